This is an optimization exercise on Yosys and OpenROAD, whose aim is small area, a short achievable clock period and few clock cycles, not a production implementation. RTL that was checked went through simulation tests only; none was proved equivalent to the original. The runs stand in the order in which they began. Some may have run side by side, so a run need not build on the results above it, and the first need not be the original design. The series may have gaps, and a smaller design here may also do less where the tests do not look. No functional check of the RTL was part of runs 7 to 10.

## design.v

```verilog
`timescale 1ns / 1ps
module div_algo (
   output  reg 	[15 : 0]   Q,
   output  reg  	[15 : 0]   R,
   input    		[15 : 0]   N,
   input    		[15 : 0]   D);
	integer i;
	always@(*) begin
		Q = 0;
		R = 0;
		for(i = 15; i >= 0; i = i - 1) begin
			R = R << 1;
			R[0] = N[i];
			if(R >= D)begin
				R = R - D;
				Q[i] = 1;
			end 
		end 
	end 
endmodule
`timescale 1ns / 1ps
module base2_to_base3_fsm(
    output reg [31 : 0]  	base3_no,
    output reg           	done,
    output reg [15 : 0]   	N,
    output reg [15 : 0]   	D,
    input		[15 : 0]    base2_no,
    input             		en,
    input              		clk,
    input              		rst,
    input    	[15 : 0]   	Q,
    input    	[15 : 0]   	R);
	reg [15:0] base2_no_r, base2_no_r_q;
	reg [31:0] base3_no_q;
	reg [15:0] N_q;
	reg[1:0] next_state, state;
	integer i, next_i;
	always@(posedge clk)begin
		if(rst)
			state <= 0;
		else
			state <= next_state;
		i <= next_i;
		base2_no_r_q <= base2_no_r;
		base3_no_q <= base3_no;
		N_q <= N;
	end 
	always@(*) done = (state == 3);
	always@(*)begin
		N = (state == 1) ? base2_no_r_q : N_q;
		D = 3;
	end
	always@(*)begin
		next_state = state;
		next_i = i;
		base2_no_r = base2_no_r_q;
		base3_no = base3_no_q;
		case(state)
		0: begin
			base3_no = 0;
			next_i = 0;
			if(en == 1)begin
				base2_no_r = base2_no;
				next_state = 1;
			end else
				next_state = 0;
		end 
		1:begin
			next_state = 2;
		end 
		2:begin
			base3_no[i +: 2] = R[1:0]; 
			next_i = i + 2; 
			base2_no_r = Q;
			if(base2_no_r != 0)
				next_state = 1;
			else
				next_state = 3;
		end 
		3:begin
			next_state = 0;
		end 
		endcase
	end 
endmodule
`timescale 1ns / 1ps
module base2_to_base3 (
    output   [31 : 0]  base3_no,
    output             done,
    input    [15 : 0]  base2_no,
    input              en,
    input              clk,
    input              rst);
	wire[15:0] D, N, Q, R;
	base2_to_base3_fsm fsm(.base3_no(base3_no), .done(done),.N(N),.D(D),.base2_no(base2_no),.en(en),.clk(clk),.rst(rst),.Q(Q),.R(R));
	div_algo div(.Q(Q), .N(N), .D(D), .R(R));
endmodule
`timescale 1ns / 1ps
module process (
        input                clk,		    		 
        input                rst,		    		 
        input  [23:0]        in_pix,	        	 
        output [7:0]         str_addr,           
        input  [15:0]        str_data,           
        output  reg [6-1:0]  row, col, 	       
        output  reg          out_we, 		   	 
        output  reg [23:0]   out_pix,	        	 
        output  reg          gray_done,		    
        output  reg          compress_done,		 
        output  reg          encode_done         
    );
	reg en;
	wire done;
	reg [15:0] base2;
	wire [31:0] base3_no;
	base2_to_base3 b2_to_b3(.base3_no(base3_no), .done(done), .base2_no(base2), .en(en), .clk(clk), .rst(rst));
	reg [4:0] state, next_state;
	reg [6-1:0] i, j;
	reg [6-1:0] next_i, next_j;
	reg [6-1:0] block_i, block_j;
	reg [6-1:0]	next_block_i, next_block_j;
	reg [23:0] RGB, RGB_q;  
	reg [1:0] min_index, max_index, min_index_q, max_index_q;
	reg [1:0] iterator;
	reg [11:0] sum, next_sum;
	reg [7:0] AVG, VAR, AVG_q, VAR_q;
	reg [4:0] beta, next_beta; 
	reg [15:0] aux, aux_q;  
	reg [7:0] Lm, Hm, Lm_q, Hm_q;
	reg [1:0] op, next_op;  
	reg [11:0] string_iterator, next_string_iterator;
	reg [27:0] base3_iterator, next_base3_iterator;
	reg [27:0] base3, base3_q;
	reg second_ignored, second_ignored_q;
	reg [6-1:0] second_i, second_j, second_i_q, second_j_q;
	assign str_addr = string_iterator[11:4];
	always@(posedge clk)begin
		if(rst)begin
			state <= 0;
			i <= 0;
			j <= 0;
			block_i <= 0;
			block_j <= 0;
			string_iterator <= 0;
		end else begin
			state <= next_state;
			i <= next_i;
			j <= next_j;
			block_i <= next_block_i;
			block_j <= next_block_j;
			string_iterator <= next_string_iterator;
		end
		op <= next_op;
		sum <= next_sum;
		beta <= next_beta;
		base3_iterator <= next_base3_iterator;
		RGB_q <= RGB;
		min_index_q <= min_index;
		max_index_q <= max_index;
		AVG_q <= AVG;
		VAR_q <= VAR;
		aux_q <= aux;
		Lm_q <= Lm;
		Hm_q <= Hm;
		base3_q <= base3;
		second_ignored_q <= second_ignored;
		second_i_q <= second_i;
		second_j_q <= second_j;
	end 
	always@(*)begin
		en = (state == 11) && (done == 0);
		base2 = str_data;
	end
	always@(*)begin
		next_state = state;
		next_i = i;
		next_j = j;
		next_block_i = block_i;
		next_block_j = block_j;
		next_op = op;
		next_sum = sum;
		next_beta = beta;
		next_string_iterator = string_iterator;
		next_base3_iterator = base3_iterator;
		RGB = RGB_q;
		min_index = min_index_q;
		max_index = max_index_q;
		AVG = AVG_q;
		VAR = VAR_q;
		aux = aux_q;
		Lm = Lm_q;
		Hm = Hm_q;
		base3 = base3_q;
		second_ignored = second_ignored_q;
		second_i = second_i_q;
		second_j = second_j_q;
		row = i + block_i;
		col = j + block_j;
		out_pix = 0;
		out_we =	0;
		gray_done = 0;
		compress_done = 0;
		encode_done =  0;
		case(state)
		0:begin
			RGB = in_pix;
			max_index = 0;
			min_index = 0;
			for(iterator = 1; iterator < 3; iterator = iterator + 1)begin
				if(RGB[iterator*8 +: 8] <= RGB[min_index*8 +: 8])
						min_index = iterator;
				if(RGB[iterator*8 +: 8] >= RGB[max_index*8 +: 8])
						max_index = iterator;
			end
			next_state = 1;
		end 
		1:begin
			out_pix[23:16] = 0;
			out_pix[7:0] = 0;
			out_pix[15:8] = (RGB[min_index*8 +: 8] + RGB[max_index*8 +: 8])/2;
			out_we = 1;
			if(i <= 63 && j < 63)begin
				next_i = i;
				next_j = j + 1;
				next_state = 0;
			end
			else if(i < 63 && j == 63)begin
				next_i = i + 1;
				next_j = 0;
				next_state = 0;
			end
			else if(i == 63 && j == 63)
				next_state = 2;
		end 
		2:begin
			gray_done = 1;
			next_op = 0;
			next_sum = 0;
			AVG = 0;
			VAR = 0;
			next_i = 0;
			next_j = 0;
			next_block_i = 0;
			next_block_j = 0;
			next_state = 3;
		end 
		3:begin
			case(op)
				0: next_state = 4;
				1: next_state = 5;
				2: next_state = 6;
				3: next_state = 7;
			endcase
		end 
		4:begin
			next_sum = sum + in_pix[15:8];
			next_state = 8;
		end 
		5:begin
			next_sum = sum + ((in_pix[15:8] > AVG) ? (in_pix[15:8] - AVG) : (AVG - in_pix[15:8]));
			next_state = 8;
		end 
		6:begin
			if(in_pix[15:8] >= AVG)begin
				aux[{i[1:0], j[1:0]}] = 1;
				next_beta = beta + 1;
			end else
				aux[{i[1:0], j[1:0]}] = 0;
			next_state = 8;
		end 
		7:begin
			out_pix[23:16] = 0;
			out_pix[7:0] = 0;
			if(aux[{i[1:0], j[1:0]}] == 0)
				out_pix[15:8] = Lm;
			else
				out_pix[15:8] = Hm;
			out_we = 1;
			next_state = 8;
		end 
		8:begin
			next_state = 3;
			if(i <= 3 && j < 3)begin
				next_i = i;
				next_j = j + 1;
			end
			else if(i < 3 && j == 3)begin
				next_i = i + 1;
				next_j = 0;
			end
			else if(i == 3 && j == 3)begin
				case(op)
				0:begin
					AVG = sum /16;
					next_sum = 0;
					next_i = 0;
					next_j = 0;
					next_op = 1;
				end 
				1:begin
					VAR = sum /16;
					next_sum = 0;
					next_i = 0;
					next_j = 0;
					next_beta = 0;
					next_op = 2;
				end 
				2:begin
					Lm = AVG - {VAR, 4'b0000}/{5'd16 - beta, 1'b0};
					Hm = AVG + {VAR, 4'b0000}/{beta, 1'b0};
					next_i = 0;
					next_j = 0;
					next_op = 3;
				end 
				3:begin
					next_state = 9;
				end 
				endcase
			end 
		end 
		9:begin
			next_op = 0;
			next_sum = 0;
			AVG = 0;
			VAR = 0;
			Lm = 0;
			Hm = 0;
			next_i = 0;
			next_j = 0;
			if(block_i + 3 <= 63 && block_j + 3  < 63)begin
				next_block_i = block_i;
				next_block_j = block_j + 4;
				next_state = 3;
			end
			else if(block_i + 3   < 63 && block_j + 3  == 63)begin
				next_block_i = block_i + 4;
				next_block_j = 0;
				next_state = 3;
			end
			else if(block_i + 3  == 63 && block_j + 3  == 63)
				next_state = 10;
		end 
		10:begin
			compress_done = 1;
			next_i = 0;
			next_j = 0;
			next_block_i = 0;
			next_block_j = 0;
			next_string_iterator = 0;
			next_state = 11;
		end 
		11:begin
			if(done == 0)begin
				next_state = 11;
			end
			else begin
				base3 = base3_no[27:0];
				next_string_iterator = string_iterator + 16;
				next_base3_iterator = 0;
				second_ignored = 0;
				next_op = 0;
				next_state = 17;
			end
		end 
		17:begin
			case(op)
				0:next_state = 15;
				1:next_state = 16;
			endcase
		end 
		15:begin
			next_state = 13;
			if(i == 0 && j == 0)begin 
				Hm = in_pix[15:8];
			end
			else if(in_pix[15:8] != Hm && second_ignored == 0)begin 
					second_ignored = 1;
					second_i = row; 
					second_j = col;
					next_op = 1;
					next_i = 0;
					next_j = 1;
					next_state = 17;
			end
			else if(i == 3 && j == 3 && second_ignored == 0)begin
				second_i = block_i;
				second_j = block_j + 1;
				next_op = 1;
				next_i = 0;
				next_j = 1;
				next_state = 17;
			end
		end 
		16:begin
			if(row != second_i || col != second_j) begin 
				if(base3[base3_iterator +: 2] == 1)begin
					out_pix[7:0] = 0;
					out_pix[23:16] = 0;
					out_pix[15:8] = in_pix[15:8] + 1;
					out_we = 1;
					next_base3_iterator = base3_iterator + 2;
				end
				else if(base3[base3_iterator +: 2] == 2) begin
					out_pix[7:0] = 0;
					out_pix[23:16] = 0;
					out_pix[15:8] = in_pix[15:8] - 1;
					out_we = 1;
					next_base3_iterator = base3_iterator + 2;
				end
				else if(base3[base3_iterator +: 2] == 0)
					next_base3_iterator = base3_iterator + 2;
			end
			next_state = 13;
		end 
		13:begin
			next_state = 17;
			if(i <= 3 && j < 3)begin
				next_i = i;
				next_j = j + 1;
			end
			else if(i < 3 && j == 3)begin
				next_i = i + 1;
				next_j = 0;
			end
			else if(i == 3 && j == 3)
				next_state = 14;
		end 
		14:begin
			next_state = 11;
			next_i = 0;
			next_j = 0;
			second_ignored = 0;
			next_op = 0;
			next_base3_iterator = 0;
			if(block_i + 3 <= 63 && block_j + 3  < 63)begin
				next_block_i = block_i;
				next_block_j = block_j + 4;
			end
			else if(block_i + 3   < 63 && block_j + 3  == 63)begin
				next_block_i = block_i + 4;
				next_block_j = 0;
			end
			else if(block_i + 3  == 63 && block_j + 3  == 63)
				next_state = 18;
		end 
		18:begin
			encode_done = 1;
		end 
		endcase
	end 
endmodule
```

## run.sh

```bash
#!/bin/bash
# synth_recipe.tcl (not shown) runs the flow's synth.tcl, then flattens the netlist and writes it again
# the make line also repeats each setting of config.mk as NAME=value (left out here)
make -C /OpenROAD-flow-scripts/flow DESIGN_CONFIG=/design/flow/config.mk WORK_HOME=/design/flow/orfs CLKGATE_MAP_FILE= SYNTH_SCRIPT=/design/flow/synth_recipe.tcl finish
```

## config.mk

```make
export PLATFORM = sky130hd
export DESIGN_NAME = process
export DESIGN_NICKNAME = process
export VERILOG_FILES = /design/flow/design.v
export SDC_FILE = /design/flow/constraint.sdc
export NUM_CORES = 4
export LEC_CHECK = 0
export CAP_MARGIN = 20
export CORE_MARGIN = 2
export CORE_UTILIZATION = 40
export SLEW_MARGIN = 20
```

## constraint.sdc

```tcl
create_clock -name core_clock -period 25.0 [get_ports {clk}]
set_input_delay 5.0000 -clock core_clock [delete_from_list [all_inputs] [get_ports {clk}]]
set_output_delay 5.0000 -clock core_clock [all_outputs]
set_load 0.01 [all_outputs]
```

==> impl_metrics.tcl, run 1 <==
set metrics [dict create \
    critPathArrivalTime_ps 23050 \
    cts_inserted_buffers 30 \
    path_class "flop to flop" \
    syn_area_um2 26230 \
    r2r-end "base3_q[23]" \
    crit_cells 86 \
    syn2layout_area_growth_pct 9.440 \
    fin_area_um2 28710 \
    io_pins 90 \
    grt_start_max_net_pins 50 \
    timing.rr.start "b2_to_b3.fsm.state[1]" \
    path_delay_family "simple AND/OR/NAND/NOR gates" \
    yosys-top-cells-area "edfxtp_1 (22%), ha_1 (9.8%), dfxtp_1 (6.0%)" \
    clock_sinks 268 \
    synth_top_area_cell "edfxtp_1" \
    hpwl_um 52050 \
    io_buffers 73 \
    worstSetupStartpoint "b2_to_b3.fsm.state[1]" \
    rr_worst_depth 86 \
    finalCriticalPeriod_ps 22690 \
    synth_cells 3130 \
    grt_usage_pct 19.66 \
    seq_area_um2 7259 \
    antenna_found_initial 1 \
    drc 0 \
    synthDistinctLibCells 133 \
    finalSetupViolCount 0 \
    cts-root-buf "clkbuf_16" \
    multiInputGateArea_um2 17880 \
    critPathCaptureType "flop" \
    hold_viol 0 \
    synth_ff_type "edfxtp_1" \
    synth_top_area_share_pct 21.64 \
    setup_tns_ps 0 \
    clkTransAtPathRegs_ps 60 \
    tightest_slew_ps 1019 \
    fin_ws_ps 2310 \
    dpl-instance-area_um2 27600 \
    rows 93 \
    drive_above_1_share_pct 7.712 \
    viasPerCell 5.709 \
    first_pass_iters 5 \
    clk_path_buf_depth 3 \
    cp-endpoint "base3_q[23]" \
    cp_common_cell "ha_1" \
    num_antenna_cells 0 \
    rsz0062_at_grt "no" \
    slew_headroom_pct 30.98 \
    grt_overflow_total 0 \
    vias 22940 \
    postSynthAreaPerCell_um2 8.380 \
    skew_ps 23.94 \
    slowest_stage "dfxtp_2" \
    slew_violations 0 \
    synth_edf_count 189 \
    routed_wl_um 68150 \
    drv_cap 0 \
    h-tree-depth 1 \
    tritoncts "done" \
    coreArea_um2 64700 \
    crit_buf_inv 10 \
    grt_pass1_vias 21630 \
    wl_per_cell_um 16.96 \
    post-place-ws_ps 1260 \
    fillers 6509 \
    rrSetupSlack_ps 2310 \
    post-place-cells 3960 \
    ys.warnings.count 3 \
    critPathMaxFanout 23 \
    start_util_pct 40.54 \
    fin_crit_sh_pct 90.76 \
    gp_congestion 0.8894 \
    critical_path_required_ps 25360 \
    die_area_um2 67640 \
    min-delay-path-class "flop to flop" \
    synth-async-reset-ratio_pct 0 \
    start_kind "flop" \
    drtIter0Drc 1604 \
    ant_nets 0 \
    fp.dieW_um 260.1 \
    clock_latency_ps 580 \
    die_h_um 260.1 \
    ys_seq_area_share_pct 27.67 \
    grt_pass1_wl_um 111500 \
    status "complete, no violations" \
    ys_seq_elements 268 \
    fmax_ghz 0.04407 \
    slowest_delay_ps 610 \
    final_nets 3395 \
    cts_hold_buf 0 \
    layoutNonFillerInstCount 4019 \
]
cell type report:
| cell class | instances | share of cell area, % |
|---|---|---|
| multi-input combinational | 2605 | 62.30 |
| sequential | 268 | 25.29 |
| clock inverter | 14 | 0.6059 |
| clock buffer | 42 | 3.064 |
| timing repair buffer | 100 | 3.252 |
| tap | 855 | 3.727 |
| inverter | 135 | 1.765 |
layout by cell type (no fill, tap or decap), types with 67 or more instances in the layout:
master / count
nor2_1: 324
nand2_1: 320
ha_1: 205
a21oi_1: 191
edfxtp_1: 189
o21ai_0: 160
inv_1: 128
xnor2_1: 117
nor3_1: 97
nand3_1: 91
xor2_1: 84
dfxtp_1: 77
clkdlybuf4s50_1: 73
mux2i_1: 67
per-layer routing:
metal | vias to the layer above | GRT usage [%] | share of wire [%]
met3 | 89 | 1.959 | 4.1
li1 | 11580 | - | -
met4 | 2 | 4.889 | 2.4
met1 | 10770 | 27.27 | 48
met2 | 504 | 32.71 | 46
met5 | - | 0 | 0.019
repair_timing:
action | 4_1_cts | 5_1_grt
endpoints found under the setup margin | 0 | 58
gates resized for setup | 0 | 6
buffers inserted | 0 | 3
kinds of logic after synthesis:
logic type / count (synthesis) / share of synthesized area, %
fa+ha+maj: 214 / 10.40
mux: 128 / 5.839
xor+xnor: 206 / 7.036
other cells: 1 / 0.01430
simple gates: 1222 / 23.29
flops: 268 / 27.67
buf+inv: 272 / 4.494
compound gates: 819 / 21.26
worst min path at each step:
stage / start / endpoint / slack [ps] / depth (start not counted)
after CTS: b2_to_b3.fsm.base3_no_q[10] / b2_to_b3.fsm.base3_no_q[10] / 450 / 2
after global routing: b2_to_b3.fsm.base3_no_q[4] / b2_to_b3.fsm.base3_no_q[4] / 470 / 2
after global placement: b2_to_b3.fsm.base3_no_q[14] / b2_to_b3.fsm.base3_no_q[14] / 430 / 2
after floorplan: b2_to_b3.fsm.base3_no_q[0] / b2_to_b3.fsm.base3_no_q[0] / 420 / 2
final: b2_to_b3.fsm.base3_no_q[15] / b2_to_b3.fsm.base3_no_q[15] / 450 / 2
after detailed placement: b2_to_b3.fsm.base3_no_q[4] / b2_to_b3.fsm.base3_no_q[4] / 440 / 2
per-stage QoR:
stage / hold WS [ps] / utilization (%)
after floorplan: 418.4 / -
after global routing: 466.8 / 44.37
final: 452.9 / 44.37
after detailed placement: 435.2 / 42.66
after CTS: 453.1 / 44.29
after global placement: 430.9 / 42.66
cells in the mapped netlist, types with 45 or more instances:
master	n
a21o_1	64
a21oi_1	191
and2_1	45
clkbuf_1	87
dfxtp_1	79
edfxtp_1	189
ha_1	206
inv_1	128
mux2i_1	67
nand2_1	321
nand3_1	91
nand4_1	49
nor2_1	325
nor3_1	97
o21a_1	54
o21ai_0	161
xnor2_1	118
xor2_1	84
worst min-delay path, stage by stage (launching register included):
cell     delay, ps
dfxtp_1        300
nand2_1         40
o21ai_1         60
registers in the layout (all words and copies together), names as in the netlist, 12 cells and up:
signal / cells
b2_to_b3.fsm.base2_no_r_q: 16
RGB_q: 24
b2_to_b3.fsm.i: 31
aux_q: 16
b2_to_b3.fsm.base3_no_q: 28
sum: 12
b2_to_b3.fsm.N_q: 16
base3_q: 28
Testbench counts, summed over its fixed seeds: cycles 1,278,137.
Power of run 1 is not shown: the default activity estimate is doubtful for this run.
==> run 2: changes to the inputs <==
==> design.v (replaced) <==
`timescale 1ns / 1ps
module process (
        input                clk,
        input                rst,
        input  [23:0]        in_pix,
        output [7:0]         str_addr,
        input  [15:0]        str_data,
        output reg [5:0]     row, col,
        output reg           out_we,
        output [23:0]        out_pix,
        output reg           gray_done,
        output reg           compress_done,
        output reg           encode_done
    );
	localparam PH_GRAY = 2'd0, PH_CMP = 2'd1, PH_ENC = 2'd2, PH_DONE = 2'd3;
	localparam C_P1 = 2'd0, C_P3 = 2'd1, C_P2 = 2'd2, C_WT = 2'd3;
	localparam E_RD = 2'd0, E_AL = 2'd1, E_WR = 2'd2;
	localparam T_NONE = 2'd0, T_P1 = 2'd1, T_P2 = 2'd2, T_ER = 2'd3;
	reg [1:0]  ph;
	reg [12:0] gc;           
	reg [1:0]  cp;           
	reg [1:0]  ep;           
	reg [3:0]  k;            
	reg [8:0]  n;            
	reg [7:0]  e;            
	reg [7:0]  g_q;          
	reg [1:0]  v_tag;        
	reg [1:0]  d_tag;        
	reg [3:0]  d_k;
	reg [23:0] in_q;
	reg [11:0] S;            
	reg [11:0] D;            
	reg [4:0]  beta;
	reg [15:0] bm;           
	reg        div_go, div_rdy;
	reg [3:0]  dcnt;
	reg [7:0]  num, qh, ql, avgB;
	reg [3:0]  rh, rl;
	reg [15:0] val;
	reg [31:0] dig;          
	reg [3:0]  ccnt;
	reg [7:0]  q0, oth;
	reg        found;
	reg [3:0]  s;
	assign out_pix  = {8'd0, g_q, 8'd0};
	assign str_addr = e;
	wire [7:0] G = in_q[15:8];
	wire [7:0] cr = in_q[23:16], cg = in_q[15:8], cb = in_q[7:0];
	wire [7:0] mx1 = (cr > cg) ? cr : cg;
	wire [7:0] mn1 = (cr > cg) ? cg : cr;
	wire [7:0] mx  = (cb > mx1) ? cb : mx1;
	wire [7:0] mn  = (cb < mn1) ? cb : mn1;
	wire [8:0] mm  = mx + mn;
	wire [7:0] gray = mm[8:1];
	wire [7:0] avg  = S[11:4];
	wire [8:0] diff = {1'b0, G} - {1'b0, avg};
	wire       ge   = ~diff[8];
	wire [4:0] dl   = 5'd16 - beta;
	wire [4:0] th   = {rh, num[7]};
	wire [4:0] tl   = {rl, num[7]};
	wire       gh   = th >= beta;
	wire       gl   = tl >= dl;
	wire [4:0] th2  = th - beta;
	wire [4:0] tl2  = tl - dl;
	wire [12:0] sad = {D, 1'b0} - {9'd0, S[3:0]};
	reg [15:0] v3;
	reg [1:0]  r3;
	integer i;
	always @(*) begin
		r3 = 2'd0;
		for (i = 15; i >= 0; i = i - 1) begin
			if ({r3, val[i]} >= 3'd3) begin
				v3[i] = 1'b1;
				r3 = {r3, val[i]} - 3'd3;
			end else begin
				v3[i] = 1'b0;
				r3 = {r3[0], val[i]};
			end
		end
	end
	wire [3:0] s_eff = found ? s : (G != q0) ? 4'd15 : 4'd1;
	reg  [31:0] pd_al;
	integer j;
	always @(*) begin
		pd_al = 32'd0;
		for (j = 1; j < 16; j = j + 1)
			if (j < s_eff)
				pd_al[2*j +: 2] = dig[2*j +: 2];
			else if (j > s_eff)
				pd_al[2*j +: 2] = dig[2*j-2 +: 2];
	end
	reg [3:0] wk;
	reg       wany;
	integer m;
	always @(*) begin
		wk = 4'd0;
		wany = 1'b0;
		for (m = 15; m >= 1; m = m - 1)
			if (dig[2*m +: 2] != 2'd0) begin
				wk = m;
				wany = 1'b1;
			end
	end
	wire [1:0] wdig = dig[2*wk +: 2];
	wire [7:0] wlvl = bm[wk] ? q0 : oth;
	reg [5:0] n_row, n_col;
	reg       n_we;
	reg [1:0] n_tag;
	reg [3:0] n_k;
	reg [1:0] nb_ph, nb_cp, nb_ep;
	reg [8:0] nb_n;
	reg [7:0] nb_e, n_blk;
	reg [12:0] nb_gc;
	reg       p3go;
	always @(posedge clk) begin
		in_q  <= in_pix;
		d_tag <= v_tag;
		d_k   <= k;
		case (d_tag)
		T_P1: S <= (d_k == 4'd0 ? 12'd0 : S) + G;
		T_P2: begin
			D    <= (d_k == 4'd0 ? 12'd0 : D) + (ge ? {4'd0, diff[7:0]} : 12'd0);
			beta <= (d_k == 4'd0 ? 5'd0 : beta) + ge;
			bm   <= {bm[14:0], ge};
		end
		T_ER: begin
			bm <= {(G == q0) | (d_k == 4'd0), bm[15:1]};
			if (d_k == 4'd0) begin
				q0 <= G;
				found <= 1'b0;
			end else if (!found && G != q0) begin
				found <= 1'b1;
				s <= d_k;
				oth <= G;
			end
		end
		default: ;
		endcase
		div_go <= (d_tag == T_P2) && (d_k == 4'd15);
		if (div_go) begin
			num  <= sad[11:4];
			avgB <= avg;
			rh   <= 4'd0;
			rl   <= 4'd0;
			dcnt <= 4'd11;
		end else if (dcnt != 4'd0) begin
			num <= {num[6:0], 1'b0};
			rh  <= gh ? th2[3:0] : th[3:0];
			rl  <= gl ? tl2[3:0] : tl[3:0];
			qh  <= {qh[6:0], gh};
			ql  <= {ql[6:0], gl};
			dcnt <= dcnt - 4'd1;
			if (dcnt == 4'd1) div_rdy <= 1'b1;
		end
		if (ccnt != 4'd0) begin
			val  <= v3;
			ccnt <= ccnt - 4'd1;
		end
		gray_done     <= 1'b0;
		compress_done <= 1'b0;
		n_we  = 1'b0;
		n_tag = T_NONE;
		n_k   = 4'd0;
		nb_ph = ph;
		nb_cp = cp;
		nb_ep = ep;
		nb_n  = n;
		nb_e  = e;
		nb_gc = gc + 13'd1;
		p3go  = 1'b0;
		case (ph)
		PH_GRAY: begin
			g_q <= gray;
			if (gc == 13'd8191) begin
				gray_done <= 1'b1;
				nb_ph = PH_CMP;
				nb_cp = C_P1;
				nb_n  = 9'd0;
				n_tag = T_P1;
			end else
				n_we = nb_gc[1];
		end
		PH_CMP: begin
			case (cp)
			C_P1: if (k != 4'd15) begin
					n_tag = T_P1; n_k = k + 4'd1;
				end else if (n == 9'd0) begin
					nb_cp = C_P2; n_tag = T_P2; div_rdy <= 1'b0;
				end else if (div_rdy) begin
					nb_cp = C_P3; p3go = 1'b1;
				end else
					nb_cp = C_WT;
			C_P3: if (k != 4'd15) begin
					n_k = k + 4'd1; p3go = 1'b1;
				end else if (n != 9'd256) begin
					nb_cp = C_P2; n_tag = T_P2; div_rdy <= 1'b0;
				end else begin
					compress_done <= 1'b1;
					nb_ph = PH_ENC;
					nb_ep = E_RD;
					nb_e  = 8'd0;
					n_tag = T_ER;
				end
			C_P2: if (k != 4'd15) begin
					n_tag = T_P2; n_k = k + 4'd1;
				end else begin
					nb_n = n + 9'd1;
					if (n != 9'd255) begin
						nb_cp = C_P1; n_tag = T_P1;
					end else
						nb_cp = C_WT;
				end
			C_WT: if (div_rdy) begin
					nb_cp = C_P3; p3go = 1'b1;
				end
			endcase
			if (p3go) begin
				g_q <= bm[15] ? avgB + qh : avgB - ql;
				bm  <= {bm[14:0], 1'b0};
				n_we = 1'b1;
			end
		end
		PH_ENC: begin
			case (ep)
			E_RD: begin
				if (k == 4'd0) begin
					val  <= str_data;
					ccnt <= 4'd14;
				end
				if (ccnt != 4'd0)
					dig[29:0] <= {r3, dig[29:2]};
				if (k != 4'd15) begin
					n_tag = T_ER; n_k = k + 4'd1;
				end else
					nb_ep = E_AL;
			end
			E_AL: begin
				dig   <= pd_al;
				nb_ep = E_WR;
			end
			default: begin
				if (wany) begin
					n_k  = wk;
					n_we = 1'b1;
					g_q  <= (wdig == 2'd1) ? wlvl + 8'd1 : wlvl - 8'd1;
					dig[2*wk +: 2] <= 2'd0;
				end else if (e != 8'd255) begin
					nb_e  = e + 8'd1;
					nb_ep = E_RD;
					n_tag = T_ER;
				end else begin
					nb_ph = PH_DONE;
					encode_done <= 1'b1;
				end
			end
			endcase
		end
		default: ;
		endcase
		if (nb_ph == PH_GRAY) begin
			n_row = nb_gc[12:7];
			n_col = {nb_gc[6:2], nb_gc[0]};
		end else begin
			if (nb_ph == PH_CMP)
				n_blk = (nb_cp == C_P3 || nb_cp == C_WT) ? nb_n[7:0] - 8'd1 : nb_n[7:0];
			else
				n_blk = nb_e;
			n_row = {n_blk[7:4], n_k[3:2]};
			n_col = {n_blk[3:0], n_k[1:0]};
		end
		ph     <= nb_ph;
		cp     <= nb_cp;
		ep     <= nb_ep;
		n      <= nb_n;
		e      <= nb_e;
		gc     <= nb_gc;
		v_tag  <= n_tag;
		k      <= n_k;
		out_we <= n_we;
		row    <= n_row;
		col    <= n_col;
		if (rst) begin
			ph <= PH_GRAY;
			gc <= 13'd0;
			k  <= 4'd0;
			v_tag <= T_NONE;
			d_tag <= T_NONE;
			out_we <= 1'b0;
			row <= 6'd0;
			col <= 6'd0;
			gray_done <= 1'b0;
			compress_done <= 1'b0;
			encode_done <= 1'b0;
			ccnt <= 4'd0;
			dcnt <= 4'd0;
			e <= 8'd0;
			div_go <= 1'b0;
		end
	end
endmodule
==> impl_metrics.tcl, run 2 <==
set metrics [dict create \
    status "complete, no violations" \
    crit_buf_inv 2 \
    rsz0062_at_grt "no" \
    synth_ff_type "dfxtp_1" \
    tritoncts "done" \
    h-tree-depth 1 \
    syn2layout_area_growth_pct 13.56 \
    min-delay-path-class "flop to flop" \
    critPathArrivalTime_ps 14120 \
    synthDistinctLibCells 83 \
    coreArea_um2 40550 \
    grt_usage_pct 18.43 \
    final_nets 2021 \
    start_util_pct 40.33 \
    final_util_pct 45.80 \
    slowest_delay_ps 580 \
    yosysMostFrequentCell "nor2_1" \
    antenna_found_initial 1 \
    finalCriticalPeriod_ps 13730 \
    final_common_cell "nor2_1" \
    slowest_stage "a2111oi_1" \
    grt_pass1_vias 13040 \
    postSynthAreaPerCell_um2 9.076 \
    reg_top3 "dig (32), in_q (24)" \
    path_delay_family "compound AO/OA/AOI/OAI gates" \
    synth_edf_count 124 \
    ant_nets 0 \
    path_class "flop to flop" \
    rows 74 \
    slew_headroom_pct 29.81 \
    ys_seq_area_share_pct 39.29 \
    wl_per_cell_um 16.19 \
    worstSetupStartpoint "val[14]" \
    clock_sinks 259 \
    post-cts-setup-buffers 0 \
    grt_overflow_total 0 \
    hp-start "k[0]" \
    io_buffers 73 \
    largest_reg_flops 32 \
    clock_latency_ps 590 \
    io_pins 90 \
    largest-register "dig" \
    ys_seq_elements 259 \
    num_antenna_cells 0 \
    cts.repair.resized 0 \
    synth_top_area_share_pct 22.77 \
    seq_area_um2 6427 \
    timing.rr.start "val[14]" \
    vias 13270 \
    setup_tns_ps 0 \
    critical_path_required_ps 25390 \
    start_kind "flop" \
    die_area_um2 42520 \
    cts-root-buf "clkbuf_16" \
    first_pass_iters 6 \
    grt_start_max_net_pins 57 \
    drive_above_1_share_pct 5.842 \
    drtIter0Drc 851 \
    synth_cells 1802 \
    finalSetupViolCount 0 \
    gp_congestion 0.8792 \
    viasPerCell 5.493 \
    clkTransAtPathRegs_ps 60 \
    fmax_ghz 0.07283 \
    fin_area_um2 18570 \
    fp.dieW_um 206.2 \
    hold_viol 0 \
    dpl-instance-area_um2 17600 \
    fin_crit_sh_pct 54.92 \
    routed_wl_um 39100 \
    skew_ps 29.51 \
    yosys-top-cells-area "edfxtp_1 (23%), dfxtp_1 (17%), ha_1 (8.6%)" \
    fillers 3924 \
    syn_area_um2 16360 \
    tightest_slew_ps 1053 \
    cp_common_cell "ha_1" \
    clk_path_buf_depth 3 \
    hpwl_um 28630 \
    synthTopCellsByCount "nor2_1 (174), inv_1 (140), dfxtp_1 (135), a21oi_1 (128), edfxtp_1 (124)" \
    drv_cap 0 \
    multiInputGateArea_um2 9104 \
    synth-async-reset-ratio_pct 0 \
    slew_violations 0 \
    synth_top_area_cell "edfxtp_1" \
    critPathCaptureType "flop" \
    cts_inserted_buffers 30 \
    cts_hold_buf 0 \
    ys.warnings.count 1 \
    critPathMaxFanout 9 \
    die_h_um 206.2 \
    grt_pass1_wl_um 64490 \
    final_cell_mix "nor2_1 (173), inv_1 (140), dfxtp_1 (134)" \
    drc 0 \
]
==> run 2: cell type report <==
class                      count  area share [%]
timing repair buffer          92           4.675
sequential                   259           34.60
multi-input combinational   1333           49.01
inverter                     143           2.890
clock buffer                  47           4.776
clock inverter                 9          0.4581
tap                          532           3.584
==> run 2: per-layer routing <==
layer	vias to the layer above	global-route usage, %	routed length, um
li1	6624	-	-
met4	0	4.388	622
met2	302	31.86	18620
met5	-	0	0
met3	54	2.491	1899
met1	6285	24.34	17950
==> run 2: logic make-up (layout without fill, tap and decap cells) <==
kind of cell,Yosys count,count (layout),synth area share [%]
xor gates and xnor gates,98,98,5.248
buffers and inverters,225,291,5.531
adders and majority gates,120,120,9.547
muxes,65,65,4.154
and+or+nand+nor,537,537,16.16
other,1,16,0.02293
DFF,259,259,39.29
AOI/OAI and AO/OA,497,497,20.05
==> run 2: path summary, 6_finish.rpt <==
kind,cells past startpoint,to,slack (ps)
worst min register to register,0,d_k[0],380
worst max-delay path,64,dig[29],11270
worst max register to register,64,dig[29],11270
worst min-delay path,0,d_k[0],380
==> run 2: per-stage QoR <==
stage	instances	hold slack [ps]	setup WS, ps
after floorplan	1817	354.6	12850
after global placement	2358	365.6	12120
after detailed placement	2359	366.8	11490
after CTS	2415	375.9	11440
after global routing	2415	393.9	9942
final	2415	376.4	11270
Testbench counts for the RTL of run 2, summed over its fixed seeds: cycles 428,710.
Power of run 2 is not shown: the default activity estimate is doubtful for this run.
==> run 3: changes to the inputs <==
==> design.v (replaced) <==
`timescale 1ns / 1ps
module process (
        input                clk,
        input                rst,
        input  [23:0]        in_pix,
        output [7:0]         str_addr,
        input  [15:0]        str_data,
        output reg [5:0]     row, col,
        output reg           out_we,
        output [23:0]        out_pix,
        output reg           gray_done,
        output reg           compress_done,
        output reg           encode_done
    );
	localparam PH_GRAY = 2'd0, PH_CMP = 2'd1, PH_ENC = 2'd2, PH_DONE = 2'd3;
	localparam C_P1 = 2'd0, C_P3 = 2'd1, C_P2 = 2'd2, C_WT = 2'd3;
	localparam E_RD = 2'd0, E_AL = 2'd1, E_WK = 2'd2;
	localparam T_NONE = 2'd0, T_P1 = 2'd1, T_P2 = 2'd2, T_ER = 2'd3;
	reg [1:0]  ph;
	reg [1:0]  gs;           
	reg [1:0]  cp;           
	reg [1:0]  ep;           
	reg [7:0]  g_q;          
	reg [1:0]  v_tag;        
	reg [1:0]  d_tag;        
	reg [3:0]  d_k;          
	reg [23:0] in_q;
	reg [11:0] S;            
	reg [11:0] D;            
	reg [4:0]  beta;
	reg [15:0] bm;           
	reg        div_go, div_rdy;
	reg [3:0]  dcnt;
	reg [7:0]  num, qh, ql, avgB;
	reg [3:0]  rh, rl;
	reg [15:0] val;          
	reg [7:0]  q0, oth;
	reg        found;
	reg [3:0]  s;            
	reg [3:0]  p;            
	wire [7:0] blk = {row[5:2], col[5:2]};
	wire [3:0] k   = {row[1:0], col[1:0]};
	assign out_pix  = {8'd0, g_q, 8'd0};
	assign str_addr = blk;
	wire [7:0] G = in_q[15:8];
	wire [7:0] cr = in_q[23:16], cg = in_q[15:8], cb = in_q[7:0];
	wire       rg  = cr > cg;
	wire [7:0] mx1 = rg ? cr : cg;
	wire [7:0] mn1 = rg ? cg : cr;
	wire [7:0] mx  = (cb > mx1) ? cb : mx1;
	wire [7:0] mn  = (cb < mn1) ? cb : mn1;
	wire [8:0] mm  = mx + mn;
	wire [7:0] avg  = S[11:4];
	wire [8:0] diff = {1'b0, G} - {1'b0, avg};
	wire       ge   = ~diff[8];
	wire [4:0] dl   = 5'd16 - beta;
	wire [4:0] th   = {rh, num[7]};
	wire [4:0] tl   = {rl, num[7]};
	wire       gh   = th >= beta;
	wire       gl   = tl >= dl;
	wire [4:0] th2  = th - beta;
	wire [4:0] tl2  = tl - dl;
	wire [12:0] sad = {D, 1'b0} - {9'd0, S[3:0]};
	function [1:0] madd3;   
		input [1:0] a, b;
		case ({a, b})
		4'b0000, 4'b0110, 4'b1001: madd3 = 2'd0;
		4'b0001, 4'b0100, 4'b1010: madd3 = 2'd1;
		4'b0010, 4'b1000, 4'b0101: madd3 = 2'd2;
		default:                   madd3 = 2'bxx;
		endcase
	endfunction
	function [1:0] neg3;
		input [1:0] a;
		neg3 = {a[0], a[1]};
	endfunction
	reg [1:0]  pre [0:15];
	reg [15:0] v3;
	reg [1:0]  r3;
	reg [1:0]  up;
	integer i, l, bs;
	always @(*) begin
		for (i = 0; i < 16; i = i + 1)
			pre[i] = {1'b0, val[15-i]};
		for (l = 0; l < 4; l = l + 1)
			for (i = 0; i < 16; i = i + 1)
				if ((i >> l) & 1) begin
					bs = ((i >> (l + 1)) << (l + 1)) + (1 << l) - 1;
					up = ((i & ((1 << l) - 1)) % 2 == 0) ? neg3(pre[bs]) : pre[bs];
					pre[i] = madd3(up, pre[i]);
				end
		r3 = pre[15];
		v3[15] = 1'b0;
		for (i = 0; i < 15; i = i + 1)
			v3[14-i] = (pre[i] == 2'd2) | (pre[i] == 2'd1 & val[14-i]);
	end
	wire [3:0] s_al = found ? s : (G != q0) ? 4'd15 : 4'd1;
	wire [3:0] sx   = (ep == E_AL) ? s_al : s;
	wire [3:0] pc   = (ep == E_AL) ? 4'd1 : p;
	wire [3:0] pp   = (pc == sx) ? pc + 4'd1 : pc;
	wire       eqp  = (ep == E_AL) ? bm[pp + 4'd1] : bm[pp];
	wire [7:0] lvl  = eqp ? q0 : oth;
	reg [5:0] n_row, n_col;
	reg       n_we;
	reg [1:0] n_tag;
	reg [1:0] nb_ph, nb_cp, nb_ep;
	reg [7:0] n_blk;
	reg [3:0] n_k;
	reg       p3go;
	always @(posedge clk) begin
		in_q  <= in_pix;
		d_tag <= v_tag;
		d_k   <= k;
		case (d_tag)
		T_P1: S <= (d_k == 4'd0 ? 12'd0 : S) + G;
		T_P2: begin
			D    <= (d_k == 4'd0 ? 12'd0 : D) + (ge ? {4'd0, diff[7:0]} : 12'd0);
			beta <= (d_k == 4'd0 ? 5'd0 : beta) + ge;
			bm   <= {bm[14:0], ge};
		end
		T_ER: begin
			bm <= {(G == q0) | (d_k == 4'd0), bm[15:1]};
			if (d_k == 4'd0) begin
				q0 <= G;
				found <= 1'b0;
			end else if (!found && G != q0) begin
				found <= 1'b1;
				s <= d_k;
				oth <= G;
			end
		end
		default: ;
		endcase
		div_go <= (d_tag == T_P2) && (d_k == 4'd15);
		if (div_go) begin
			num  <= sad[11:4];
			avgB <= avg;
			rh   <= 4'd0;
			rl   <= 4'd0;
			dcnt <= 4'd11;
		end else if (dcnt != 4'd0) begin
			num <= {num[6:0], 1'b0};
			rh  <= gh ? th2[3:0] : th[3:0];
			rl  <= gl ? tl2[3:0] : tl[3:0];
			qh  <= {qh[6:0], gh};
			ql  <= {ql[6:0], gl};
			dcnt <= dcnt - 4'd1;
			if (dcnt == 4'd1) div_rdy <= 1'b1;
		end
		gray_done     <= 1'b0;
		compress_done <= 1'b0;
		n_we  = 1'b0;
		n_tag = T_NONE;
		nb_ph = ph;
		nb_cp = cp;
		nb_ep = ep;
		n_blk = blk;
		n_k   = 4'd0;
		n_row = row;
		n_col = col;
		p3go  = 1'b0;
		case (ph)
		PH_GRAY: begin
			g_q <= mm[8:1];
			gs  <= gs + 2'd1;
			n_col[0] = ~col[0];
			if (gs == 2'd3)
				{n_row, n_col[5:1]} = {row, col[5:1]} + 11'd1;
			n_we = ~gs[1] & gs[0] | gs[1] & ~gs[0];
			if (gs == 2'd3 && {row, col} == 12'hfff) begin
				gray_done <= 1'b1;
				nb_ph = PH_CMP;
				nb_cp = C_P1;
				n_tag = T_P1;
				n_we  = 1'b0;
			end
		end
		PH_CMP: begin
			case (cp)
			C_P1: if (k != 4'd15) begin
					n_tag = T_P1; n_k = k + 4'd1;
				end else if (blk == 8'd0) begin
					nb_cp = C_P2; n_tag = T_P2; div_rdy <= 1'b0;
				end else begin
					n_blk = blk - 8'd1;
					if (div_rdy) begin
						nb_cp = C_P3; p3go = 1'b1;
					end else
						nb_cp = C_WT;
				end
			C_P3: if (k != 4'd15) begin
					n_k = k + 4'd1; p3go = 1'b1;
				end else if (blk != 8'd255) begin
					n_blk = blk + 8'd1;
					nb_cp = C_P2; n_tag = T_P2; div_rdy <= 1'b0;
				end else begin
					compress_done <= 1'b1;
					nb_ph = PH_ENC;
					nb_ep = E_RD;
					n_blk = 8'd0;
					n_tag = T_ER;
				end
			C_P2: if (k != 4'd15) begin
					n_tag = T_P2; n_k = k + 4'd1;
				end else if (blk != 8'd255) begin
					n_blk = blk + 8'd1;
					nb_cp = C_P1; n_tag = T_P1;
				end else
					nb_cp = C_WT;
			default: if (div_rdy) begin
					nb_cp = C_P3; p3go = 1'b1;
				end
			endcase
			if (p3go) begin
				g_q <= bm[15] ? avgB + qh : avgB - ql;
				bm  <= {bm[14:0], 1'b0};
				n_we = 1'b1;
			end
			n_row = {n_blk[7:4], n_k[3:2]};
			n_col = {n_blk[3:0], n_k[1:0]};
		end
		PH_ENC: begin
			case (ep)
			E_RD: begin
				if (k == 4'd0)
					val <= str_data;
				if (k != 4'd15) begin
					n_tag = T_ER; n_k = k + 4'd1;
				end else
					nb_ep = E_AL;
			end
			default: begin
				if (ep == E_AL)
					s <= s_al;
				nb_ep = E_WK;
				if (val != 16'd0) begin
					val <= v3;
					p   <= pp + 4'd1;
					n_k = pp;
					if (r3 != 2'd0) begin
						n_we = 1'b1;
						g_q  <= (r3 == 2'd1) ? lvl + 8'd1 : lvl - 8'd1;
					end
				end else if (blk != 8'd255) begin
					n_blk = blk + 8'd1;
					nb_ep = E_RD;
					n_tag = T_ER;
				end else begin
					nb_ph = PH_DONE;
					encode_done <= 1'b1;
				end
			end
			endcase
			n_row = {n_blk[7:4], n_k[3:2]};
			n_col = {n_blk[3:0], n_k[1:0]};
		end
		default: ;
		endcase
		ph     <= nb_ph;
		cp     <= nb_cp;
		ep     <= nb_ep;
		v_tag  <= n_tag;
		out_we <= n_we;
		row    <= n_row;
		col    <= n_col;
		if (rst) begin
			ph <= PH_GRAY;
			gs <= 2'd0;
			v_tag <= T_NONE;
			d_tag <= T_NONE;
			out_we <= 1'b0;
			row <= 6'd0;
			col <= 6'd0;
			gray_done <= 1'b0;
			compress_done <= 1'b0;
			encode_done <= 1'b0;
			dcnt <= 4'd0;
			div_go <= 1'b0;
		end
	end
endmodule
==> impl_metrics.tcl, run 3 <==
set metrics [dict create \
    first_pass_iters 6 \
    ys.warnings.count 2 \
    drc 0 \
    drive_above_1_share_pct 4.664 \
    slowest_stage "dfxtp_1" \
    layoutNonFillerInstCount 2063 \
    grt_usage_pct 18.38 \
    ys_seq_area_share_pct 36.10 \
    rr_worst_depth 23 \
    status "complete, no violations" \
    rrSetupSlack_ps 18680 \
    yosysMostFrequentCell "nor2_1" \
    post-place-cells 2031 \
    tightest_slew_ps 1036 \
    critical_path_required_ps 20000 \
    io_buffers 73 \
    fin_crit_sh_pct 27.11 \
    ant_nets 0 \
    finalCriticalPeriod_ps 6777 \
    grt_pass1_wl_um 53630 \
    synth_top_area_share_pct 23.65 \
    slew_headroom_pct 30.97 \
    crit_buf_inv 1 \
    slowest_delay_ps 680 \
    slew_violations 0 \
    rows 68 \
    cts-root-buf "clkbuf_16" \
    r2r-end "g_q[6]" \
    final_nets 1767 \
    dpl-instance-area_um2 14850 \
    routed_wl_um 32990 \
    syn_area_um2 13840 \
    fp.dieW_um 190.0 \
    setup_tns_ps 0 \
    final_cell_mix "nor2_1 (159), a21oi_1 (146), ha_1 (122)" \
    yosys-top-cells-area "edfxtp_1 (24%), dfxtp_1 (12%), ha_1 (11%)" \
    hold_viol 0 \
    synth-async-reset-ratio_pct 0 \
    grt_pass1_vias 10510 \
    antenna_found_initial 0 \
    hpwl_um 23890 \
    path_class "flop to primary output" \
    postSynthAreaPerCell_um2 8.813 \
    timing.rr.start "p[0]" \
    fmax_ghz 0.1476 \
    min-delay-path-class "flop to flop" \
    vias 11240 \
    grt_overflow_total 0 \
    synth_top_area_cell "edfxtp_1" \
    cts.repair.resized 0 \
    largest-register "in_q" \
    h-tree-depth 4 \
    synth_edf_count 109 \
    ys_seq_elements 195 \
    skew_ps 21.44 \
    io_pins 90 \
    grt_start_max_net_pins 30 \
    clk_path_buf_depth 2 \
    drtIter0Drc 799 \
    final_common_cell "nor2_1" \
    num_antenna_cells 0 \
    post-cts-setup-buffers 0 \
    fin_hold_ws_ps 434.4 \
    wl_per_cell_um 15.99 \
    cts_inserted_buffers 17 \
    clkTransAtPathRegs_ps 80 \
    reg_top3 "in_q (24), bm (16), val (16)" \
    clock_sinks 195 \
    largest_reg_flops 24 \
    worstSetupStartpoint "row[2]" \
    viasPerCell 5.448 \
    drv_cap 0 \
    tritoncts "done" \
    critPathArrivalTime_ps 1780 \
    path_delay_family "flip-flops" \
    synthDistinctLibCells 74 \
    critPathMaxFanout 17 \
    fin_area_um2 15450 \
    syn2layout_area_growth_pct 11.64 \
    die_area_um2 36100 \
    finalSetupViolCount 0 \
    coreArea_um2 34290 \
    gp_congestion 0.8489 \
    synth_cells 1570 \
    fillers 3281 \
    die_h_um 190.0 \
    start_util_pct 40.36 \
    start_kind "flop" \
    synthTopCellsByCount "nor2_1 (159), a21oi_1 (148), ha_1 (122), edfxtp_1 (109), inv_1 (107)" \
    clock_latency_ps 460 \
    crit_cells 1 \
    cts_hold_buf 0 \
    rsz0062_at_grt "no" \
    cp-endpoint "row[2]" \
    critPathCaptureType "primary output" \
    synth_ff_type "edfxtp_1" \
    cp_cell_sequence "clkdlybuf4s50_1" \
]
-- run 3: cell count changes in the layout (fill, tap and decap cells not counted), sizes merged, moves of 20 or more --
| cell | delta |
|---|---|
| a21oi | +20 |
| dfxtp | -49 |
| inv | -30 |
| clkbuf | -27 |
| xnor2 | +21 |
| a222oi | -24 |
-- run 3: per-stage QoR --
step	utilization (%)	setup slack (ps)
6_report	45.05	18220
5_1_grt	45.05	18170
4_1_cts	45.02	18210
3_5_place_dp	43.30	18710
3_3_place_gp	43.27	18530
2_1_floorplan	-	19280
-- run 3: layout make-up --
type / count / area, um^2 / area share, %
well taps: 455 / 569.3 / 3.685
inverters: 110 / 412.9 / 2.673
flip-flops and latches: 195 / 4995 / 32.33
clock buffers: 20 / 479.2 / 3.102
multi-input cells: 1183 / 8033 / 52.00
repair buffers: 88 / 847.1 / 5.484
clock inverters: 12 / 111.4 / 0.7209
-- run 3: worst reg2reg max path: cells and delay by family, from the launching register on --
| kind | cells | cell delay (ps) |
|---|---|---|
| and+or+nand+nor | 2 | 530 |
| AOI/OAI and AO/OA | 13 | 2730 |
| DFF | 1 | 580 |
| muxes | 3 | 910 |
| adders and majority gates | 2 | 690 |
| xor gates and xnor gates | 3 | 650 |
-- run 3: worst min path at each step --
stage	startpoint	end	slack, ps	cells past startpoint
floorplan	row[0]	d_k[2]	390	0
global placement	col[0]	d_k[0]	430	0
detailed placement	col[0]	d_k[0]	430	0
CTS	col[0]	d_k[0]	440	0
global route	col[0]	d_k[0]	450	0
finish	col[0]	d_k[0]	430	0
-- run 3: cells by family after synthesis --
logic type      count (synthesis)  synth area share, %
fa+ha+maj                     130                12.19
flops                         195                36.10
buf+inv                       207                6.402
simple gates                  447                15.08
mux                            55                4.232
xor+xnor                      103                6.574
other cells                     1              0.02710
compound gates                432                19.40
-- run 3: metal layers --
metal	vias to the layer above	share of wire (%)	GRT usage, %
met5	-	0	0
met4	0	1.7	5.039
met3	43	4.1	2.804
met2	274	48	31.54
met1	5280	46	24.02
li1	5643	-	-
Testbench counts for the RTL of run 3, summed over its fixed seeds: cycles 436,486.
Power of run 3 is not shown: the default activity estimate is doubtful for this run.
==> run 4: changes to the inputs <==
--- a/design.v
+++ b/design.v
@@ -13,7 +13,7 @@
         output reg           encode_done
     );
 	localparam PH_GRAY = 2'd0, PH_CMP = 2'd1, PH_ENC = 2'd2, PH_DONE = 2'd3;
-	localparam C_P1 = 2'd0, C_P3 = 2'd1, C_P2 = 2'd2, C_WT = 2'd3;
+	localparam C_P1 = 2'd0, C_P3 = 2'd1, C_P2 = 2'd2;
 	localparam E_RD = 2'd0, E_AL = 2'd1, E_WK = 2'd2;
 	localparam T_NONE = 2'd0, T_P1 = 2'd1, T_P2 = 2'd2, T_ER = 2'd3;
 	reg [1:0]  ph;
@@ -29,26 +29,28 @@
 	reg [11:0] D;            
 	reg [4:0]  beta;
 	reg [15:0] bm;           
-	reg        div_go, div_rdy;
-	reg [3:0]  dcnt;
-	reg [7:0]  num, qh, ql, avgB;
-	reg [3:0]  rh, rl;
-	reg [15:0] val;          
-	reg [7:0]  q0, oth;
-	reg        found;
-	reg [3:0]  s;            
-	reg [3:0]  p;            
+	reg [15:0] qv;           
+	reg [7:0]  x0;           
+	reg [7:0]  x1;           
+	reg [3:0]  x2;           
+	reg [3:0]  x3;           
+	reg        x4;           
+	wire [7:0] qh = qv[15:8], ql = qv[7:0], avgB = x0, num = x1;
+	wire [3:0] rh = x2, rl = x3;
+	wire       first = x4;
+	wire [15:0] val = qv;
+	wire [7:0] q0 = x0, oth = x1;
+	wire [3:0] s = x2, p = x3;
+	wire       found = x4;
 	wire [7:0] blk = {row[5:2], col[5:2]};
 	wire [3:0] k   = {row[1:0], col[1:0]};
 	assign out_pix  = {8'd0, g_q, 8'd0};
 	assign str_addr = blk;
 	wire [7:0] G = in_q[15:8];
 	wire [7:0] cr = in_q[23:16], cg = in_q[15:8], cb = in_q[7:0];
-	wire       rg  = cr > cg;
-	wire [7:0] mx1 = rg ? cr : cg;
-	wire [7:0] mn1 = rg ? cg : cr;
-	wire [7:0] mx  = (cb > mx1) ? cb : mx1;
-	wire [7:0] mn  = (cb < mn1) ? cb : mn1;
+	wire       rg  = cr >= cg, rb = cr >= cb, gb = cg >= cb;
+	wire [7:0] mx  = (rg & rb) ? cr : gb ? cg : cb;
+	wire [7:0] mn  = (~rg & ~rb) ? cr : gb ? cb : cg;
 	wire [8:0] mm  = mx + mn;
 	wire [7:0] avg  = S[11:4];
 	wire [8:0] diff = {1'b0, G} - {1'b0, avg};
@@ -70,29 +72,42 @@
 		default:                   madd3 = 2'bxx;
 		endcase
 	endfunction
-	function [1:0] neg3;
-		input [1:0] a;
-		neg3 = {a[0], a[1]};
+	function [2:0] step3;
+		input [1:0] r;
+		input       b;
+		case ({r, b})
+		3'b000:  step3 = 3'b0_00;
+		3'b001:  step3 = 3'b0_01;
+		3'b010:  step3 = 3'b0_10;
+		3'b011:  step3 = 3'b1_00;
+		3'b100:  step3 = 3'b1_01;
+		3'b101:  step3 = 3'b1_10;
+		default: step3 = 3'bxxx;
+		endcase
 	endfunction
-	reg [1:0]  pre [0:15];
+	reg [1:0]  pre [0:7];    
+	reg [1:0]  rin;
+	reg [2:0]  t1, t0;
 	reg [15:0] v3;
 	reg [1:0]  r3;
-	reg [1:0]  up;
 	integer i, l, bs;
 	always @(*) begin
-		for (i = 0; i < 16; i = i + 1)
-			pre[i] = {1'b0, val[15-i]};
-		for (l = 0; l < 4; l = l + 1)
-			for (i = 0; i < 16; i = i + 1)
+		for (i = 0; i < 8; i = i + 1)
+			pre[i] = (val[15-2*i -: 2] == 2'd3) ? 2'd0 : val[15-2*i -: 2];
+		for (l = 0; l < 3; l = l + 1)
+			for (i = 0; i < 8; i = i + 1)
 				if ((i >> l) & 1) begin
 					bs = ((i >> (l + 1)) << (l + 1)) + (1 << l) - 1;
-					up = ((i & ((1 << l) - 1)) % 2 == 0) ? neg3(pre[bs]) : pre[bs];
-					pre[i] = madd3(up, pre[i]);
-				end
-		r3 = pre[15];
-		v3[15] = 1'b0;
-		for (i = 0; i < 15; i = i + 1)
-			v3[14-i] = (pre[i] == 2'd2) | (pre[i] == 2'd1 & val[14-i]);
+					pre[i] = madd3(pre[bs], pre[i]);
+				end
+		r3 = pre[7];
+		for (i = 0; i < 8; i = i + 1) begin
+			rin = (i == 0) ? 2'd0 : pre[i-1];
+			t1 = step3(rin, val[15-2*i]);
+			t0 = step3(t1[1:0], val[14-2*i]);
+			v3[15-2*i] = t1[2];
+			v3[14-2*i] = t0[2];
+		end
 	end
 	wire [3:0] s_al = found ? s : (G != q0) ? 4'd15 : 4'd1;
 	wire [3:0] sx   = (ep == E_AL) ? s_al : s;
@@ -121,31 +136,28 @@
 		T_ER: begin
 			bm <= {(G == q0) | (d_k == 4'd0), bm[15:1]};
 			if (d_k == 4'd0) begin
-				q0 <= G;
-				found <= 1'b0;
+				x0 <= G;
+				x4 <= 1'b0;
 			end else if (!found && G != q0) begin
-				found <= 1'b1;
-				s <= d_k;
-				oth <= G;
+				x4 <= 1'b1;
+				x2 <= d_k;
+				x1 <= G;
 			end
 		end
 		default: ;
 		endcase
-		div_go <= (d_tag == T_P2) && (d_k == 4'd15);
-		if (div_go) begin
-			num  <= sad[11:4];
-			avgB <= avg;
-			rh   <= 4'd0;
-			rl   <= 4'd0;
-			dcnt <= 4'd11;
-		end else if (dcnt != 4'd0) begin
-			num <= {num[6:0], 1'b0};
-			rh  <= gh ? th2[3:0] : th[3:0];
-			rl  <= gl ? tl2[3:0] : tl[3:0];
-			qh  <= {qh[6:0], gh};
-			ql  <= {ql[6:0], gl};
-			dcnt <= dcnt - 4'd1;
-			if (dcnt == 4'd1) div_rdy <= 1'b1;
+		if (ph == PH_CMP && cp == C_P1) begin
+			if (k == 4'd1) begin
+				x1 <= sad[11:4];
+				x0 <= avg;
+				x2 <= 4'd0;
+				x3 <= 4'd0;
+			end else if (k >= 4'd2 && k <= 4'd12) begin
+				x1 <= {num[6:0], 1'b0};
+				x2 <= gh ? th2[3:0] : th[3:0];
+				x3 <= gl ? tl2[3:0] : tl[3:0];
+				qv <= {qh[6:0], gh, ql[6:0], gl};
+			end
 		end
 		gray_done     <= 1'b0;
 		compress_done <= 1'b0;
@@ -173,26 +185,24 @@
 				nb_cp = C_P1;
 				n_tag = T_P1;
 				n_we  = 1'b0;
+				x4 <= 1'b1;
 			end
 		end
 		PH_CMP: begin
 			case (cp)
 			C_P1: if (k != 4'd15) begin
 					n_tag = T_P1; n_k = k + 4'd1;
-				end else if (blk == 8'd0) begin
-					nb_cp = C_P2; n_tag = T_P2; div_rdy <= 1'b0;
+				end else if (first) begin
+					nb_cp = C_P2; n_tag = T_P2; x4 <= 1'b0;
 				end else begin
 					n_blk = blk - 8'd1;
-					if (div_rdy) begin
-						nb_cp = C_P3; p3go = 1'b1;
-					end else
-						nb_cp = C_WT;
+					nb_cp = C_P3; p3go = 1'b1;
 				end
 			C_P3: if (k != 4'd15) begin
 					n_k = k + 4'd1; p3go = 1'b1;
 				end else if (blk != 8'd255) begin
 					n_blk = blk + 8'd1;
-					nb_cp = C_P2; n_tag = T_P2; div_rdy <= 1'b0;
+					nb_cp = C_P2; n_tag = T_P2;
 				end else begin
 					compress_done <= 1'b1;
 					nb_ph = PH_ENC;
@@ -202,14 +212,11 @@
 				end
 			C_P2: if (k != 4'd15) begin
 					n_tag = T_P2; n_k = k + 4'd1;
-				end else if (blk != 8'd255) begin
+				end else begin
 					n_blk = blk + 8'd1;
 					nb_cp = C_P1; n_tag = T_P1;
-				end else
-					nb_cp = C_WT;
-			default: if (div_rdy) begin
-					nb_cp = C_P3; p3go = 1'b1;
-				end
+				end
+			default: ;
 			endcase
 			if (p3go) begin
 				g_q <= bm[15] ? avgB + qh : avgB - ql;
@@ -223,7 +230,7 @@
 			case (ep)
 			E_RD: begin
 				if (k == 4'd0)
-					val <= str_data;
+					qv <= str_data;
 				if (k != 4'd15) begin
 					n_tag = T_ER; n_k = k + 4'd1;
 				end else
@@ -231,11 +238,11 @@
 			end
 			default: begin
 				if (ep == E_AL)
-					s <= s_al;
+					x2 <= s_al;
 				nb_ep = E_WK;
 				if (val != 16'd0) begin
-					val <= v3;
-					p   <= pp + 4'd1;
+					qv <= v3;
+					x3 <= pp + 4'd1;
 					n_k = pp;
 					if (r3 != 2'd0) begin
 						n_we = 1'b1;
@@ -274,8 +281,6 @@
 			gray_done <= 1'b0;
 			compress_done <= 1'b0;
 			encode_done <= 1'b0;
-			dcnt <= 4'd0;
-			div_go <= 1'b0;
 		end
 	end
 endmodule
==> impl_metrics.tcl, run 4 <==
set metrics [dict create \
    status "complete, no violations" \
    synth-async-reset-ratio_pct 0 \
    hpwl_um 24760 \
    slowest_stage "dfxtp_1" \
    tritoncts "done" \
    grt_pass1_vias 10470 \
    drv_cap 0 \
    rr_worst_depth 24 \
    finalSetupViolCount 0 \
    drtIter0Drc 686 \
    fmax_ghz 0.1488 \
    cts.repair.resized 0 \
    yosysMostFrequentCell "a21oi_1" \
    critPathMaxFanout 13 \
    vias 10990 \
    dpl-instance-area_um2 13310 \
    hold_viol 0 \
    final_cell_mix "a21oi_1 (154), nor2_1 (148), ha_1 (130)" \
    crit_buf_inv 1 \
    finalCriticalPeriod_ps 6720 \
    synth_top_area_share_pct 17.64 \
    largest_reg_flops 24 \
    wl_per_cell_um 17.18 \
    synth_top_area_cell "dfxtp_1" \
    drc 0 \
    skew_ps 13.66 \
    cp_cell_sequence "clkdlybuf4s50_1" \
    slew_headroom_pct 32.37 \
    path_class "flop to primary output" \
    syn2layout_area_growth_pct 12.16 \
    synthTopCellsByCount "a21oi_1 (154), nor2_1 (148), ha_1 (130), nand2_1 (111), dfxtp_1 (109)" \
    die_h_um 179.9 \
    rows 64 \
    post-cts-setup-buffers 0 \
    clk_path_buf_depth 2 \
    viasPerCell 5.630 \
    final_nets 1723 \
    h-tree-depth 4 \
    synth_ff_type "dfxtp_1" \
    slew_violations 0 \
    ys.warnings.count 2 \
    largest-register "in_q" \
    rsz0062_at_grt "no" \
    first_pass_iters 7 \
    timing.rr.start "ep[1]" \
    postSynthAreaPerCell_um2 8.165 \
    reg_top3 "in_q (24), bm (16), qv (16)" \
    ys_seq_area_share_pct 27.35 \
    coreArea_um2 30510 \
    syn_area_um2 12370 \
    worstSetupStartpoint "col[1]" \
    tightest_slew_ps 1012 \
    r2r-end "g_q[6]" \
    cts_hold_buf 0 \
    die_area_um2 32350 \
    fin_crit_sh_pct 26.88 \
    yosys-top-cells-area "dfxtp_1 (18%), ha_1 (13%), edfxtp_1 (9.7%)" \
    path_delay_family "flip-flops" \
    gp_congestion 0.8806 \
    critPathCaptureType "primary output" \
    grt_usage_pct 20.79 \
    final_common_cell "a21oi_1" \
    clock_sinks 149 \
    ys_seq_elements 149 \
    clkTransAtPathRegs_ps 60 \
    cp-endpoint "col[1]" \
    start_kind "flop" \
    grt_start_max_net_pins 31 \
    rrSetupSlack_ps 18580 \
    setup_tns_ps 0 \
    synth_edf_count 40 \
    fp.dieW_um 179.9 \
    grt_pass1_wl_um 55150 \
    critPathArrivalTime_ps 1720 \
    drive_above_1_share_pct 4.563 \
    critical_path_required_ps 20000 \
    synth_cells 1515 \
    synthDistinctLibCells 73 \
    crit_cells 1 \
    min-delay-path-class "flop to flop" \
    num_antenna_cells 0 \
    clock_latency_ps 440 \
    antenna_found_initial 0 \
    cts_inserted_buffers 17 \
    start_util_pct 40.54 \
    cts-root-buf "clkbuf_16" \
    slowest_delay_ps 650 \
    io_buffers 73 \
    io_pins 90 \
    routed_wl_um 33530 \
    ant_nets 0 \
    fin_area_um2 13870 \
    grt_overflow_total 0 \
]
## run 4: cell type report
type / instances / area (um^2)
clock buffer: 22 / 465.4
inverter: 102 / 382.9
clock inverter: 10 / 97.59
multi-input combinational: 1185 / 8205
sequential: 149 / 3383
fill: 3011 / 16640
timing repair buffer: 88 / 843.3
tap: 396 / 495.5
## run 4: cell families (layout without fill, tap and decap cells)
family / after synthesis / in the layout / share of synthesized area (%)
and+or+nand+nor: 417 / 417 / 15.65
other: 1 / 16 / 0.03032
adders and majority gates: 139 / 139 / 14.53
DFF: 149 / 149 / 27.35
muxes: 66 / 66 / 5.472
buffers and inverters: 196 / 222 / 6.858
AOI/OAI and AO/OA: 454 / 454 / 23.38
xor gates and xnor gates: 93 / 93 / 6.737
## run 4: worst min-delay path by stage
stage,start,end,slack (ps),depth (start not counted)
after floorplan,row[0],d_k[2],390,0
after global routing,v_tag[1],d_tag[1],460,1
after CTS,v_tag[1],d_tag[1],440,1
after detailed placement,v_tag[1],d_tag[1],430,1
final,v_tag[1],d_tag[1],440,1
after global placement,v_tag[0],d_tag[0],420,1
## run 4: routing by layer
metal / vias to the layer above / track usage, % / routed length (um)
li1: 5443 / - / -
met1: 5228 / 27.22 / 15350
met2: 279 / 35.48 / 16050
met3: 39 / 3.282 / 1589
met4: 0 / 5.691 / 543
met5: - / 0 / 0
## run 4: metrics by stage
stage                     setup slack (ps)  hold slack, ps  cells  util [%]
after floorplan                      19340           392.2   1530         -
after global placement               18470           419.7   1920     43.62
after detailed placement             18410           428.3   1920     43.62
after CTS                            18260           442.6   1952     45.47
after global routing                 18130           458.1   1952     45.47
final                                18280           441.6   1952     45.47
Testbench counts for the RTL of run 4, summed over its fixed seeds: cycles 436,518.
Power of run 4 is not shown: the default activity estimate is doubtful for this run.
==> run 5: changes to the inputs <==
==> flow/run.sh (new file) <==
#!/bin/bash
# The standard layout, with ORFS's repair_timing aiming for a setup slack
# of at least 19 ns at the design's 25 ns clock, so that the port buffers and
# slow drivers on the longest paths are sized for speed. make's full output
# goes to standard.log; ORFS keeps each step's log under orfs/logs.
set -euo pipefail
bash standard.sh SETUP_SLACK_MARGIN=19 finish > standard.log 2>&1
==> standard.sh (new file) <==
#!/bin/bash
# synth_recipe.tcl (not shown) runs the flow's synth.tcl, then flattens the netlist and writes it again
# the make line also repeats each setting of config.mk as NAME=value (left out here)
make -C /OpenROAD-flow-scripts/flow DESIGN_CONFIG=/design/flow/config.mk WORK_HOME=/design/flow/orfs CLKGATE_MAP_FILE= SYNTH_SCRIPT=/design/flow/synth_recipe.tcl "${@:-finish}"
removed: run.sh
==> impl_metrics.tcl, run 5 <==
set metrics [dict create \
    io_buffers 73 \
    antenna_found_initial 0 \
    die_area_um2 32350 \
    grt_start_max_net_pins 31 \
    grt_pass1_vias 10580 \
    wl_per_cell_um 17.39 \
    num_antenna_cells 0 \
    tritoncts "done" \
    drtIter0Drc 717 \
    routed_wl_um 34190 \
    hold_depth 0 \
    fmax_ghz 0.1664 \
    cp_cell_sequence "buf_2" \
    clk_path_buf_depth 2 \
    drive_above_1_share_pct 9.299 \
    start_kind "flop" \
    drc 0 \
    synth_top_area_share_pct 17.64 \
    clock_latency_ps 440 \
    slowest_delay_ps 410 \
    path_delay_family "flip-flops" \
    critPathArrivalTime_ps 1010 \
    fin_ws_ps 18990 \
    path_class "flop to primary output" \
    rr_worst_depth 24 \
    drv_cap 0 \
    yosysMostFrequentCell "a21oi_1" \
    synth_edf_count 40 \
    hp-start "col[0]" \
    crit_buf_inv 1 \
    critical_path_required_ps 20000 \
    critPathCaptureType "primary output" \
    synthDistinctLibCells 73 \
    rrSetupSlack_ps 19240 \
    rsz0062_at_grt "yes" \
    grt_pass1_wl_um 55720 \
    hold-path-endpoint "d_k[0]" \
    fp.dieW_um 179.9 \
    largest-register "in_q" \
    clock_sinks 149 \
    first_pass_iters 5 \
    final_nets 1737 \
    reg_top3 "in_q (24), bm (16), qv (16)" \
    io_pins 90 \
    gp_congestion 0.8806 \
    start_util_pct 40.54 \
    rows 64 \
    slowest_stage "edfxtp_1" \
    clkTransAtPathRegs_ps 70 \
    synth-async-reset-ratio_pct 0 \
    vias 11120 \
    yosys-top-cells-area "dfxtp_1 (18%), ha_1 (13%), edfxtp_1 (9.7%)" \
    final_common_cell "a21oi_1" \
    cts_hold_buf 0 \
    post-place-ws_ps 18410 \
    synth_cells 1515 \
    hpwl_um 24760 \
    final_cell_mix "a21oi_1 (152), nor2_1 (148), ha_1 (130)" \
    fin_crit_sh_pct 24.04 \
    syn_area_um2 12370 \
    finalSetupViolCount 0 \
    ant_nets 0 \
    grt_usage_pct 21.04 \
    grt_overflow_total 0 \
    ys.warnings.count 2 \
    r2r-end "g_q[6]" \
    viasPerCell 5.657 \
    finalCriticalPeriod_ps 6010 \
    worstSetupStartpoint "g_q[5]" \
    slew_headroom_pct 32.87 \
    status "complete, no violations" \
    h-tree-depth 4 \
    hold_viol 0 \
    synthTopCellsByCount "a21oi_1 (154), nor2_1 (148), ha_1 (130), nand2_1 (111), dfxtp_1 (109)" \
    min-delay-path-class "flop to flop" \
    tightest_slew_ps 1004 \
    cts_inserted_buffers 17 \
    synth_top_area_cell "dfxtp_1" \
    setup_tns_ps 0 \
    die_h_um 179.9 \
    ys_seq_area_share_pct 27.35 \
    syn2layout_area_growth_pct 12.67 \
    largest_reg_flops 24 \
    cts-root-buf "clkbuf_16" \
    synth_ff_type "dfxtp_1" \
    slew_violations 0 \
    skew_ps 13.19 \
    critPathMaxFanout 1 \
    coreArea_um2 30510 \
    timing.rr.start "ep[1]" \
    ys_seq_elements 149 \
    postSynthAreaPerCell_um2 8.165 \
]
## run 5: cell counts after synthesis
Identical to the previous run, type by type.
## run 5: final cells by class
| cell class | instances | area [um^2] |
|---|---|---|
| fill | 3020 | 16570 |
| multi-input combinational | 1185 | 8264 |
| sequential | 149 | 3445 |
| timing repair buffer | 102 | 787.0 |
| tap | 396 | 495.5 |
| clock buffer | 22 | 465.4 |
| inverter | 102 | 382.9 |
| clock inverter | 10 | 97.59 |
## run 5: how the worst max path moves through the flow
stage                              to  slack, ps  depth (start not counted)
after floorplan           str_addr[0]      19340                          1
after global placement         col[5]      18470                          2
after detailed placement       col[5]      18410                          2
after CTS                      col[1]      18920                          1
after global routing           g_q[6]      18890                         24
final                     out_pix[13]      18990                          1
## run 5: cells by family (layout without fill, tap and decap cells)
logic type	after synthesis	after routing	synth area share, %
AO/OA/AOI/OAI	454	454	23.38
AND/OR/NAND/NOR	417	417	15.65
buffers and inverters	196	236	6.858
flip-flops	149	149	27.35
adder cells (fa/ha/maj)	139	139	14.53
XOR/XNOR	93	93	6.737
multiplexers	66	66	5.472
other	1	16	0.03032
## run 5: stage by stage
stage	instances	cell area [um^2]	hold slack (ps)	utilization, %
2_1_floorplan	1530	12430	392.2	-
3_3_place_gp	1920	13310	419.7	43.62
3_5_place_dp	1920	13310	428.3	43.62
4_1_cts	1966	13890	416.9	45.52
5_1_grt	1966	13940	420.7	45.68
6_report	1966	13940	415.8	45.68
## run 5: repair_timing
| item | CTS | global route |
|---|---|---|
| gates resized for setup | 156 | 19 |
| pin swaps | 0 | 1 |
| setup buffers | 14 | 0 |
| endpoints found under the setup margin | 42 | 14 |
## run 5: routing by layer
layer	vias up	global-route usage, %	part of all wire (%)
met5	-	0	0
met4	0	6.114	1.9
met3	51	3.160	4.2
met2	298	36.08	48
met1	5297	27.36	46
li1	5476	-	-
Power of run 5 is not shown: the default activity estimate is doubtful for this run.
==> run 6: changes to the inputs <==
==> flow/run.sh (replaced) <==
#!/bin/bash
# The standard layout, with ORFS's repair_timing aiming for a setup slack
# of at least 19.5 ns at the design's 25 ns clock, so that the port buffers and
# slow drivers on the longest paths are sized for speed. make's full output
# goes to standard.log; ORFS keeps each step's log under orfs/logs.
set -euo pipefail
bash standard.sh SETUP_SLACK_MARGIN=19.5 finish > standard.log 2>&1
==> impl_metrics.tcl, run 6 <==
set metrics [dict create \
    cts-root-buf "clkbuf_16" \
    clk_path_buf_depth 2 \
    first_pass_iters 5 \
    routed_wl_um 34440 \
    ant_nets 0 \
    critPathArrivalTime_ps 1020 \
    synth_ff_type "dfxtp_1" \
    ys_seq_area_share_pct 27.35 \
    final_cell_mix "a21oi_1 (148), nor2_1 (148), ha_1 (128)" \
    path_delay_family "flip-flops" \
    slew_violations 0 \
    r2r-end "g_q[5]" \
    die_h_um 179.9 \
    timing.rr.start "in_q[10]" \
    antenna_found_initial 0 \
    dpl-instance-area_um2 13330 \
    synth_top_area_share_pct 17.64 \
    hold-path-endpoint "d_tag[0]" \
    synth_cells 1515 \
    grt_pass1_wl_um 55240 \
    finalSetupViolCount 0 \
    vias 11070 \
    path_class "flop to primary output" \
    slew_headroom_pct 29.84 \
    yosys-top-cells-area "dfxtp_1 (18%), ha_1 (13%), edfxtp_1 (9.7%)" \
    reg_top3 "in_q (24), bm (16), qv (16)" \
    grt_start_max_net_pins 31 \
    fin_area_um2 14390 \
    io_pins 90 \
    status "complete, no violations" \
    hold_depth 1 \
    viasPerCell 5.580 \
    grt_usage_pct 21.02 \
    rr_worst_depth 24 \
    grt_pass1_vias 10620 \
    start_util_pct 40.54 \
    fmax_ghz 0.1660 \
    postSynthAreaPerCell_um2 8.165 \
    fp.dieW_um 179.9 \
    num_antenna_cells 0 \
    drc 0 \
    synth_top_area_cell "dfxtp_1" \
    skew_ps 17.12 \
    syn_area_um2 12370 \
    wl_per_cell_um 17.37 \
    drtIter0Drc 785 \
    hpwl_um 24910 \
    grt_overflow_total 0 \
    coreArea_um2 30510 \
    slowest_delay_ps 420 \
    drv_cap 0 \
    largest_reg_flops 24 \
    cts_inserted_buffers 17 \
    rows 64 \
    rrSetupSlack_ps 19630 \
    finalCriticalPeriod_ps 6024 \
    min-delay-path-class "flop to flop" \
    synth_edf_count 40 \
    syn2layout_area_growth_pct 16.30 \
    synth-async-reset-ratio_pct 0 \
    cp_cell_sequence "buf_2" \
    slowest_stage "edfxtp_1" \
    hp-start "v_tag[0]" \
    critical_path_required_ps 20000 \
    clock_sinks 149 \
    fin_crit_sh_pct 24.10 \
    setup_tns_ps 0 \
    start_kind "flop" \
    h-tree-depth 4 \
    gp_congestion 0.8740 \
    drive_above_1_share_pct 11.53 \
    critPathMaxFanout 1 \
    tightest_slew_ps 1049 \
    tritoncts "done" \
    largest-register "in_q" \
    final_nets 1754 \
    rsz0062_at_grt "yes" \
    crit_buf_inv 1 \
    die_area_um2 32350 \
    critPathCaptureType "primary output" \
    ys_seq_elements 149 \
    fillers 2965 \
    hold_viol 0 \
    clkTransAtPathRegs_ps 70 \
    yosysMostFrequentCell "a21oi_1" \
    synthDistinctLibCells 73 \
    clock_latency_ps 450 \
    io_buffers 73 \
    synthTopCellsByCount "a21oi_1 (154), nor2_1 (148), ha_1 (130), nand2_1 (111), dfxtp_1 (109)" \
    ys.warnings.count 2 \
]
run 6: worst max path at each step:
stage                 from           to  slack [ps]  cells past startpoint
finish              g_q[1]   out_pix[9]       18980                      1
global route        g_q[0]   out_pix[8]       18940                      1
CTS                 g_q[7]  out_pix[15]       18970                      1
detailed placement     rst       row[2]       18440                      2
global placement       rst       col[5]       18460                      2
floorplan           col[2]  str_addr[0]       19500                      1
run 6: layer usage:
| metal | part of all wire [%] | up-vias | global-route usage, % |
|---|---|---|---|
| met1 | 44 | 5206 | 26.42 |
| met2 | 49 | 306 | 35.98 |
| met3 | 5.7 | 49 | 4.417 |
| li1 | - | 5504 | - |
| met5 | 0 | - | 0 |
| met4 | 2.2 | 0 | 6.602 |
run 6: cell families after synthesis:
logic type	after synthesis	share of synthesized area [%]
AO/OA/AOI/OAI	454	23.38
XOR/XNOR	93	6.737
adder cells (fa/ha/maj)	139	14.53
buffers and inverters	196	6.858
flip-flops	149	27.35
multiplexers	66	5.472
other	1	0.03032
AND/OR/NAND/NOR	417	15.65
run 6: final cells by class:
| class | instances | area, um^2 | area share [%] |
|---|---|---|---|
| Timing Repair Buffer | 119 | 1052 | 7.315 |
| Tap cell | 396 | 495.5 | 3.444 |
| Multi-Input combinational cell | 1185 | 8377 | 58.23 |
| Sequential cell | 149 | 3452 | 24.00 |
| Clock buffer | 17 | 425.4 | 2.957 |
| Inverter | 102 | 382.9 | 2.662 |
| Clock inverter | 15 | 200.2 | 1.392 |
run 6: metrics by stage:
step / hold slack, ps / worst slack, ps / utilization (%) / std cells
global placement: 419.8 / 18460 / 43.70 / 1921
detailed placement: 428.6 / 18440 / 43.70 / 1921
global route: 455.2 / 18940 / 47.15 / 1983
floorplan: 392.2 / 19500 / - / 1530
finish: 438.8 / 18980 / 47.15 / 1983
CTS: 442.6 / 18970 / 46.49 / 1972
run 6: what timing repair did:
action                                  in CTS  in global routing
buffers inserted                            19                 11
hold buffers                                 0                  0
gates resized for setup                    198                 26
pin swaps                                    5                 14
endpoints found under the setup margin      66                 42
Power of run 6 is not shown: the default activity estimate is doubtful for this run.
==> run 7: changes to the inputs <==
--- a/design.v
+++ b/design.v
@@ -16,6 +16,8 @@
 	localparam C_P1 = 2'd0, C_P3 = 2'd1, C_P2 = 2'd2;
 	localparam E_RD = 2'd0, E_AL = 2'd1, E_WK = 2'd2;
 	localparam T_NONE = 2'd0, T_P1 = 2'd1, T_P2 = 2'd2, T_ER = 2'd3;
+	localparam A_HOLD = 3'd0, A_INC = 3'd1, A_TOG = 3'd2, A_DEC = 3'd3,
+	           A_CLRK = 3'd4, A_WALK = 3'd5, A_NEXT = 3'd6;
 	reg [1:0]  ph;
 	reg [1:0]  gs;           
 	reg [1:0]  cp;           
@@ -58,10 +60,12 @@
 	wire [4:0] dl   = 5'd16 - beta;
 	wire [4:0] th   = {rh, num[7]};
 	wire [4:0] tl   = {rl, num[7]};
-	wire       gh   = th >= beta;
-	wire       gl   = tl >= dl;
-	wire [4:0] th2  = th - beta;
-	wire [4:0] tl2  = tl - dl;
+	wire [5:0] dh   = {1'b0, th} - {1'b0, beta};
+	wire [5:0] dq   = {1'b0, tl} - {1'b0, dl};
+	wire       gh   = ~dh[5];
+	wire       gl   = ~dq[5];
+	wire [4:0] th2  = dh[4:0];
+	wire [4:0] tl2  = dq[4:0];
 	wire [12:0] sad = {D, 1'b0} - {9'd0, S[3:0]};
 	function [1:0] madd3;   
 		input [1:0] a, b;
@@ -119,8 +123,8 @@
 	reg       n_we;
 	reg [1:0] n_tag;
 	reg [1:0] nb_ph, nb_cp, nb_ep;
-	reg [7:0] n_blk;
-	reg [3:0] n_k;
+	reg [2:0] am;            
+	reg [11:0] a_inc, n_a;
 	reg       p3go;
 	always @(posedge clk) begin
 		in_q  <= in_pix;
@@ -166,20 +170,15 @@
 		nb_ph = ph;
 		nb_cp = cp;
 		nb_ep = ep;
-		n_blk = blk;
-		n_k   = 4'd0;
-		n_row = row;
-		n_col = col;
+		am    = A_HOLD;
 		p3go  = 1'b0;
 		case (ph)
 		PH_GRAY: begin
 			g_q <= mm[8:1];
 			gs  <= gs + 2'd1;
-			n_col[0] = ~col[0];
-			if (gs == 2'd3)
-				{n_row, n_col[5:1]} = {row, col[5:1]} + 11'd1;
+			am  = (gs == 2'd3) ? A_INC : A_TOG;
 			n_we = ~gs[1] & gs[0] | gs[1] & ~gs[0];
-			if (gs == 2'd3 && {row, col} == 12'hfff) begin
+			if (gs == 2'd3 && {blk, k} == 12'hfff) begin
 				gray_done <= 1'b1;
 				nb_ph = PH_CMP;
 				nb_cp = C_P1;
@@ -191,30 +190,32 @@
 		PH_CMP: begin
 			case (cp)
 			C_P1: if (k != 4'd15) begin
-					n_tag = T_P1; n_k = k + 4'd1;
+					n_tag = T_P1; am = A_INC;
 				end else if (first) begin
-					nb_cp = C_P2; n_tag = T_P2; x4 <= 1'b0;
+					nb_cp = C_P2; n_tag = T_P2; x4 <= 1'b0; am = A_CLRK;
 				end else begin
-					n_blk = blk - 8'd1;
-					nb_cp = C_P3; p3go = 1'b1;
-				end
-			C_P3: if (k != 4'd15) begin
-					n_k = k + 4'd1; p3go = 1'b1;
-				end else if (blk != 8'd255) begin
-					n_blk = blk + 8'd1;
-					nb_cp = C_P2; n_tag = T_P2;
-				end else begin
-					compress_done <= 1'b1;
-					nb_ph = PH_ENC;
-					nb_ep = E_RD;
-					n_blk = 8'd0;
-					n_tag = T_ER;
-				end
-			C_P2: if (k != 4'd15) begin
-					n_tag = T_P2; n_k = k + 4'd1;
-				end else begin
-					n_blk = blk + 8'd1;
-					nb_cp = C_P1; n_tag = T_P1;
+					nb_cp = C_P3; p3go = 1'b1; am = A_DEC;
+				end
+			C_P3: begin
+					am = A_INC;
+					if (k != 4'd15) begin
+						p3go = 1'b1;
+					end else if (blk != 8'd255) begin
+						nb_cp = C_P2; n_tag = T_P2;
+					end else begin
+						compress_done <= 1'b1;
+						nb_ph = PH_ENC;
+						nb_ep = E_RD;
+						n_tag = T_ER;
+					end
+				end
+			C_P2: begin
+					am = A_INC;
+					if (k != 4'd15)
+						n_tag = T_P2;
+					else begin
+						nb_cp = C_P1; n_tag = T_P1;
+					end
 				end
 			default: ;
 			endcase
@@ -223,8 +224,6 @@
 				bm  <= {bm[14:0], 1'b0};
 				n_we = 1'b1;
 			end
-			n_row = {n_blk[7:4], n_k[3:2]};
-			n_col = {n_blk[3:0], n_k[1:0]};
 		end
 		PH_ENC: begin
 			case (ep)
@@ -232,7 +231,7 @@
 				if (k == 4'd0)
 					qv <= str_data;
 				if (k != 4'd15) begin
-					n_tag = T_ER; n_k = k + 4'd1;
+					n_tag = T_ER; am = A_INC;
 				end else
 					nb_ep = E_AL;
 			end
@@ -243,13 +242,13 @@
 				if (val != 16'd0) begin
 					qv <= v3;
 					x3 <= pp + 4'd1;
-					n_k = pp;
+					am = A_WALK;
 					if (r3 != 2'd0) begin
 						n_we = 1'b1;
 						g_q  <= (r3 == 2'd1) ? lvl + 8'd1 : lvl - 8'd1;
 					end
 				end else if (blk != 8'd255) begin
-					n_blk = blk + 8'd1;
+					am = A_NEXT;
 					nb_ep = E_RD;
 					n_tag = T_ER;
 				end else begin
@@ -258,11 +257,20 @@
 				end
 			end
 			endcase
-			n_row = {n_blk[7:4], n_k[3:2]};
-			n_col = {n_blk[3:0], n_k[1:0]};
 		end
 		default: ;
 		endcase
+		a_inc = {blk, k | {4{am == A_NEXT}}} + 12'd1;
+		case (am)
+		A_INC, A_NEXT: n_a = a_inc;
+		A_TOG:         n_a = {blk, k[3:1], ~k[0]};
+		A_DEC:         n_a = {blk - 8'd1, 4'd0};
+		A_CLRK:        n_a = {blk, 4'd0};
+		A_WALK:        n_a = {blk, pp};
+		default:       n_a = {blk, k};
+		endcase
+		n_row = {n_a[11:8], n_a[3:2]};
+		n_col = {n_a[7:4], n_a[1:0]};
 		ph     <= nb_ph;
 		cp     <= nb_cp;
 		ep     <= nb_ep;
==> flow/run.sh (replaced) <==
#!/bin/bash
# The standard layout, with ORFS's repair_timing aiming for a setup slack
# of at least 19 ns at the design's 25 ns clock, so that the port buffers and
# slow drivers on the longest paths are sized for speed. make's full output
# goes to standard.log; ORFS keeps each step's log under orfs/logs.
set -euo pipefail
bash standard.sh SETUP_SLACK_MARGIN=19 finish > standard.log 2>&1
==> impl_metrics.tcl, run 7 <==
set metrics [dict create \
    status "complete, no violations" \
    path_delay_family "flip-flops" \
    drv_cap 0 \
    cts_hold_buf 0 \
    hold_viol 0 \
    tightest_slew_ps 1012 \
    clkTransAtPathRegs_ps 80 \
    clock_latency_ps 460 \
    post-place-cells 1938 \
    fin_crit_sh_pct 24.17 \
    start_util_pct 40.57 \
    slowest_delay_ps 420 \
    skew_ps 18.57 \
    met3_usage_pct 3.687 \
    die_h_um 179.9 \
    start_kind "flop" \
    yosysMostFrequentCell "nor2_1" \
    hpwl_um 25320 \
    grt_pass1_wl_um 54770 \
    gp_congestion 0.9086 \
    syn2layout_area_growth_pct 13.59 \
    tritoncts "done" \
    min-delay-path-class "flop to flop" \
    synth_edf_count 40 \
    path_class "flop to primary output" \
    routed_wl_um 34290 \
    drc 0 \
    grt_usage_pct 20.96 \
    synth_cells 1523 \
    die_area_um2 32370 \
    rsz0062_at_grt "yes" \
    syn_area_um2 12380 \
    synth_top_area_share_pct 17.63 \
    postSynthAreaPerCell_um2 8.127 \
    antenna_found_initial 0 \
    slew_headroom_pct 32.31 \
    ys_seq_elements 149 \
    ant_nets 0 \
    ys.warnings.count 2 \
    critPathMaxFanout 1 \
    critPathCaptureType "primary output" \
    cp_cell_sequence "buf_2" \
    fmax_ghz 0.1655 \
    grt_pass1_vias 10380 \
    synth-async-reset-ratio_pct 0 \
    h-tree-depth 4 \
    final_cell_mix "nor2_1 (168), a21oi_1 (147), ha_1 (126)" \
    coreArea_um2 30510 \
    io_pins 90 \
    synth_ff_type "dfxtp_1" \
    cts_inserted_buffers 17 \
    first_pass_iters 5 \
    finalSetupViolCount 0 \
    drive_above_1_share_pct 10.34 \
    grtUsageMet1_pct 28.68 \
    clock_sinks 149 \
    slew_violations 0 \
    num_antenna_cells 0 \
    synth_top_area_cell "dfxtp_1" \
    clk_path_buf_depth 2 \
    fp.dieW_um 179.9 \
    cts-root-buf "clkbuf_16" \
    vias 11070 \
    grt_start_max_net_pins 33 \
    rows 64 \
    fin_hold_ws_ps 455.3 \
    reg_top3 "in_q (24), bm (16), qv (16)" \
    yosys-top-cells-area "dfxtp_1 (18%), ha_1 (13%), edfxtp_1 (9.7%)" \
    wl_per_cell_um 17.22 \
    synthTopCellsByCount "nor2_1 (169), a21oi_1 (147), ha_1 (126), nand2_1 (113), dfxtp_1 (109)" \
    synthDistinctLibCells 75 \
    busiest_layer "met2" \
    largest_reg_flops 24 \
    io_buffers 73 \
    critPathArrivalTime_ps 1040 \
    ys_seq_area_share_pct 27.34 \
    viasPerCell 5.559 \
    met2_usage_pct 33.32 \
    finalCriticalPeriod_ps 6044 \
    crit_buf_inv 1 \
    slowest_stage "edfxtp_1" \
    setup_tns_ps 0 \
    largest-register "in_q" \
    grt_overflow_total 0 \
    final_common_cell "nor2_1" \
    critical_path_required_ps 20000 \
    final_nets 1758 \
    drtIter0Drc 711 \
    layoutNonFillerInstCount 1991 \
]
## run 7: path summary, 6_finish.rpt
kind / slack (ps) / to / cells past startpoint / startpoint
hold reg to reg: 460 / d_tag[1] / 1 / v_tag[1]
setup / recovery: 18960 / out_pix[15] / 1 / g_q[7]
hold / removal: 460 / d_tag[1] / 1 / v_tag[1]
setup reg to reg: 19180 / g_q[6] / 23 / x3[3]
## run 7: per-layer routing
metal | part of all wire (%) | vias to the layer above
met3 | 5.1 | 46
li1 | - | 5548
met4 | 2.1 | 0
met5 | 0 | -
met1 | 48 | 5175
met2 | 45 | 298
## run 7: final cells by class
cell class,count,area [um^2]
fill,2951,16450
tap,396,495.5
clock buffer,18,439.2
sequential,149,3451
inverter,95,356.6
timing repair buffer,111,864.6
clock inverter,14,140.1
multi-input combinational,1208,8312
## run 7: worst reg2reg max path: stages, from the launching register on
cell	delay, ps
dfxtp_1	380
nor2b_1	180
a2111oi_4	420
buf_4	210
a21boi_1	140
a21oi_1	300
inv_1	80
ha_1	340
a32o_1	280
or2_1	240
and3_1	160
o311a_1	430
nor2_8	190
mux2_2	390
fa_1	440
a21o_1	180
a21o_1	190
a21o_1	180
a21oi_1	160
xnor2_1	80
a221oi_1	310
a21oi_1	90
o41ai_1	90
mux2i_1	120
## run 7: repair_timing
item / 4_1_cts / 5_1_grt
pin swaps: 0 / 4
resized for setup: 154 / 19
endpoints found under the setup margin: 33 / 22
setup buffers: 13 / 8
## run 7: logic make-up after synthesis
| group | count (synthesis) | share of synthesized area, % |
|---|---|---|
| AND/OR/NAND/NOR | 467 | 17.94 |
| buffers and inverters | 181 | 6.288 |
| AO/OA/AOI/OAI | 437 | 22.72 |
| flip-flops | 149 | 27.34 |
| multiplexers | 60 | 4.984 |
| adder cells (fa/ha/maj) | 136 | 14.19 |
| other | 1 | 0.03030 |
| XOR/XNOR | 92 | 6.510 |
## run 7: stage by stage
| stage | setup WS, ps | util, % | area [um^2] |
|---|---|---|---|
| floorplan | 19340 | - | 12430 |
| global placement | 18560 | 43.86 | 13380 |
| detailed placement | 18520 | 43.86 | 13380 |
| CTS | 18950 | 45.82 | 13980 |
| global route | 18880 | 46.08 | 14060 |
| finish | 18960 | 46.08 | 14060 |
Power of run 7 is not shown: the default activity estimate is doubtful for this run.
==> run 8: changes to the inputs <==
--- a/config.mk
+++ b/config.mk
@@ -5,6 +5,7 @@
 export SDC_FILE = /design/flow/constraint.sdc
 export NUM_CORES = 4
 export LEC_CHECK = 0
+export ABC_AREA = 1
 export CAP_MARGIN = 20
 export CORE_MARGIN = 2
 export CORE_UTILIZATION = 40
==> impl_metrics.tcl, run 8 <==
set metrics [dict create \
    skew_ps 13.88 \
    status "complete, no violations" \
    antenna_found_initial 0 \
    die_h_um 178.5 \
    drtIter0Drc 789 \
    synth_compound_area_share_pct 20.28 \
    die_area_um2 31880 \
    wl_per_cell_um 15.81 \
    min-delay-path-class "flop to flop" \
    critPathCaptureType "primary output" \
    gp_congestion 0.9016 \
    clock_sinks 149 \
    grt_usage_pct 22.18 \
    cp_cell_sequence "buf_2" \
    io_buffers 73 \
    post-place-ws_ps 18490 \
    fmax_ghz 0.1679 \
    finalCriticalPeriod_ps 5956 \
    clk_path_buf_depth 2 \
    clkTransAtPathRegs_ps 70 \
    postSynthAreaPerCell_um2 7.040 \
    critPathArrivalTime_ps 960 \
    synthDistinctLibCells 61 \
    critical_path_required_ps 20000 \
    ant_nets 0 \
    fin_ws_ps 19040 \
    grt_overflow_total 0 \
    multiInputGateArea_um2 7513 \
    fin_hold_ws_ps 400.7 \
    path_delay_family "flip-flops" \
    clock_latency_ps 440 \
    largest_reg_flops 24 \
    final_cell_mix "nand2_1 (277), inv_1 (259), nor2_1 (192)" \
    h-tree-depth 4 \
    grt_pass1_vias 10790 \
    synthAdderAreaFrac_pct 14.25 \
    crit_buf_inv 1 \
    synth_xor_xnor_area_share_pct 3.943 \
    slowest_delay_ps 380 \
    synthSimpleGateAreaFrac_pct 22.55 \
    fin_area_um2 13810 \
    first_pass_iters 5 \
    grt_start_max_net_pins 33 \
    syn_area_um2 12190 \
    rows 63 \
    rsz0062_at_grt "no" \
    critPathMaxFanout 1 \
    hpwl_um 26860 \
    drive_above_1_share_pct 8.991 \
    num_antenna_cells 0 \
    hold_viol 0 \
    start_kind "flop" \
    syn2layout_area_growth_pct 13.35 \
    largest-register "in_q" \
    dpl-instance-area_um2 13210 \
    synth_top_area_cell "dfxtp_1" \
    seq_area_um2 3423 \
    fillers 3055 \
    fp.dieW_um 178.5 \
    synth_ff_type "dfxtp_1" \
    tightest_slew_ps 1039 \
    ys_seq_area_share_pct 27.76 \
    routed_wl_um 34840 \
    synth_top_area_share_pct 17.91 \
    cts_inserted_buffers 17 \
    final_common_cell "nand2_1" \
    synth_edf_count 40 \
    finalSetupViolCount 0 \
    cts-root-buf "clkbuf_16" \
    synthTopCellsByCount "nand2_1 (277), inv_1 (260), nor2_1 (193), o21ai_0 (162), ha_1 (126)" \
    drc 0 \
    viasPerCell 5.222 \
    tritoncts "done" \
    yosysMostFrequentCell "nand2_1" \
    io_pins 90 \
    synth_cells 1731 \
    slew_violations 0 \
    slowest_stage "edfxtp_1" \
    setup_tns_ps 0 \
    final_nets 1976 \
    path_class "flop to primary output" \
    coreArea_um2 29800 \
    grt_pass1_wl_um 55830 \
    ys.warnings.count 2 \
    reg_top3 "in_q (24), bm (16), qv (16)" \
    start_util_pct 40.90 \
    ys_seq_elements 149 \
    fin_crit_sh_pct 23.83 \
    slew_headroom_pct 30.49 \
    synth_top_family_by_area "simple AND/OR/NAND/NOR gates" \
    drv_cap 0 \
    yosys-top-cells-area "dfxtp_1 (18%), ha_1 (13%), edfxtp_1 (9.9%)" \
    synth-async-reset-ratio_pct 0 \
    vias 11500 \
    synthMuxAreaShare_pct 0 \
]
==> run 8: cell count changes after synthesis, moves of 29 or more <==
cell and delta:
mux2i_1 -47, xnor2_1 -39, inv_1 +167, a21o_1 -29, nand3_1 +59, o21ai_0 +86, nand2_1 +164
==> run 8: worst paths after layout <==
kind / from / endpoint / slack (ps) / depth (start not counted)
setup reg to reg: ep[1] / g_q[6] / 19720 / 32
setup / recovery: g_q[2] / out_pix[10] / 19040 / 1
hold / removal: v_tag[0] / d_tag[0] / 400 / 2
hold reg to reg: v_tag[0] / d_tag[0] / 400 / 2
==> run 8: kinds of logic (layout without fill, tap and decap cells) <==
| group | after synthesis | after routing |
|---|---|---|
| simple gates | 629 | 629 |
| compound gates | 428 | 428 |
| buf+inv | 336 | 403 |
| flops | 149 | 149 |
| fa+ha+maj | 134 | 134 |
| xor+xnor | 54 | 54 |
| other cells | 1 | 16 |
==> run 8: metrics by stage <==
stage | instances | utilization [%]
2_1_floorplan | 1746 | -
3_3_place_gp | 2160 | 44.35
3_5_place_dp | 2160 | 44.35
4_1_cts | 2203 | 46.44
5_1_grt | 2203 | 46.36
6_report | 2203 | 46.36
==> run 8: cell type report <==
cell class | instances | area share, %
well taps | 390 | 3.533
repair buffers | 92 | 5.154
clock inverters | 14 | 1.259
clock buffers | 18 | 3.261
inverters | 279 | 7.609
multi-input cells | 1261 | 54.40
flip-flops and latches | 149 | 24.78
==> run 8: repair_timing <==
| action | in CTS | in global routing |
|---|---|---|
| setup endpoints to repair | 45 | 7 |
| hold buffers | 0 | 0 |
| pin swaps | 0 | 0 |
| setup buffers | 11 | 0 |
| gates resized for setup | 145 | 7 |
==> run 8: metal layers <==
layer / track usage, % / vias to the layer above / routed length [um]
met5: 0 / - / 0
met4: 5.522 / 0 / 501
met3: 3.623 / 36 / 1714
met2: 36.81 / 279 / 15860
met1: 29.98 / 5307 / 16760
li1: - / 5881 / -
Power of run 8 is not shown: the default activity estimate is doubtful for this run.
==> run 9: changes to the inputs <==
--- a/design.v
+++ b/design.v
@@ -174,7 +174,6 @@
 		p3go  = 1'b0;
 		case (ph)
 		PH_GRAY: begin
-			g_q <= mm[8:1];
 			gs  <= gs + 2'd1;
 			am  = (gs == 2'd3) ? A_INC : A_TOG;
 			n_we = ~gs[1] & gs[0] | gs[1] & ~gs[0];
@@ -220,7 +219,6 @@
 			default: ;
 			endcase
 			if (p3go) begin
-				g_q <= bm[15] ? avgB + qh : avgB - ql;
 				bm  <= {bm[14:0], 1'b0};
 				n_we = 1'b1;
 			end
@@ -243,10 +241,8 @@
 					qv <= v3;
 					x3 <= pp + 4'd1;
 					am = A_WALK;
-					if (r3 != 2'd0) begin
+					if (r3 != 2'd0)
 						n_we = 1'b1;
-						g_q  <= (r3 == 2'd1) ? lvl + 8'd1 : lvl - 8'd1;
-					end
 				end else if (blk != 8'd255) begin
 					am = A_NEXT;
 					nb_ep = E_RD;
@@ -260,6 +256,8 @@
 		end
 		default: ;
 		endcase
+		g_q <= ph[1] ? ((r3 == 2'd1) ? lvl + 8'd1 : lvl - 8'd1) :
+		       ph[0] ? (bm[15] ? avgB + qh : avgB - ql) : mm[8:1];
 		a_inc = {blk, k | {4{am == A_NEXT}}} + 12'd1;
 		case (am)
 		A_INC, A_NEXT: n_a = a_inc;
==> impl_metrics.tcl, run 9 <==
set metrics [dict create \
    status "complete, no violations" \
    clock_sinks 149 \
    cts-root-buf "clkbuf_16" \
    synth_top_area_cell "dfxtp_1" \
    ys_seq_area_share_pct 27.24 \
    critPathArrivalTime_ps 960 \
    finalCriticalPeriod_ps 5963 \
    tightest_slew_ps 928.2 \
    final_nets 1960 \
    final_common_cell "nand2_1" \
    rrSetupSlack_ps 19910 \
    tritoncts "done" \
    reg_top3 "in_q (24), bm (16), qv (16)" \
    slew_violations 0 \
    wl_per_cell_um 15.65 \
    critPathMaxFanout 1 \
    start_util_pct 40.80 \
    synth_xor_xnor_area_share_pct 3.901 \
    slowest_delay_ps 310 \
    synthDistinctLibCells 64 \
    synth_compound_area_share_pct 20.73 \
    largest_reg_flops 24 \
    hold_viol 0 \
    cts_inserted_buffers 17 \
    first_pass_iters 9 \
    syn2layout_area_growth_pct 12.65 \
    clkTransAtPathRegs_ps 60 \
    grt_pass1_vias 10850 \
    synthSimpleGateAreaFrac_pct 22.63 \
    hp-start "row[1]" \
    drtIter0Drc 858 \
    routed_wl_um 34220 \
    grt_overflow_total 0 \
    min-delay-path-class "flop to flop" \
    yosys-top-cells-area "dfxtp_1 (19%), ha_1 (13%), nand2_1 (9.0%)" \
    rows 63 \
    timing.rr.start "in_q[15]" \
    hpwl_um 26260 \
    synthTopCellsByCount "nand2_1 (292), inv_1 (249), nor2_1 (164), o21ai_0 (143), a21oi_1 (129)" \
    drive_above_1_share_pct 9.405 \
    fillers 3046 \
    rsz0062_at_grt "no" \
    drc 0 \
    fmax_ghz 0.1677 \
    path_class "flop to primary output" \
    grt_start_max_net_pins 38 \
    critical_path_required_ps 20000 \
    rr_worst_depth 31 \
    crit_buf_inv 1 \
    critPathCaptureType "primary output" \
    clock_latency_ps 440 \
    die_area_um2 31720 \
    setup_tns_ps 0 \
    postSynthAreaPerCell_um2 7.066 \
    gp_congestion 0.8881 \
    antenna_found_initial 0 \
    ant_nets 0 \
    num_antenna_cells 0 \
    cp_cell_sequence "clkdlybuf4s15_1" \
    start_kind "flop" \
    vias 11590 \
    synth_top_area_share_pct 19.32 \
    viasPerCell 5.299 \
    coreArea_um2 29720 \
    synth_cells 1716 \
    final_cell_mix "nand2_1 (292), inv_1 (248), nor2_1 (161)" \
    io_buffers 73 \
    h-tree-depth 4 \
    drv_cap 0 \
    hold-path-endpoint "d_k[3]" \
    io_pins 90 \
    finalSetupViolCount 0 \
    slowest_stage "dfxtp_1" \
    slew_headroom_pct 37.89 \
    synthAdderAreaFrac_pct 14.32 \
    ys.warnings.count 2 \
    path_delay_family "flip-flops" \
    clk_path_buf_depth 2 \
    synthMuxAreaShare_pct 0 \
    largest-register "in_q" \
    fin_crit_sh_pct 23.85 \
    skew_ps 14.24 \
    grt_pass1_wl_um 55230 \
    synth_top_family_by_area "simple AND/OR/NAND/NOR gates" \
    syn_area_um2 12130 \
    synth-async-reset-ratio_pct 0 \
    fp.dieW_um 178.1 \
    r2r-end "g_q[6]" \
    grt_usage_pct 22.03 \
    yosysMostFrequentCell "nand2_1" \
    ys_seq_elements 149 \
    multiInputGateArea_um2 7542 \
    seq_area_um2 3337 \
    hold_depth 0 \
    synth_ff_type "dfxtp_1" \
    die_h_um 178.1 \
    synth_edf_count 32 \
]
## run 9: changes by cell type after synthesis, moves of 8 or more
| cell | previous run | this run |
|---|---|---|
| dfxtp_1 | 109 | 117 |
| edfxtp_1 | 40 | 32 |
| inv_1 | 260 | 249 |
| a221oi_1 | 1 | 9 |
| nand2_1 | 277 | 292 |
| nor2_1 | 193 | 164 |
| o21ai_0 | 162 | 143 |
## run 9: worst max path at each step
stage | slack [ps] | endpoint | depth (start not counted) | from
global route | 19010 | col[1] | 1 | col[1]
floorplan | 19200 | ph[1] | 5 | rst
finish | 19040 | out_pix[8] | 1 | g_q[0]
global placement | 18550 | row[0] | 4 | rst
detailed placement | 18540 | row[5] | 4 | rst
CTS | 18980 | str_addr[2] | 1 | col[4]
## run 9: stage by stage
step / cells / worst slack (ps) / utilization (%) / hold WS (ps) / area, um^2
6_report: 2187 / 19040 / 45.96 / 407.4 / 13660
5_1_grt: 2187 / 19010 / 45.96 / 423.6 / 13660
4_1_cts: 2186 / 18980 / 46.05 / 406.7 / 13690
3_5_place_dp: 2143 / 18540 / 44.18 / 395.9 / 13130
3_3_place_gp: 2143 / 18550 / 44.17 / 396.0 / 13130
2_1_floorplan: 1731 / 19200 / - / 388.3 / 12180
## run 9: area by class of cell
type | count | share of cell area, %
Sequential cell | 149 | 24.43
Clock buffer | 20 | 3.343
Inverter | 274 | 7.575
Clock inverter | 12 | 0.5771
Multi-Input combinational cell | 1252 | 55.22
Timing Repair Buffer | 90 | 5.285
Tap cell | 390 | 3.572
## run 9: cell families after synthesis
group / after synthesis
compound gates: 427
buf+inv: 330
fa+ha+maj: 134
other cells: 1
simple gates: 621
xor+xnor: 54
flops: 149
## run 9: metal layers
metal,up-vias,GRT usage (%),share of wire (%)
met5,-,0,0
met4,0,8.060,2.5
met3,57,3.325,5.7
met2,325,34.90,44
met1,5331,30.29,48
li1,5876,-,-
## run 9: what timing repair did
| item | in CTS | in global routing |
|---|---|---|
| endpoints found under the setup margin | 32 | 23 |
| buffers inserted | 11 | 1 |
| gates resized for setup | 128 | 10 |
| hold buffers | 0 | 0 |
| hold endpoints to repair | 0 | 0 |
Power of run 9 is not shown: the default activity estimate is doubtful for this run.
==> run 10: changes to the inputs <==
--- a/design.v
+++ b/design.v
@@ -33,16 +33,14 @@
 	reg [15:0] bm;           
 	reg [15:0] qv;           
 	reg [7:0]  x0;           
-	reg [7:0]  x1;           
-	reg [3:0]  x2;           
 	reg [3:0]  x3;           
 	reg        x4;           
-	wire [7:0] qh = qv[15:8], ql = qv[7:0], avgB = x0, num = x1;
-	wire [3:0] rh = x2, rl = x3;
+	wire [7:0] qh = qv[15:8], ql = qv[7:0], avgB = x0, num = D[11:4];
+	wire [3:0] rh = D[3:0], rl = x3;
 	wire       first = x4;
 	wire [15:0] val = qv;
-	wire [7:0] q0 = x0, oth = x1;
-	wire [3:0] s = x2, p = x3;
+	wire [7:0] q0 = x0, oth = D[7:0];
+	wire [3:0] s = D[11:8], p = x3;
 	wire       found = x4;
 	wire [7:0] blk = {row[5:2], col[5:2]};
 	wire [3:0] k   = {row[1:0], col[1:0]};
@@ -144,21 +142,18 @@
 				x4 <= 1'b0;
 			end else if (!found && G != q0) begin
 				x4 <= 1'b1;
-				x2 <= d_k;
-				x1 <= G;
+				D <= {d_k, G};
 			end
 		end
 		default: ;
 		endcase
 		if (ph == PH_CMP && cp == C_P1) begin
 			if (k == 4'd1) begin
-				x1 <= sad[11:4];
+				D  <= {sad[11:4], 4'd0};
 				x0 <= avg;
-				x2 <= 4'd0;
 				x3 <= 4'd0;
 			end else if (k >= 4'd2 && k <= 4'd12) begin
-				x1 <= {num[6:0], 1'b0};
-				x2 <= gh ? th2[3:0] : th[3:0];
+				D  <= {num[6:0], 1'b0, gh ? th2[3:0] : th[3:0]};
 				x3 <= gl ? tl2[3:0] : tl[3:0];
 				qv <= {qh[6:0], gh, ql[6:0], gl};
 			end
@@ -235,7 +230,7 @@
 			end
 			default: begin
 				if (ep == E_AL)
-					x2 <= s_al;
+					D[11:8] <= s_al;
 				nb_ep = E_WK;
 				if (val != 16'd0) begin
 					qv <= v3;
==> impl_metrics.tcl, run 10 <==
set metrics [dict create \
    synth_top_area_share_pct 19.76 \
    status "complete, no violations" \
    fin_crit_sh_pct 23.89 \
    drive_above_1_share_pct 8.421 \
    ys.warnings.count 2 \
    critPathMaxFanout 7 \
    wl_per_cell_um 15.38 \
    io_pins 90 \
    start_kind "flop" \
    min-delay-path-class "flop to flop" \
    cp_cell_sequence "buf_2" \
    timing.rr.start "in_q[15]" \
    cts_inserted_buffers 17 \
    viasPerCell 5.301 \
    hold_viol 0 \
    drv_cap 0 \
    ys_seq_area_share_pct 25.08 \
    ant_nets 0 \
    routed_wl_um 33780 \
    slew_violations 0 \
    layoutNonFillerInstCount 2196 \
    rsz0062_at_grt "no" \
    clkTransAtPathRegs_ps 60 \
    start_util_pct 40.31 \
    cts-root-buf "clkbuf_16" \
    coreArea_um2 29400 \
    h-tree-depth 4 \
    grt_overflow_total 0 \
    grt_pass1_vias 10860 \
    hp-start "v_tag[1]" \
    crit_buf_inv 1 \
    grt_start_max_net_pins 29 \
    ys_seq_elements 138 \
    r2r-end "g_q[6]" \
    critPathCaptureType "primary output" \
    clock_sinks 138 \
    path_class "flop to primary output" \
    final_cell_mix "nand2_1 (324), inv_1 (234), o21ai_0 (168)" \
    synth_ff_type "dfxtp_1" \
    tightest_slew_ps 1047 \
    drtIter0Drc 847 \
    clk_path_buf_depth 2 \
    slowest_stage "dfxtp_4" \
    gp_congestion 0.9125 \
    fp.dieW_um 176.1 \
    first_pass_iters 6 \
    hold-path-endpoint "d_tag[1]" \
    syn2layout_area_growth_pct 13.42 \
    hold_depth 2 \
    largest-register "in_q" \
    tritoncts "done" \
    rrSetupSlack_ps 19670 \
    die_h_um 176.1 \
    synth-async-reset-ratio_pct 0 \
    slowest_delay_ps 380 \
    syn_area_um2 11850 \
    path_delay_family "flip-flops" \
    slew_headroom_pct 29.74 \
    synthTopCellsByCount "nand2_1 (324), inv_1 (235), o21ai_0 (168), nor2_1 (153)" \
    finalCriticalPeriod_ps 5971 \
    grt_pass1_wl_um 54770 \
    rr_worst_depth 30 \
    dpl-instance-area_um2 12830 \
    synthDistinctLibCells 64 \
    skew_ps 13.30 \
    setup_tns_ps 0 \
    grt_usage_pct 22.00 \
    yosysMostFrequentCell "nand2_1" \
    clock_latency_ps 450 \
    critPathArrivalTime_ps 970 \
    critical_path_required_ps 20000 \
    fillers 2999 \
    vias 11640 \
    postSynthAreaPerCell_um2 6.828 \
    fin_area_um2 13440 \
    largest_reg_flops 24 \
    rows 63 \
    antenna_found_initial 1 \
    die_area_um2 31030 \
    final_common_cell "nand2_1" \
    drc 0 \
    fmax_ghz 0.1675 \
    io_buffers 73 \
    post-place-cells 2153 \
    finalSetupViolCount 0 \
    hpwl_um 25840 \
    synth_cells 1736 \
    yosys-top-cells-area "dfxtp_1 (20%), ha_1 (13%), nand2_1 (10%)" \
    synth_edf_count 21 \
    fin_hold_ws_ps 403.6 \
    reg_top3 "in_q (24), bm (16), qv (16)" \
    synth_top_area_cell "dfxtp_1" \
    final_nets 1967 \
]
[run 10: changes by cell type after synthesis, sizes merged, moves of 5 or more]
cell	before	now
nand2	308	334
o21ai	153	178
inv	272	255
o211ai	19	35
nor2	175	162
clkbuf	26	37
edfxtp	32	21
o22ai	29	20
a31oi	17	25
nor3	25	17
a211oi	13	8
xor2	39	34
[run 10: cell families (layout without fill, tap and decap cells)]
| group | count (synthesis) | in the layout | share of synthesized area [%] |
|---|---|---|---|
| AOI/OAI and AO/OA | 456 | 456 | 22.56 |
| xor gates and xnor gates | 50 | 50 | 3.695 |
| adders and majority gates | 133 | 133 | 14.55 |
| buffers and inverters | 326 | 380 | 11.13 |
| DFF | 138 | 138 | 25.08 |
| other | 1 | 17 | 0.03164 |
| and+or+nand+nor | 632 | 632 | 22.96 |
[run 10: worst max-delay path by stage]
stage | cells past startpoint | end | from | slack (ps)
after global placement | 4 | col[5] | rst | 18630
after global routing | 1 | out_pix[15] | g_q[7] | 19000
after CTS | 1 | str_addr[2] | col[4] | 18990
final | 1 | col[0] | col[0] | 19030
after floorplan | 5 | col[1] | rst | 19220
after detailed placement | 4 | row[2] | rst | 18590
[run 10: final cells by class]
cell class / instances / area (um^2) / share of cell area, %
multi-input cells: 1287 / 7634 / 56.79
flip-flops and latches: 138 / 3012 / 22.40
inverters: 261 / 983.4 / 7.316
repair buffers: 87 / 690.7 / 5.138
clock buffers: 23 / 499.2 / 3.714
well taps: 390 / 488.0 / 3.630
clock inverters: 9 / 133.9 / 0.9959
diodes: 1 / 2.502 / 0.01862
[run 10: per-stage QoR]
step           setup WS (ps)  utilization, %
5_1_grt                19000           45.71
6_report               19030           45.72
4_1_cts                18990           45.93
2_1_floorplan          19220               -
3_5_place_dp           18590           43.64
3_3_place_gp           18630           43.64
[run 10: metal layers]
metal	up-vias	global-route usage [%]	part of all wire, %
met3	60	3.510	5.4
li1	5926	-	-
met5	-	0	0
met1	5342	29.42	47
met4	0	7.886	2.4
met2	312	35.88	45
[run 10: repair_timing]
item,in CTS,in global routing
hold endpoints to repair,0,0
pin swaps,0,0
setup endpoints to repair,32,24
hold buffers,0,0
buffers inserted,9,1
resized for setup,123,15
Power of run 10 is not shown: the default activity estimate is doubtful for this run.
==> run 11: changes to the inputs <==
--- a/design.v
+++ b/design.v
@@ -14,14 +14,12 @@
     );
 	localparam PH_GRAY = 2'd0, PH_CMP = 2'd1, PH_ENC = 2'd2, PH_DONE = 2'd3;
 	localparam C_P1 = 2'd0, C_P3 = 2'd1, C_P2 = 2'd2;
-	localparam E_RD = 2'd0, E_AL = 2'd1, E_WK = 2'd2;
 	localparam T_NONE = 2'd0, T_P1 = 2'd1, T_P2 = 2'd2, T_ER = 2'd3;
 	localparam A_HOLD = 3'd0, A_INC = 3'd1, A_TOG = 3'd2, A_DEC = 3'd3,
-	           A_CLRK = 3'd4, A_WALK = 3'd5, A_NEXT = 3'd6;
+	           A_CLRK = 3'd4, A_WALK = 3'd5, A_NEXT = 3'd6, A_RP = 3'd7;
 	reg [1:0]  ph;
 	reg [1:0]  gs;           
 	reg [1:0]  cp;           
-	reg [1:0]  ep;           
 	reg [7:0]  g_q;          
 	reg [1:0]  v_tag;        
 	reg [1:0]  d_tag;        
@@ -111,19 +109,21 @@
 			v3[14-2*i] = t0[2];
 		end
 	end
-	wire [3:0] s_al = found ? s : (G != q0) ? 4'd15 : 4'd1;
-	wire [3:0] sx   = (ep == E_AL) ? s_al : s;
-	wire [3:0] pc   = (ep == E_AL) ? 4'd1 : p;
-	wire [3:0] pp   = (pc == sx) ? pc + 4'd1 : pc;
-	wire       eqp  = (ep == E_AL) ? bm[pp + 4'd1] : bm[pp];
-	wire [7:0] lvl  = eqp ? q0 : oth;
+	wire [4:0] rp   = S[4:0];    
+	wire [4:0] nd   = S[9:5];    
+	wire [3:0] sx   = found ? s : 4'd1;
+	wire [3:0] pp   = (p == sx) ? p + 4'd1 : p;
+	wire       wrdy = (nd != 5'd0) && (found || nd[4]) && ({1'b0, pp} < nd);
+	wire       bend = (nd != 5'd0) && (val == 16'd0);
+	wire [3:0] eqi  = pp - nd[3:0];
+	wire [7:0] lvl  = bm[eqi] ? q0 : oth;
 	reg [5:0] n_row, n_col;
 	reg       n_we;
 	reg [1:0] n_tag;
-	reg [1:0] nb_ph, nb_cp, nb_ep;
+	reg [1:0] nb_ph, nb_cp;
 	reg [2:0] am;            
 	reg [11:0] a_inc, n_a;
-	reg       p3go;
+	reg       p3go, eswitch;
 	always @(posedge clk) begin
 		in_q  <= in_pix;
 		d_tag <= v_tag;
@@ -137,6 +137,7 @@
 		end
 		T_ER: begin
 			bm <= {(G == q0) | (d_k == 4'd0), bm[15:1]};
+			S[9:5] <= {1'b0, d_k} + 5'd1;
 			if (d_k == 4'd0) begin
 				x0 <= G;
 				x4 <= 1'b0;
@@ -164,9 +165,9 @@
 		n_tag = T_NONE;
 		nb_ph = ph;
 		nb_cp = cp;
-		nb_ep = ep;
 		am    = A_HOLD;
 		p3go  = 1'b0;
+		eswitch = 1'b0;
 		case (ph)
 		PH_GRAY: begin
 			gs  <= gs + 2'd1;
@@ -199,8 +200,8 @@
 					end else begin
 						compress_done <= 1'b1;
 						nb_ph = PH_ENC;
-						nb_ep = E_RD;
 						n_tag = T_ER;
+						eswitch = 1'b1;
 					end
 				end
 			C_P2: begin
@@ -219,35 +220,33 @@
 			end
 		end
 		PH_ENC: begin
-			case (ep)
-			E_RD: begin
-				if (k == 4'd0)
-					qv <= str_data;
-				if (k != 4'd15) begin
-					n_tag = T_ER; am = A_INC;
-				end else
-					nb_ep = E_AL;
-			end
-			default: begin
-				if (ep == E_AL)
-					D[11:8] <= s_al;
-				nb_ep = E_WK;
-				if (val != 16'd0) begin
-					qv <= v3;
-					x3 <= pp + 4'd1;
-					am = A_WALK;
-					if (r3 != 2'd0)
-						n_we = 1'b1;
-				end else if (blk != 8'd255) begin
+			if (v_tag == T_ER && k == 4'd0)
+				qv <= str_data;
+			if (bend) begin
+				if (blk != 8'd255) begin
 					am = A_NEXT;
-					nb_ep = E_RD;
 					n_tag = T_ER;
+					eswitch = 1'b1;
+					d_tag <= T_NONE;
 				end else begin
 					nb_ph = PH_DONE;
 					encode_done <= 1'b1;
 				end
-			end
-			endcase
+			end else begin
+				if (wrdy) begin
+					qv <= v3;
+					x3 <= pp + 4'd1;
+					if (r3 != 2'd0) begin
+						am = A_WALK;
+						n_we = 1'b1;
+					end
+				end
+				if (!n_we && !rp[4]) begin
+					am = A_RP;
+					n_tag = T_ER;
+					S[4:0] <= rp + 5'd1;
+				end
+			end
 		end
 		default: ;
 		endcase
@@ -260,13 +259,18 @@
 		A_DEC:         n_a = {blk - 8'd1, 4'd0};
 		A_CLRK:        n_a = {blk, 4'd0};
 		A_WALK:        n_a = {blk, pp};
+		A_RP:          n_a = {blk, rp[3:0]};
 		default:       n_a = {blk, k};
 		endcase
 		n_row = {n_a[11:8], n_a[3:2]};
 		n_col = {n_a[7:4], n_a[1:0]};
+		if (eswitch) begin
+			S[9:0] <= {5'd0, 5'd1};
+			x3 <= 4'd1;
+			x4 <= 1'b0;
+		end
 		ph     <= nb_ph;
 		cp     <= nb_cp;
-		ep     <= nb_ep;
 		v_tag  <= n_tag;
 		out_we <= n_we;
 		row    <= n_row;
==> impl_metrics.tcl, run 11 <==
set metrics [dict create \
    status "complete, no violations" \
    rsz0062_at_grt "no" \
    vias 12190 \
    num_antenna_cells 0 \
    hold_viol 0 \
    synthMuxAreaShare_pct 0 \
    final_nets 2086 \
    io_pins 90 \
    synth_top_family_by_area "simple AND/OR/NAND/NOR gates" \
    skew_ps 10.29 \
    tritoncts "done" \
    wl_per_cell_um 15.96 \
    finalCriticalPeriod_ps 5934 \
    synth_cells 1839 \
    drv_cap 0 \
    min-delay-path-class "flop to flop" \
    critPathMaxFanout 6 \
    grt_overflow_total 0 \
    path_class "flop to primary output" \
    yosysMostFrequentCell "nand2_1" \
    slew_headroom_pct 28.82 \
    tightest_slew_ps 1065 \
    drc 0 \
    largest_reg_flops 24 \
    synth_xor_xnor_area_share_pct 4.365 \
    io_buffers 73 \
    slew_violations 0 \
    worstSetupStartpoint "row[0]" \
    synth_top_area_cell "dfxtp_1" \
    ant_nets 0 \
    synthSimpleGateAreaFrac_pct 23.32 \
    slowest_delay_ps 370 \
    synth-async-reset-ratio_pct 0 \
    timing.rr.start "in_q[8]" \
    start_kind "flop" \
    drtIter0Drc 1026 \
    hpwl_um 28600 \
    fin_hold_ws_ps 398.0 \
    start_util_pct 40.33 \
    rows 64 \
    r2r-end "D[8]" \
    critPathArrivalTime_ps 930 \
    grt_usage_pct 23.56 \
    drive_above_1_share_pct 7.628 \
    coreArea_um2 30350 \
    clk_path_buf_depth 2 \
    clock_latency_ps 450 \
    ys.warnings.count 2 \
    cp-endpoint "row[0]" \
    synth_top_area_share_pct 20.77 \
    cts-root-buf "clkbuf_16" \
    synthAdderAreaFrac_pct 15.07 \
    slowest_stage "dfxtp_4" \
    die_h_um 178.9 \
    synth_edf_count 9 \
    grt_start_max_net_pins 34 \
    gp_congestion 0.8856 \
    finalSetupViolCount 0 \
    antenna_found_initial 0 \
    final_cell_mix "nand2_1 (364), inv_1 (255), o21ai_0 (198)" \
    rr_worst_depth 31 \
    synthTopCellsByCount "nand2_1 (364), inv_1 (256), o21ai_0 (198), nor2_1 (153), a21oi_1 (135)" \
    postSynthAreaPerCell_um2 6.655 \
    ys_seq_area_share_pct 22.98 \
    syn2layout_area_growth_pct 12.95 \
    cts_inserted_buffers 17 \
    largest-register "in_q" \
    cp_cell_sequence "buf_2" \
    setup_tns_ps 0 \
    h-tree-depth 4 \
    clock_sinks 136 \
    die_area_um2 32010 \
    fp.dieW_um 178.9 \
    fillers 3112 \
    critical_path_required_ps 20000 \
    ys_seq_elements 136 \
    synth_compound_area_share_pct 23.02 \
    crit_cells 1 \
    fmax_ghz 0.1685 \
    routed_wl_um 36860 \
    yosys-top-cells-area "dfxtp_1 (21%), ha_1 (14%), nand2_1 (11%)" \
    synth_ff_type "dfxtp_1" \
    clkTransAtPathRegs_ps 60 \
    grt_pass1_vias 11390 \
    critPathCaptureType "primary output" \
    final_common_cell "nand2_1" \
    viasPerCell 5.277 \
    fin_crit_sh_pct 23.74 \
    first_pass_iters 5 \
    crit_buf_inv 1 \
    grt_pass1_wl_um 59070 \
    path_delay_family "flip-flops" \
    reg_top3 "in_q (24), bm (16), qv (16)" \
    synthDistinctLibCells 59 \
    syn_area_um2 12240 \
    rrSetupSlack_ps 19870 \
]
==> run 11: stage by stage <==
step / instance area [um^2] / instances / setup WS (ps) / utilization [%]
3_5_place_dp: 13230 / 2266 / 18590 / 43.59
4_1_cts: 13870 / 2309 / 18950 / 45.69
2_1_floorplan: 12300 / 1854 / 19340 / -
3_3_place_gp: 13230 / 2266 / 18600 / 43.59
6_report: 13820 / 2310 / 19070 / 45.55
5_1_grt: 13820 / 2310 / 19020 / 45.55
==> run 11: kinds of logic (layout without fill, tap and decap cells) <==
| logic type | Yosys count | count (layout) |
|---|---|---|
| other | 1 | 16 |
| and+or+nand+nor | 670 | 670 |
| DFF | 136 | 136 |
| buffers and inverters | 337 | 397 |
| adders and majority gates | 142 | 142 |
| xor gates and xnor gates | 61 | 61 |
| AOI/OAI and AO/OA | 492 | 492 |
==> run 11: final cells by class <==
type	instances	area, um^2	area share [%]
clock buffers	21	480.5	3.475
clock inverters	10	117.6	0.8508
inverters	274	1037	7.503
multi-input cells	1381	8113	58.68
flip-flops and latches	136	2855	20.65
well taps	396	495.5	3.584
repair buffers	92	725.7	5.249
==> run 11: metal layers <==
metal	share of wire, %	track usage (%)
met1	48	32.36
met5	0.15	1.282
met2	44	37.18
met4	1.7	6.978
met3	5.9	4.495
==> run 11: how the worst min path moves through the flow <==
| stage | startpoint | to | cells after the start |
|---|---|---|---|
| finish | row[1] | d_k[3] | 0 |
| global route | row[0] | d_k[2] | 0 |
| CTS | row[1] | d_k[3] | 0 |
| detailed placement | col[1] | d_k[1] | 0 |
| global placement | col[1] | d_k[1] | 0 |
| floorplan | col[1] | d_k[1] | 0 |
==> run 11: repair_timing <==
item / in CTS / in global routing
hold buffers: 0 / 0
setup endpoints to repair: 32 / 23
setup buffers: 12 / 1
resized for setup: 131 / 13
Testbench counts for the RTL of run 11, summed over its fixed seeds: cycles 415,987.
Power of run 11 is not shown: the default activity estimate is doubtful for this run.
==> run 12: changes to the inputs <==
--- a/design.v
+++ b/design.v
@@ -18,15 +18,15 @@
 	localparam A_HOLD = 3'd0, A_INC = 3'd1, A_TOG = 3'd2, A_DEC = 3'd3,
 	           A_CLRK = 3'd4, A_WALK = 3'd5, A_NEXT = 3'd6, A_RP = 3'd7;
 	reg [1:0]  ph;
-	reg [1:0]  gs;           
 	reg [1:0]  cp;           
+	wire [1:0] gs = {cp[0], k[0]};    
 	reg [7:0]  g_q;          
 	reg [1:0]  v_tag;        
 	reg [1:0]  d_tag;        
 	reg [3:0]  d_k;          
 	reg [23:0] in_q;
 	reg [11:0] S;            
-	reg [11:0] D;            
+	reg [12:0] D;            
 	reg [4:0]  beta;
 	reg [15:0] bm;           
 	reg [15:0] qv;           
@@ -62,51 +62,35 @@
 	wire       gl   = ~dq[5];
 	wire [4:0] th2  = dh[4:0];
 	wire [4:0] tl2  = dq[4:0];
-	wire [12:0] sad = {D, 1'b0} - {9'd0, S[3:0]};
-	function [1:0] madd3;   
-		input [1:0] a, b;
-		case ({a, b})
-		4'b0000, 4'b0110, 4'b1001: madd3 = 2'd0;
-		4'b0001, 4'b0100, 4'b1010: madd3 = 2'd1;
-		4'b0010, 4'b1000, 4'b0101: madd3 = 2'd2;
-		default:                   madd3 = 2'bxx;
+	function [3:0] step4;
+		input [1:0] r;
+		input [1:0] a;
+		case ({r, a})
+		4'd0:  step4 = {2'd0, 2'd0};
+		4'd1:  step4 = {2'd0, 2'd1};
+		4'd2:  step4 = {2'd0, 2'd2};
+		4'd3:  step4 = {2'd1, 2'd0};
+		4'd4:  step4 = {2'd1, 2'd1};
+		4'd5:  step4 = {2'd1, 2'd2};
+		4'd6:  step4 = {2'd2, 2'd0};
+		4'd7:  step4 = {2'd2, 2'd1};
+		4'd8:  step4 = {2'd2, 2'd2};
+		4'd9:  step4 = {2'd3, 2'd0};
+		4'd10: step4 = {2'd3, 2'd1};
+		4'd11: step4 = {2'd3, 2'd2};
+		default: step4 = 4'bxxxx;
 		endcase
 	endfunction
-	function [2:0] step3;
-		input [1:0] r;
-		input       b;
-		case ({r, b})
-		3'b000:  step3 = 3'b0_00;
-		3'b001:  step3 = 3'b0_01;
-		3'b010:  step3 = 3'b0_10;
-		3'b011:  step3 = 3'b1_00;
-		3'b100:  step3 = 3'b1_01;
-		3'b101:  step3 = 3'b1_10;
-		default: step3 = 3'bxxx;
-		endcase
-	endfunction
-	reg [1:0]  pre [0:7];    
-	reg [1:0]  rin;
-	reg [2:0]  t1, t0;
+	reg [3:0]  t4;
 	reg [15:0] v3;
 	reg [1:0]  r3;
-	integer i, l, bs;
+	integer i;
 	always @(*) begin
-		for (i = 0; i < 8; i = i + 1)
-			pre[i] = (val[15-2*i -: 2] == 2'd3) ? 2'd0 : val[15-2*i -: 2];
-		for (l = 0; l < 3; l = l + 1)
-			for (i = 0; i < 8; i = i + 1)
-				if ((i >> l) & 1) begin
-					bs = ((i >> (l + 1)) << (l + 1)) + (1 << l) - 1;
-					pre[i] = madd3(pre[bs], pre[i]);
-				end
-		r3 = pre[7];
-		for (i = 0; i < 8; i = i + 1) begin
-			rin = (i == 0) ? 2'd0 : pre[i-1];
-			t1 = step3(rin, val[15-2*i]);
-			t0 = step3(t1[1:0], val[14-2*i]);
-			v3[15-2*i] = t1[2];
-			v3[14-2*i] = t0[2];
+		r3 = 2'd0;
+		for (i = 7; i >= 0; i = i - 1) begin
+			t4 = step4(r3, val[2*i +: 2]);
+			v3[2*i +: 2] = t4[3:2];
+			r3 = t4[1:0];
 		end
 	end
 	wire [4:0] rp   = S[4:0];    
@@ -131,7 +115,7 @@
 		case (d_tag)
 		T_P1: S <= (d_k == 4'd0 ? 12'd0 : S) + G;
 		T_P2: begin
-			D    <= (d_k == 4'd0 ? 12'd0 : D) + (ge ? {4'd0, diff[7:0]} : 12'd0);
+			D    <= (d_k == 4'd0 ? 13'd0 - {9'd0, S[3:0]} : D) + (ge ? {4'd0, diff[7:0], 1'b0} : 13'd0);
 			beta <= (d_k == 4'd0 ? 5'd0 : beta) + ge;
 			bm   <= {bm[14:0], ge};
 		end
@@ -150,7 +134,7 @@
 		endcase
 		if (ph == PH_CMP && cp == C_P1) begin
 			if (k == 4'd1) begin
-				D  <= {sad[11:4], 4'd0};
+				D[11:0] <= {D[11:4], 4'd0};
 				x0 <= avg;
 				x3 <= 4'd0;
 			end else if (k >= 4'd2 && k <= 4'd12) begin
@@ -170,7 +154,7 @@
 		eswitch = 1'b0;
 		case (ph)
 		PH_GRAY: begin
-			gs  <= gs + 2'd1;
+			nb_cp = {1'b0, cp[0] ^ k[0]};
 			am  = (gs == 2'd3) ? A_INC : A_TOG;
 			n_we = ~gs[1] & gs[0] | gs[1] & ~gs[0];
 			if (gs == 2'd3 && {blk, k} == 12'hfff) begin
@@ -277,7 +261,7 @@
 		col    <= n_col;
 		if (rst) begin
 			ph <= PH_GRAY;
-			gs <= 2'd0;
+			cp <= 2'd0;
 			v_tag <= T_NONE;
 			d_tag <= T_NONE;
 			out_we <= 1'b0;
--- a/config.mk
+++ b/config.mk
@@ -8,5 +8,5 @@
 export ABC_AREA = 1
 export CAP_MARGIN = 20
 export CORE_MARGIN = 2
-export CORE_UTILIZATION = 40
+export CORE_UTILIZATION = 65
 export SLEW_MARGIN = 20
==> impl_metrics.tcl, run 12 <==
set metrics [dict create \
    vias 11950 \
    num_antenna_cells 0 \
    drc 0 \
    ant_nets 0 \
    wl_per_cell_um 16.83 \
    path_delay_family "flip-flops" \
    reg_top3 "in_q (24), bm (16), qv (16)" \
    clk_path_buf_depth 2 \
    ys_seq_elements 134 \
    largest_reg_flops 24 \
    clock_latency_ps 430 \
    cts-root-buf "clkbuf_16" \
    yosys-top-cells-area "dfxtp_1 (17%), ha_1 (14%), nand2_1 (8.9%)" \
    start_util_pct 66.50 \
    clock_sinks 134 \
    routed_wl_um 34060 \
    fin_crit_sh_pct 23.91 \
    largest-register "in_q" \
    slowest_delay_ps 330 \
    syn_area_um2 12030 \
    drive_above_1_share_pct 9.248 \
    antenna_found_initial 0 \
    fin_ws_ps 19020 \
    setup_tns_ps 0 \
    grt_start_max_net_pins 36 \
    cp_cell_sequence "clkdlybuf4s15_2" \
    finalCriticalPeriod_ps 5979 \
    start_kind "flop" \
    coreArea_um2 18090 \
    slew_violations 0 \
    fmax_ghz 0.1673 \
    final_util_pct 74.27 \
    final_nets 1963 \
    fillers 1538 \
    die_h_um 140.0 \
    drtIter0Drc 1025 \
    die_area_um2 19610 \
    grt_overflow_total 0 \
    skew_ps 11.33 \
    grt_pass1_wl_um 55770 \
    fin_hold_ws_ps 409.0 \
    post-place-ws_ps 18590 \
    final_cell_mix "nand2_1 (286), inv_1 (242), o21ai_0 (200)" \
    hpwl_um 25240 \
    tritoncts "done" \
    postSynthAreaPerCell_um2 6.972 \
    synthTopCellsByCount "nand2_1 (286), inv_1 (243), o21ai_0 (201), ha_1 (130), nor2_1 (128)" \
    tightest_slew_ps 1063 \
    synthDistinctLibCells 63 \
    drv_cap 0 \
    finalSetupViolCount 0 \
    viasPerCell 5.905 \
    hold_viol 0 \
    critPathCaptureType "primary output" \
    gp_congestion 0.9965 \
    synth_ff_type "dfxtp_1" \
    first_pass_iters 24 \
    io_buffers 73 \
    syn2layout_area_growth_pct 11.69 \
    h-tree-depth 4 \
    critical_path_required_ps 20000 \
    slew_headroom_pct 28.86 \
    rsz0062_at_grt "no" \
    slowest_stage "dfxtp_1" \
    synth-async-reset-ratio_pct 0 \
    synth_edf_count 29 \
    path_class "flop to primary output" \
    fp.dieW_um 140.0 \
    io_pins 90 \
    final_common_cell "nand2_1" \
    ys.warnings.count 1 \
    cts_hold_buf 0 \
    critPathMaxFanout 1 \
    clkTransAtPathRegs_ps 60 \
    ys_seq_area_share_pct 24.72 \
    synth_cells 1725 \
    cts_inserted_buffers 17 \
    min-delay-path-class "flop to flop" \
    grt_usage_pct 34.95 \
    status "complete, no violations" \
    critPathArrivalTime_ps 980 \
    grt_pass1_vias 11230 \
    synth_top_area_cell "dfxtp_1" \
    yosysMostFrequentCell "nand2_1" \
    crit_buf_inv 1 \
    rows 49 \
    synth_top_area_share_pct 17.48 \
]
[run 12: worst paths after layout]
| kind | startpoint | end | slack, ps | depth (start not counted) |
|---|---|---|---|---|
| hold reg to reg | row[0] | d_k[2] | 410 | 0 |
| setup reg to reg | x4 | g_q[7] | 19550 | 27 |
| setup / recovery | g_q[4] | out_pix[12] | 19020 | 1 |
| hold / removal | row[0] | d_k[2] | 410 | 0 |
[run 12: cell type report]
| cell class | count | area, um^2 | area share, % |
|---|---|---|---|
| repair buffers | 94 | 770.7 | 5.738 |
| clock buffers | 19 | 432.9 | 3.223 |
| clock inverters | 13 | 170.2 | 1.267 |
| flip-flops and latches | 134 | 3018 | 22.47 |
| well taps | 229 | 286.5 | 2.133 |
| inverters | 253 | 958.4 | 7.135 |
| multi-input cells | 1282 | 7796 | 58.04 |
[run 12: repair_timing]
item,4_1_cts,5_1_grt
cloned,0,0
endpoints found under the hold margin,0,0
resized for setup,122,15
setup endpoints to repair,33,20
buffers inserted,8,2
[run 12: kinds of logic after synthesis]
group	Yosys count	synth area share (%)
and+or+nand+nor	594	22.32
AOI/OAI and AO/OA	471	22.25
buffers and inverters	324	11.09
adders and majority gates	139	15.02
DFF	134	24.72
xor gates and xnor gates	59	4.297
muxes	3	0.2705
other	1	0.03118
[run 12: stage by stage]
stage | instance area [um^2] | cells
2_1_floorplan | 12080 | 1740
3_3_place_gp | 12810 | 1982
3_5_place_dp | 12810 | 1982
4_1_cts | 13450 | 2022
5_1_grt | 13430 | 2024
6_report | 13430 | 2024
[run 12: routing by layer]
| metal | part of all wire, % | track usage, % | vias up |
|---|---|---|---|
| li1 | - | - | 5914 |
| met1 | 44 | 46.43 | 5467 |
| met2 | 46 | 57.07 | 509 |
| met3 | 7.8 | 5.744 | 61 |
| met4 | 3.0 | 13.98 | 0 |
| met5 | 0 | 0 | - |
Testbench counts for the RTL of run 12, summed over its fixed seeds: cycles 415,987.
Power of run 12 is not shown: the default activity estimate is doubtful for this run.
==> run 13: changes to the inputs <==
--- a/config.mk
+++ b/config.mk
@@ -8,5 +8,5 @@
 export ABC_AREA = 1
 export CAP_MARGIN = 20
 export CORE_MARGIN = 2
-export CORE_UTILIZATION = 65
+export CORE_UTILIZATION = 40
 export SLEW_MARGIN = 20
==> impl_metrics.tcl, run 13 <==
set metrics [dict create \
    grt_overflow_total 0 \
    critPathMaxFanout 7 \
    rsz0062_at_grt "no" \
    final_common_cell "nand2_1" \
    largest_reg_flops 24 \
    cts-root-buf "clkbuf_16" \
    die_h_um 177.4 \
    slowest_delay_ps 380 \
    start_kind "flop" \
    h-tree-depth 4 \
    post-place-ws_ps 18550 \
    critPathArrivalTime_ps 970 \
    coreArea_um2 29640 \
    fin_crit_sh_pct 23.88 \
    hpwl_um 27760 \
    ys_seq_elements 134 \
    final_nets 1964 \
    cts_inserted_buffers 17 \
    fin_ws_ps 19030 \
    synth_ff_type "dfxtp_1" \
    synth_top_area_share_pct 17.48 \
    final_cell_mix "nand2_1 (286), inv_1 (242), o21ai_0 (200)" \
    grt_usage_pct 23.53 \
    ant_nets 0 \
    path_class "flop to primary output" \
    drive_above_1_share_pct 9.521 \
    slew_violations 0 \
    grt_pass1_vias 11010 \
    viasPerCell 5.358 \
    yosysMostFrequentCell "nand2_1" \
    start_util_pct 40.58 \
    synth-async-reset-ratio_pct 0 \
    post-place-cells 2143 \
    slowest_stage "dfxtp_4" \
    layoutNonFillerInstCount 2186 \
    syn2layout_area_growth_pct 13.32 \
    die_area_um2 31470 \
    crit_buf_inv 1 \
    synthDistinctLibCells 63 \
    synth_edf_count 29 \
    routed_wl_um 36680 \
    fin_hold_ws_ps 409.3 \
    reg_top3 "in_q (24), bm (16), qv (16)" \
    postSynthAreaPerCell_um2 6.972 \
    clkTransAtPathRegs_ps 60 \
    cts_hold_buf 0 \
    antenna_found_initial 0 \
    yosys-top-cells-area "dfxtp_1 (17%), ha_1 (14%), nand2_1 (8.9%)" \
    fmax_ghz 0.1675 \
    syn_area_um2 12030 \
    first_pass_iters 5 \
    drc 0 \
    io_pins 90 \
    num_antenna_cells 0 \
    slew_headroom_pct 29.97 \
    synthTopCellsByCount "nand2_1 (286), inv_1 (243), o21ai_0 (201), ha_1 (130), nor2_1 (128)" \
    wl_per_cell_um 16.78 \
    path_delay_family "flip-flops" \
    setup_tns_ps 0 \
    largest-register "in_q" \
    critPathCaptureType "primary output" \
    rows 63 \
    io_buffers 73 \
    timing.rr.start "x4" \
    clock_latency_ps 450 \
    vias 11710 \
    ys.warnings.count 1 \
    gp_congestion 0.9013 \
    hold_viol 0 \
    cp_cell_sequence "buf_2" \
    drv_cap 0 \
    synth_top_area_cell "dfxtp_1" \
    hp-start "row[0]" \
    clk_path_buf_depth 2 \
    min-delay-path-class "flop to flop" \
    finalSetupViolCount 0 \
    skew_ps 13.44 \
    status "complete, no violations" \
    grt_start_max_net_pins 37 \
    fp.dieW_um 177.4 \
    grt_pass1_wl_um 58310 \
    critical_path_required_ps 20000 \
    tightest_slew_ps 1041 \
    drtIter0Drc 861 \
    finalCriticalPeriod_ps 5971 \
    synth_cells 1725 \
    tritoncts "done" \
    clock_sinks 134 \
    ys_seq_area_share_pct 24.72 \
    worstSetupStartpoint "row[1]" \
]
run 13: cell counts after synthesis:
No cell type changed its count.
run 13: cell families after synthesis:
logic type / count (synthesis) / share of synthesized area, %
xor+xnor: 59 / 4.297
compound gates: 471 / 22.25
fa+ha+maj: 139 / 15.02
flops: 134 / 24.72
buf+inv: 324 / 11.09
mux: 3 / 0.2705
simple gates: 594 / 22.32
other cells: 1 / 0.03118
run 13: routing by layer:
metal	GRT usage [%]	share of wire (%)	wire length [um]
met5	0	0	0
met4	6.694	1.9	689
met3	3.706	5.7	2102
met2	38.96	46	16800
met1	31.57	47	17090
run 13: area by class of cell:
type | count | area [um^2]
well taps | 390 | 488.0
flip-flops and latches | 134 | 3017
clock inverters | 8 | 102.6
repair buffers | 95 | 735.7
fillers | 3098 | 16010
clock buffers | 24 | 535.5
inverters | 253 | 958.4
multi-input cells | 1282 | 7791
run 13: final timing paths:
check / cells past startpoint / slack [ps] / to
hold / removal: 0 / 410 / d_k[2]
setup / recovery: 1 / 19030 / row[1]
hold reg to reg: 0 / 410 / d_k[2]
setup reg to reg: 27 / 19520 / g_q[7]
run 13: metrics by stage:
stage / utilization [%] / cell area (um^2)
after detailed placement: 43.89 / 13010
after global routing: 45.98 / 13630
after floorplan: - / 12080
after CTS: 46.07 / 13650
after global placement: 43.89 / 13010
final: 45.98 / 13630
run 13: what timing repair did:
| action | 4_1_cts | 5_1_grt |
|---|---|---|
| setup endpoints to repair | 32 | 29 |
| resized for setup | 132 | 15 |
| hold endpoints to repair | 0 | 0 |
| setup buffers | 9 | 2 |
Power of run 13 is not shown: the default activity estimate is doubtful for this run.
==> run 14: changes to the inputs <==
--- a/config.mk
+++ b/config.mk
@@ -9,4 +9,6 @@
 export CAP_MARGIN = 20
 export CORE_MARGIN = 2
 export CORE_UTILIZATION = 40
+export CTS_CLUSTER_DIAMETER = 300
+export CTS_CLUSTER_SIZE = 60
 export SLEW_MARGIN = 20
==> impl_metrics.tcl, run 14 <==
set metrics [dict create \
    fp.dieW_um 177.4 \
    antenna_found_initial 0 \
    num_antenna_cells 0 \
    synth_edf_count 29 \
    clkTransAtPathRegs_ps 60 \
    wl_per_cell_um 16.78 \
    ant_nets 0 \
    slew_headroom_pct 29.97 \
    largest_reg_flops 24 \
    post-place-ws_ps 18550 \
    viasPerCell 5.358 \
    grt_overflow_total 0 \
    synth_top_area_share_pct 17.48 \
    die_h_um 177.4 \
    synthTopCellsByCount "nand2_1 (286), inv_1 (243), o21ai_0 (201), ha_1 (130), nor2_1 (128)" \
    final_cell_mix "nand2_1 (286), inv_1 (242), o21ai_0 (200)" \
    drive_above_1_share_pct 9.521 \
    clk_path_buf_depth 2 \
    final_nets 1964 \
    fmax_ghz 0.1675 \
    final_common_cell "nand2_1" \
    post-place-cells 2143 \
    status "complete, no violations" \
    drtIter0Drc 861 \
    coreArea_um2 29640 \
    finalSetupViolCount 0 \
    syn2layout_area_growth_pct 13.32 \
    fillers 3098 \
    ys.warnings.count 1 \
    critPathMaxFanout 7 \
    cts_inserted_buffers 17 \
    slowest_stage "dfxtp_4" \
    finalCriticalPeriod_ps 5971 \
    fin_ws_ps 19030 \
    clock_latency_ps 450 \
    clock_sinks 134 \
    rows 63 \
    tritoncts "done" \
    cts-root-buf "clkbuf_16" \
    h-tree-depth 4 \
    io_buffers 73 \
    hpwl_um 27760 \
    start_kind "flop" \
    setup_tns_ps 0 \
    yosys-top-cells-area "dfxtp_1 (17%), ha_1 (14%), nand2_1 (8.9%)" \
    grt_pass1_vias 11010 \
    postSynthAreaPerCell_um2 6.972 \
    grt_pass1_wl_um 58310 \
    start_util_pct 40.58 \
    fin_crit_sh_pct 23.88 \
    drc 0 \
    layoutNonFillerInstCount 2186 \
    min-delay-path-class "flop to flop" \
    yosysMostFrequentCell "nand2_1" \
    rrSetupSlack_ps 19520 \
    synth_cells 1725 \
    dpl-instance-area_um2 13010 \
    synth-async-reset-ratio_pct 0 \
    ys_seq_elements 134 \
    slew_violations 0 \
    gp_congestion 0.9013 \
    hold_viol 0 \
    grt_start_max_net_pins 37 \
    critical_path_required_ps 20000 \
    io_pins 90 \
    path_delay_family "flip-flops" \
    ys_seq_area_share_pct 24.72 \
    skew_ps 13.44 \
    cts_hold_buf 0 \
    rsz0062_at_grt "no" \
    syn_area_um2 12030 \
    cp_cell_sequence "buf_2" \
    path_class "flop to primary output" \
    critPathCaptureType "primary output" \
    critPathArrivalTime_ps 970 \
    largest-register "in_q" \
    routed_wl_um 36680 \
    synth_ff_type "dfxtp_1" \
    synthDistinctLibCells 63 \
    slowest_delay_ps 380 \
    grt_usage_pct 23.53 \
    reg_top3 "in_q (24), bm (16), qv (16)" \
    tightest_slew_ps 1041 \
    vias 11710 \
    first_pass_iters 5 \
    drv_cap 0 \
    crit_buf_inv 1 \
    synth_top_area_cell "dfxtp_1" \
    fin_area_um2 13630 \
    die_area_um2 31470 \
]
-- run 14: cell counts after synthesis --
No cell type changed its count.
-- run 14: final cells by class --
class | count | area [um^2] | area share (%)
clock buffers | 24 | 535.5 | 3.929
clock inverters | 8 | 102.6 | 0.7528
inverters | 253 | 958.4 | 7.033
multi-input cells | 1282 | 7791 | 57.17
flip-flops and latches | 134 | 3017 | 22.14
well taps | 390 | 488.0 | 3.581
repair buffers | 95 | 735.7 | 5.398
-- run 14: stage by stage --
step	hold slack [ps]	util [%]
4_1_cts	401.6	46.07
5_1_grt	419.5	45.98
3_3_place_gp	417.2	43.89
3_5_place_dp	423.0	43.89
6_report	409.3	45.98
2_1_floorplan	424.5	-
-- run 14: cells by family after synthesis --
kind of cell,count (synthesis),share of synthesized area [%]
adders and majority gates,139,15.02
xor gates and xnor gates,59,4.297
buffers and inverters,324,11.09
and+or+nand+nor,594,22.32
other,1,0.03118
AOI/OAI and AO/OA,471,22.25
DFF,134,24.72
muxes,3,0.2705
-- run 14: metal layers --
metal / GRT usage (%) / vias to the layer above / part of all wire [%]
li1: - / 5905 / -
met1: 31.57 / 5386 / 47
met2: 38.96 / 379 / 46
met3: 3.706 / 43 / 5.7
met4: 6.694 / 0 / 1.9
met5: 0 / - / 0
-- run 14: final timing paths --
| check | from | endpoint | cells after the start |
|---|---|---|---|
| worst max-delay path | row[1] | row[1] | 1 |
| worst min-delay path | row[0] | d_k[2] | 0 |
| worst max register to register | x4 | g_q[7] | 27 |
| worst min register to register | row[0] | d_k[2] | 0 |
-- run 14: repair_timing --
item / CTS / global route
setup endpoints to repair: 32 / 29
buffers inserted: 9 / 2
resized for setup: 132 / 15
pin swaps: 0 / 0
Power of run 14 is not shown: the default activity estimate is doubtful for this run.
==> run 15: changes to the inputs <==
--- a/config.mk
+++ b/config.mk
@@ -9,6 +9,5 @@
 export CAP_MARGIN = 20
 export CORE_MARGIN = 2
 export CORE_UTILIZATION = 40
-export CTS_CLUSTER_DIAMETER = 300
-export CTS_CLUSTER_SIZE = 60
+export CTS_BUF_LIST = sky130_fd_sc_hd__clkbuf_8
 export SLEW_MARGIN = 20
==> impl_metrics.tcl, run 15 <==
set metrics [dict create \
    coreArea_um2 29640 \
    h-tree-depth 4 \
    antenna_found_initial 0 \
    grt_overflow_total 0 \
    yosys-top-cells-area "dfxtp_1 (17%), ha_1 (14%), nand2_1 (8.9%)" \
    synthTopCellsByCount "nand2_1 (286), inv_1 (243), o21ai_0 (201), ha_1 (130), nor2_1 (128)" \
    slowest_delay_ps 360 \
    clock_latency_ps 490 \
    slew_headroom_pct 28.66 \
    crit_cells 1 \
    rsz0062_at_grt "yes" \
    final_nets 1969 \
    skew_ps 13.41 \
    drive_above_1_share_pct 9.994 \
    cp-endpoint "str_addr[5]" \
    synthDistinctLibCells 63 \
    ant_nets 0 \
    die_h_um 177.4 \
    routed_wl_um 36640 \
    timing.rr.start "D[11]" \
    r2r-end "g_q[7]" \
    synth_cells 1725 \
    synth_ff_type "dfxtp_1" \
    slowest_stage "dfxtp_4" \
    synth-async-reset-ratio_pct 0 \
    ys.warnings.count 1 \
    yosysMostFrequentCell "nand2_1" \
    postSynthAreaPerCell_um2 6.972 \
    cts_hold_buf 0 \
    reg_top3 "in_q (24), bm (16), qv (16)" \
    critical_path_required_ps 20000 \
    worstSetupStartpoint "row[3]" \
    path_class "flop to primary output" \
    syn_area_um2 12030 \
    critPathCaptureType "primary output" \
    num_antenna_cells 0 \
    hold_viol 0 \
    rrSetupSlack_ps 19510 \
    grt_usage_pct 23.59 \
    hpwl_um 27760 \
    cts_inserted_buffers 17 \
    rr_worst_depth 27 \
    grt_start_max_net_pins 37 \
    synth_edf_count 29 \
    path_delay_family "flip-flops" \
    status "complete, no violations" \
    start_util_pct 40.58 \
    setup_tns_ps 0 \
    ys_seq_elements 134 \
    fmax_ghz 0.1671 \
    drc 0 \
    clkTransAtPathRegs_ps 90 \
    wl_met1_um 17380 \
    grt_pass1_wl_um 58280 \
    io_pins 90 \
    synth_top_area_share_pct 17.48 \
    drtIter0Drc 998 \
    gp_congestion 0.9013 \
    slew_violations 0 \
    finalSetupViolCount 0 \
    ys_seq_area_share_pct 24.72 \
    largest-register "in_q" \
    final_util_pct 45.80 \
    tritoncts "done" \
    min-delay-path-class "flop to flop" \
    finalCriticalPeriod_ps 5983 \
    routed-wl-met2_um 16710 \
    io_buffers 73 \
    first_pass_iters 6 \
    syn2layout_area_growth_pct 12.88 \
    clock_sinks 134 \
    start_kind "flop" \
    wl_met3_um 1835 \
    fin_crit_sh_pct 23.93 \
    critPathArrivalTime_ps 980 \
    clk_path_buf_depth 2 \
    final_common_cell "nand2_1" \
    grt_pass1_vias 11010 \
    largest_reg_flops 24 \
    tightest_slew_ps 1060 \
    wl_per_cell_um 16.72 \
    drv_cap 0 \
    synth_top_area_cell "dfxtp_1" \
    final_cell_mix "nand2_1 (286), inv_1 (244), o21ai_0 (200)" \
    cts-root-buf "clkbuf_8" \
    critPathMaxFanout 3 \
    cp_cell_sequence "buf_2" \
    vias 11770 \
    crit_buf_inv 1 \
    top_layer_used "met4" \
    fp.dieW_um 177.4 \
    rows 63 \
    die_area_um2 31470 \
    viasPerCell 5.373 \
]
-- run 15: cell counts after synthesis --
No cell type changed its count.
-- run 15: how the worst min path moves through the flow --
stage              from       end  slack, ps  depth (start not counted)
2_1_floorplan  v_tag[0]  d_tag[0]        420                          2
3_3_place_gp     row[0]    d_k[2]        420                          0
3_5_place_dp     row[0]    d_k[2]        420                          0
4_1_cts        v_tag[1]  d_tag[1]        460                          2
5_1_grt        v_tag[1]  d_tag[1]        480                          2
6_report       v_tag[1]  d_tag[1]        450                          2
-- run 15: layer usage --
layer,track usage [%],vias to the layer above
met3,3.620,41
met2,39.04,362
met4,6.831,0
li1,-,5914
met5,0,-
met1,31.70,5455
-- run 15: cell type report --
type | instances | area [um^2]
clock buffers | 19 | 261.5
multi-input cells | 1282 | 7791
clock inverters | 13 | 200.2
flip-flops and latches | 134 | 3022
repair buffers | 100 | 854.6
inverters | 253 | 958.4
fillers | 3114 | 16060
well taps | 390 | 488.0
-- run 15: what timing repair did --
item                       in CTS  in global routing
setup endpoints to repair      32                 29
gates resized for setup       158                 17
setup buffers                  14                  2
-- run 15: kinds of logic (layout without fill, tap and decap cells) --
family,count (synthesis),count (layout),share of synthesized area [%]
AND/OR/NAND/NOR,594,594,22.32
AO/OA/AOI/OAI,471,471,22.25
buffers and inverters,324,385,11.09
adder cells (fa/ha/maj),139,139,15.02
flip-flops,134,134,24.72
XOR/XNOR,59,59,4.297
multiplexers,3,3,0.2705
other,1,16,0.03118
-- run 15: stage by stage --
step	instance area [um^2]	hold WS, ps	std cells	worst slack, ps
floorplan	12080	424.5	1740	19330
global placement	13010	417.2	2143	18600
detailed placement	13010	423.0	2143	18550
CTS	13480	455.6	2189	19000
global route	13580	480.7	2191	18990
finish	13580	453.2	2191	19020
Power of run 15 is not shown: the default activity estimate is doubtful for this run.
==> run 16: changes to the inputs <==
==> flow/run.sh (replaced) <==
#!/bin/bash
# The standard layout, with ORFS's repair_timing aiming for a setup slack
# of at least 19.2 ns at the design's 25 ns clock, so that the port buffers and
# slow drivers on the longest paths are sized for speed. make's full output
# goes to standard.log; ORFS keeps each step's log under orfs/logs.
set -euo pipefail
bash standard.sh SETUP_SLACK_MARGIN=19.2 finish > standard.log 2>&1
==> impl_metrics.tcl, run 16 <==
set metrics [dict create \
    status "complete, no violations" \
    die_h_um 177.4 \
    fin_crit_sh_pct 23.90 \
    critPathArrivalTime_ps 970 \
    wl_per_cell_um 16.72 \
    first_pass_iters 6 \
    coreArea_um2 29640 \
    tightest_slew_ps 1021 \
    hpwl_um 27760 \
    ys.warnings.count 1 \
    num_antenna_cells 0 \
    grt_overflow_total 0 \
    rsz0062_at_grt "yes" \
    antenna_found_initial 0 \
    crit_buf_inv 1 \
    grt_pass1_vias 11060 \
    path_delay_family "flip-flops" \
    slowest_stage "dfxtp_4" \
    start_util_pct 40.58 \
    io_pins 90 \
    syn2layout_area_growth_pct 13.69 \
    finalSetupViolCount 0 \
    ant_nets 0 \
    synth_cells 1725 \
    synth_edf_count 29 \
    ys_seq_elements 134 \
    clock_latency_ps 490 \
    drive_above_1_share_pct 10.22 \
    slowest_delay_ps 370 \
    finalCriticalPeriod_ps 5974 \
    skew_ps 13.11 \
    synthDistinctLibCells 63 \
    fp.dieW_um 177.4 \
    tritoncts "done" \
    grt_start_max_net_pins 37 \
    critical_path_required_ps 20000 \
    slew_violations 0 \
    drtIter0Drc 938 \
    gp_congestion 0.9013 \
    slew_headroom_pct 31.29 \
    path_class "flop to primary output" \
    clock_sinks 134 \
    synth-async-reset-ratio_pct 0 \
    largest-register "in_q" \
    grt_pass1_wl_um 58420 \
    synth_top_area_share_pct 17.48 \
    routed_wl_um 36620 \
    vias 11760 \
    hold_viol 0 \
    drv_cap 0 \
    fillers 3104 \
    synth_top_area_cell "dfxtp_1" \
    post-place-ws_ps 18550 \
    critPathMaxFanout 3 \
    yosysMostFrequentCell "nand2_1" \
    setup_tns_ps 0 \
    fmax_ghz 0.1674 \
    reg_top3 "in_q (24), bm (16), qv (16)" \
    start_kind "flop" \
    viasPerCell 5.369 \
    syn_area_um2 12030 \
    yosys-top-cells-area "dfxtp_1 (17%), ha_1 (14%), nand2_1 (8.9%)" \
    ys_seq_area_share_pct 24.72 \
    rows 63 \
    cts-root-buf "clkbuf_8" \
    final_common_cell "nand2_1" \
    clk_path_buf_depth 2 \
    grt_usage_pct 23.65 \
    die_area_um2 31470 \
    drc 0 \
    min-delay-path-class "flop to flop" \
    largest_reg_flops 24 \
    io_buffers 73 \
    synth_ff_type "dfxtp_1" \
    final_nets 1969 \
    final_cell_mix "nand2_1 (286), inv_1 (244), o21ai_0 (200)" \
    clkTransAtPathRegs_ps 90 \
    h-tree-depth 4 \
    synthTopCellsByCount "nand2_1 (286), inv_1 (243), o21ai_0 (201), ha_1 (130), nor2_1 (128)" \
    fin_ws_ps 19030 \
    cp_cell_sequence "buf_6" \
    postSynthAreaPerCell_um2 6.972 \
    critPathCaptureType "primary output" \
    cts_inserted_buffers 17 \
]
[run 16: cell count changes in the layout (fill, tap and decap cells not counted), sizes merged]
cell	change
dlymetal6s2s	+1
clkdlybuf4s50	-1
[run 16: cell type report]
type                    instances  area, um^2  area share, %
inverters                     253       958.4          7.010
multi-input cells            1282        7795          57.01
repair buffers                100       944.7          6.909
well taps                     390       488.0          3.569
flip-flops and latches        134        3025          22.13
clock buffers                  19       261.5          1.913
clock inverters                13       200.2          1.464
[run 16: metrics by stage]
step | instance area (um^2) | hold slack [ps] | utilization, % | cells
4_1_cts | 13590 | 453.9 | 45.84 | 2191
6_report | 13670 | 454.0 | 46.13 | 2191
3_3_place_gp | 13010 | 417.2 | 43.89 | 2143
5_1_grt | 13670 | 481.3 | 46.13 | 2191
2_1_floorplan | 12080 | 424.5 | - | 1740
3_5_place_dp | 13010 | 423.0 | 43.89 | 2143
[run 16: what timing repair did]
action | CTS | global route
gates resized for setup | 175 | 18
setup buffers | 16 | 0
setup endpoints to repair | 49 | 42
hold buffers | 0 | 0
[run 16: cell families (layout without fill, tap and decap cells)]
logic type	after synthesis	after routing	share of synthesized area (%)
mux	3	3	0.2705
other cells	1	16	0.03118
xor+xnor	59	59	4.297
fa+ha+maj	139	139	15.02
flops	134	134	24.72
buf+inv	324	385	11.09
compound gates	471	471	22.25
simple gates	594	594	22.32
[run 16: path summary, 6_finish.rpt]
check	from	slack [ps]	end	cells after the start
setup reg to reg	D[11]	19490	g_q[7]	27
hold reg to reg	v_tag[1]	450	d_tag[1]	2
hold / removal	v_tag[1]	450	d_tag[1]	2
setup / recovery	col[2]	19030	str_addr[0]	1
[run 16: layer usage]
metal	GRT usage [%]	part of all wire (%)	wire length (um)
met1	31.67	47	17120
met2	39.20	46	16680
met3	3.728	5.7	2095
met4	6.831	2.0	735
met5	0	0	0
Power of run 16 is not shown: the default activity estimate is doubtful for this run.

==> re-timing with driven ports <==
How much do the figures lean on ideal ports? The routed layouts below were timed once more, with nothing changed but the port constraints. Step 1: set_driving_cell puts a clkbuf_16 on clk and a buf_2 on each other input, an assumption about the parent block. Step 2, shift: input delay + t, output delay - t, t = (earliest + latest rising clock arrival at the registers) / 2. This alone moves slack from input paths to output paths. Three values: ideal, step 1, step 2; two values: the first two.
run | shift t [ns] | slack for setup (ns) | hold WS [ns] | worst data-port slew with drivers (ns)
run 1 | 0.627 | 2.310 / 2.310 / 2.310 | 0.453 / 0.453 / 0.453 | 0.07
run 2 | 0.626 | 11.270 / 11.270 / 11.270 | 0.376 / 0.376 / 0.376 | 0.05
run 3 | 0.501 | 18.223 / 18.171 / 18.672 | 0.434 / 0.434 / 0.434 | 0.04
run 4 | 0.481 | 18.280 / 18.229 / 18.449 | 0.442 / 0.442 / 0.442 | 0.04
run 5 | 0.482 | 18.990 / 18.938 / 18.821 | 0.416 / 0.416 / 0.416 | 0.04
run 6 | 0.490 | 18.976 / 18.925 / 19.091 | 0.439 / 0.439 / 0.439 | 0.04
run 7 | 0.500 | 18.956 / 18.904 / 18.984 | 0.455 / 0.455 / 0.455 | 0.05
run 8 | 0.484 | 19.043 / 18.992 / 18.656 | 0.401 / 0.401 / 0.401 | 0.04
run 9 | 0.487 | 19.037 / 18.985 / 18.913 | 0.407 / 0.407 / 0.407 | 0.05
run 10 | 0.494 | 19.028 / 18.975 / 18.648 | 0.404 / 0.404 / 0.404 | 0.04
run 11 | 0.493 | 19.066 / 19.015 / 18.707 | 0.398 / 0.398 / 0.398 | 0.04
run 12 | 0.475 | 19.021 / 18.974 / 18.740 | 0.409 / 0.409 / 0.409 | 0.05
run 13 | 0.488 | 19.029 / 18.979 / 18.704 | 0.409 / 0.409 / 0.409 | 0.04
run 14 | 0.488 | 19.029 / 18.979 / 18.704 | 0.409 / 0.409 / 0.409 | 0.04
run 15 | 0.529 | 19.017 / 18.970 / 18.709 | 0.453 / 0.453 / 0.453 | 0.05
run 16 | 0.526 | 19.026 / 18.978 / 18.922 | 0.454 / 0.454 / 0.454 | 0.04
After both steps setup and hold are still met in every run listed. For run 8, which loses most, drivers alone change the setup slack by -0.051 ns; drivers and shift together by -0.387 ns.
